What follows belongs to an exercise in optimizing a design on an open flow for small area, a short achievable clock period and few clock cycles per item; a production flow would make more cautious choices.
RTL that was checked went through simulation tests only; none was proved equivalent to the original.
Order is by start time. A run may have started before the one above it ended, and the first run may already hold edits.
The series may have gaps, and a smaller design here may also do less where the tests do not look.
Function not checked in runs 4 to 12: the RTL went through the layout flow alone.
Power and IR drop assume default switching activity.

### run.sh
#!/bin/bash
# synth_recipe.tcl (not shown) runs the flow's synth.tcl, then flattens the netlist and writes it again
# the make line also repeats each setting of config.mk as NAME=value (left out here)
make -C /OpenROAD-flow-scripts/flow DESIGN_CONFIG=/design/flow/config.mk WORK_HOME=/design/flow/orfs CLKGATE_MAP_FILE= SYNTH_SCRIPT=/design/flow/synth_recipe.tcl finish
### constraint.sdc
create_clock -name core_clock -period 10.0 [get_ports {clk}]
set_input_delay 2.0000 -clock core_clock [delete_from_list [all_inputs] [get_ports {clk}]]
set_output_delay 2.0000 -clock core_clock [all_outputs]
set_load 0.01 [all_outputs]
### design.v
module radix4_table
(
input signed[6:0] dividend_index, 
input[3:0] divisor_index,
output[1:0] q_table
);
wire dividend_index_neg = dividend_index[6] ;
wire dividend_index_fix = dividend_index_neg ? ~dividend_index + 1 : dividend_index ;
wire d_1000 = (divisor_index == 4'b1000);
wire d_1001 = (divisor_index == 4'b1001);
wire d_1010 = (divisor_index == 4'b1010);
wire d_1011 = (divisor_index == 4'b1011);
wire d_1100 = (divisor_index == 4'b1100);
wire d_1101 = (divisor_index == 4'b1101);
wire d_1110 = (divisor_index == 4'b1110);
wire d_1111 = (divisor_index == 4'b1111);
wire x_ge_12 = (dividend_index >= 12) ;
wire x_ge_14 = (dividend_index >= 14) ;
wire x_ge_15 = (dividend_index >= 15) ;
wire x_ge_16 = (dividend_index >= 16) ;
wire x_ge_18 = (dividend_index >= 18) ;
wire x_ge_20 = (dividend_index >= 20) ;
wire x_ge_24 = (dividend_index >= 24) ;
wire x_ge_4 = (dividend_index >= 4) ;
wire x_ge_6 = (dividend_index >= 6) ;
wire x_ge_8 = (dividend_index >= 8) ;
wire x_ge_neg4 = (dividend_index >= -4) ;
wire x_ge_neg6 = (dividend_index >= -6) ;
wire x_ge_neg8 = (dividend_index >= -8) ;
wire x_ge_neg13 = (dividend_index >= -13) ;
wire x_ge_neg15 = (dividend_index >= -15) ;
wire x_ge_neg16 = (dividend_index >= -16) ;
wire x_ge_neg18 = (dividend_index >= -18) ;
wire x_ge_neg20 = (dividend_index >= -20) ;
wire x_ge_neg22 = (dividend_index >= -22) ;
wire x_ge_neg24 = (dividend_index >= -24) ;
wire d_1000_q_2 = (d_1000 & x_ge_12 ) ;
wire d_1000_q_1 = (d_1000 & x_ge_4 & ~x_ge_12 ) ;
wire d_1000_q_0 = (d_1000 & ~x_ge_4 & x_ge_neg4 ) ;
wire d_1000_q_neg1 = (d_1000 & x_ge_neg13 & ~x_ge_neg4 ) ;
wire d_1000_q_neg2 = (d_1000 & ~x_ge_neg13  ) ;
wire d_1001_q_2 = (d_1001 & x_ge_14 ) ;
wire d_1001_q_1 = (d_1001 & x_ge_4 & ~x_ge_14 ) ;
wire d_1001_q_0 = (d_1001 & x_ge_neg6 & ~x_ge_4 ) ;
wire d_1001_q_neg1 = (d_1001 & x_ge_neg15 & ~x_ge_neg6 ) ;
wire d_1001_q_neg2 = (d_1001 & ~x_ge_neg15  ) ;
wire d_1010_q_2 = (d_1010 & x_ge_15 ) ;
wire d_1010_q_1 = (d_1010 & x_ge_4 & ~x_ge_15 ) ;
wire d_1010_q_0 = (d_1010 & x_ge_neg6 & ~x_ge_4 ) ;
wire d_1010_q_neg1 = (d_1010 & x_ge_neg16 & ~x_ge_neg6 ) ;
wire d_1010_q_neg2 = (d_1010 & ~x_ge_neg16  ) ;
wire d_1011_q_2 = (d_1011 & x_ge_16 ) ;
wire d_1011_q_1 = (d_1011 & x_ge_4 & ~x_ge_16 ) ;
wire d_1011_q_0 = (d_1011 & x_ge_neg6 & ~x_ge_4 ) ;
wire d_1011_q_neg1 = (d_1011 & x_ge_neg18 & ~x_ge_neg6 ) ;
wire d_1011_q_neg2 = (d_1011 & ~x_ge_neg18  ) ;
wire d_1100_q_2 = (d_1100 & x_ge_18 ) ;
wire d_1100_q_1 = (d_1100 & x_ge_6 & ~x_ge_18 ) ;
wire d_1100_q_0 = (d_1100 & x_ge_neg8 & ~x_ge_6 ) ;
wire d_1100_q_neg1 = (d_1100 & x_ge_neg20 & ~x_ge_neg8 ) ;
wire d_1100_q_neg2 = (d_1100 & ~x_ge_neg20  ) ;
wire d_1101_q_2 = (d_1101 & x_ge_20 ) ;
wire d_1101_q_1 = (d_1101 & x_ge_6 & ~x_ge_20 ) ;
wire d_1101_q_0 = (d_1101 & x_ge_neg8 & ~x_ge_6 ) ;
wire d_1101_q_neg1 = (d_1101 & x_ge_neg20 & ~x_ge_neg8 ) ;
wire d_1101_q_neg2 = (d_1101 & ~x_ge_neg20  ) ;
wire d_1110_q_2 = (d_1110 & x_ge_20 ) ;
wire d_1110_q_1 = (d_1110 & x_ge_8 & ~x_ge_20 ) ;
wire d_1110_q_0 = (d_1110 & x_ge_neg8 & ~x_ge_8 ) ;
wire d_1110_q_neg1 = (d_1110 & x_ge_neg22 & ~x_ge_neg8 ) ;
wire d_1110_q_neg2 = (d_1110 & ~x_ge_neg22  ) ;
wire d_1111_q_2 = (d_1111 & x_ge_24 ) ;
wire d_1111_q_1 = (d_1111 & x_ge_8 & ~x_ge_24 ) ;
wire d_1111_q_0 = (d_1111 & x_ge_neg8 & ~x_ge_8 ) ;
wire d_1111_q_neg1 = (d_1111 & x_ge_neg24 & ~x_ge_neg8 ) ;
wire d_1111_q_neg2 = (d_1111 & ~x_ge_neg24  ) ;
wire q_2 = d_1111_q_2 | d_1110_q_2 | d_1101_q_2 | d_1100_q_2
			| d_1011_q_2 | d_1010_q_2 | d_1001_q_2 | d_1000_q_2;
wire q_1 = d_1111_q_1 | d_1110_q_1 | d_1101_q_1 | d_1100_q_1
			| d_1011_q_1 | d_1010_q_1 | d_1001_q_1 | d_1000_q_1;
wire q_0 = d_1111_q_0 | d_1110_q_0 | d_1101_q_0 | d_1100_q_0
			| d_1011_q_0 | d_1010_q_0 | d_1001_q_0 | d_1000_q_0;
wire q_neg1 = d_1111_q_neg1 | d_1110_q_neg1 | d_1101_q_neg1 | d_1100_q_neg1
			| d_1011_q_neg1 | d_1010_q_neg1 | d_1001_q_neg1 | d_1000_q_neg1;
wire q_neg2 = d_1111_q_neg2 | d_1110_q_neg2 | d_1101_q_neg2 | d_1100_q_neg2
			| d_1011_q_neg2 | d_1010_q_neg2 | d_1001_q_neg2 | d_1000_q_neg2;
assign q_table = (q_2 | q_neg2) ? 2'b10 : (q_1 | q_neg1) ? 2'b01 : q_0 ? 2'b00 : 2'b00 ;
endmodule
module pre_processing#(
parameter DW = 32,
parameter V  = 2,
parameter K  = 2)
(
input				start,
input[DW-1:0]		dividend,
input[DW-1:0] 		divisor,
output[DW/2-1:0] 	iterations,
output[DW+2:0] 		divisor_star,
output[DW+5:0] 		dividend_star,
output[DW/2-1:0] 	recovery
);
reg[DW-1:0]  divisor_temp;
reg[DW+2:0]  dividend_temp;
reg[DW/2-1:0]	 recovery_temp ;
reg[DW/2-1:0]     iterations_temp;
always @(*)
begin
if(start)
begin
	casez(divisor)
	    32'b1zzz_zzzz_zzzz_zzzz_zzzz_zzzz_zzzz_zzzz : 
			begin 
				divisor_temp = divisor;
				dividend_temp = {2'b0 , dividend , 1'b0 };
				iterations_temp = 1;
				recovery_temp   = 32;
			end
		32'b01zz_zzzz_zzzz_zzzz_zzzz_zzzz_zzzz_zzzz  : 
			begin 
				divisor_temp = {divisor[30:0] , 1'b0 };
				dividend_temp = {3'b0 , dividend  };
				iterations_temp = 2;
				recovery_temp   = 31;
			end
		32'b001z_zzzz_zzzz_zzzz_zzzz_zzzz_zzzz_zzzz  : 
			begin 
				divisor_temp = {divisor[29:0] , 2'b00 };
				dividend_temp = {2'b0 , dividend , 1'b0 };
				iterations_temp = 2;
				recovery_temp   = 30;
			end
		32'b0001_zzzz_zzzz_zzzz_zzzz_zzzz_zzzz_zzzz  : 
			begin 
				divisor_temp = {divisor[28:0] , 3'b000 };
				dividend_temp = {3'b0 , dividend  };
				iterations_temp = 3;
				recovery_temp   = 29;
			end
		32'b0000_1zzz_zzzz_zzzz_zzzz_zzzz_zzzz_zzzz  : 
			begin 
				divisor_temp = {divisor[27:0] , 4'b0000 };
				dividend_temp = {2'b0 , dividend , 1'b0 };
				iterations_temp = 3;
				recovery_temp   = 28;
			end	
		32'b0000_01zz_zzzz_zzzz_zzzz_zzzz_zzzz_zzzz : 
			begin 
				divisor_temp = {divisor[26:0] , 5'b00000};
				dividend_temp = {3'b0 , dividend  };
				iterations_temp = 4;
				recovery_temp   = 27;
			end			
		32'b0000_001z_zzzz_zzzz_zzzz_zzzz_zzzz_zzzz  : 
			begin 
				divisor_temp = {divisor[25:0] , 6'b000000 };
				dividend_temp = {2'b0 , dividend , 1'b0 };
				iterations_temp = 4;
				recovery_temp   = 26;
			end	
		32'b0000_0001_zzzz_zzzz_zzzz_zzzz_zzzz_zzzz : 
			begin 
				divisor_temp = {divisor[24:0] , 7'b0000000 };
				dividend_temp = {3'b0 , dividend  };
				iterations_temp = 5;
				recovery_temp   = 25;
			end	
		32'b0000_0000_1zzz_zzzz_zzzz_zzzz_zzzz_zzzz  : 
			begin 
				divisor_temp = {divisor[23:0] , 8'b00000000 } ;
				dividend_temp = {2'b0 , dividend ,1'b0 };
				iterations_temp = 5;
				recovery_temp   = 24;
			end	
		32'b0000_0000_01zz_zzzz_zzzz_zzzz_zzzz_zzzz : 
			begin 
				divisor_temp = {divisor[22:0] , 9'b000000000 };
				dividend_temp = {3'b0 , dividend  };
				iterations_temp = 6;
				recovery_temp   = 23;
			end	
		32'b0000_0000_001z_zzzz_zzzz_zzzz_zzzz_zzzz  : 
			begin 
				divisor_temp = {divisor[21:0] , 10'b0 } ;
				dividend_temp = {2'b0 , dividend ,1'b0 };
				iterations_temp = 6;
				recovery_temp   = 22;
			end
		32'b0000_0000_0001_zzzz_zzzz_zzzz_zzzz_zzzz : 
			begin 
				divisor_temp = {divisor[20:0] , 11'b0};
				dividend_temp = {3'b0 , dividend  };
				iterations_temp = 7;
				recovery_temp   = 21;
			end	
		32'b0000_0000_0000_1zzz_zzzz_zzzz_zzzz_zzzz  : 
			begin 
				divisor_temp = {divisor[19:0] , 12'b0 } ;
				dividend_temp = {2'b0 , dividend ,1'b0 };
				iterations_temp = 7;
				recovery_temp   = 20;
			end		
		32'b0000_0000_0000_01zz_zzzz_zzzz_zzzz_zzzz : 
			begin 
				divisor_temp = {divisor[18:0] , 13'b0 };
				dividend_temp = {3'b0 , dividend  };
				iterations_temp = 8;
				recovery_temp   = 19;
			end	
		32'b0000_0000_0000_001z_zzzz_zzzz_zzzz_zzzz  : 
			begin 
				divisor_temp = {divisor[17:0] , 14'b0 } ;
				dividend_temp = {2'b0 , dividend ,1'b0 };
				iterations_temp = 8;
				recovery_temp   = 18;
			end		
		32'b0000_0000_0000_0001_zzzz_zzzz_zzzz_zzzz : 
			begin 
				divisor_temp = {divisor[16:0] , 15'b0 };
				dividend_temp = {3'b0 , dividend  };
				iterations_temp = 9;
				recovery_temp   = 17;
			end	
		32'b0000_0000_0000_0000_1zzz_zzzz_zzzz_zzzz  : 
			begin 
				divisor_temp = {divisor[15:0] , 16'b0 } ;
				dividend_temp = {2'b0 , dividend ,1'b0 };
				iterations_temp = 9;
				recovery_temp   = 16;
			end		
		32'b0000_0000_0000_0000_01zz_zzzz_zzzz_zzzz : 
			begin 
				divisor_temp = {divisor[14:0] , 17'b0 };
				dividend_temp = {3'b0 , dividend  };
				iterations_temp = 10;
				recovery_temp   = 15;
			end	
		32'b0000_0000_0000_0000_001z_zzzz_zzzz_zzzz  : 
			begin 
				divisor_temp = {divisor[13:0] , 18'b0 } ;
				dividend_temp = {2'b0 , dividend ,1'b0 };
				iterations_temp = 10;
				recovery_temp   = 14;
			end		
		32'b0000_0000_0000_0000_0001_zzzz_zzzz_zzzz : 
			begin 
				divisor_temp = {divisor[12:0] , 19'b0 };
				dividend_temp = {3'b0 , dividend  };
				iterations_temp = 11;
				recovery_temp   = 13;
			end	
		32'b0000_0000_0000_0000_0000_1zzz_zzzz_zzzz  : 
			begin 
				divisor_temp = {divisor[11:0] , 20'b0 } ;
				dividend_temp = {2'b0 , dividend ,1'b0 };
				iterations_temp = 11;
				recovery_temp   = 12;
			end		
		32'b0000_0000_0000_0000_0000_01zz_zzzz_zzzz : 
			begin 
				divisor_temp = {divisor[10:0] , 21'b0 };
				dividend_temp = {3'b0 , dividend  };
				iterations_temp = 12;
				recovery_temp   = 11;
			end	
		32'b0000_0000_0000_0000_0000_001z_zzzz_zzzz  : 
			begin 
				divisor_temp = {divisor[9:0] , 22'b0 } ;
				dividend_temp = {2'b0 , dividend ,1'b0 };
				iterations_temp = 12;
				recovery_temp   = 10;
			end		
		32'b0000_0000_0000_0000_0000_0001_zzzz_zzzz : 
			begin 
				divisor_temp = {divisor[8:0] , 23'b0 };
				dividend_temp = {3'b0 , dividend  };
				iterations_temp = 13;
				recovery_temp   = 9;
			end	
		32'b0000_0000_0000_0000_0000_0000_1zzz_zzzz  : 
			begin 
				divisor_temp = {divisor[7:0] , 24'b0 } ;
				dividend_temp = {2'b0 , dividend ,1'b0 };
				iterations_temp = 13;
				recovery_temp   = 8;
			end		
		32'b0000_0000_0000_0000_0000_0000_01zz_zzzz : 
			begin 
				divisor_temp = {divisor[6:0] , 25'b0 };
				dividend_temp = {3'b0 , dividend  };
				iterations_temp = 14;
				recovery_temp   = 7;
			end	
		32'b0000_0000_0000_0000_0000_0000_001z_zzzz  : 
			begin 
				divisor_temp = {divisor[5:0] , 26'b0 } ;
				dividend_temp = {2'b0 , dividend ,1'b0 };
				iterations_temp = 14;
				recovery_temp   = 6;
			end		
		32'b0000_0000_0000_0000_0000_0000_0001_zzzz : 
			begin 
				divisor_temp = {divisor[4:0] , 27'b0 };
				dividend_temp = {3'b0 , dividend  };
				iterations_temp = 15;
				recovery_temp   = 5;
			end	
		32'b0000_0000_0000_0000_0000_0000_0000_1zzz  : 
			begin 
				divisor_temp = {divisor[3:0] , 28'b0 } ;
				dividend_temp = {2'b0 , dividend ,1'b0 };
				iterations_temp = 15;
				recovery_temp   = 4;
			end		
		32'b0000_0000_0000_0000_0000_0000_0000_01zz : 
			begin 
				divisor_temp = {divisor[2:0] , 29'b0 };
				dividend_temp = {3'b0 , dividend  };
				iterations_temp = 16;
				recovery_temp   = 3;
			end	
		32'b0000_0000_0000_0000_0000_0000_0000_001z  : 
			begin 
				divisor_temp = {divisor[1:0] , 30'b0 } ;
				dividend_temp = {2'b0 , dividend ,1'b0 };
				iterations_temp = 16;
				recovery_temp   = 2;
			end		
		32'b0000_0000_0000_0000_0000_0000_0000_0001 : 
			begin 
				divisor_temp = {divisor[0] , 31'b0 };
				dividend_temp = {3'b0 , dividend  };
				iterations_temp = 17;
				recovery_temp   = 1;
			end	
		32'b0000_0000_0000_0000_0000_0000_0000_0000  : 
			begin 
				divisor_temp = 0 ;
				dividend_temp = 0;
				iterations_temp = 0;
				recovery_temp   = 0;
			end		
		default:
			begin
				divisor_temp = 0 ;
				dividend_temp = 0;
				iterations_temp = 0;
				recovery_temp   = 0;
			end
	endcase
end
else begin
				divisor_temp = 0 ;
				dividend_temp = 0;
				iterations_temp = 0;
				recovery_temp   = 0;
end
end
assign dividend_star = {3'b0 , dividend_temp};
assign divisor_star = {3'b0 , divisor_temp};
assign iterations = iterations_temp;
assign recovery   = recovery_temp;
endmodule
module on_the_fly_conversion(
input clk,
input rst_n,
input[2:0] q_in,
input[1:0] state_in ,
output[31:0] q_out
);
reg[31:0] qm_reg;
reg[31:0] q_reg;
wire q_in_010 = (q_in == 3'b010);
wire q_in_001 = (q_in == 3'b001);
wire q_in_000 = (q_in[1:0] == 2'b00);
wire q_in_101 = (q_in == 3'b101);
wire q_in_110 = (q_in == 3'b110);
wire active = (state_in == 2'b01);
wire hold   = (state_in == 2'b10);
wire[31:0] qm_next = hold ? qm_reg :
	   (active & q_in_010 ) ? {q_reg[29:0] , 2'b01 } :
	   (active & q_in_001) ? {q_reg[29:0] , 2'b00 } :
	   (active & q_in_000) ? {qm_reg[29:0] , 2'b11 } :
	   (active & q_in_101 )? {qm_reg[29:0] , 2'b10 } :
	   (active & q_in_110) ? {qm_reg[29:0] , 2'b01 } : 32'b0;
wire[31:0] q_next  = hold ? q_reg :
	   (active & q_in_010) ? {q_reg[29:0] , 2'b10 } :
	   (active & q_in_001) ? {q_reg[29:0] , 2'b01 } :
	   (active & q_in_000) ? {q_reg[29:0] , 2'b00 } :
	   (active & q_in_101) ? {qm_reg[29:0] , 2'b11 } :
	   (active & q_in_110) ? {qm_reg[29:0] , 2'b10 } : 32'b0;
always @(posedge clk , negedge rst_n )
begin
	if (!rst_n)
	begin
		qm_reg <= 0;
		q_reg <= 0 ;
	end
	else
	begin 
		qm_reg <= qm_next;
		q_reg <= q_next ;
	end
end
assign q_out = q_reg ;
endmodule
module srt_4_div#(
parameter DW = 32)(
input 				clk,
input 				rst_n,
input				start,
input[DW-1:0]		dividend,
input[DW-1:0] 		divisor,
output[DW-1:0] 		quotient,
output[DW-1:0] 		reminder,
output				divfinish,
output				diverror
);
wire[DW/2-1:0] 		iterations;
wire[DW+2:0] 	divisor_star;
wire[DW+5:0] 	dividend_star;
wire[DW/2-1:0] 		recovery;
pre_processing u1(
.start(start),
.dividend(dividend),
.divisor(divisor),
.iterations(iterations),
.divisor_star(divisor_star),
.dividend_star(dividend_star),
.recovery(recovery)
);
wire[DW+3:0]			w_0_4 = dividend_star[DW+3:0]; 
   localparam				idle = 2'b00 , div = 2'b01 , hold = 2'b10 , finish = 2'b11 ;
reg[1:0]				state , state_next ;
reg[DW/4:0]	   			counter , counter_next ;
reg[DW+3:0] 		    w_reg,w_temp;
reg[DW+3:0] 		    divisor_reg,divisor_temp;
reg[DW/2-1:0] 			iterations_temp,iterations_reg,recovery_temp,recovery_reg;
   reg 				divbyzero_reg, divbyzero_temp;
wire[1:0]				state_in = state ;
wire[DW+3:0] divisor_real = divisor_reg ;
wire[DW+3:0] divisor_2_real = divisor_real << 1;
wire[DW+3:0] divisor_neg  = ~divisor_real + 1'b1;
wire[DW+3:0] divisor_2_neg = divisor_neg << 1;
wire dividend_eq_0_t = (dividend == 0);
wire divisor_eq_0_t = (divisor == 0);
wire signed[6:0] dividend_index = w_reg[DW+3:DW-3];
wire[3:0] divisor_index  = divisor_reg[DW:DW-3];
wire[1:0] q_table ;
radix4_table u2(
.dividend_index(dividend_index),
.divisor_index(divisor_index),
.q_table(q_table)
);
wire[DW+3:0] w_next_temp = ({dividend_index[6] , q_table} == 3'b001) ? divisor_neg + w_reg :
								({dividend_index[6] , q_table} == 3'b010) ? w_reg + divisor_2_neg :
									({dividend_index[6] , q_table} == 3'b101) ? w_reg + divisor_real :
										({dividend_index[6] , q_table} == 3'b110) ? w_reg + divisor_2_real :
											(q_table ==2'b00) ?  w_reg : 12'b0 ;
wire[DW+3:0] w_next = w_next_temp << 2 ;
wire[2:0]	 q_in   = {dividend_index[6] , q_table} ; 
wire[DW-1:0] q_out_1;
on_the_fly_conversion u3(
.clk(clk),
.rst_n(rst_n),
.q_in(q_in),
.state_in(state_in) ,
.q_out(q_out_1)
);
always @(posedge clk , negedge rst_n )
begin
	if (!rst_n)
	begin
		state <= idle;
		divisor_reg <= 0 ;
		counter <= 0 ;
		w_reg   <= 0 ;
		iterations_reg <= 0;
		recovery_reg <= 0;
	        divbyzero_reg <= 0;
	end
	else
	begin
		state   <= state_next;
		divisor_reg <= divisor_temp ;
		counter <= counter_next;
		w_reg   <= w_temp ;
		iterations_reg <= iterations_temp;
		recovery_reg <= recovery_temp;
         	divbyzero_reg <= divbyzero_temp;
	end
end
always @(*)
begin
	case(state)
		idle : 
		begin
			if (start & ~divisor_eq_0_t)
			begin
				state_next = div;
				divisor_temp = {divisor_star , 1'b0} ;
				w_temp = w_0_4 ;   
				counter_next = 0;
				iterations_temp = iterations;
				recovery_temp = recovery;
			        divbyzero_temp = 0;
			end else 
			if (start & divisor_eq_0_t)
			begin
				state_next = hold;
				divisor_temp = 0  ;
				w_temp = 0 ;
				counter_next = 0;
				iterations_temp = 0;
				recovery_temp = 0;
			        divbyzero_temp = 1;
			end else
			begin
				state_next = idle;
				divisor_temp = 0  ;
				w_temp = 0;
				counter_next = 0;
				iterations_temp = 0;
				recovery_temp = 0;
			        divbyzero_temp = 0;
			end
		end
		div:
		begin
			if(counter != iterations_reg - 1 )
			begin
				state_next = div;
				w_temp = w_next ;
				divisor_temp = divisor_reg ;
				counter_next = counter + 1'b1;
				iterations_temp = iterations_reg;
				recovery_temp = recovery_reg;
			        divbyzero_temp = 0;
			end
			else 
				begin
					state_next = (counter == 16) ? finish : hold;
					w_temp = w_next_temp;
					divisor_temp = divisor_reg ;
					counter_next =  counter + 1'b1;
					iterations_temp = iterations_reg;
					recovery_temp = recovery_reg;
			                divbyzero_temp = 0;
				end
			end
		finish:
		begin
			state_next = idle;
			divisor_temp = 0 ;
			counter_next = 0 ;
			w_temp   = 0 ;
			iterations_temp = 0;
			recovery_temp = 0;
		        divbyzero_temp = 0;
		end
		hold:
		  begin
		     divisor_temp = divisor_reg;
		     w_temp   = w_reg;
		     iterations_temp = 0;
		     recovery_temp = recovery_reg;
		     divbyzero_temp = divbyzero_reg;
		     if (counter == 16)
		       begin
			state_next = finish;
			counter_next = 0 ;
		       end
		     else
		       begin
			  state_next = hold;
			  counter_next = counter + 1'b1;
		       end
		  end
	endcase
end
wire   w_reg_unsign = (w_reg[DW+3] == 1) ;
wire[DW+3:0]   w_reg_fix = w_reg_unsign ? w_reg + divisor_real : w_reg ;
wire[DW-1:0]   q_out_fix = w_reg_unsign ? q_out_1 - 1 : q_out_1 ;
wire[DW+32:0]   reminder_temp = ({28'b0 , w_reg_fix} << recovery_reg);
assign reminder = reminder_temp[DW+32:DW+1];
assign quotient	= q_out_fix;
assign diverror  = divbyzero_reg;
assign divfinish = (state == finish) ;
endmodule
### config.mk
export PLATFORM = sky130hd
export DESIGN_NAME = srt_4_div
export DESIGN_NICKNAME = srt_4_div
export VERILOG_FILES = /design/flow/design.v
export SDC_FILE = /design/flow/constraint.sdc
export NUM_CORES = 4
export LEC_CHECK = 0
export CAP_MARGIN = 20
export CORE_MARGIN = 2
export CORE_UTILIZATION = 40
export SLEW_MARGIN = 20
==> run_results.csv, run 1 <==
group,metric,value,unit
power_and_ir_drop,p_sw_share,55.2,%
layout,layout_common_cells,"nand2_1, nor2_1, a21oi_1, o21ai_0, dfrtp_1",
timing,finalMaxSlewViolations,0,
power_and_ir_drop,seqPwrFrac,14.2,%
timing,setup_viol,0,
logic_synthesis,synthSimpleGateAreaFrac,21.1,%
logic_synthesis,synth_seq_cells,153,
setup_path,cpPeakStageDelay,750,ps
logic_synthesis,syn_inst,3330,
placed_design,portBuffers,132,
detailed_routing,vias_per_cell,6.83,
setup_path,critPathLaunch,"w_reg[17]",
clocking,numCtsBuffers,17,
layout,fillerInstances,6230,
setup_path,cp.required,8000,ps
global_routing,grt_usage,32.2,%
clocking,clock-sinks,153,
logic_synthesis,yosysSeqAreaShare,15.7,%
logic_synthesis,ys_warn_count,3,
detailed_routing,wl_per_cell,25.8,µm
logic_synthesis,synth_fa_ha_area_share,7.54,%
global_routing,grt_pass1_wl,160000,µm
detailed_routing,firstDrtPassIters,9,
die,row_count,90,
logic_synthesis,synth_top_cell_by_area,"dfrtp_1",
timing,timing.hold.ws,500,ps
job,drv_cap,0,
setup_path,crit_path_cell_trace,"ha_1 > nand4_1 > nor3_1 > o21ai_0 > and2_1 > o32ai_1 > nor2_1 > a221oi_1 > mux4_2 > nor2_1 > o32ai_1 > o2bb2ai_1 > clkdlybuf4s50_1",
clocking,clock_latency,510,ps
min_path,hp-start,"u3.qm_reg[29]",
logic_synthesis,synth_edf_count,0,
logic_synthesis,synth-xor-area-share,6.20,%
clocking,cts_root_buffer,"clkbuf_16",
placed_design,hpwl,76900,µm
logic_synthesis,synth_top_area_share,15.7,%
global_routing,grt_pass1_vias,25625,
detailed_routing,vias,27658,
setup_path,critPathKind,"reg -> out",
layout,drive_above_1_share,6.18,%
timing,fin_skew,20.1,ps
logic_synthesis,synth_ff_type,"dfrtp_1",
logic_synthesis,synth_compound_area_share,35.8,%
layout,final_common_cell,"nand2_1",
die,core,60400,µm²
logic_synthesis,ys_top_cells_by_area,"dfrtp_1, ha_1, nand2_1",
logic_synthesis,syn-num-nets,3542,
setup_path,crit_arrival,5550,ps
clocking,cts_tree,"yes",
setup_path,start_kind,"flip-flop",
detailed_routing,ant_nets,0,
setup_path,timing.rr.start,"divisor_reg[3]",
layout,areaGrowthSynthToFinish,8.68,%
outcome,run_status,"timing/DRC/antenna clean",
power_and_ir_drop,p_int,2940,µW
logic_synthesis,synth_top_family_by_area,"compound AO/OA/AOI/OAI gates",
power_and_ir_drop,pwr-share-clk,11.0,%
logic_synthesis,mappedNetlistArea,24400,µm²
power_and_ir_drop,power_leakage,0.0106,µW
clocking,htreeDepth,4,
timing,rsz0062_at_grt,"false",
timing,hold_viol,0,
die,io_pins,133,
clocking,hold_buffers,0,
logic_synthesis,async_flop_share,100,%
timing,worst_slew_pin_slew,1260,ps
clocking,clk_path_buf_depth,2,
timing,fin_tns_setup,0,ps
power_and_ir_drop,p_comb_share,74.8,%
global_routing,antenna_found_initial,2,
die,chipHeight,251,µm
die,design.die.area,63100,µm²
timing,fmax,0.133,GHz
power_and_ir_drop,p_total,6580,µW
placed_design,dpl.cell_count,4017,
logic_synthesis,synth.mux.area_fraction,6.96,%
logic_synthesis,synth_cell_types,109,
min_path,hold_class,"reg -> reg",
layout,final_nets,3466,
power_and_ir_drop,switching_power,3630,µW
timing,fin_crit,7550,ps
logic_synthesis,syn_avg_cell_area,7.34,µm²
detailed_routing,drc_errors,0,
global_routing,grt_overflow,0,
timing,slew_headroom,15.1,%
setup_path,r2r_slack,3310,ps
detailed_routing,first_iter_violations,3818,
clocking,cts_setup_buffers,0,
layout,largest_reg_flops,36,
timing,finalCritPeriodShare,75.5,%
power_and_ir_drop,power.density,248,nW/µm²
clocking,path_clk_slew,80,ps
clocking,ctsResizeCount,0,
global_routing,grt_max_degree,97,
setup_path,cp_max_fo,13,
layout,fin_cells,4050,
die,start_util,40.5,%
power_and_ir_drop,ir_drop,0.000169,V
placed_design,gp_congestion,1.03,
setup_path,critPathSlowestCell,"a221oi_1",
die,fp.dieW,251,µm
detailed_routing,routed_wl,104000,µm
setup_path,end_kind,"output pin",
kinds of logic after synthesis:
logic type               after synthesis
AO/OA/AOI/OAI                       1256
XOR/XNOR                             173
adder cells (fa/ha/maj)              145
buffers and inverters                375
flip-flops                           153
multiplexers                         147
AND/OR/NAND/NOR                     1081
power groups by stage:
stage | registers (µW) | logic (µW) | clock network [µW]
after floorplan | 834 | 3480 | 0
after global placement | 927 | 4820 | 0
after detailed placement | 933 | 4770 | 0
after CTS | 920 | 4800 | 733
after global routing | 942 | 5300 | 753
final | 934 | 4920 | 723
through the flow:
stage	setup WS (ps)	util, %	cell area (µm²)
6_report	2450	44.0	26600
3_3_place_gp	3200	43.0	25900
4_1_cts	2650	44.0	26600
5_1_grt	2330	44.0	26600
2_1_floorplan	4440	-	24400
3_5_place_dp	3200	43.0	25900
final cells by class:
class,instances,area (µm²),share of cell area (%)
diodes,1,2.50,0.00942
clock buffers,17,425,1.60
clock inverters,15,196,0.739
inverters,83,312,1.17
multi-input cells,2802,19000,71.6
flip-flops and latches,153,3830,14.4
well taps,782,978,3.68
repair buffers,197,1810,6.80
cell usage after synthesis (all sizes together), types with 17 or more instances:
cell and n:
nor3 88, nand3 80, inv 82, or3 23
nand2b 33, and3 43, a211oi 45, nand4 39
nand2 371, o21ai 248, nor2b 26, a21oi 252
a22o 33, a221o 21, mux2 24, ha 141
a211o 17, nor2 254, mux2i 107, a2bb2oi 17
or4 18, xnor2 97, a31oi 34, a221oi 63
o211ai 57, a222oi 39, a21o 73, o221ai 20
o21a 37, and2 25, a22oi 85, xor2 76
o22ai 39, nor4 43, dfrtp 153, buf 88
clkbuf 203
worst max-delay path: cells and delay by family (launching register included):
kind / cells / cell delay (ps)
flops: 1 / 480
compound gates: 5 / 1930
mux: 1 / 400
buf+inv: 1 / 550
fa+ha+maj: 1 / 600
simple gates: 5 / 1060
worst paths after layout:
path	cells past startpoint	to
min in group asynchronous	1	counter[8]
max	13	reminder[27]
min reg2reg	2	u3.qm_reg[29]
min	2	u3.qm_reg[29]
max reg2reg	19	w_reg[35]
max in group asynchronous	2	recovery_reg[0]
metal layers:
layer | track usage, % | part of all wire, % | vias up
met4 | 14.6 | 4.7 | 2
met3 | 5.55 | 9.0 | 268
met1 | 43.4 | 42 | 13238
li1 | - | - | 12581
met2 | 50.1 | 44 | 1569
met5 | 0 | 0.012 | -
Testbench counts, summed over its fixed seeds: cycles 60,800, divisions 3,200.
==> run 2, diff against run 1 <==
==> design.v (replaced) <==
module radix4_table;
endmodule
module pre_processing (
input  [31:0] a,
input  [31:0] d,
output [5:0]  lz_a,
output [5:0]  lz_d,
output [5:0]  k,
output [31:0] d_shl
);
function [5:0] clz32;
	input [31:0] x;
	integer i;
	begin
		clz32 = 6'd32;
		for (i = 0; i < 32; i = i + 1)
			if (x[i]) clz32 = 6'd31 - i[5:0];
	end
endfunction
assign lz_a = clz32(a);
assign lz_d = clz32(d);
assign k    = lz_d - lz_a;
assign d_shl = d << k[4:0];
endmodule
module on_the_fly_conversion;
endmodule
module srt_4_div#(
parameter DW = 32)(
input 				clk,
input 				rst_n,
input				start,
input[DW-1:0]		dividend,
input[DW-1:0] 		divisor,
output[DW-1:0] 		quotient,
output[DW-1:0] 		reminder,
output				divfinish,
output				diverror
);
reg st_prep, st_iter, st_fin;
reg [DW-1:0] r_reg;      
reg [DW-1:0] d_reg;      
reg [DW-1:0] q_reg;      
reg [4:0]    cnt;
reg          dz_reg;
wire [5:0] lz_a, lz_d;
wire [DW-1:0] d_shl;
wire [5:0] k;
wire       k_neg;
pre_processing u1 (
	.a(r_reg),
	.d(d_reg),
	.lz_a(lz_a),
	.lz_d(lz_d),
	.k(k),
	.d_shl(d_shl)
);
assign k_neg = k[5];
wire d_zero = lz_d[5];
wire [DW:0] diff = {1'b0, r_reg} - {1'b0, d_reg};
wire        q_bit = ~diff[DW];
wire last = (cnt == 5'd0);
always @(posedge clk, negedge rst_n)
begin
	if (!rst_n) begin
		st_prep <= 1'b0;
		st_iter <= 1'b0;
		st_fin  <= 1'b0;
	end else begin
		st_prep <= start;
		st_iter <= (st_prep & ~k_neg & ~d_zero) | (st_iter & ~last);
		st_fin  <= (st_prep & (k_neg | d_zero)) | (st_iter & last);
	end
end
always @(posedge clk)
begin
	if (start) begin
		r_reg <= dividend;
		d_reg <= divisor;
		q_reg <= {DW{1'b0}};
	end else if (st_prep) begin
		d_reg  <= d_shl;
		cnt    <= k[4:0];
		dz_reg <= d_zero;
	end else if (st_iter) begin
		if (q_bit)
			r_reg <= diff[DW-1:0];
		d_reg <= {1'b0, d_reg[DW-1:1]};
		q_reg <= {q_reg[DW-2:0], q_bit};
		cnt   <= cnt - 5'd1;
	end
end
assign quotient  = q_reg;
assign reminder  = r_reg;
assign divfinish = st_fin;
assign diverror  = dz_reg;
endmodule
==> run 2 against run 1 <==
Net effect:
- still clean on timing, DRC and antenna
- register-to-register slack gained 1800 ps
- non-clock buffer count decreased by 57
- critical path depth increased by 4
- die area shrank 65%
- first-iteration DRC count shrank 80%
- core utilization rose by 5.2 points
- clock-buffer cell count fell by 8
- global-route usage fell by 8.1 points
- cell count decreased by 66%
- critical endpoint is now d_reg[31]
==> run_results.csv, run 2 <==
group,metric,value,unit
die,start_util,40.3,%
clocking,path_clk_slew,90,ps
logic_synthesis,ys_top_cells_by_area,"edfxtp_1, nand2_1, dfxtp_1",
job,drv_cap,0,
logic_synthesis,synth_ff_type,"edfxtp_1",
setup_path,critPathSlowestCell,"fa_4",
setup_path,crit_path_cell_trace,"nor2b_1 > o21ai_0 > a21oi_1 > o211ai_1 > a21oi_1 > o31ai_1 > a31oi_1 > o41ai_1 > ha_1 > fa_4 > mux4_2 > nand2_1 > o21ai_0 > nor2_1 > a21oi_1 > mux2_2 > a22o_1",
timing,rsz0062_at_grt,"false",
min_path,hold_class,"reg -> reg",
setup_path,start_kind,"flip-flop",
timing,fin_crit,4860,ps
layout,post-route-util,49.2,%
logic_synthesis,synth_cell_types,68,
setup_path,end_kind,"flip-flop",
logic_synthesis,synth.most_common_cell,"nand2_1",
timing,timing.hold.ws,459,ps
detailed_routing,routed_wl,26700,µm
die,io_pins,133,
min_path,min_path_cells,2,
layout,drive_above_1_share,5.56,%
outcome,run_status,"timing/DRC/antenna clean",
layout,final_common_cell,"nand2_1",
setup_path,critPathKind,"reg -> reg",
setup_path,cp.depth,17,
clocking,cts_root_buffer,"clkbuf_16",
layout,fillerInstances,2078,
clocking,ctsResizeCount,0,
setup_path,crit_buf_inv,0,
timing,hold_viol,0,
clocking,hold_buffers,0,
logic_synthesis,async_flop_share,2.86,%
clocking,clock-sinks,105,
detailed_routing,first_iter_violations,755,
global_routing,antenna_found_initial,0,
logic_synthesis,yosysSeqAreaShare,33.5,%
logic_synthesis,syn_inst,1016,
layout,final-seq-area,2820,µm²
timing,finalCritPeriodShare,48.6,%
logic_synthesis,synth_top_cell_by_area,"edfxtp_1",
global_routing,grt_overflow,0,
die,fp.dieW,149,µm
logic_synthesis,synth_edf_count,70,
placed_design,portBuffers,132,
setup_path,path_delay_family,"adder cells",
setup_path,crit_top_cell,"a21oi_1",
detailed_routing,firstDrtPassIters,6,
detailed_routing,ant_nets,0,
detailed_routing,vias_per_cell,5.92,
logic_synthesis,synth_seq_cells,105,
logic_synthesis,syn_avg_cell_area,8.27,µm²
die,core,20800,µm²
clocking,numCtsBuffers,9,
setup_path,crit_arrival,4980,ps
clocking,clk_path_buf_depth,2,
layout,final_nets,1219,
logic_synthesis,synth_top_area_share,25.0,%
layout,layout_common_cells,"nand2_1, clkdlybuf4s50_1, a21oi_1, o21ai_0, nor2_1",
timing,slew_headroom,24.7,%
clocking,cts_tree,"yes",
die,design.die.area,22200,µm²
setup_path,cp_max_fo,40,
timing,worst_slew_pin_slew,1120,ps
timing,finalMaxSlewViolations,0,
die,chipHeight,149,µm
clocking,cts_setup_buffers,0,
placed_design,hpwl,19100,µm
global_routing,grt_max_degree,80,
setup_path,cp.required,10120,ps
logic_synthesis,mappedNetlistArea,8400,µm²
timing,setup_viol,0,
global_routing,grt_pass1_vias,7818,
clocking,clock_latency,370,ps
detailed_routing,wl_per_cell,19.2,µm
detailed_routing,drc_errors,0,
layout,multi_input_area,5190,µm²
setup_path,r2r_cells,17,
timing,fmax,0.206,GHz
die,row_count,53,
logic_synthesis,synth_commonest_cells,"nand2_1, a21oi_1, o21ai_0",
logic_synthesis,syn-num-nets,1124,
logic_synthesis,ys_warn_count,2,
timing,fin_tns_setup,0,ps
global_routing,grt_usage,24.1,%
timing,fin_skew,9.88,ps
global_routing,grt_pass1_wl,42300,µm
setup_path,cpPeakStageDelay,1270,ps
placed_design,gp_congestion,0.906,
layout,areaGrowthSynthToFinish,21.9,%
detailed_routing,vias,8234,
clocking,htreeDepth,3,
layout,n_antenna_cell,0,
==> run 2: cell count changes after synthesis, moves of 79 or more <==
cell	previous run	this run
nor2_1	252	77
xnor2_1	97	11
ha_1	141	39
o21ai_0	228	85
nand2_1	368	172
mux2i_1	107	28
a21oi_1	251	95
dfrtp_1	153	3
clkbuf_1	202	48
==> run 2: kinds of logic after synthesis <==
logic type / synth area share, %
and+or+nand+nor: 17.4
buffers and inverters: 5.12
muxes: 8.70
adders and majority gates: 6.29
xor gates and xnor gates: 2.71
DFF: 33.5
AOI/OAI and AO/OA: 26.3
==> run 2: area by class of cell <==
type                    instances  share of cell area [%]
clock buffers                   9                    2.20
repair buffers                140                    13.5
flip-flops and latches        105                    27.5
multi-input cells             797                    50.7
inverters                      58                    2.13
well taps                     275                    3.36
clock inverters                 7                   0.684
==> run 2: worst register-to-register path: cells and delay by family, from the launching register on <==
kind | cells | cell delay (ps)
AO/OA/AOI/OAI | 10 | 1380
adder cells (fa/ha/maj) | 2 | 1510
flip-flops | 1 | 520
AND/OR/NAND/NOR | 3 | 350
multiplexers | 2 | 880
==> run 2: path summary, 6_finish.rpt <==
| kind | startpoint | to | slack, ps |
|---|---|---|---|
| max | d_reg[1] | d_reg[31] | 5140 |
| min | q_reg[31] | q_reg[31] | 460 |
| max reg2reg | d_reg[1] | d_reg[31] | 5140 |
| min reg2reg | q_reg[31] | q_reg[31] | 460 |
| max in group asynchronous | rst_n | st_prep | 8040 |
| min in group asynchronous | rst_n | st_iter | 1810 |
==> run 2: routing by layer <==
metal	up-vias	wire length, µm	GRT usage, %
met5	-	0	0
met4	0	429	5.90
met3	37	2240	5.72
met2	355	12300	38.9
met1	3893	11800	32.6
li1	3949	-	-
==> run 2: through the flow <==
| stage | area (µm²) | instances | setup slack (ps) |
|---|---|---|---|
| 3_3_place_gp | 9940 | 1375 | 5110 |
| 6_report | 10200 | 1391 | 5140 |
| 5_1_grt | 10200 | 1391 | 4750 |
| 2_1_floorplan | 8400 | 1016 | 5900 |
| 4_1_cts | 10200 | 1391 | 5030 |
| 3_5_place_dp | 9940 | 1375 | 5050 |
Testbench counts for the RTL of run 2, summed over its fixed seeds: cycles 28,792, divisions 3,200.
Power of run 2 is not shown: default switching activity piles up to over one toggle a cycle in this logic, so the estimate is an artifact.
==> run 3, diff against run 2 <==
--- a/config.mk
+++ b/config.mk
@@ -5,7 +5,9 @@
 export SDC_FILE = /design/flow/constraint.sdc
 export NUM_CORES = 4
 export LEC_CHECK = 0
+export ABC_CLOCK_PERIOD_IN_PS = 3000
 export CAP_MARGIN = 20
 export CORE_MARGIN = 2
 export CORE_UTILIZATION = 40
+export SETUP_SLACK_MARGIN = 5
 export SLEW_MARGIN = 20
==> run 3 against run 2 <==
Net effect:
- core utilization increased by 0.20 points
- area after synthesis unchanged
- synthesized cell count unchanged
- register-to-register slack improved by 90 ps
- flip-flop and latch count unchanged
- critical path depth decreased by 2
- critical path type unchanged
- fmax increased by 1.8%
- worst setup slack improved by 87 ps
- highest routed layer unchanged
==> run_results.csv, run 3 <==
group,metric,value,unit
setup_path,r2r_cells,15,
clocking,cts_root_buffer,"clkbuf_16",
setup_path,cp_max_fo,12,
logic_synthesis,synth_seq_cells,105,
clocking,clk_path_buf_depth,2,
timing,fmax,0.210,GHz
timing,fin_crit,4770,ps
global_routing,antenna_found_initial,0,
job,drv_cap,0,
layout,final_nets,1221,
setup_path,r2r_slack,5230,ps
clocking,clock-sinks,105,
die,fp.dieW,149,µm
detailed_routing,routed_wl,26900,µm
min_path,hold_class,"reg -> reg",
detailed_routing,firstDrtPassIters,5,
detailed_routing,vias,8233,
timing,fin_skew,10.7,ps
layout,final_common_cell,"nand2_1",
die,row_count,53,
setup_path,r2r-end,"d_reg[31]",
setup_path,end_kind,"flip-flop",
timing,slew_headroom,25.6,%
logic_synthesis,synth_top_cell_by_area,"edfxtp_1",
setup_path,endpoint,"d_reg[31]",
die,chipHeight,149,µm
timing,rsz0062_at_grt,"false",
timing,finalCritPeriodShare,47.7,%
layout,areaGrowthSynthToFinish,22.4,%
clocking,path_clk_slew,90,ps
timing,finalMaxSlewViolations,0,
die,start_util,40.3,%
logic_synthesis,synth_edf_count,70,
outcome,run_status,"timing/DRC/antenna clean",
setup_path,cp.required,10120,ps
logic_synthesis,synth_top_area_share,25.0,%
setup_path,critPathKind,"reg -> reg",
global_routing,grt_usage,24.1,%
die,io_pins,133,
timing,setup_ws,5230,ps
logic_synthesis,syn_avg_cell_area,8.27,µm²
logic_synthesis,syn-num-nets,1124,
global_routing,grt_overflow,0,
logic_synthesis,synth.most_common_cell,"nand2_1",
logic_synthesis,mappedNetlistArea,8400,µm²
placed_design,gp_congestion,0.906,
global_routing,grt_max_degree,80,
timing,fin_tns_setup,0,ps
die,core,20800,µm²
logic_synthesis,async_flop_share,2.86,%
clocking,numCtsBuffers,9,
clocking,hold_buffers,0,
placed_design,hpwl,19100,µm
detailed_routing,wl_per_cell,19.3,µm
setup_path,crit_arrival,4890,ps
detailed_routing,ant_nets,0,
clocking,htreeDepth,3,
placed_design,post-place-ws,5050,ps
detailed_routing,vias_per_cell,5.91,
logic_synthesis,ys_warn_count,2,
logic_synthesis,syn_inst,1016,
logic_synthesis,ys_top_cells_by_area,"edfxtp_1, nand2_1, dfxtp_1",
detailed_routing,first_iter_violations,751,
placed_design,placed_area,9940,µm²
timing,hold_viol,0,
setup_path,critPathLaunch,"d_reg[1]",
timing,worst_slew_pin_slew,1110,ps
logic_synthesis,synth_commonest_cells,"nand2_1, a21oi_1, o21ai_0",
placed_design,portBuffers,132,
clocking,clock_latency,370,ps
layout,fillerInstances,2074,
layout,drive_above_1_share,5.81,%
global_routing,grt_pass1_vias,7818,
layout,layout_common_cells,"nand2_1, clkdlybuf4s50_1, a21oi_1, o21ai_0, nor2_1",
setup_path,timing.rr.start,"d_reg[1]",
global_routing,grt_pass1_wl,42300,µm
timing,setup_viol,0,
layout,design_area,10300,µm²
setup_path,start_kind,"flip-flop",
die,design.die.area,22200,µm²
layout,post-route-util,49.4,%
layout,n_antenna_cell,0,
logic_synthesis,synth_ff_type,"edfxtp_1",
detailed_routing,drc_errors,0,
logic_synthesis,synth_cell_types,68,
clocking,cts_tree,"yes",
logic_synthesis,yosysSeqAreaShare,33.5,%
-- run 3: cell counts after synthesis --
No cell type changed its count.
-- run 3: cells by family (layout without fill, tap and decap cells) --
family	after synthesis	count (layout)	share of synthesized area, %
buffers and inverters	114	216	5.12
AND/OR/NAND/NOR	333	333	17.4
multiplexers	51	51	8.70
flip-flops	105	105	33.5
XOR/XNOR	26	26	2.71
adder cells (fa/ha/maj)	41	41	6.29
AO/OA/AOI/OAI	346	346	26.3
-- run 3: per-layer routing --
metal | vias to the layer above | GRT usage (%) | routed length [µm]
met4 | 0 | 5.90 | 428
met5 | - | 0 | 0
li1 | 3946 | - | -
met1 | 3876 | 32.6 | 11900
met3 | 34 | 5.72 | 2310
met2 | 377 | 38.9 | 12300
-- run 3: area by class of cell --
class / count / area (µm²) / area share (%)
clock buffer: 9 / 225 / 2.19
clock inverter: 7 / 70.1 / 0.681
inverter: 58 / 218 / 2.12
multi-input combinational: 797 / 5190 / 50.5
sequential: 105 / 2820 / 27.4
tap: 275 / 344 / 3.35
timing repair buffer: 142 / 1420 / 13.8
-- run 3: worst max-delay path, stage by stage, from the launching register on --
cell and delay, ps:
edfxtp_1 510, nor2_1 90, o311ai_0 320, a311oi_1 190, o31ai_1 230, a211oi_1 110
o31ai_1 240, a211o_1 180, a21oi_1 90, fa_4 1040, buf_6 230, mux4_2 530
o211ai_1 180, o21ai_0 110, mux2_2 270, a22o_1 190
-- run 3: what timing repair did --
action | 4_1_cts | 5_1_grt
resized for setup | 0 | 1
setup endpoints to repair | 0 | 21
setup buffers | 0 | 2
-- run 3: per-stage QoR --
step,instances,hold slack (ps)
global placement,1375,444
floorplan,1016,481
CTS,1391,461
detailed placement,1375,451
global route,1393,484
finish,1393,459
-- run 3: how the worst min path moves through the flow --
stage               startpoint         to  slack (ps)  cells past startpoint
global route         q_reg[26]  q_reg[27]         480                      2
detailed placement   q_reg[31]  q_reg[31]         450                      2
global placement     q_reg[31]  q_reg[31]         440                      2
CTS                  q_reg[31]  q_reg[31]         460                      2
floorplan            q_reg[31]  q_reg[31]         480                      2
finish               q_reg[31]  q_reg[31]         460                      2
Power of run 3 is left out for the same reason.
==> run 4, diff against run 3 <==
==> design.v (replaced) <==
module radix4_table;
endmodule
module pre_processing (
input  [31:0] a,
input  [31:0] d,
output [5:0]  k,
output [31:0] d_shl
);
function [5:0] clz32;
	input [31:0] x;
	integer i;
	begin
		clz32 = 6'd32;
		for (i = 0; i < 32; i = i + 1)
			if (x[i]) clz32 = 6'd31 - i[5:0];
	end
endfunction
wire [5:0] lz_a = clz32(a);
wire [5:0] lz_d = clz32(d);
assign k     = lz_d - lz_a;
assign d_shl = d << {k[4:1], 1'b0};
endmodule
module on_the_fly_conversion;
endmodule
module srt_4_div#(
parameter DW = 32)(
input 				clk,
input 				rst_n,
input				start,
input[DW-1:0]		dividend,
input[DW-1:0] 		divisor,
output[DW-1:0] 		quotient,
output[DW-1:0] 		reminder,
output				divfinish,
output				diverror
);
reg st_prep, st_iter, st_fin;
reg [DW-1:0] r_reg;      
reg [DW-1:0] d_reg;      
reg [DW-1:0] q_reg;      
reg [3:0]    cnt;        
reg          dz_reg;
wire [5:0]    k;
wire [DW-1:0] d_shl;
pre_processing u1 (
	.a(r_reg),
	.d(d_reg),
	.k(k),
	.d_shl(d_shl)
);
wire [DW+1:0] t1 = {2'b00, r_reg} - {1'b0, d_reg, 1'b0};
wire          qa = ~t1[DW+1];
wire [DW-1:0] r1 = qa ? t1[DW-1:0] : r_reg;
wire [DW:0]   t2 = {1'b0, r1} - {1'b0, d_reg};
wire          qb = ~t2[DW];
wire [DW-1:0] r2 = qb ? t2[DW-1:0] : r1;
wire last = (cnt == 4'd0);
reg [DW-1:0] d_smear;
integer j;
always @(*) begin
	d_smear[DW-1] = divisor[DW-1];
	for (j = DW-2; j >= 0; j = j - 1)
		d_smear[j] = d_smear[j+1] | divisor[j];
end
wire early = ~|(dividend & ~{1'b0, d_smear[DW-1:1]});
wire in_dz = ~|divisor;
always @(posedge clk, negedge rst_n)
begin
	if (!rst_n) begin
		st_prep <= 1'b0;
		st_iter <= 1'b0;
		st_fin  <= 1'b0;
	end else begin
		st_prep <= start & ~early;
		st_iter <= st_prep | (st_iter & ~last);
		st_fin  <= (start & early) | (st_iter & last);
	end
end
always @(posedge clk)
begin
	if (start) begin
		r_reg <= dividend;
		d_reg <= divisor;
		q_reg <= {DW{1'b0}};
		dz_reg <= in_dz;
	end else if (st_prep) begin
		d_reg  <= d_shl;
		cnt    <= k[4:1];
	end else if (st_iter) begin
		r_reg <= r2;
		d_reg <= {2'b00, d_reg[DW-1:2]};
		q_reg <= {q_reg[DW-3:0], qa, qb};
		cnt   <= cnt - 4'd1;
	end
end
assign quotient  = q_reg;
assign reminder  = r_reg;
assign divfinish = st_fin;
assign diverror  = dz_reg;
endmodule
--- a/config.mk
+++ b/config.mk
@@ -5,7 +5,6 @@
 export SDC_FILE = /design/flow/constraint.sdc
 export NUM_CORES = 4
 export LEC_CHECK = 0
-export ABC_CLOCK_PERIOD_IN_PS = 3000
 export CAP_MARGIN = 20
 export CORE_MARGIN = 2
 export CORE_UTILIZATION = 40
==> run 4 against run 3 <==
Net effect:
- still clean on timing, DRC and antenna
- flip-flop and latch count fell by 1
- fmax fell by 18%
- core utilization rose by 4.9 points
- register-to-register slack got worse by 1100 ps
- largest cell class unchanged
- highest routed layer unchanged
==> run_results.csv, run 4 <==
group,metric,value,unit
timing,hold_viol,0,
die,start_util,40.5,%
logic_synthesis,mappedNetlistArea,10100,µm²
clocking,cts_tree,"yes",
timing,fmax,0.172,GHz
timing,fin_skew,17.5,ps
layout,multi_input_area,7430,µm²
timing,worst_slew_pin_slew,1130,ps
logic_synthesis,ys_top_cells_by_area,"edfxtp_1, ha_1, dfxtp_1",
logic_synthesis,synth_top_area_share,20.5,%
timing,finalMaxSlewViolations,0,
detailed_routing,first_iter_violations,1211,
min_path,hold_class,"reg -> reg",
logic_synthesis,synth_top_cell_by_area,"edfxtp_1",
global_routing,grt_pass1_wl,59600,µm
die,row_count,58,
logic_synthesis,syn_inst,1231,
global_routing,grtUsageMet2,46.1,%
timing,fin_crit,5820,ps
logic_synthesis,yosysSeqAreaShare,27.5,%
placed_design,hpwl,27200,µm
global_routing,grt_max_degree,90,
placed_design,gp_congestion,0.964,
global_routing,met1_usage,40.2,%
die,chipHeight,163,µm
logic_synthesis,synth_cell_types,84,
clocking,numCtsBuffers,9,
logic_synthesis,synth_ff_type,"edfxtp_1",
clocking,clock-sinks,104,
outcome,run_status,"timing/DRC/antenna clean",
detailed_routing,vias_per_cell,6.22,
timing,rsz0062_at_grt,"true",
detailed_routing,wl_per_cell,22.4,µm
setup_path,critPathKind,"reg -> reg",
clocking,htreeDepth,3,
global_routing,grt_overflow,0,
global_routing,grt.busiest_layer,"met2",
job,drv_cap,0,
logic_synthesis,synth_edf_count,69,
logic_synthesis,syn_avg_cell_area,8.23,µm²
logic_synthesis,ys_warn_count,2,
layout,final-seq-area,2790,µm²
setup_path,cp_max_fo,5,
layout,final_nets,1559,
detailed_routing,firstDrtPassIters,5,
timing,finalCritPeriodShare,58.2,%
timing,fin_tns_setup,0,ps
setup_path,crit_arrival,5900,ps
clocking,clock_latency,380,ps
logic_synthesis,synth.most_common_cell,"nor2_1",
global_routing,grt_usage,29.1,%
global_routing,met3_usage,4.55,%
detailed_routing,ant_nets,0,
global_routing,grt_pass1_vias,10310,
clocking,clk_path_buf_depth,2,
layout,drive_above_1_share,19.1,%
setup_path,end_kind,"flip-flop",
placed_design,portBuffers,132,
logic_synthesis,async_flop_share,2.88,%
logic_synthesis,synth_seq_cells,104,
die,core,25000,µm²
layout,areaGrowthSynthToFinish,34.2,%
clocking,cts_root_buffer,"clkbuf_16",
setup_path,start_kind,"flip-flop",
die,fp.dieW,163,µm
detailed_routing,routed_wl,39300,µm
layout,layout_common_cells,"clkdlybuf4s50_1, nor2_1, a21oi_1, nand2_1, buf_4",
clocking,hold_buffers,0,
logic_synthesis,syn-num-nets,1368,
global_routing,antenna_found_initial,1,
layout,final_common_cell,"clkdlybuf4s50_1",
detailed_routing,vias,10926,
timing,slew_headroom,24.9,%
timing,setup_viol,0,
timing,timing.hold.ws,484,ps
die,io_pins,133,
layout,fillerInstances,2352,
clocking,path_clk_slew,80,ps
setup_path,cp.required,10080,ps
logic_synthesis,synth_commonest_cells,"nor2_1, a21oi_1, nand2_1",
die,design.die.area,26600,µm²
detailed_routing,drc_errors,0,
## run 4: final cells by class
| type | count | share of cell area, % |
|---|---|---|
| inverter | 81 | 2.24 |
| sequential | 104 | 20.5 |
| tap | 330 | 3.04 |
| antenna | 1 | 0.0184 |
| clock inverter | 7 | 0.691 |
| timing repair buffer | 232 | 17.2 |
| multi-input combinational | 994 | 54.7 |
| clock buffer | 9 | 1.66 |
## run 4: path summary, 6_finish.rpt
kind / slack (ps) / startpoint / endpoint / depth (start not counted)
max: 4180 / r_reg[1] / r_reg[6] / 25
min: 480 / q_reg[0] / q_reg[0] / 2
max reg2reg: 4180 / r_reg[1] / r_reg[6] / 25
min reg2reg: 480 / q_reg[0] / q_reg[0] / 2
max in group asynchronous: 8040 / rst_n / st_prep / 1
min in group asynchronous: 1810 / rst_n / st_fin / 1
## run 4: kinds of logic after synthesis
kind of cell               Yosys count  synth area share, %
AOI/OAI and AO/OA                  460                 31.5
xor gates and xnor gates            49                 4.24
adders and majority gates           70                 8.87
buffers and inverters              136                 5.83
DFF                                104                 27.5
muxes                               53                 5.45
and+or+nand+nor                    359                 16.6
## run 4: through the flow
stage | util (%) | setup WS (ps) | area (µm²) | std cells
final | 54.3 | 4180 | 13600 | 1758
after global routing | 54.3 | 4030 | 13600 | 1757
after CTS | 51.8 | 4410 | 13000 | 1724
after detailed placement | 47.0 | 3150 | 11800 | 1650
after global placement | 47.0 | 3280 | 11800 | 1650
after floorplan | - | 4880 | 10200 | 1231
## run 4: per-layer routing
layer | up-vias | share of wire [%]
met4 | 0 | 3.8
met3 | 95 | 8.2
met1 | 5256 | 43
met5 | - | 0
li1 | 5053 | -
met2 | 522 | 45
## run 4: what timing repair did
item | CTS | global route
cloned | 7 | 1
resized for setup | 85 | 72
buffers inserted | 51 | 32
endpoints found under the setup margin | 70 | 69
pin swaps | 23 | 39
## run 4: worst max-delay path: stages, from the launching register on
cell	delay [ps]
edfxtp_1	410
inv_1	80
ha_2	180
inv_2	40
fa_2	390
a211oi_4	320
o21ai_4	110
nand4b_1	160
nand3_2	160
nor3_4	260
o31a_4	230
buf_12	140
mux2_4	330
ha_4	220
nor2b_4	120
o31a_1	280
o21ba_4	250
nand4b_1	260
a21o_1	280
a2111oi_4	390
buf_4	180
o21a_4	230
buf_12	160
a211oi_2	40
a211oi_1	220
a21oi_1	60
Power of run 4 is left out for the same reason.
==> run 5, diff against run 4 <==
==> flow/run.sh (new file) <==
#!/bin/bash
# Standard ORFS layout, with timing repair aimed past the clock period:
# repair_timing works until the setup slack reaches SETUP_SLACK_MARGIN.
set -euo pipefail
MARGIN=$(cat "$(dirname "$0")/margin.txt")
bash standard.sh SETUP_SLACK_MARGIN=$MARGIN finish > make_finish.log 2>&1
==> flow/margin.txt (new file) <==
6.5
==> standard.sh (new file) <==
#!/bin/bash
# synth_recipe.tcl (not shown) runs the flow's synth.tcl, then flattens the netlist and writes it again
# the make line also repeats each setting of config.mk as NAME=value (left out here)
make -C /OpenROAD-flow-scripts/flow DESIGN_CONFIG=/design/flow/config.mk WORK_HOME=/design/flow/orfs CLKGATE_MAP_FILE= SYNTH_SCRIPT=/design/flow/synth_recipe.tcl "${@:-finish}"
--- a/config.mk
+++ b/config.mk
@@ -8,5 +8,4 @@
 export CAP_MARGIN = 20
 export CORE_MARGIN = 2
 export CORE_UTILIZATION = 40
-export SETUP_SLACK_MARGIN = 5
 export SLEW_MARGIN = 20
removed: run.sh
==> run 5 against run 4 <==
Net effect:
- cell count rose by 5.2%
- flip-flop and latch count stayed put
- non-clock buffer count increased by 88
- still clean on timing, DRC and antenna
- clock-buffer cell count stayed put
- die area unchanged
==> run_results.csv, run 5 <==
group,metric,value,unit
setup_path,end_kind,"flip-flop",
min_path,hold_path_end,"q_reg[30]",
setup_path,crit_arrival,5680,ps
detailed_routing,vias_per_cell,6.28,
die,start_util,40.5,%
detailed_routing,wl_per_cell,23.7,µm
die,row_count,58,
setup_path,start_kind,"flip-flop",
logic_synthesis,synth_edf_count,69,
setup_path,crit_top_cell,"a21o_1",
timing,setup_viol,0,
logic_synthesis,synth_cell_types,84,
clocking,path_clk_slew,90,ps
logic_synthesis,synth_top_area_share,20.5,%
detailed_routing,firstDrtPassIters,5,
logic_synthesis,syn-num-nets,1368,
placed_design,hpwl,28300,µm
timing,timing.hold.ws,492,ps
min_path,hold_class,"reg -> reg",
detailed_routing,ant_nets,0,
clocking,clk_path_buf_depth,2,
global_routing,grt_overflow,0,
logic_synthesis,synth_commonest_cells,"nor2_1, a21oi_1, nand2_1",
setup_path,critPathSlowestCell,"edfxtp_1",
global_routing,met1_usage,41.1,%
logic_synthesis,synth_seq_cells,104,
timing,finalCritPeriodShare,55.8,%
timing,fin_tns_setup,0,ps
global_routing,grt_max_degree,54,
min_path,min_path_cells,1,
detailed_routing,vias,11619,
timing,rsz0062_at_grt,"true",
outcome,run_status,"timing/DRC/antenna clean",
layout,final_common_cell,"buf_4",
layout,drive_above_1_share,31.6,%
global_routing,grt_pass1_wl,63500,µm
setup_path,cp_max_fo,12,
global_routing,grt_usage,31.1,%
layout,n_antenna_cell,0,
min_path,hp-start,"q_reg[30]",
setup_path,cp.depth,21,
global_routing,antenna_found_initial,0,
layout,final_nets,1652,
die,io_pins,133,
die,design.die.area,26600,µm²
die,chipHeight,163,µm
global_routing,grt.busiest_layer,"met2",
logic_synthesis,ys_warn_count,2,
setup_path,r2r_slack,4420,ps
logic_synthesis,mappedNetlistArea,10100,µm²
setup_path,cpPeakStageDelay,500,ps
logic_synthesis,syn_inst,1231,
detailed_routing,drc_errors,0,
clocking,hold_buffers,0,
die,fp.dieW,163,µm
global_routing,met3_usage,6.35,%
timing,finalMaxSlewViolations,0,
timing,worst_slew_pin_slew,856,ps
setup_path,timing.rr.start,"d_reg[8]",
setup_path,r2r_cells,21,
placed_design,portBuffers,132,
timing,fmax,0.179,GHz
global_routing,grtUsageMet2,49.5,%
clocking,numCtsBuffers,9,
layout,areaGrowthSynthToFinish,49.6,%
detailed_routing,first_iter_violations,1127,
global_routing,grt_pass1_vias,10910,
clocking,cts_tree,"yes",
logic_synthesis,synth.most_common_cell,"nor2_1",
setup_path,critPathKind,"reg -> reg",
logic_synthesis,async_flop_share,2.88,%
setup_path,cp.required,10100,ps
logic_synthesis,syn_avg_cell_area,8.23,µm²
logic_synthesis,ys_top_cells_by_area,"edfxtp_1, ha_1, dfxtp_1",
placed_design,gp_congestion,0.983,
clocking,clock-sinks,104,
logic_synthesis,yosysSeqAreaShare,27.5,%
timing,hold_viol,0,
clocking,htreeDepth,3,
logic_synthesis,synth_top_cell_by_area,"edfxtp_1",
setup_path,crit_buf_inv,4,
timing,slew_headroom,41.5,%
setup_path,r2r-end,"r_reg[9]",
detailed_routing,routed_wl,43900,µm
setup_path,crit_path_cell_trace,"inv_1 > ha_1 > nand4_1 > nand4b_1 > nand3_2 > nor3_4 > o31a_4 > bufbuf_16 > o21ai_1 > ha_1 > a21o_1 > a21o_1 > nand4b_1 > a21o_1 > a2111oi_4 > buf_4 > o21a_4 > buf_12 > nor2_1 > a211oi_1 > a21oi_1",
job,drv_cap,0,
timing,fin_skew,9.49,ps
setup_path,path_delay_family,"compound AO/OA/AOI/OAI gates",
clocking,clock_latency,370,ps
die,core,25000,µm²
timing,fin_crit,5580,ps
layout,layout_common_cells,"buf_4, nor2_1, clkdlybuf4s50_1, nand2_1, a21oi_1",
logic_synthesis,synth_ff_type,"edfxtp_1",
clocking,cts_root_buffer,"clkbuf_16",
## run 5: cell types whose count changed in the layout (fill, tap and decap cells not counted), sizes merged, moves of 3 or more
cell           change
dlygate4sd2       +18
clkinvlp           +3
dlymetal6s2s      +15
clkbuf             +4
clkdlybuf4s50     -43
clkdlybuf4s15      +3
o21a               +3
buf               +91
## run 5: final cells by class
class	instances	area (µm²)
timing repair buffer	320	3200
tap	330	413
clock buffer	9	225
inverter	81	317
fill	2187	9880
multi-input combinational	998	8110
timing repair inverter	1	7.51
sequential	104	2790
clock inverter	7	93.8
## run 5: through the flow
stage	instance area (µm²)	worst slack, ps	util [%]	std cells
finish	15200	4420	60.5	1850
global route	15200	4280	60.5	1850
CTS	13900	4560	55.5	1771
detailed placement	11900	3300	47.3	1649
global placement	11900	3360	47.3	1649
floorplan	10400	4880	-	1231
## run 5: worst max-delay path by stage
stage | start | to | slack (ps)
finish | d_reg[8] | r_reg[9] | 4420
global route | d_reg[16] | r_reg[9] | 4280
CTS | r_reg[1] | r_reg[3] | 4560
detailed placement | d_reg[0] | r_reg[4] | 3300
global placement | d_reg[0] | r_reg[30] | 3360
floorplan | r_reg[1] | r_reg[18] | 4880
## run 5: logic make-up after synthesis
logic type,Yosys count,share of synthesized area [%]
flip-flops,104,27.5
AND/OR/NAND/NOR,359,16.6
buffers and inverters,136,5.83
AO/OA/AOI/OAI,460,31.5
XOR/XNOR,49,4.24
adder cells (fa/ha/maj),70,8.87
multiplexers,53,5.45
## run 5: repair_timing
item | CTS | global route
hold endpoints to repair | 0 | 0
setup endpoints to repair | 145 | 99
pin swaps | 61 | 35
cloned | 13 | 4
resized for setup | 238 | 139
buffers inserted | 93 | 75
## run 5: metal layers
| layer | part of all wire (%) | wire (µm) |
|---|---|---|
| met4 | 5.0 | 2170 |
| met5 | 0 | 0 |
| met1 | 41 | 18000 |
| met3 | 9.0 | 3970 |
| met2 | 45 | 19700 |
## run 5: worst reg2reg max path: stages, from the launching register on
cell and delay (ps):
edfxtp_1 500, inv_1 230, ha_1 440, nand4_1 200
nand4b_1 290, nand3_2 160, nor3_4 60, o31a_4 350
bufbuf_16 310, o21ai_1 230, ha_1 360, a21o_1 220
a21o_1 230, nand4b_1 260, a21o_1 280, a2111oi_4 350
buf_4 220, o21a_4 210, buf_12 140, nor2_1 40
a211oi_1 170, a21oi_1 70
Power of run 5 is left out for the same reason.
==> run 6, diff against run 5 <==
==> design.v (replaced) <==
module radix4_table;
endmodule
module pre_processing (
input  [31:0] dividend,
input  [31:0] divisor,
output [5:0]  lz_a,
output [5:0]  lz_d,
output        early,
input  [5:0]  lza_reg,
input  [5:0]  lzd_reg,
input  [31:0] d,
output [4:0]  k,
output [31:0] d_shl
);
function [5:0] clz32;
	input [31:0] x;
	integer i;
	begin
		clz32 = 6'd32;
		for (i = 0; i < 32; i = i + 1)
			if (x[i]) clz32 = 6'd31 - i[5:0];
	end
endfunction
assign lz_a = clz32(dividend);
assign lz_d = clz32(divisor);
reg [31:0] d_smear;
integer j;
always @(*) begin
	d_smear[31] = divisor[31];
	for (j = 30; j >= 0; j = j - 1)
		d_smear[j] = d_smear[j+1] | divisor[j];
end
assign early = ~|(dividend & ~{1'b0, d_smear[31:1]});
wire [5:0] kk = lzd_reg - lza_reg;
assign k     = kk[4:0];
assign d_shl = d << k;
endmodule
module on_the_fly_conversion;
endmodule
module srt_4_div#(
parameter DW = 32)(
input 				clk,
input 				rst_n,
input				start,
input[DW-1:0]		dividend,
input[DW-1:0] 		divisor,
output[DW-1:0] 		quotient,
output[DW-1:0] 		reminder,
output				divfinish,
output				diverror
);
reg st_prep, st_iter, st_fin;
reg [DW-1:0] r_reg;      
reg [DW-1:0] d_reg;      
reg [DW-1:0] q_reg;      
reg [4:0]    cnt;        
reg [5:0]    lza_reg, lzd_reg;
reg          dz_reg;
wire [5:0]    lz_a, lz_d;
wire          early;
wire [4:0]    k;
wire [DW-1:0] d_shl;
pre_processing u1 (
	.dividend(dividend),
	.divisor(divisor),
	.lz_a(lz_a),
	.lz_d(lz_d),
	.early(early),
	.lza_reg(lza_reg),
	.lzd_reg(lzd_reg),
	.d(d_reg),
	.k(k),
	.d_shl(d_shl)
);
wire [DW:0] diff  = {1'b0, r_reg} - {1'b0, d_reg};
wire        q_bit = ~diff[DW];
wire last = (cnt == 5'd0);
always @(posedge clk, negedge rst_n)
begin
	if (!rst_n) begin
		st_prep <= 1'b0;
		st_iter <= 1'b0;
		st_fin  <= 1'b0;
	end else begin
		st_prep <= start & ~early;
		st_iter <= st_prep | (st_iter & ~last);
		st_fin  <= (start & early) | (st_iter & last);
	end
end
always @(posedge clk)
begin
	lza_reg <= lz_a;
	lzd_reg <= lz_d;
	if (start) begin
		r_reg  <= dividend;
		d_reg  <= divisor;
		q_reg  <= {DW{1'b0}};
		dz_reg <= ~|divisor;
	end else if (st_prep) begin
		d_reg <= d_shl;
		cnt   <= k;
	end else if (st_iter) begin
		if (q_bit)
			r_reg <= diff[DW-1:0];
		d_reg <= {1'b0, d_reg[DW-1:1]};
		q_reg <= {q_reg[DW-2:0], q_bit};
		cnt   <= cnt - 5'd1;
	end
end
assign quotient  = q_reg;
assign reminder  = r_reg;
assign divfinish = st_fin;
assign diverror  = dz_reg;
endmodule
==> flow/run.sh (replaced) <==
#!/bin/bash
# Standard ORFS layout (standard.sh) with extra make variables, one
# per line in flow/args.txt: e.g. a setup repair margin aimed past the clock
# period, and the cell used for the port buffers.
set -euo pipefail
HERE=$(dirname "$0")
mapfile -t EXTRA < <(grep -v '^\s*$' "$HERE/args.txt")
bash standard.sh "${EXTRA[@]}" finish > make_finish.log 2>&1
==> flow/args.txt (new file) <==
SETUP_SLACK_MARGIN=6.5
BUFFER_PORTS_ARGS=-buffer_cell sky130_fd_sc_hd__buf_1
--- a/config.mk
+++ b/config.mk
@@ -7,5 +7,5 @@
 export LEC_CHECK = 0
 export CAP_MARGIN = 20
 export CORE_MARGIN = 2
-export CORE_UTILIZATION = 40
+export CORE_UTILIZATION = 60
 export SLEW_MARGIN = 20
removed: flow/margin.txt
==> run 6 against run 5 <==
Net effect:
- non-clock buffer count is 179 lower
- core utilization is 9.3 points higher
- synthesized cell count is 13% lower
- worst setup slack better by 2100 ps
- critical path depth is 16 lower
- still clean on timing, DRC and antenna
==> run_results.csv, run 6 <==
group,metric,value,unit
setup_path,r2r_slack,6710,ps
layout,layout_common_cells,"nand2_1, buf_1, a21oi_1, nor2_1, edfxtp_1",
logic_synthesis,synth_commonest_cells,"nand2_1, a21oi_1, nor2_1",
die,core,14500,µm²
placed_design,portBuffers,132,
timing,setup_viol,0,
logic_synthesis,async_flop_share,2.61,%
logic_synthesis,synth_top_cell_by_area,"edfxtp_1",
layout,final_common_cell,"nand2_1",
layout,drive_above_1_share,7.89,%
clocking,clock_latency,430,ps
logic_synthesis,synth_top_area_share,23.7,%
layout,fillerInstances,1270,
clocking,htreeDepth,4,
setup_path,cp.required,10160,ps
logic_synthesis,synth_ff_type,"edfxtp_1",
power_and_ir_drop,power_leakage,0.00398,µW
job,drv_cap,0,
logic_synthesis,mappedNetlistArea,8850,µm²
setup_path,critPathSlowestCell,"clkbuf_8",
outcome,run_status,"timing/DRC/antenna clean",
timing,finalMaxSlewViolations,0,
logic_synthesis,yosysSeqAreaShare,34.1,%
clocking,hold_buffers,0,
clocking,clk_path_buf_depth,2,
die,design.die.area,15700,µm²
logic_synthesis,synth_seq_cells,115,
layout,multi_input_area,5430,µm²
setup_path,critPathKind,"in -> reg",
logic_synthesis,ys_warn_count,2,
setup_path,path_delay_family,"buffers and inverters",
power_and_ir_drop,p_total,2600,µW
timing,fin_tns_setup,0,ps
logic_synthesis,synth.most_common_cell,"nand2_1",
timing,rsz0062_at_grt,"true",
detailed_routing,firstDrtPassIters,6,
die,fp.dieW,125,µm
detailed_routing,drc_errors,0,
setup_path,timing.rr.start,"lzd_reg[0]",
detailed_routing,vias_per_cell,6.33,
clocking,path_clk_slew,60,ps
min_path,hold_class,"reg -> reg",
detailed_routing,vias,8726,
layout,final-seq-area,3020,µm²
global_routing,grt_max_degree,115,
logic_synthesis,synth_edf_count,70,
setup_path,crit_buf_inv,2,
global_routing,grt_pass1_wl,41800,µm
clocking,numCtsBuffers,17,
clocking,cts_root_buffer,"clkbuf_16",
setup_path,critPathLaunch,"start",
die,io_pins,133,
die,start_util,61.1,%
die,row_count,44,
clocking,clock-sinks,115,
logic_synthesis,synth_cell_types,79,
logic_synthesis,syn_avg_cell_area,8.25,µm²
timing,worst_slew_pin_slew,962,ps
detailed_routing,routed_wl,27000,µm
logic_synthesis,syn_inst,1073,
setup_path,cp_max_fo,114,
setup_path,start_kind,"input pin",
setup_path,crit_arrival,3620,ps
placed_design,hpwl,20000,µm
setup_path,end_kind,"flip-flop",
logic_synthesis,syn-num-nets,1180,
global_routing,grt_usage,33.9,%
global_routing,antenna_found_initial,3,
power_and_ir_drop,ir_drop,0.000182,V
global_routing,grt_pass1_vias,7759,
power_and_ir_drop,power.density,257,nW/µm²
timing,hold_viol,0,
detailed_routing,ant_nets,0,
timing,fin_crit,3450,ps
layout,areaGrowthSynthToFinish,14.3,%
min_path,hp-start,"q_reg[5]",
layout,final_nets,1286,
global_routing,grt_overflow,0,
timing,finalCritPeriodShare,34.5,%
setup_path,cpPeakStageDelay,570,ps
setup_path,crit_path_cell_trace,"clkbuf_4 > clkbuf_8 > nor3b_1 > a221oi_1 > nand3_1",
timing,fmax,0.290,GHz
placed_design,gp_congestion,0.930,
detailed_routing,first_iter_violations,1115,
clocking,cts_tree,"yes",
timing,fin_skew,12.9,ps
logic_synthesis,ys_top_cells_by_area,"edfxtp_1, dfxtp_1, nand2_1",
detailed_routing,wl_per_cell,19.6,µm
timing,slew_headroom,35.8,%
die,chipHeight,125,µm
-- run 6: worst register-to-register path, stage by stage, from the launching register on --
cell and delay (ps):
dfxtp_1 300, inv_1 60, ha_1 140, inv_1 70, fa_1 500, a21o_1 250, a21oi_2 240, xnor2_4 240
nor2_4 390, nand2b_1 230, nor2_2 320, a31o_2 210, nand2_1 90
-- run 6: layout make-up --
| class | count | share of cell area, % |
|---|---|---|
| clock inverter | 14 | 1.43 |
| tap | 184 | 2.28 |
| sequential | 115 | 29.8 |
| timing repair buffer | 141 | 5.90 |
| multi-input combinational | 835 | 53.7 |
| inverter | 69 | 2.56 |
| antenna | 2 | 0.0495 |
| clock buffer | 18 | 4.24 |
-- run 6: cell families after synthesis --
kind of cell	synth area share, %
and+or+nand+nor	18.6
adders and majority gates	5.82
xor gates and xnor gates	3.25
buffers and inverters	5.60
DFF	34.1
AOI/OAI and AO/OA	23.1
muxes	9.57
-- run 6: metrics by stage --
stage / hold slack [ps] / instance area, µm² / util [%] / std cells / worst slack (ps)
finish: 463 / 10100 / 69.9 / 1378 / 6550
global route: 482 / 10100 / 69.8 / 1376 / 6440
CTS: 466 / 10000 / 69.2 / 1374 / 6530
detailed placement: 457 / 9430 / 65.1 / 1342 / 5890
global placement: 447 / 9430 / 65.1 / 1342 / 5920
floorplan: 481 / 8860 / - / 1073 / 6580
-- run 6: path summary, 6_finish.rpt --
kind	to	depth (start not counted)
min in group asynchronous	st_fin	1
setup reg to reg	d_reg[31]	12
setup / recovery	r_reg[31]	5
max in group asynchronous	st_iter	1
hold / removal	q_reg[6]	2
hold reg to reg	q_reg[6]	2
-- run 6: power by group --
| group | total [µW] | leakage [µW] | internal, µW | switching, µW |
|---|---|---|---|---|
| combinational | 1270 | 0.00260 | 504 | 769 |
| sequential | 732 | 0.00110 | 645 | 86.8 |
| clock | 594 | 0.000272 | 349 | 245 |
-- run 6: repair_timing --
| action | 4_1_cts | 5_1_grt |
|---|---|---|
| gates resized for setup | 3 | 14 |
| setup buffers | 0 | 0 |
| hold endpoints to repair | 0 | 0 |
| setup endpoints to repair | 41 | 72 |
| pin swaps | 0 | 1 |
| gates cloned | 0 | 1 |
-- run 6: layer usage --
layer | part of all wire (%) | vias to the layer above | global-route usage (%)
li1 | - | 4131 | -
met1 | 43 | 4071 | 49.9
met2 | 44 | 480 | 50.7
met3 | 11 | 44 | 7.57
met4 | 1.5 | 0 | 8.56
met5 | 0 | - | 0
==> run 7, diff against run 6 <==
--- a/design.v
+++ b/design.v
@@ -75,6 +75,7 @@
 wire [DW:0] diff  = {1'b0, r_reg} - {1'b0, d_reg};
 wire        q_bit = ~diff[DW];
 wire last = (cnt == 5'd0);
+wire idle = ~(st_prep | st_iter | st_fin);
 always @(posedge clk, negedge rst_n)
 begin
 	if (!rst_n) begin
@@ -91,7 +92,7 @@
 begin
 	lza_reg <= lz_a;
 	lzd_reg <= lz_d;
-	if (start) begin
+	if (idle) begin
 		r_reg  <= dividend;
 		d_reg  <= divisor;
 		q_reg  <= {DW{1'b0}};
==> flow/args.txt (replaced) <==
SETUP_SLACK_MARGIN=7
BUFFER_PORTS_ARGS=-buffer_cell sky130_fd_sc_hd__buf_1
==> run 7 against run 6 <==
Net effect:
- die area is 1.4% lower
- critical endpoint is now lzd_reg[1]
- first-iteration DRC count rose by 11%
- clock skew is 5.8 ps lower
- sequential share of layout area shrank 4.0 points
- worst setup slack better by 210 ps
- critical path depth increased by 4
- register-to-register slack gained 110 ps
- core utilization grew 12 points
- fmax rose by 6.5%
- synthesized cell count is 2.9% lower
- highest routed layer unchanged
- largest cell class unchanged
- flip-flop and latch count unchanged
- worst hold slack worse by 6.8 ps
==> run_results.csv, run 7 <==
group,metric,value,unit
outcome,run_status,"timing/DRC/antenna clean",
die,core,14400,µm²
timing,finalCritPeriodShare,32.4,%
job,drv_cap,0,
logic_synthesis,synth_edf_count,70,
logic_synthesis,synth_top_area_share,24.1,%
setup_path,crit_top_cell,"o31ai_2",
timing,hold_viol,0,
timing,fin_skew,7.17,ps
setup_path,path_delay_family,"compound AO/OA/AOI/OAI gates",
detailed_routing,vias_per_cell,6.69,
global_routing,grt_overflow,0,
timing,fmax,0.309,GHz
die,chipHeight,125,µm
logic_synthesis,ys_top_cells_by_area,"edfxtp_1, dfxtp_1, nand2_1",
setup_path,r2r-end,"r_reg[3]",
detailed_routing,drc_errors,0,
timing,timing.hold.ws,456,ps
setup_path,cp.required,10340,ps
clocking,cts_tree,"yes",
clocking,clock-sinks,115,
logic_synthesis,synth_top_cell_by_area,"edfxtp_1",
global_routing,grt_pass1_vias,8404,
setup_path,timing.rr.start,"r_reg[0]",
logic_synthesis,ys_warn_count,2,
setup_path,r2r_slack,6820,ps
setup_path,crit_buf_inv,1,
logic_synthesis,synth_cell_types,71,
logic_synthesis,synth.most_common_cell,"nand2_1",
layout,drive_above_1_share,25.6,%
setup_path,cp_max_fo,4,
layout,layout_common_cells,"nand2_1, buf_1, a21oi_1, nor2_1, edfxtp_1",
clocking,htreeDepth,4,
logic_synthesis,mappedNetlistArea,8730,µm²
logic_synthesis,yosysSeqAreaShare,34.6,%
placed_design,placed_area,9400,µm²
logic_synthesis,syn_inst,1042,
die,io_pins,133,
setup_path,critPathKind,"in -> reg",
logic_synthesis,synth_ff_type,"edfxtp_1",
placed_design,gp_congestion,0.929,
logic_synthesis,async_flop_share,2.61,%
detailed_routing,routed_wl,32000,µm
die,start_util,60.7,%
timing,setup_viol,0,
setup_path,critPathSlowestCell,"o31a_1",
placed_design,hpwl,19800,µm
min_path,hold_class,"reg -> reg",
min_path,hp-start,"q_reg[31]",
layout,design_area,11700,µm²
timing,rsz0062_at_grt,"true",
timing,worst_slew_pin_slew,1030,ps
timing,fin_tns_setup,0,ps
timing,fin_crit,3240,ps
global_routing,antenna_found_initial,0,
detailed_routing,firstDrtPassIters,6,
detailed_routing,wl_per_cell,22.4,µm
setup_path,cpPeakStageDelay,290,ps
detailed_routing,first_iter_violations,1233,
clocking,cts_root_buffer,"clkbuf_16",
layout,final_nets,1336,
layout,areaGrowthSynthToFinish,34.1,%
layout,n_antenna_cell,0,
logic_synthesis,syn-num-nets,1149,
global_routing,grt_max_degree,86,
clocking,path_clk_slew,60,ps
setup_path,crit_path_cell_trace,"buf_6 > o31a_1 > o31ai_1 > a21boi_1 > o31ai_2 > a211oi_2 > o31ai_2 > a211oi_1 > nor3_1",
setup_path,start_kind,"input pin",
clocking,clock_latency,420,ps
detailed_routing,ant_nets,0,
placed_design,portBuffers,132,
timing,finalMaxSlewViolations,0,
die,fp.dieW,125,µm
clocking,numCtsBuffers,17,
logic_synthesis,synth_commonest_cells,"nand2_1, a21oi_1, nor2_1",
min_path,min_path_cells,2,
logic_synthesis,synth_seq_cells,115,
setup_path,r2r_cells,14,
logic_synthesis,syn_avg_cell_area,8.38,µm²
setup_path,crit_arrival,3590,ps
die,row_count,44,
die,design.die.area,15500,µm²
layout,final_common_cell,"nand2_1",
clocking,clk_path_buf_depth,2,
clocking,hold_buffers,0,
timing,slew_headroom,31.3,%
global_routing,grt_pass1_wl,45600,µm
detailed_routing,vias,9543,
setup_path,end_kind,"flip-flop",
global_routing,grt_usage,37.1,%
min_path,hold_path_end,"q_reg[31]",
==> run 7: worst max path at each step <==
stage	from	depth (start not counted)	end	slack [ps]
floorplan	dividend[1]	9	lza_reg[1]	6710
global placement	dividend[1]	10	lza_reg[1]	6190
detailed placement	divisor[1]	10	lzd_reg[1]	6210
CTS	dividend[4]	10	lza_reg[1]	6670
global route	divisor[1]	10	lzd_reg[1]	6690
finish	divisor[3]	9	lzd_reg[1]	6760
==> run 7: cell type report <==
cell class	instances	area [µm²]
clock inverter	14	111
fill	922	2670
sequential	115	3020
timing repair buffer	215	1470
multi-input combinational	810	6160
tap	184	230
clock buffer	18	450
inverter	70	263
==> run 7: stage by stage <==
step,setup slack (ps),instances,utilization (%)
floorplan,6710,1042,-
global placement,6190,1322,65.4
detailed placement,6210,1322,65.4
CTS,6670,1389,75.0
global route,6690,1426,81.5
finish,6760,1426,81.5
==> run 7: timing repair <==
action,4_1_cts,5_1_grt
pin swaps,27,68
endpoints found under the hold margin,0,0
cloned,6,1
setup endpoints to repair,88,110
buffers inserted,29,36
resized for setup,115,168
==> run 7: routing by layer <==
layer	routed length, µm	part of all wire, %	vias to the layer above	global-route usage, %
met5	0	0	-	0
met4	1300	4.1	0	11.8
met3	4020	13	138	8.85
met2	14300	45	752	55.6
met1	12300	38	4462	53.4
li1	-	-	4191	-
==> run 7: logic make-up (layout without fill, tap and decap cells) <==
group / after synthesis / after routing / synth area share [%]
AND/OR/NAND/NOR: 340 / 341 / 17.0
buffers and inverters: 118 / 317 / 5.36
flip-flops: 115 / 115 / 34.6
AO/OA/AOI/OAI: 327 / 327 / 23.7
XOR/XNOR: 32 / 32 / 3.30
adder cells (fa/ha/maj): 40 / 40 / 5.91
multiplexers: 70 / 70 / 10.1
==> run 7: worst reg2reg max path, stage by stage (launching register included) <==
cell and delay [ps]:
edfxtp_1 370, inv_1 70, ha_2 190, fa_2 360, nor2b_2 140, o31a_1 190
o221ai_2 170, and2_4 190, a211oi_4 330, o22ai_4 130, o2111ai_4 280, o21ai_4 80
buf_6 140, nand2_8 80, buf_12 160
Power of run 7 is not shown: the default activity estimate is doubtful for this run.
==> run 8, diff against run 7 <==
==> flow/args.txt (replaced) <==
SETUP_SLACK_MARGIN=6.5
BUFFER_PORTS_ARGS=-buffer_cell sky130_fd_sc_hd__buf_1
==> run 8 against run 7 <==
Net effect:
- clock-buffer cell count did not move
- clock skew rose by 7.1 ps
- cell count fell by 4.3%
- critical path depth rose by 1
==> run_results.csv, run 8 <==
group,metric,value,unit
logic_synthesis,synth.most_common_cell,"nand2_1",
logic_synthesis,ys_warn_count,2,
timing,fin_skew,14.2,ps
die,core,14400,µm²
clocking,numCtsBuffers,17,
layout,n_antenna_cell,0,
global_routing,grt_usage,34.6,%
detailed_routing,firstDrtPassIters,5,
logic_synthesis,synth_cell_types,71,
timing,hold_viol,0,
global_routing,grt_pass1_vias,7881,
logic_synthesis,synth_commonest_cells,"nand2_1, a21oi_1, nor2_1",
clocking,clock-sinks,115,
layout,final_nets,1274,
clocking,cts_root_buffer,"clkbuf_16",
global_routing,antenna_found_initial,0,
timing,fmax,0.297,GHz
logic_synthesis,ys_top_cells_by_area,"edfxtp_1, dfxtp_1, nand2_1",
setup_path,critPathKind,"in -> reg",
die,io_pins,133,
die,design.die.area,15500,µm²
power_and_ir_drop,power.density,388,nW/µm²
setup_path,crit_arrival,3690,ps
clocking,clk_path_buf_depth,2,
clocking,cts_tree,"yes",
job,drv_cap,0,
detailed_routing,vias_per_cell,6.26,
timing,finalCritPeriodShare,33.7,%
logic_synthesis,syn_avg_cell_area,8.38,µm²
timing,slew_headroom,27.4,%
timing,fin_crit,3370,ps
die,start_util,60.7,%
timing,finalMaxSlewViolations,0,
placed_design,gp_congestion,0.957,
setup_path,start_kind,"input pin",
placed_design,hpwl,19500,µm
logic_synthesis,synth_edf_count,70,
detailed_routing,vias,8543,
global_routing,grt_overflow,0,
detailed_routing,first_iter_violations,991,
clocking,path_clk_slew,60,ps
timing,rsz0062_at_grt,"false",
min_path,hold_class,"reg -> reg",
detailed_routing,drc_errors,0,
global_routing,grt_pass1_wl,42500,µm
timing,worst_slew_pin_slew,1090,ps
die,fp.dieW,125,µm
setup_path,end_kind,"flip-flop",
clocking,hold_buffers,0,
die,row_count,44,
setup_path,crit_path_cell_trace,"buf_1 > nor2_1 > o31ai_2 > a211oi_2 > o31ai_1 > a211oi_1 > nor3_1 > o31ai_1 > a211oi_1 > o31a_1",
setup_path,critPathSlowestCell,"a211oi_1",
clocking,htreeDepth,4,
setup_path,cpPeakStageDelay,260,ps
setup_path,cp_max_fo,5,
logic_synthesis,synth_ff_type,"edfxtp_1",
power_and_ir_drop,ir_drop,0.000269,V
layout,final-seq-area,3020,µm²
placed_design,portBuffers,132,
power_and_ir_drop,p_total,3940,µW
detailed_routing,ant_nets,0,
outcome,run_status,"timing/DRC/antenna clean",
layout,drive_above_1_share,8.47,%
clocking,clock_latency,430,ps
power_and_ir_drop,power_leakage,0.00397,µW
layout,multi_input_area,5380,µm²
logic_synthesis,syn_inst,1042,
logic_synthesis,synth_top_area_share,24.1,%
logic_synthesis,synth_seq_cells,115,
die,chipHeight,125,µm
timing,fin_tns_setup,0,ps
global_routing,grt_max_degree,104,
detailed_routing,routed_wl,26800,µm
layout,layout_common_cells,"nand2_1, buf_1, a21oi_1, nor2_1, o21ai_0",
setup_path,cp.required,10320,ps
logic_synthesis,async_flop_share,2.61,%
layout,final_common_cell,"nand2_1",
logic_synthesis,yosysSeqAreaShare,34.6,%
layout,areaGrowthSynthToFinish,16.3,%
layout,fillerInstances,1218,
logic_synthesis,synth_top_cell_by_area,"edfxtp_1",
timing,timing.hold.ws,460,ps
timing,setup_viol,0,
detailed_routing,wl_per_cell,19.6,µm
logic_synthesis,mappedNetlistArea,8730,µm²
logic_synthesis,syn-num-nets,1149,
run 8: cell counts after synthesis:
No cell type changed its count.
run 8: worst paths after layout:
| kind | to | cells after the start | start | slack [ps] |
|---|---|---|---|---|
| setup / recovery | lza_reg[1] | 10 | dividend[1] | 6630 |
| hold / removal | q_reg[31] | 2 | q_reg[31] | 460 |
| setup reg to reg | r_reg[20] | 12 | d_reg[0] | 6640 |
| hold reg to reg | q_reg[31] | 2 | q_reg[31] | 460 |
| max in group asynchronous | st_fin | 1 | rst_n | 8470 |
| min in group asynchronous | st_iter | 1 | rst_n | 1370 |
run 8: cell families after synthesis:
| kind of cell | share of synthesized area, % |
|---|---|
| mux | 10.1 |
| simple gates | 17.0 |
| buf+inv | 5.36 |
| flops | 34.6 |
| compound gates | 23.7 |
| xor+xnor | 3.30 |
| fa+ha+maj | 5.91 |
run 8: per-stage QoR:
step	util, %	worst slack (ps)	area, µm²	std cells
6_report	70.7	6630	10200	1364
5_1_grt	70.7	6500	10200	1364
4_1_cts	70.0	6540	10100	1361
3_5_place_dp	65.2	5900	9370	1323
3_3_place_gp	65.2	6000	9370	1323
2_1_floorplan	-	6610	8730	1042
run 8: repair_timing:
item,in CTS,in global routing
resized for setup,6,14
buffers inserted,4,3
pin swaps,1,2
endpoints found under the setup margin,41,38
gates cloned,2,0
run 8: where the power goes:
| part | switching [µW] | internal [µW] | leakage (µW) |
|---|---|---|---|
| registers | 185 | 856 | 0.00110 |
| logic | 1350 | 944 | 0.00257 |
| clock network | 247 | 363 | 0.000289 |
| total | 1780 | 2160 | 0.00397 |
run 8: cell type report:
cell class                      count  area share, %
Sequential cell                   115           29.7
Clock inverter                     14           1.39
Multi-Input combinational cell    811           52.9
Timing Repair Buffer              152           6.65
Inverter                           70           2.59
Clock buffer                       18           4.44
Tap cell                          184           2.27
run 8: worst max-delay path, delay by kind of cell:
kind / cells / cell delay [ps]
buf+inv: 1 / 130
compound gates: 7 / 1290
simple gates: 2 / 280
run 8: layer usage:
metal	wire length, µm	vias up	part of all wire, %	GRT usage (%)
met3	2370	53	8.8	7.04
met2	12000	405	45	51.8
met4	508	0	1.9	9.52
li1	-	4075	-	-
met1	11900	4010	44	51.1
met5	0	-	0	0
==> run 9, diff against run 8 <==
--- a/design.v
+++ b/design.v
@@ -3,22 +3,22 @@
 module pre_processing (
 input  [31:0] dividend,
 input  [31:0] divisor,
-output [5:0]  lz_a,
-output [5:0]  lz_d,
+output [4:0]  lz_a,
+output [4:0]  lz_d,
 output        early,
-input  [5:0]  lza_reg,
-input  [5:0]  lzd_reg,
+input  [4:0]  lza_reg,
+input  [4:0]  lzd_reg,
 input  [31:0] d,
 output [4:0]  k,
 output [31:0] d_shl
 );
-function [5:0] clz32;
+function [4:0] clz32;
 	input [31:0] x;
 	integer i;
 	begin
-		clz32 = 6'd32;
-		for (i = 0; i < 32; i = i + 1)
-			if (x[i]) clz32 = 6'd31 - i[5:0];
+		clz32 = 5'd31;
+		for (i = 1; i < 32; i = i + 1)
+			if (x[i]) clz32 = 5'd31 - i[4:0];
 	end
 endfunction
 assign lz_a = clz32(dividend);
@@ -31,8 +31,7 @@
 		d_smear[j] = d_smear[j+1] | divisor[j];
 end
 assign early = ~|(dividend & ~{1'b0, d_smear[31:1]});
-wire [5:0] kk = lzd_reg - lza_reg;
-assign k     = kk[4:0];
+assign k     = lzd_reg - lza_reg;
 assign d_shl = d << k;
 endmodule
 module on_the_fly_conversion;
@@ -54,9 +53,9 @@
 reg [DW-1:0] d_reg;      
 reg [DW-1:0] q_reg;      
 reg [4:0]    cnt;        
-reg [5:0]    lza_reg, lzd_reg;
+reg [4:0]    lza_reg, lzd_reg;
 reg          dz_reg;
-wire [5:0]    lz_a, lz_d;
+wire [4:0]    lz_a, lz_d;
 wire          early;
 wire [4:0]    k;
 wire [DW-1:0] d_shl;
@@ -72,8 +71,14 @@
 	.k(k),
 	.d_shl(d_shl)
 );
-wire [DW:0] diff  = {1'b0, r_reg} - {1'b0, d_reg};
-wire        q_bit = ~diff[DW];
+wire [DW-1:0] diff;
+wire          q_bit;
+sub_bk u4 (
+	.a(r_reg),
+	.b(d_reg),
+	.diff(diff),
+	.ge(q_bit)
+);
 wire last = (cnt == 5'd0);
 wire idle = ~(st_prep | st_iter | st_fin);
 always @(posedge clk, negedge rst_n)
@@ -102,7 +107,7 @@
 		cnt   <= k;
 	end else if (st_iter) begin
 		if (q_bit)
-			r_reg <= diff[DW-1:0];
+			r_reg <= diff;
 		d_reg <= {1'b0, d_reg[DW-1:1]};
 		q_reg <= {q_reg[DW-2:0], q_bit};
 		cnt   <= cnt - 5'd1;
@@ -113,3 +118,34 @@
 assign divfinish = st_fin;
 assign diverror  = dz_reg;
 endmodule
+module sub_bk (
+input  [31:0] a,
+input  [31:0] b,
+output [31:0] diff,
+output        ge
+);
+wire [31:0] p0 = a ^ ~b;
+wire [31:0] g0 = a & ~b;
+reg [32:0] g, p;
+integer i, s;
+always @(*) begin
+	g[0] = 1'b1;
+	p[0] = 1'b0;
+	for (i = 0; i < 32; i = i + 1) begin
+		g[i+1] = g0[i];
+		p[i+1] = p0[i];
+	end
+	for (s = 1; s < 64; s = s * 2)
+		for (i = 2*s-1; i <= 32; i = i + 2*s) begin
+			g[i] = g[i] | (p[i] & g[i-s]);
+			p[i] = p[i] & p[i-s];
+		end
+	for (s = 32; s >= 1; s = s / 2)
+		for (i = 3*s-1; i <= 32; i = i + 2*s) begin
+			g[i] = g[i] | (p[i] & g[i-s]);
+			p[i] = p[i] & p[i-s];
+		end
+end
+assign diff = p0 ^ g[31:0];
+assign ge   = g[32];
+endmodule
==> run 9 against run 8 <==
Net effect:
- sequential power is essentially flat
- fmax shrank 2.4%
- clock power shrank 3.4%
- via count shrank 4.4%
- non-clock buffer count grew 29
==> run_results.csv, run 9 <==
group,metric,value,unit
power_and_ir_drop,p_sw_share,42.0,%
global_routing,grt_max_degree,96,
timing,setup_viol,0,
setup_path,start_kind,"input pin",
setup_path,r2r_slack,6550,ps
detailed_routing,vias_per_cell,6.31,
setup_path,r2r_cells,13,
placed_design,portBuffers,132,
logic_synthesis,mappedNetlistArea,8530,µm²
setup_path,timing.rr.start,"d_reg[1]",
job,drv_cap,0,
placed_design,gp_congestion,0.952,
die,fp.dieW,123,µm
global_routing,grt_overflow,0,
power_and_ir_drop,p_int,2190,µW
logic_synthesis,synth_cell_types,68,
clocking,clk_path_buf_depth,2,
die,chipHeight,123,µm
setup_path,end_kind,"flip-flop",
global_routing,grt_pass1_wl,38700,µm
detailed_routing,drc_errors,0,
clocking,clock-sinks,115,
power_and_ir_drop,ir_drop,0.000244,V
detailed_routing,wl_per_cell,20.3,µm
setup_path,cp.required,10300,ps
layout,final_common_cell,"buf_1",
logic_synthesis,synth.most_common_cell,"nand2_1",
clocking,clock_latency,420,ps
detailed_routing,firstDrtPassIters,6,
logic_synthesis,synth_top_area_share,24.6,%
layout,areaGrowthSynthToFinish,20.0,%
setup_path,crit_arrival,3760,ps
layout,fin_cells,1294,
die,io_pins,133,
setup_path,r2r-end,"r_reg[30]",
timing,rsz0062_at_grt,"true",
timing,worst_slew_pin_slew,1030,ps
logic_synthesis,async_flop_share,2.61,%
logic_synthesis,ys_warn_count,3,
timing,fin_skew,9.45,ps
setup_path,cp_max_fo,6,
power_and_ir_drop,seqPwrFrac,27.8,%
die,core,13900,µm²
clocking,cts_tree,"yes",
detailed_routing,first_iter_violations,864,
timing,fin_tns_setup,0,ps
logic_synthesis,ys_top_cells_by_area,"edfxtp_1, dfxtp_1, a21oi_1",
timing,fmax,0.289,GHz
power_and_ir_drop,power.density,369,nW/µm²
min_path,hold_path_end,"q_reg[31]",
global_routing,grt_pass1_vias,7136,
timing,timing.hold.ws,452,ps
power_and_ir_drop,p_comb_share,56.6,%
detailed_routing,vias,8164,
layout,final_nets,1222,
clocking,htreeDepth,4,
clocking,cts_root_buffer,"clkbuf_16",
timing,fin_crit,3460,ps
power_and_ir_drop,pwr-share-clk,15.6,%
min_path,hp-start,"q_reg[31]",
die,design.die.area,15200,µm²
global_routing,antenna_found_initial,0,
logic_synthesis,synth_ff_type,"edfxtp_1",
logic_synthesis,syn_inst,948,
clocking,hold_buffers,0,
logic_synthesis,synth_seq_cells,115,
logic_synthesis,synth_edf_count,70,
clocking,numCtsBuffers,17,
setup_path,critPathKind,"in -> reg",
placed_design,dpl.cell_count,1225,
power_and_ir_drop,power_leakage,0.00406,µW
timing,finalMaxSlewViolations,0,
detailed_routing,routed_wl,26300,µm
power_and_ir_drop,p_total,3780,µW
layout,drive_above_1_share,13.7,%
logic_synthesis,synth_top_cell_by_area,"edfxtp_1",
placed_design,hpwl,18300,µm
die,start_util,61.5,%
layout,layout_common_cells,"buf_1, nand2_1, a21oi_1, inv_1, nor2_1",
logic_synthesis,syn-num-nets,1069,
outcome,run_status,"timing/DRC/antenna clean",
clocking,path_clk_slew,60,ps
power_and_ir_drop,switching_power,1590,µW
detailed_routing,ant_nets,0,
min_path,min_path_cells,2,
layout,n_antenna_cell,0,
logic_synthesis,synth_commonest_cells,"nand2_1, a21oi_1, inv_1",
die,row_count,43,
layout,post-route-util,73.8,%
min_path,hold_class,"reg -> reg",
global_routing,grt_usage,34.0,%
logic_synthesis,yosysSeqAreaShare,35.4,%
logic_synthesis,syn_avg_cell_area,9.00,µm²
timing,finalCritPeriodShare,34.6,%
timing,hold_viol,0,
timing,slew_headroom,31.5,%
## run 9: changes by cell type after synthesis, moves of 9 or more
cell      change
a211oi_1     -11
fa_1         +15
inv_1        +16
mux2i_1      -16
nand2_1      -38
nand3_1      +15
nor2_1       -24
o21ai_0      -35
o21ai_1      +14
xnor2_1       -9
## run 9: worst max-delay path by stage
stage | start | endpoint | slack, ps
finish | divisor[30] | st_fin | 6540
global route | d_reg[1] | r_reg[30] | 6460
CTS | d_reg[1] | r_reg[12] | 6510
detailed placement | divisor[1] | st_fin | 6020
global placement | divisor[1] | st_fin | 6060
floorplan | r_reg[2] | r_reg[0] | 6520
## run 9: routing by layer
metal,track usage [%],vias to the layer above,routed length [µm]
li1,-,3774,-
met5,0,-,0
met3,8.67,55,2710
met4,12.4,0,731
met1,44.7,3859,10300
met2,54.3,476,12600
## run 9: cells by family after synthesis
| logic type | Yosys count | synth area share, % |
|---|---|---|
| AOI/OAI and AO/OA | 282 | 21.0 |
| xor gates and xnor gates | 22 | 2.43 |
| adders and majority gates | 54 | 9.41 |
| buffers and inverters | 134 | 6.44 |
| DFF | 115 | 35.4 |
| muxes | 67 | 11.2 |
| and+or+nand+nor | 274 | 14.2 |
## run 9: power by group through the flow
stage / sequential [µW] / clock (µW) / combinational (µW)
after global routing: 1080 / 613 / 2370
after CTS: 1070 / 592 / 1840
after floorplan: 1080 / 0 / 1280
final: 1050 / 589 / 2140
after global placement: 1090 / 0 / 1750
after detailed placement: 1090 / 0 / 1790
## run 9: area by class of cell
class | count | area [µm²]
sequential | 115 | 3020
multi-input combinational | 699 | 5160
clock inverter | 8 | 42.5
timing repair buffer | 181 | 940
fill | 1103 | 3640
tap | 180 | 225
clock buffer | 24 | 536
inverter | 87 | 327
## run 9: metrics by stage
stage	area, µm²	setup WS [ps]
floorplan	8530	6520
global placement	9140	6060
detailed placement	9140	6020
CTS	9770	6510
global route	10200	6460
finish	10200	6540
## run 9: repair_timing
action	4_1_cts	5_1_grt
endpoints found under the setup margin	37	38
cloned	0	3
hold endpoints to repair	0	0
setup buffers	3	30
pin swaps	0	12
resized for setup	9	34
## run 9: worst max-delay path: stages
cell and delay, ps:
buf_1 160, or4_1 610, nand2b_1 240, nor2_2 250, a311oi_2 190, a2bb2o_1 310
==> run 10, diff against run 9 <==
==> flow/args.txt (replaced) <==
SETUP_SLACK_MARGIN=6
BUFFER_PORTS_ARGS=-buffer_cell sky130_fd_sc_hd__buf_1
==> run 10 against run 9 <==
Net effect:
- worst hold slack barely moved
- register-to-register slack got worse by 310 ps
- synthesized cell count unchanged
- wire length is 5.0% lower
- largest cell class unchanged
- highest routed layer unchanged
==> run_results.csv, run 10 <==
group,metric,value,unit
outcome,run_status,"timing/DRC/antenna clean",
placed_design,portBuffers,132,
logic_synthesis,ys_warn_count,3,
setup_path,cp.required,10150,ps
timing,fin_skew,9.88,ps
clocking,clock-sinks,115,
timing,timing.hold.ws,452,ps
logic_synthesis,synth_cell_types,68,
detailed_routing,vias_per_cell,6.31,
clocking,clk_path_buf_depth,2,
clocking,cts_setup_buffers,0,
power_and_ir_drop,power.density,358,nW/µm²
clocking,hold_buffers,0,
clocking,ctsResizeCount,0,
layout,areaGrowthSynthToFinish,14.2,%
clocking,cts_root_buffer,"clkbuf_16",
timing,finalCritPeriodShare,37.6,%
timing,slew_headroom,34.4,%
logic_synthesis,mappedNetlistArea,8530,µm²
global_routing,grt_pass1_vias,7131,
timing,setup_ws,6240,ps
logic_synthesis,synth.most_common_cell,"nand2_1",
logic_synthesis,syn-num-nets,1069,
timing,fin_tns_setup,0,ps
timing,hold_viol,0,
detailed_routing,firstDrtPassIters,6,
clocking,clock_latency,420,ps
placed_design,post-place-ws,6020,ps
die,start_util,61.5,%
logic_synthesis,syn_inst,948,
setup_path,end_kind,"flip-flop",
clocking,path_clk_slew,60,ps
die,core,13900,µm²
setup_path,r2r-end,"d_reg[14]",
layout,final_common_cell,"buf_1",
detailed_routing,vias,7941,
min_path,hold_path_end,"q_reg[31]",
power_and_ir_drop,power_leakage,0.00383,µW
logic_synthesis,synth_edf_count,70,
die,chipHeight,123,µm
min_path,hold_class,"reg -> reg",
layout,n_antenna_cell,0,
setup_path,start_kind,"flip-flop",
setup_path,cp_max_fo,39,
setup_path,crit_arrival,3910,ps
min_path,hp-start,"q_reg[31]",
layout,drive_above_1_share,8.44,%
global_routing,antenna_found_initial,0,
power_and_ir_drop,p_total,3490,µW
power_and_ir_drop,ir_drop,0.000241,V
timing,fmax,0.266,GHz
logic_synthesis,synth_top_cell_by_area,"edfxtp_1",
logic_synthesis,synth_top_area_share,24.6,%
die,io_pins,133,
global_routing,grt_overflow,0,
logic_synthesis,syn_avg_cell_area,9.00,µm²
global_routing,grt_max_degree,96,
timing,worst_slew_pin_slew,984,ps
clocking,htreeDepth,4,
min_path,min_path_cells,2,
setup_path,r2r_slack,6240,ps
placed_design,gp_congestion,0.952,
layout,layout_common_cells,"buf_1, nand2_1, a21oi_1, inv_1, nor2_1",
logic_synthesis,synth_ff_type,"edfxtp_1",
logic_synthesis,ys_top_cells_by_area,"edfxtp_1, dfxtp_1, a21oi_1",
logic_synthesis,async_flop_share,2.61,%
detailed_routing,first_iter_violations,816,
job,drv_cap,0,
global_routing,grt_pass1_wl,38500,µm
logic_synthesis,yosysSeqAreaShare,35.4,%
logic_synthesis,synth_commonest_cells,"nand2_1, a21oi_1, inv_1",
die,row_count,43,
setup_path,critPathKind,"reg -> reg",
setup_path,timing.rr.start,"lzd_reg[0]",
logic_synthesis,synth_seq_cells,115,
clocking,numCtsBuffers,17,
layout,fillerInstances,1178,
timing,rsz0062_at_grt,"false",
clocking,cts_tree,"yes",
die,design.die.area,15200,µm²
detailed_routing,drc_errors,0,
detailed_routing,wl_per_cell,19.9,µm
detailed_routing,ant_nets,0,
placed_design,hpwl,18300,µm
timing,fin_crit,3760,ps
layout,final_nets,1186,
timing,finalMaxSlewViolations,0,
global_routing,grt_usage,33.7,%
timing,setup_viol,0,
detailed_routing,routed_wl,25000,µm
setup_path,r2r_cells,11,
die,fp.dieW,123,µm
==> run 10: cell count changes in the layout (fill, tap and decap cells not counted), moves of 3 or more <==
cell and change:
buf_4 -31, ha_1 +4, ha_4 -4, inv_1 +3
inv_2 -3
==> run 10: worst max-delay path by stage <==
| stage | start | to | slack, ps |
|---|---|---|---|
| 3_5_place_dp | divisor[1] | st_fin | 6020 |
| 6_report | lzd_reg[0] | d_reg[14] | 6240 |
| 4_1_cts | d_reg[2] | r_reg[12] | 6140 |
| 2_1_floorplan | r_reg[2] | r_reg[0] | 6520 |
| 5_1_grt | d_reg[21] | r_reg[0] | 6060 |
| 3_3_place_gp | divisor[1] | st_fin | 6060 |
==> run 10: metrics by stage <==
stage | area, µm² | cells | utilization, %
6_report | 9750 | 1258 | 70.2
5_1_grt | 9750 | 1258 | 70.2
4_1_cts | 9720 | 1257 | 70.0
3_5_place_dp | 9140 | 1225 | 65.8
3_3_place_gp | 9140 | 1225 | 65.8
2_1_floorplan | 8530 | 948 | -
==> run 10: cell families after synthesis <==
| kind of cell | Yosys count | share of synthesized area (%) |
|---|---|---|
| compound gates | 282 | 21.0 |
| xor+xnor | 22 | 2.43 |
| fa+ha+maj | 54 | 9.41 |
| buf+inv | 134 | 6.44 |
| flops | 115 | 35.4 |
| mux | 67 | 11.2 |
| simple gates | 274 | 14.2 |
==> run 10: area by class of cell <==
type,instances,area [µm²],area share (%)
multi-input combinational,699,4990,51.2
sequential,115,3020,31.0
timing repair buffer,145,606,6.21
clock buffer,24,536,5.49
inverter,87,327,3.35
tap,180,225,2.31
clock inverter,8,42.5,0.437
==> run 10: metal layers <==
metal	track usage [%]	part of all wire [%]	up-vias
li1	-	-	3717
met1	44.4	41	3732
met2	54.0	47	426
met3	8.67	9.2	66
met4	11.9	3.1	0
met5	0	0	-
==> run 10: worst max-delay path: stages (launching register included) <==
cell	delay, ps
dfxtp_1	300
inv_1	40
ha_1	160
inv_1	60
fa_2	510
buf_4	500
mux2_2	430
a22o_1	270
mux2i_1	460
mux2i_1	290
a221oi_1	360
a21oi_1	80
==> run 10: report_power, final <==
part / switching, µW / internal (µW)
Combinational: 1030 / 785
Clock: 218 / 372
Sequential: 229 / 857
Total: 1480 / 2010
==> run 11, diff against run 10 <==
--- a/design.v
+++ b/design.v
@@ -97,21 +97,18 @@
 begin
 	lza_reg <= lz_a;
 	lzd_reg <= lz_d;
-	if (idle) begin
-		r_reg  <= dividend;
-		d_reg  <= divisor;
-		q_reg  <= {DW{1'b0}};
+	if (idle | (st_iter & q_bit))
+		r_reg <= idle ? dividend : diff;
+	if (idle)
+		d_reg <= divisor;
+	else if (st_prep)
+		d_reg <= d_shl;
+	else
+		d_reg <= {1'b0, d_reg[DW-1:1]};
+	q_reg <= idle ? {DW{1'b0}} : {q_reg[DW-2:0], q_bit & st_iter};
+	cnt <= st_prep ? k : cnt - 5'd1;
+	if (idle)
 		dz_reg <= ~|divisor;
-	end else if (st_prep) begin
-		d_reg <= d_shl;
-		cnt   <= k;
-	end else if (st_iter) begin
-		if (q_bit)
-			r_reg <= diff;
-		d_reg <= {1'b0, d_reg[DW-1:1]};
-		q_reg <= {q_reg[DW-2:0], q_bit};
-		cnt   <= cnt - 5'd1;
-	end
 end
 assign quotient  = q_reg;
 assign reminder  = r_reg;
==> flow/args.txt (replaced) <==
SETUP_SLACK_MARGIN=6.5
BUFFER_PORTS_ARGS=-buffer_cell sky130_fd_sc_hd__buf_1
==> run 11 against run 10 <==
Net effect:
- via count fell by 2.3%
- synthesized cell count fell by 2.3%
- clock skew fell by 2.8 ps
- die area fell by 7.2%
- largest power group unchanged
==> run_results.csv, run 11 <==
group,metric,value,unit
outcome,run_status,"timing/DRC/antenna clean",
setup_path,crit_arrival,3920,ps
setup_path,critPathSlowestCell,"nor4_2",
logic_synthesis,syn-num-nets,1047,
setup_path,cp_max_fo,6,
clocking,clock_latency,430,ps
setup_path,crit_path_cell_trace,"buf_1 > nor4_2 > nand2_1 > nor3_4 > inv_2 > a2111o_1 > nor3b_2 > a21oi_2 > a32o_1",
detailed_routing,drc_errors,0,
detailed_routing,first_iter_violations,954,
logic_synthesis,synth_seq_cells,115,
logic_synthesis,synth_ff_type,"dfxtp_1",
die,design.die.area,14100,µm²
placed_design,gp_congestion,0.957,
logic_synthesis,syn_avg_cell_area,8.53,µm²
global_routing,grt_pass1_wl,37400,µm
timing,setup_viol,0,
global_routing,antenna_found_initial,0,
layout,final_common_cell,"nor2_1",
clocking,path_clk_slew,60,ps
die,io_pins,133,
timing,rsz0062_at_grt,"true",
global_routing,grt_usage,34.2,%
timing,fin_skew,7.12,ps
power_and_ir_drop,power.density,380,nW/µm²
layout,n_antenna_cell,0,
logic_synthesis,synth_edf_count,35,
detailed_routing,vias_per_cell,6.25,
clocking,clock-sinks,115,
global_routing,grt_pass1_vias,7127,
logic_synthesis,ys_top_cells_by_area,"dfxtp_1, edfxtp_1, a21oi_1",
timing,slew_headroom,31.8,%
detailed_routing,firstDrtPassIters,8,
placed_design,portBuffers,132,
logic_synthesis,syn_inst,926,
logic_synthesis,mappedNetlistArea,7900,µm²
clocking,cts_root_buffer,"clkbuf_16",
logic_synthesis,synth_top_cell_by_area,"dfxtp_1",
setup_path,cp.required,10310,ps
layout,fin_cells,1241,
power_and_ir_drop,power_leakage,0.00378,µW
layout,drive_above_1_share,14.5,%
die,core,12700,µm²
detailed_routing,vias,7756,
timing,finalCritPeriodShare,36.1,%
setup_path,start_kind,"input pin",
die,fp.dieW,119,µm
placed_design,post-place-ws,5810,ps
setup_path,critPathKind,"in -> reg",
layout,areaGrowthSynthToFinish,21.5,%
logic_synthesis,ys_warn_count,3,
placed_design,hpwl,17100,µm
logic_synthesis,async_flop_share,2.61,%
logic_synthesis,yosysSeqAreaShare,33.8,%
global_routing,grt_overflow,0,
timing,fin_crit,3610,ps
logic_synthesis,synth.most_common_cell,"nor2_1",
job,drv_cap,0,
detailed_routing,routed_wl,24800,µm
detailed_routing,ant_nets,0,
layout,final_nets,1177,
layout,layout_common_cells,"nor2_1, buf_1, a21oi_1, inv_1, nand2_1",
clocking,cts_tree,"yes",
clocking,numCtsBuffers,17,
placed_design,dpl.cell_count,1197,
clocking,htreeDepth,4,
die,chipHeight,119,µm
timing,hold_viol,0,
timing,fin_tns_setup,0,ps
timing,fmax,0.277,GHz
timing,finalMaxSlewViolations,0,
layout,fillerInstances,981,
die,start_util,62.1,%
power_and_ir_drop,ir_drop,0.000222,V
die,row_count,41,
min_path,hold_class,"reg -> reg",
setup_path,end_kind,"flip-flop",
detailed_routing,wl_per_cell,20.0,µm
timing,setup_ws,6390,ps
logic_synthesis,synth_commonest_cells,"nor2_1, a21oi_1, inv_1",
timing,timing.hold.ws,452,ps
timing,worst_slew_pin_slew,1020,ps
setup_path,cpPeakStageDelay,370,ps
clocking,hold_buffers,0,
logic_synthesis,synth_top_area_share,19.5,%
clocking,clk_path_buf_depth,2,
global_routing,grt_max_degree,64,
logic_synthesis,synth_cell_types,67,
run 11: cell types whose count changed after synthesis, sizes merged, moves of 7 or more:
| cell | before | now |
|---|---|---|
| a211oi | 9 | 18 |
| and2 | 0 | 32 |
| buf | 24 | 10 |
| clkbuf | 23 | 33 |
| dfxtp | 42 | 77 |
| edfxtp | 70 | 35 |
| mux2 | 9 | 1 |
| mux2i | 36 | 23 |
| nand2 | 115 | 66 |
| nand3 | 24 | 5 |
| nor2 | 79 | 132 |
| o211ai | 16 | 7 |
| o21a | 14 | 4 |
| o22ai | 3 | 10 |
run 11: power breakdown:
| part | total (µW) | internal [µW] | leakage [µW] | switching (µW) |
|---|---|---|---|---|
| Clock | 589 | 349 | 0.000286 | 240 |
| Sequential | 1020 | 826 | 0.00103 | 190 |
| Combinational | 2040 | 903 | 0.00246 | 1140 |
| Total | 3640 | 2080 | 0.00378 | 1570 |
run 11: logic make-up after synthesis:
logic type	after synthesis	synth area share [%]
buffers and inverters	129	6.25
xor gates and xnor gates	25	2.87
AOI/OAI and AO/OA	263	20.2
muxes	48	9.90
adders and majority gates	54	10.2
DFF	115	33.8
and+or+nand+nor	292	16.8
run 11: layout make-up:
cell class                 count  area (µm²)  share of cell area [%]
multi-input combinational    683        5080                    53.0
sequential                   115        2700                    28.2
timing repair buffer         153         701                    7.30
clock buffer                  20         479                    4.99
inverter                      86         323                    3.36
tap                          172         215                    2.24
clock inverter                12        93.8                   0.978
run 11: critical path: cells and delay by family:
kind / cells / cell delay [ps]
buf+inv: 2 / 270
compound gates: 3 / 710
simple gates: 4 / 940
run 11: path summary, 6_finish.rpt:
path / from / end / slack [ps] / depth (start not counted)
setup / recovery: divisor[27] / st_fin / 6390 / 9
hold / removal: q_reg[25] / q_reg[26] / 450 / 1
setup reg to reg: d_reg[9] / r_reg[15] / 6500 / 13
hold reg to reg: q_reg[25] / q_reg[26] / 450 / 1
max in group asynchronous: rst_n / st_prep / 8450 / 1
min in group asynchronous: rst_n / st_prep / 1380 / 1
run 11: stage by stage:
| step | utilization [%] | cell area, µm² | total power (µW) |
|---|---|---|---|
| floorplan | - | 7950 | 2240 |
| global placement | 67.5 | 8590 | 2700 |
| detailed placement | 67.5 | 8590 | 2730 |
| CTS | 73.0 | 9290 | 3430 |
| global route | 75.4 | 9600 | 3890 |
| finish | 75.4 | 9600 | 3640 |
run 11: per-layer routing:
layer  vias to the layer above  global-route usage [%]  share of wire (%)
met4                         0                    10.5                2.4
met5                         -                    1.84                  0
li1                       3560                       -                  -
met3                        52                    8.06                 11
met1                      3665                    47.9                 41
met2                       479                    52.3                 46
run 11: what timing repair did:
action	in CTS	in global routing
setup endpoints to repair	42	42
buffers inserted	6	4
resized for setup	15	56
cloned	1	1
pin swaps	9	20
==> run 12, diff against run 11 <==
--- a/design.v
+++ b/design.v
@@ -13,26 +13,53 @@
 output [31:0] d_shl
 );
 function [4:0] clz32;
-	input [31:0] x;
-	integer i;
+	input [31:0] v;
+	reg [15:0] h;
+	reg [7:0]  q;
+	reg [3:0]  n;
+	reg [1:0]  t;
 	begin
-		clz32 = 5'd31;
-		for (i = 1; i < 32; i = i + 1)
-			if (x[i]) clz32 = 5'd31 - i[4:0];
+		clz32[4] = ~|v[31:16];
+		h = clz32[4] ? v[15:0] : v[31:16];
+		clz32[3] = ~|h[15:8];
+		q = clz32[3] ? h[7:0] : h[15:8];
+		clz32[2] = ~|q[7:4];
+		n = clz32[2] ? q[3:0] : q[7:4];
+		clz32[1] = ~|n[3:2];
+		t = clz32[1] ? n[1:0] : n[3:2];
+		clz32[0] = ~t[1];
 	end
 endfunction
 assign lz_a = clz32(dividend);
 assign lz_d = clz32(divisor);
-reg [31:0] d_smear;
-integer j;
-always @(*) begin
-	d_smear[31] = divisor[31];
-	for (j = 30; j >= 0; j = j - 1)
-		d_smear[j] = d_smear[j+1] | divisor[j];
-end
-assign early = ~|(dividend & ~{1'b0, d_smear[31:1]});
-assign k     = lzd_reg - lza_reg;
-assign d_shl = d << k;
+wire [7:0] d_nib;
+wire [7:0] d_hi;      
+wire [7:0] bad;
+genvar g;
+generate
+	for (g = 0; g < 8; g = g + 1) begin : nib
+		wire [3:0] a4 = dividend[4*g+3:4*g];
+		wire [3:0] d4 = divisor[4*g+3:4*g];
+		assign d_nib[g] = |d4;
+		wire [3:0] above = {1'b0, d4[3], |d4[3:2], |d4[3:1]};
+		assign bad[g] = |(a4 & ~above) & ~d_hi[g];
+	end
+endgenerate
+assign d_hi[7] = 1'b0;
+assign d_hi[6] = d_nib[7];
+assign d_hi[5] = |d_nib[7:6];
+assign d_hi[4] = |d_nib[7:5];
+assign d_hi[3] = |d_nib[7:4];
+assign d_hi[2] = |d_nib[7:3];
+assign d_hi[1] = |d_nib[7:2];
+assign d_hi[0] = |d_nib[7:1];
+assign early = ~|bad;
+assign k = lzd_reg - lza_reg;
+wire [31:0] s0 = k[0] ? {d[30:0],  1'b0}  : d;
+wire [31:0] s1 = k[1] ? {s0[29:0], 2'b0}  : s0;
+wire [31:0] s2 = k[2] ? {s1[27:0], 4'b0}  : s1;
+wire [31:0] s3 = k[3] ? {s2[23:0], 8'b0}  : s2;
+assign d_shl   = k[4] ? {s3[15:0], 16'b0} : s3;
 endmodule
 module on_the_fly_conversion;
 endmodule
==> run 12 against run 11 <==
Net effect:
- still clean
- register-to-register slack worse by 90 ps
- via count is 0.75% higher
- worst hold slack better by 2.1 ps
- flip-flop and latch count stayed put
- first-iteration DRC count fell by 2.1%
- critical endpoint is now lza_reg[0]
- largest cell class unchanged
- highest routed layer is now met5
==> run_results.csv, run 12 <==
group,metric,value,unit
outcome,run_status,"timing/DRC/antenna clean",
logic_synthesis,syn_inst,864,
detailed_routing,vias,7814,
logic_synthesis,synth_top_cell_by_area,"dfxtp_1",
global_routing,grt_pass1_wl,39500,µm
timing,slew_headroom,35.6,%
timing,finalCritPeriodShare,37.7,%
setup_path,critPathKind,"in -> reg",
power_and_ir_drop,power.density,386,nW/µm²
layout,final-seq-area,2700,µm²
detailed_routing,firstDrtPassIters,6,
clocking,clock-sinks,115,
logic_synthesis,synth_seq_cells,115,
logic_synthesis,synth_ff_type,"dfxtp_1",
timing,fin_crit,3770,ps
placed_design,hpwl,19100,µm
die,start_util,61.0,%
logic_synthesis,yosysSeqAreaShare,34.8,%
setup_path,end_kind,"flip-flop",
timing,fin_tns_setup,0,ps
setup_path,cp.required,10360,ps
setup_path,r2r_cells,14,
setup_path,start_kind,"input pin",
timing,fin_skew,13.8,ps
logic_synthesis,synth.most_common_cell,"nand2_1",
logic_synthesis,synth_commonest_cells,"nand2_1, a21oi_1, dfxtp_1",
layout,final_nets,1136,
logic_synthesis,synth_edf_count,35,
timing,rsz0062_at_grt,"true",
timing,fmax,0.265,GHz
logic_synthesis,synth_cell_types,62,
timing,hold_viol,0,
layout,fillerInstances,859,
setup_path,r2r_slack,6410,ps
job,drv_cap,0,
setup_path,cp_max_fo,5,
global_routing,grt_usage,39.1,%
clocking,cts_tree,"yes",
global_routing,grt_overflow,0,
timing,finalMaxSlewViolations,0,
clocking,clk_path_buf_depth,2,
clocking,hold_buffers,0,
timing,setup_viol,0,
die,core,12600,µm²
global_routing,grt_pass1_vias,7268,
layout,design_area,9760,µm²
layout,final_common_cell,"buf_1",
placed_design,placed_area,8400,µm²
setup_path,critPathLaunch,"dividend[30]",
placed_design,portBuffers,132,
min_path,hold_class,"reg -> reg",
power_and_ir_drop,ir_drop,0.000264,V
logic_synthesis,syn-num-nets,985,
layout,multi_input_area,5060,µm²
clocking,clock_latency,430,ps
layout,areaGrowthSynthToFinish,27.4,%
detailed_routing,first_iter_violations,934,
detailed_routing,wl_met3,3120,µm
global_routing,antenna_found_initial,0,
die,row_count,41,
detailed_routing,wl_met2,12800,µm
logic_synthesis,synth_top_area_share,20.1,%
detailed_routing,wl_met1,9970,µm
logic_synthesis,ys_top_cells_by_area,"dfxtp_1, edfxtp_1, mux2i_1",
clocking,cts_root_buffer,"clkbuf_16",
power_and_ir_drop,power_leakage,0.00401,µW
logic_synthesis,mappedNetlistArea,7660,µm²
setup_path,endpoint,"lza_reg[0]",
timing,worst_slew_pin_slew,964,ps
placed_design,gp_congestion,0.996,
detailed_routing,routed_wl,27300,µm
logic_synthesis,syn_avg_cell_area,8.87,µm²
logic_synthesis,async_flop_share,2.61,%
setup_path,r2r-end,"r_reg[27]",
detailed_routing,ant_nets,0,
setup_path,crit_arrival,4130,ps
detailed_routing,top_layer_used,"met5",
layout,n_antenna_cell,0,
die,fp.dieW,117,µm
die,chipHeight,117,µm
clocking,numCtsBuffers,17,
die,io_pins,133,
detailed_routing,wl_per_cell,22.8,µm
layout,drive_above_1_share,18.8,%
clocking,htreeDepth,4,
layout,layout_common_cells,"buf_1, nand2_1, a21oi_1, nor2_1",
logic_synthesis,ys_warn_count,3,
detailed_routing,drc_errors,0,
detailed_routing,vias_per_cell,6.51,
die,design.die.area,13700,µm²
setup_path,timing.rr.start,"d_reg[8]",
global_routing,grt_max_degree,61,
clocking,path_clk_slew,60,ps
-- run 12: kinds of logic after synthesis --
group                    after synthesis  share of synthesized area, %
AND/OR/NAND/NOR                      246                          15.2
XOR/XNOR                              24                          2.84
buffers and inverters                113                          5.57
adder cells (fa/ha/maj)               54                          10.5
AO/OA/AOI/OAI                        240                          20.0
multiplexers                          72                          11.1
flip-flops                           115                          34.8
-- run 12: report_power, final --
| group | total (µW) | internal (µW) | switching, µW |
|---|---|---|---|
| Clock | 617 | 354 | 262 |
| Sequential | 1020 | 826 | 198 |
| Combinational | 2130 | 945 | 1180 |
| Total | 3770 | 2130 | 1650 |
-- run 12: per-stage QoR --
stage                     util (%)  hold WS (ps)  power (µW)  setup WS, ps  std cells
final                         77.7           454        3770          6230       1200
after global routing          77.7           474        3990          6170       1200
after CTS                     74.1           457        3520          6320       1184
after detailed placement      66.8           439        2760          5150       1132
after global placement        66.8           431        2670          5230       1132
after floorplan                  -           435        2230          5950        864
-- run 12: final cells by class --
| class | count | share of cell area, % |
|---|---|---|
| Sequential cell | 115 | 27.6 |
| Clock inverter | 15 | 1.67 |
| Clock buffer | 17 | 4.36 |
| Timing Repair Buffer | 176 | 9.65 |
| Inverter | 68 | 2.64 |
| Multi-Input combinational cell | 637 | 51.9 |
| Tap cell | 172 | 2.20 |
-- run 12: critical path: stages --
cell and delay (ps):
buf_6 100, or4_4 570, buf_4 170, a211o_4 340, o21ai_4 180, a221oi_4 100
a221o_1 340, a21oi_2 160, a21boi_2 160
-- run 12: what timing repair did --
action,4_1_cts,5_1_grt
gates cloned,1,1
pin swaps,19,39
buffers inserted,19,15
endpoints found under the setup margin,45,39
gates resized for setup,39,75
-- run 12: per-layer routing --
| metal | up-vias | track usage [%] |
|---|---|---|
| met2 | 577 | 62.1 |
| met3 | 136 | 11.1 |
| met1 | 3708 | 50.1 |
| met4 | 2 | 17.4 |
| li1 | 3391 | - |
| met5 | - | 0 |
-- run 12: worst min path at each step --
stage,from,end,cells past startpoint
final,q_reg[11],q_reg[12],1
after CTS,q_reg[11],q_reg[12],1
after global routing,q_reg[11],q_reg[12],1
after global placement,q_reg[25],q_reg[26],1
after detailed placement,q_reg[11],q_reg[12],1
after floorplan,cnt[0],cnt[0],1
==> run 13, diff against run 12 <==
--- a/design.v
+++ b/design.v
@@ -13,21 +13,12 @@
 output [31:0] d_shl
 );
 function [4:0] clz32;
-	input [31:0] v;
-	reg [15:0] h;
-	reg [7:0]  q;
-	reg [3:0]  n;
-	reg [1:0]  t;
+	input [31:0] x;
+	integer i;
 	begin
-		clz32[4] = ~|v[31:16];
-		h = clz32[4] ? v[15:0] : v[31:16];
-		clz32[3] = ~|h[15:8];
-		q = clz32[3] ? h[7:0] : h[15:8];
-		clz32[2] = ~|q[7:4];
-		n = clz32[2] ? q[3:0] : q[7:4];
-		clz32[1] = ~|n[3:2];
-		t = clz32[1] ? n[1:0] : n[3:2];
-		clz32[0] = ~t[1];
+		clz32 = 5'd31;
+		for (i = 1; i < 32; i = i + 1)
+			if (x[i]) clz32 = 5'd31 - i[4:0];
 	end
 endfunction
 assign lz_a = clz32(dividend);
==> run 13 against run 12 <==
Net effect:
- clock skew rose by 0.84 ps
- sequential power barely moved
- clock power fell by 5.3%
- register-to-register slack improved by 240 ps
- critical endpoint is now lza_reg[2]
- highest routed layer is now met4
==> run_results.csv, run 13 <==
group,metric,value,unit
die,fp.dieW,119,µm
timing,finalMaxSlewViolations,0,
timing,finalCritPeriodShare,33.8,%
timing,fin_crit,3380,ps
die,design.die.area,14100,µm²
detailed_routing,wl_per_cell,20.3,µm
min_path,hold_class,"reg -> reg",
timing,slew_headroom,31.0,%
layout,drive_above_1_share,8.06,%
detailed_routing,first_iter_violations,790,
placed_design,gp_congestion,1.02,
setup_path,cp_max_fo,5,
layout,layout_common_cells,"buf_1, inv_1, nor2_1, a21oi_1, dfxtp_1",
power_and_ir_drop,power.density,382,nW/µm²
layout,final_common_cell,"buf_1",
setup_path,critPathKind,"in -> reg",
setup_path,crit_top_cell,"nand2_1",
logic_synthesis,synth_ff_type,"dfxtp_1",
logic_synthesis,syn_inst,909,
logic_synthesis,synth_seq_cells,115,
timing,fin_skew,14.6,ps
timing,timing.hold.ws,449,ps
detailed_routing,vias,7625,
detailed_routing,routed_wl,24600,µm
setup_path,cp.required,10270,ps
layout,areaGrowthSynthToFinish,15.8,%
logic_synthesis,synthSimpleGateAreaFrac,15.8,%
detailed_routing,drc_errors,0,
clocking,hold_buffers,0,
setup_path,critPathSlowestCell,"nor4_1",
logic_synthesis,ys_warn_count,3,
placed_design,portBuffers,132,
logic_synthesis,synth_top_cell_by_area,"dfxtp_1",
setup_path,crit_arrival,3650,ps
logic_synthesis,synth.mux.area_fraction,10.4,%
logic_synthesis,synth.most_common_cell,"inv_1",
clocking,htreeDepth,4,
outcome,run_status,"timing/DRC/antenna clean",
power_and_ir_drop,power_leakage,0.00382,µW
layout,n_antenna_cell,0,
layout,final_nets,1150,
setup_path,path_delay_family,"simple AND/OR/NAND/NOR gates",
logic_synthesis,synth_edf_count,35,
logic_synthesis,synth_cell_types,62,
clocking,cts_root_buffer,"clkbuf_16",
logic_synthesis,yosysSeqAreaShare,33.7,%
die,chipHeight,119,µm
setup_path,end_kind,"flip-flop",
logic_synthesis,synth_commonest_cells,"inv_1, nor2_1, a21oi_1",
logic_synthesis,ys_top_cells_by_area,"dfxtp_1, edfxtp_1, mux2i_1",
logic_synthesis,syn_avg_cell_area,8.72,µm²
clocking,cts_tree,"yes",
clocking,clk_path_buf_depth,2,
job,drv_cap,0,
logic_synthesis,synth_top_family_by_area,"compound AO/OA/AOI/OAI gates",
setup_path,crit_path_cell_trace,"buf_1 > nor4_1 > o41ai_1 > nand2_1 > nand2_1 > nand2_1 > a21oi_1",
timing,fmax,0.296,GHz
timing,fin_tns_setup,0,ps
clocking,clock_latency,430,ps
timing,worst_slew_pin_slew,1030,ps
logic_synthesis,mappedNetlistArea,7920,µm²
detailed_routing,vias_per_cell,6.28,
die,io_pins,133,
layout,fillerInstances,1046,
timing,hold_viol,0,
detailed_routing,firstDrtPassIters,5,
clocking,path_clk_slew,60,ps
global_routing,grt_max_degree,122,
clocking,numCtsBuffers,17,
global_routing,grt_usage,35.2,%
setup_path,crit_buf_inv,1,
die,start_util,62.0,%
power_and_ir_drop,p_total,3500,µW
clocking,clock-sinks,115,
power_and_ir_drop,ir_drop,0.000217,V
setup_path,start_kind,"input pin",
timing,setup_viol,0,
timing,rsz0062_at_grt,"true",
setup_path,cpPeakStageDelay,750,ps
placed_design,hpwl,17800,µm
logic_synthesis,synth_compound_area_share,20.5,%
global_routing,grt_overflow,0,
global_routing,grt_pass1_wl,38600,µm
logic_synthesis,synth-xor-area-share,2.73,%
global_routing,grt_pass1_vias,7204,
logic_synthesis,synth_fa_ha_area_share,10.1,%
detailed_routing,ant_nets,0,
global_routing,antenna_found_initial,0,
die,row_count,41,
logic_synthesis,synth_top_area_share,19.5,%
die,core,12800,µm²
logic_synthesis,syn-num-nets,1030,
logic_synthesis,async_flop_share,2.61,%
## run 13: changes by cell type after synthesis, sizes merged, moves of 11 or more
| cell | before | now |
|---|---|---|
| a21o | 17 | 6 |
| clkbuf | 38 | 27 |
| inv | 67 | 87 |
| nand2 | 92 | 75 |
| nand3 | 3 | 24 |
| nor3 | 5 | 20 |
## run 13: worst register-to-register path, stage by stage (launching register included)
cell	delay (ps)
dfxtp_1	420
inv_1	70
ha_1	330
nand3_1	120
o221a_2	310
and3_1	190
nand2_1	80
a31oi_1	130
a211o_1	320
o21a_1	220
fa_2	470
o21ai_4	190
buf_12	180
## run 13: layer usage
metal | part of all wire, % | GRT usage [%]
met5 | 0 | 0
met4 | 4.8 | 17.9
met3 | 9.5 | 7.95
met2 | 46 | 55.0
met1 | 40 | 45.9
## run 13: report_power, final
part,internal (µW),switching [µW]
sequential,819,193
combinational,815,1090
clock,338,246
## run 13: stage by stage
| step | std cells | worst slack, ps | util [%] | area [µm²] |
|---|---|---|---|---|
| after detailed placement | 1178 | 6080 | 66.7 | 8520 |
| after global routing | 1214 | 6490 | 71.8 | 9180 |
| after floorplan | 909 | 6570 | - | 7930 |
| final | 1214 | 6620 | 71.8 | 9180 |
| after CTS | 1213 | 6560 | 71.7 | 9150 |
| after global placement | 1178 | 6020 | 66.7 | 8520 |
## run 13: layout make-up
class                      count  area [µm²]  area share (%)
inverter                      87         330            3.60
sequential                   115        2670            29.1
multi-input combinational    665        4790            52.2
tap                          172         215            2.35
clock inverter                14         116            1.27
timing repair inverter         1        5.00          0.0545
clock buffer                  18         450            4.91
timing repair buffer         142         599            6.53
## run 13: kinds of logic after synthesis
logic type               Yosys count
buffers and inverters            130
AND/OR/NAND/NOR                  268
flip-flops                       115
XOR/XNOR                          23
AO/OA/AOI/OAI                    251
multiplexers                      68
adder cells (fa/ha/maj)           54
## run 13: repair_timing
item	in CTS	in global routing
gates resized for setup	2	5
pin swaps	2	1
endpoints found under the setup margin	33	44
buffers inserted	2	0
gates cloned	1	1
## run 13: final timing paths
| path | start | end | slack, ps | cells past startpoint |
|---|---|---|---|---|
| max in group asynchronous | rst_n | st_prep | 8460 | 1 |
| worst min register to register | q_reg[26] | q_reg[27] | 450 | 1 |
| min in group asynchronous | rst_n | st_iter | 1380 | 1 |
| worst max-delay path | dividend[11] | lza_reg[2] | 6620 | 7 |
| worst max register to register | d_reg[10] | r_reg[14] | 6650 | 12 |
| worst min-delay path | q_reg[26] | q_reg[27] | 450 | 1 |
Testbench counts for the RTL of run 13, summed over its fixed seeds: cycles 27,282, divisions 3,200.
==> run 14, diff against run 13 <==
--- a/config.mk
+++ b/config.mk
@@ -8,4 +8,5 @@
 export CAP_MARGIN = 20
 export CORE_MARGIN = 2
 export CORE_UTILIZATION = 60
+export CTS_BUF_LIST = sky130_fd_sc_hd__clkbuf_8
 export SLEW_MARGIN = 20
==> run 14 against run 13 <==
Net effect:
- non-clock buffer count unchanged
- cell count unchanged
- core utilization decreased by 1.5 points
- critical path type is now reg -> reg
- largest cell class unchanged
- largest power group unchanged
==> run_results.csv, run 14 <==
group,metric,value,unit
layout,final_common_cell,"buf_1",
logic_synthesis,ys_warn_count,3,
global_routing,grtUsageMet2,53.4,%
setup_path,critPathLaunch,"d_reg[11]",
detailed_routing,routed_wl,24300,µm
logic_synthesis,synth.most_common_cell,"inv_1",
placed_design,hpwl,17800,µm
logic_synthesis,synth_top_cell_by_area,"dfxtp_1",
timing,rsz0062_at_grt,"true",
clocking,clock_latency,460,ps
detailed_routing,vias,7558,
layout,areaGrowthSynthToFinish,13.4,%
timing,slew_headroom,30.9,%
layout,final_nets,1150,
global_routing,grt.busiest_layer,"met2",
clocking,clock-sinks,115,
die,fp.dieW,119,µm
placed_design,placed_area,8520,µm²
global_routing,antenna_found_initial,0,
logic_synthesis,ys_top_cells_by_area,"dfxtp_1, edfxtp_1, mux2i_1",
logic_synthesis,async_flop_share,2.61,%
detailed_routing,drc_errors,0,
timing,setup_viol,0,
min_path,hp-start,"q_reg[26]",
logic_synthesis,yosysSeqAreaShare,33.7,%
global_routing,met3_usage,8.86,%
detailed_routing,wl_per_cell,20.0,µm
setup_path,r2r-end,"r_reg[18]",
die,io_pins,133,
die,start_util,62.0,%
detailed_routing,ant_nets,0,
global_routing,grt_pass1_vias,7209,
timing,worst_slew_pin_slew,1030,ps
power_and_ir_drop,power_leakage,0.00373,µW
placed_design,portBuffers,132,
logic_synthesis,synth_cell_types,62,
die,row_count,41,
global_routing,grt_usage,34.9,%
logic_synthesis,mappedNetlistArea,7920,µm²
setup_path,cp.required,10170,ps
logic_synthesis,synth_top_area_share,19.5,%
global_routing,grt_overflow,0,
logic_synthesis,synth_commonest_cells,"inv_1, nor2_1, a21oi_1",
die,core,12800,µm²
die,design.die.area,14100,µm²
setup_path,r2r_slack,6630,ps
clocking,path_clk_slew,80,ps
global_routing,met1_usage,45.0,%
detailed_routing,vias_per_cell,6.23,
timing,fin_skew,13.1,ps
timing,finalCritPeriodShare,33.7,%
setup_path,critPathKind,"reg -> reg",
logic_synthesis,syn_avg_cell_area,8.72,µm²
detailed_routing,firstDrtPassIters,5,
clocking,cts_tree,"yes",
global_routing,grt_max_degree,122,
min_path,hold_class,"reg -> reg",
setup_path,timing.rr.start,"d_reg[11]",
logic_synthesis,synth_seq_cells,115,
timing,timing.hold.ws,453,ps
clocking,numCtsBuffers,17,
power_and_ir_drop,power.density,371,nW/µm²
clocking,htreeDepth,4,
job,drv_cap,0,
outcome,run_status,"timing/DRC/antenna clean",
logic_synthesis,synth_edf_count,35,
clocking,cts_root_buffer,"clkbuf_8",
timing,hold_viol,0,
timing,finalMaxSlewViolations,0,
setup_path,end_kind,"flip-flop",
layout,fillerInstances,1084,
layout,n_antenna_cell,0,
setup_path,endpoint,"r_reg[18]",
layout,drive_above_1_share,7.97,%
logic_synthesis,syn-num-nets,1030,
setup_path,crit_arrival,3540,ps
clocking,clk_path_buf_depth,2,
timing,fin_crit,3370,ps
placed_design,gp_congestion,1.02,
die,chipHeight,119,µm
setup_path,start_kind,"flip-flop",
detailed_routing,first_iter_violations,805,
logic_synthesis,synth_ff_type,"dfxtp_1",
layout,design_area,8990,µm²
power_and_ir_drop,ir_drop,0.000223,V
timing,fmax,0.297,GHz
setup_path,cp_max_fo,16,
global_routing,grt_pass1_wl,38000,µm
setup_path,r2r_cells,12,
logic_synthesis,syn_inst,909,
layout,layout_common_cells,"buf_1, inv_1, nor2_1, a21oi_1, dfxtp_1",
timing,fin_tns_setup,0,ps
==> run 14: cell counts after synthesis <==
Identical to the previous run, type by type.
==> run 14: cells by family after synthesis <==
logic type,share of synthesized area (%)
flops,33.7
fa+ha+maj,10.1
simple gates,15.8
compound gates,20.5
mux,10.4
xor+xnor,2.73
buf+inv,6.66
==> run 14: worst min path at each step <==
stage	cells after the start	end	slack (ps)
4_1_cts	1	q_reg[27]	460
5_1_grt	1	q_reg[27]	470
3_3_place_gp	1	q_reg[23]	430
3_5_place_dp	1	q_reg[22]	440
6_report	1	q_reg[27]	450
2_1_floorplan	1	cnt[0]	430
==> run 14: cell type report <==
cell class | instances | area [µm²] | share of cell area [%]
multi-input cells | 665 | 4790 | 53.3
flip-flops and latches | 115 | 2670 | 29.7
repair buffers | 142 | 599 | 6.67
inverters | 87 | 330 | 3.68
clock buffers | 17 | 234 | 2.60
well taps | 172 | 215 | 2.39
clock inverters | 15 | 146 | 1.63
repair inverters | 1 | 5.00 | 0.0557
==> run 14: timing repair <==
action,CTS,global route
buffers inserted,2,0
pin swaps,2,0
cloned,1,1
hold buffers,0,0
hold endpoints to repair,0,0
gates resized for setup,1,5
setup endpoints to repair,32,45
==> run 14: layer usage <==
| metal | up-vias | routed length (µm) |
|---|---|---|
| li1 | 3513 | - |
| met1 | 3489 | 9600 |
| met2 | 459 | 11000 |
| met3 | 97 | 2390 |
| met4 | 0 | 1320 |
| met5 | - | 0 |
==> run 14: power breakdown <==
part | switching [µW] | total, µW | internal [µW]
combinational | 1080 | 1890 | 812
clock | 225 | 429 | 203
sequential | 192 | 1010 | 817
==> run 14: critical path: stages, from the launching register on <==
cell,delay [ps]
dfxtp_1,500
inv_1,80
ha_1,300
o21a_1,130
o211ai_1,80
and3b_1,200
nor3_1,210
a31oi_1,170
a211o_1,320
o21a_1,220
fa_2,470
o21ai_4,190
buf_12,180
==> run 14: metrics by stage <==
stage               instances  total power (µW)  util [%]  setup slack (ps)
floorplan                 909              2290         -              6570
global placement         1178              2780      66.7              6020
detailed placement       1178              2810      66.7              6080
CTS                      1213              3310      70.1              6540
global route             1214              3600      70.4              6470
finish                   1214              3330      70.4              6630
==> run 15, diff against run 14 <==
==> flow/args.txt (replaced) <==
SETUP_SLACK_MARGIN=6.8
BUFFER_PORTS_ARGS=-buffer_cell sky130_fd_sc_hd__buf_1
--- a/config.mk
+++ b/config.mk
@@ -8,5 +8,4 @@
 export CAP_MARGIN = 20
 export CORE_MARGIN = 2
 export CORE_UTILIZATION = 60
-export CTS_BUF_LIST = sky130_fd_sc_hd__clkbuf_8
 export SLEW_MARGIN = 20
==> run 15 against run 14 <==
Net effect:
- first-iteration DRC count is 10% higher
- non-clock buffer count is 9 higher
- wire length is 10% higher
- sequential share of layout area is 1.6 points lower
- critical path type unchanged
- still clean on timing, DRC and antenna
- core utilization is 4.5 points higher
- area after synthesis stayed put
- power is 11% higher
- flip-flop and latch count stayed put
- synthesized cell count stayed put
==> run_results.csv, run 15 <==
group,metric,value,unit
outcome,run_status,"timing/DRC/antenna clean",
layout,drive_above_1_share,13.2,%
clocking,numCtsBuffers,17,
setup_path,crit_arrival,3330,ps
placed_design,hpwl,19700,µm
timing,rsz0062_at_grt,"true",
timing,hold_viol,0,
layout,final_common_cell,"buf_1",
clocking,hold_buffers,0,
clocking,cts_tree,"yes",
detailed_routing,drc_errors,0,
logic_synthesis,synth_top_area_share,19.5,%
clocking,htreeDepth,4,
logic_synthesis,synth_cell_types,62,
layout,areaGrowthSynthToFinish,20.7,%
setup_path,start_kind,"flip-flop",
logic_synthesis,synth_top_cell_by_area,"dfxtp_1",
detailed_routing,ant_nets,0,
logic_synthesis,synthSimpleGateAreaFrac,15.8,%
global_routing,antenna_found_initial,1,
logic_synthesis,synth.mux.area_fraction,10.4,%
timing,fin_crit,3210,ps
detailed_routing,first_iter_violations,888,
logic_synthesis,synth.most_common_cell,"inv_1",
timing,setup_viol,0,
detailed_routing,routed_wl,26800,µm
logic_synthesis,synth-xor-area-share,2.73,%
power_and_ir_drop,power_leakage,0.00394,µW
setup_path,end_kind,"flip-flop",
logic_synthesis,synth_ff_type,"dfxtp_1",
logic_synthesis,synth_fa_ha_area_share,10.1,%
timing,fin_tns_setup,0,ps
setup_path,critPathLaunch,"d_reg[9]",
setup_path,path_delay_family,"compound AO/OA/AOI/OAI gates",
global_routing,grt_pass1_wl,41400,µm
min_path,hp-start,"q_reg[17]",
logic_synthesis,synth_commonest_cells,"inv_1, nor2_1, a21oi_1",
power_and_ir_drop,p_total,3700,µW
setup_path,cpPeakStageDelay,460,ps
logic_synthesis,ys_warn_count,3,
placed_design,portBuffers,132,
global_routing,grt_usage,37.9,%
detailed_routing,vias_per_cell,6.51,
logic_synthesis,synth_edf_count,35,
logic_synthesis,syn_avg_cell_area,8.72,µm²
die,core,12800,µm²
logic_synthesis,ys_top_cells_by_area,"dfxtp_1, edfxtp_1, mux2i_1",
detailed_routing,vias,7966,
layout,multi_input_area,5060,µm²
logic_synthesis,synth_seq_cells,115,
die,io_pins,133,
logic_synthesis,mappedNetlistArea,7920,µm²
clocking,cts_root_buffer,"clkbuf_16",
job,drv_cap,0,
timing,fin_skew,11.1,ps
setup_path,critPathSlowestCell,"fa_2",
logic_synthesis,synth_compound_area_share,20.5,%
setup_path,cp_max_fo,14,
timing,worst_slew_pin_slew,794,ps
clocking,clock-sinks,115,
die,start_util,62.0,%
global_routing,grt_pass1_vias,7783,
setup_path,crit_buf_inv,2,
power_and_ir_drop,power.density,387,nW/µm²
logic_synthesis,async_flop_share,2.61,%
clocking,clk_path_buf_depth,2,
layout,final_nets,1158,
timing,slew_headroom,47.0,%
logic_synthesis,syn-num-nets,1030,
die,row_count,41,
die,fp.dieW,119,µm
min_path,hold_class,"reg -> reg",
logic_synthesis,synth_top_family_by_area,"compound AO/OA/AOI/OAI gates",
clocking,clock_latency,420,ps
placed_design,gp_congestion,0.979,
setup_path,critPathKind,"reg -> reg",
die,chipHeight,119,µm
detailed_routing,firstDrtPassIters,7,
setup_path,timing.rr.start,"d_reg[9]",
timing,finalMaxSlewViolations,0,
setup_path,cp.required,10130,ps
die,design.die.area,14100,µm²
timing,finalCritPeriodShare,32.1,%
timing,fmax,0.312,GHz
logic_synthesis,yosysSeqAreaShare,33.7,%
setup_path,crit_path_cell_trace,"inv_1 > ha_4 > nand3_2 > o221a_4 > and3_4 > nand2_1 > a31oi_2 > a211o_1 > o21a_1 > fa_2 > o21ai_4 > buf_12",
power_and_ir_drop,ir_drop,0.000233,V
layout,layout_common_cells,"buf_1, inv_1, nor2_1, a21oi_1, nand2_1",
layout,fillerInstances,936,
global_routing,grt_overflow,0,
layout,final-seq-area,2690,µm²
detailed_routing,wl_per_cell,21.9,µm
logic_synthesis,syn_inst,909,
clocking,path_clk_slew,60,ps
global_routing,grt_max_degree,67,
run 15: cell families after synthesis:
family | count (synthesis)
AO/OA/AOI/OAI | 251
XOR/XNOR | 23
adder cells (fa/ha/maj) | 54
buffers and inverters | 130
flip-flops | 115
multiplexers | 68
AND/OR/NAND/NOR | 268
run 15: path summary, 6_finish.rpt:
check                      slack, ps         to  cells after the start
max                             6790  r_reg[29]                     12
min                              450  q_reg[18]                      1
max reg2reg                     6790  r_reg[29]                     12
min reg2reg                      450  q_reg[18]                      1
max in group asynchronous       8440    st_prep                      1
min in group asynchronous       1390     st_fin                      1
run 15: timing repair:
action / 4_1_cts / 5_1_grt
setup endpoints to repair: 42 / 47
setup buffers: 3 / 6
gates cloned: 1 / 0
pin swaps: 6 / 10
gates resized for setup: 18 / 32
run 15: area by class of cell:
class / instances / area share (%)
Tap cell: 172 / 2.25
Multi-Input combinational cell: 665 / 52.9
Clock inverter: 10 / 0.981
Sequential cell: 115 / 28.1
Timing Repair Buffer: 151 / 7.06
Clock buffer: 22 / 5.30
Inverter: 87 / 3.41
Antenna cell: 1 / 0.0262
run 15: layer usage:
| layer | GRT usage, % | routed length, µm | up-vias |
|---|---|---|---|
| met3 | 7.52 | 2340 | 114 |
| met5 | 0 | 0 | - |
| met2 | 61.6 | 12600 | 562 |
| met4 | 21.3 | 1630 | 0 |
| li1 | - | - | 3519 |
| met1 | 47.1 | 10200 | 3771 |
run 15: power breakdown:
group	switching [µW]	internal, µW
Combinational	1170	890
Sequential	197	825
Clock	230	385
Total	1600	2100
run 15: stage by stage:
stage	cells	instance area (µm²)	hold slack (ps)	utilization [%]	setup slack [ps]
2_1_floorplan	909	8060	435	-	6730
3_3_place_gp	1180	8660	429	67.8	6100
3_5_place_dp	1180	8660	437	67.8	6100
4_1_cts	1216	9380	450	73.5	6800
5_1_grt	1223	9560	470	74.9	6690
6_report	1223	9560	450	74.9	6790
==> run 16, diff against run 15 <==
--- a/config.mk
+++ b/config.mk
@@ -8,4 +8,5 @@
 export CAP_MARGIN = 20
 export CORE_MARGIN = 2
 export CORE_UTILIZATION = 60
+export CTS_BUF_LIST = sky130_fd_sc_hd__clkbuf_8
 export SLEW_MARGIN = 20
==> run 16 against run 15 <==
Net effect:
- power shrank 3.3%
- via count shrank 1.2%
- worst hold slack gained 3.3 ps
- cell count is essentially flat
- cell area shrank 2.1%
- area after synthesis is the same
- still clean
==> run_results.csv, run 16 <==
group,metric,value,unit
outcome,run_status,"timing/DRC/antenna clean",
die,design.die.area,14100,µm²
logic_synthesis,syn_avg_cell_area,8.72,µm²
timing,fin_skew,11.7,ps
placed_design,hpwl,19700,µm
layout,areaGrowthSynthToFinish,18.2,%
power_and_ir_drop,power.density,382,nW/µm²
detailed_routing,ant_nets,0,
die,start_util,62.0,%
clocking,cts_root_buffer,"clkbuf_8",
timing,finalMaxSlewViolations,0,
setup_path,start_kind,"flip-flop",
layout,multi_input_area,5050,µm²
logic_synthesis,mappedNetlistArea,7920,µm²
clocking,htreeDepth,4,
placed_design,portBuffers,132,
logic_synthesis,synth_ff_type,"dfxtp_1",
detailed_routing,drc_errors,0,
logic_synthesis,ys_top_cells_by_area,"dfxtp_1, edfxtp_1, mux2i_1",
logic_synthesis,synth_top_cell_by_area,"dfxtp_1",
timing,slew_headroom,45.7,%
logic_synthesis,synth_top_area_share,19.5,%
layout,fillerInstances,974,
layout,n_antenna_cell,0,
global_routing,grt_overflow,0,
setup_path,critPathLaunch,"r_reg[19]",
layout,drive_above_1_share,12.8,%
timing,fmax,0.313,GHz
logic_synthesis,synth_commonest_cells,"inv_1, nor2_1, a21oi_1",
detailed_routing,wl_per_cell,22.1,µm
logic_synthesis,synth.most_common_cell,"inv_1",
logic_synthesis,ys_warn_count,3,
timing,setup_viol,0,
die,io_pins,133,
clocking,path_clk_slew,80,ps
clocking,hold_buffers,0,
die,row_count,41,
global_routing,grt_pass1_wl,41200,µm
detailed_routing,vias,7874,
layout,layout_common_cells,"buf_1, inv_1, nor2_1, a21oi_1, nand2_1",
logic_synthesis,synth_edf_count,35,
logic_synthesis,async_flop_share,2.61,%
setup_path,end_kind,"flip-flop",
global_routing,grt_pass1_vias,7704,
min_path,hold_class,"reg -> reg",
die,fp.dieW,119,µm
logic_synthesis,yosysSeqAreaShare,33.7,%
layout,final-seq-area,2690,µm²
clocking,clock_latency,450,ps
setup_path,timing.rr.start,"r_reg[19]",
power_and_ir_drop,power_leakage,0.00384,µW
clocking,clk_path_buf_depth,2,
timing,timing.hold.ws,453,ps
layout,final_nets,1158,
logic_synthesis,syn-num-nets,1030,
setup_path,cp_max_fo,14,
min_path,min_path_cells,1,
power_and_ir_drop,ir_drop,0.000223,V
clocking,cts_tree,"yes",
detailed_routing,routed_wl,27000,µm
detailed_routing,first_iter_violations,919,
detailed_routing,firstDrtPassIters,6,
clocking,numCtsBuffers,17,
placed_design,gp_congestion,0.979,
setup_path,crit_arrival,3350,ps
setup_path,endpoint,"r_reg[3]",
timing,worst_slew_pin_slew,813,ps
timing,finalCritPeriodShare,32.0,%
logic_synthesis,synth_cell_types,62,
setup_path,critPathKind,"reg -> reg",
die,core,12800,µm²
job,drv_cap,0,
logic_synthesis,syn_inst,909,
setup_path,r2r-end,"r_reg[3]",
timing,hold_viol,0,
setup_path,cp.required,10160,ps
layout,final_common_cell,"buf_1",
layout,design_area,9360,µm²
timing,fin_crit,3200,ps
setup_path,r2r_cells,11,
layout,post-route-util,73.3,%
detailed_routing,vias_per_cell,6.44,
global_routing,grt_max_degree,67,
timing,fin_tns_setup,0,ps
global_routing,antenna_found_initial,0,
logic_synthesis,synth_seq_cells,115,
die,chipHeight,119,µm
global_routing,grt_usage,37.9,%
clocking,clock-sinks,115,
timing,rsz0062_at_grt,"true",
setup_path,r2r_slack,6800,ps
placed_design,placed_area,8660,µm²
## run 16: cell counts after synthesis
Identical to the previous run, type by type.
## run 16: routing by layer
layer / vias to the layer above / global-route usage (%) / wire length [µm]
met3: 107 / 8.24 / 2310
met1: 3729 / 47.1 / 10300
met5: - / 0 / 0
met4: 0 / 21.9 / 1520
met2: 510 / 61.0 / 12800
li1: 3528 / - / -
## run 16: cells by family after synthesis
family | count (synthesis) | synth area share, %
simple gates | 268 | 15.8
fa+ha+maj | 54 | 10.1
buf+inv | 130 | 6.66
xor+xnor | 23 | 2.73
compound gates | 251 | 20.5
flops | 115 | 33.7
mux | 68 | 10.4
## run 16: power breakdown
part	leakage, µW	switching, µW	internal, µW	total (µW)
Combinational	0.00259	1180	899	2080
Clock	0.000218	209	259	468
Sequential	0.00103	201	826	1030
Total	0.00384	1590	1980	3580
## run 16: how the worst min path moves through the flow
stage               startpoint         to  slack (ps)
floorplan               cnt[0]     cnt[0]         430
global placement     q_reg[18]  q_reg[19]         430
detailed placement   q_reg[28]  q_reg[29]         440
CTS                  q_reg[28]  q_reg[29]         450
global route         q_reg[14]  q_reg[15]         470
finish               q_reg[25]  q_reg[26]         450
## run 16: through the flow
| step | worst slack [ps] | power (µW) | instances |
|---|---|---|---|
| global route | 6710 | 3810 | 1222 |
| finish | 6800 | 3580 | 1222 |
| detailed placement | 6100 | 2910 | 1180 |
| global placement | 6100 | 2830 | 1180 |
| CTS | 6810 | 3460 | 1219 |
| floorplan | 6730 | 2340 | 909 |
## run 16: layout make-up
class | count | area share (%)
multi-input cells | 665 | 53.9
repair buffers | 151 | 7.11
inverters | 87 | 3.49
flip-flops and latches | 115 | 28.7
well taps | 172 | 2.30
clock buffers | 19 | 2.79
clock inverters | 13 | 1.68
## run 16: what timing repair did
action	in CTS	in global routing
buffers inserted	6	3
gates cloned	1	0
pin swaps	4	9
endpoints found under the setup margin	43	49
resized for setup	12	35
## run 16: critical path, cell delays in order, from the launching register on
cell      delay, ps
edfxtp_1        440
ha_1            330
nand4_1         150
o21bai_2        260
o41ai_4         110
o21ai_1         140
a31oi_1          90
a211o_1         360
o21a_1          200
fa_2            430
o21ai_4         180
buf_12          180
==> run 17, diff against run 16 <==
--- a/config.mk
+++ b/config.mk
@@ -8,5 +8,5 @@
 export CAP_MARGIN = 20
 export CORE_MARGIN = 2
 export CORE_UTILIZATION = 60
-export CTS_BUF_LIST = sky130_fd_sc_hd__clkbuf_8
+export CTS_BUF_LIST = sky130_fd_sc_hd__clkbuf_4
 export SLEW_MARGIN = 20
==> run 17 against run 16 <==
Net effect:
- combinational power barely moved
- cell area fell by 2.1%
- clock-buffer cell count fell by 1
- largest power group unchanged
==> run_results.csv, run 17 <==
group,metric,value,unit
logic_synthesis,synth.most_common_cell,"inv_1",
die,design.die.area,14100,µm²
detailed_routing,ant_nets,0,
die,fp.dieW,119,µm
power_and_ir_drop,seqPwrFrac,29.5,%
layout,design_area,9170,µm²
global_routing,grt_pass1_vias,7744,
detailed_routing,vias_per_cell,6.51,
layout,post-route-util,71.8,%
min_path,hold_class,"reg -> reg",
detailed_routing,routed_wl,26800,µm
setup_path,end_kind,"flip-flop",
layout,layout_common_cells,"buf_1, inv_1, nor2_1, a21oi_1, nand2_1",
timing,fin_skew,19.5,ps
power_and_ir_drop,switching_power,1580,µW
power_and_ir_drop,pwr-share-clk,10.7,%
logic_synthesis,syn_avg_cell_area,8.72,µm²
layout,areaGrowthSynthToFinish,15.7,%
logic_synthesis,synth_top_area_share,19.5,%
detailed_routing,first_iter_violations,775,
detailed_routing,vias,7950,
global_routing,grt_max_degree,67,
setup_path,start_kind,"flip-flop",
detailed_routing,drc_errors,0,
outcome,run_status,"timing/DRC/antenna clean",
power_and_ir_drop,p_int,1890,µW
clocking,hold_buffers,0,
logic_synthesis,synth_ff_type,"dfxtp_1",
setup_path,critPathSlowestCell,"dfxtp_1",
timing,finalCritPeriodShare,32.8,%
logic_synthesis,mappedNetlistArea,7920,µm²
setup_path,cp.required,10280,ps
logic_synthesis,ys_warn_count,3,
clocking,clock-sinks,115,
power_and_ir_drop,ir_drop,0.000249,V
setup_path,critPathKind,"reg -> reg",
timing,fin_crit,3280,ps
placed_design,portBuffers,132,
power_and_ir_drop,p_sw_share,45.4,%
logic_synthesis,yosysSeqAreaShare,33.7,%
timing,hold_viol,0,
clocking,numCtsBuffers,17,
clocking,cts_root_buffer,"clkbuf_4",
detailed_routing,firstDrtPassIters,6,
logic_synthesis,syn-num-nets,1030,
layout,final_common_cell,"buf_1",
power_and_ir_drop,p_comb_share,59.8,%
logic_synthesis,syn_inst,909,
timing,setup_viol,0,
setup_path,cp_max_fo,7,
clocking,path_clk_slew,120,ps
logic_synthesis,synth_top_cell_by_area,"dfxtp_1",
timing,worst_slew_pin_slew,795,ps
clocking,htreeDepth,4,
global_routing,antenna_found_initial,1,
timing,fmax,0.305,GHz
timing,timing.hold.ws,462,ps
logic_synthesis,ys_top_cells_by_area,"dfxtp_1, edfxtp_1, mux2i_1",
global_routing,grt_overflow,0,
placed_design,placed_area,8660,µm²
setup_path,crit_path_cell_trace,"inv_1 > ha_1 > o211ai_1 > and3b_1 > nor3_1 > a31oi_1 > a211o_1 > o21a_1 > fa_2 > o21ai_4 > buf_4",
timing,slew_headroom,46.9,%
placed_design,gp_congestion,0.979,
die,io_pins,133,
min_path,min_path_cells,1,
logic_synthesis,synth_edf_count,35,
timing,finalMaxSlewViolations,0,
setup_path,cpPeakStageDelay,540,ps
die,core,12800,µm²
die,row_count,41,
global_routing,grt_usage,37.6,%
logic_synthesis,synth_seq_cells,115,
job,drv_cap,0,
setup_path,r2r_cells,11,
clocking,clock_latency,550,ps
power_and_ir_drop,power_leakage,0.00379,µW
logic_synthesis,synth_cell_types,62,
die,start_util,62.0,%
timing,fin_tns_setup,0,ps
detailed_routing,wl_per_cell,21.9,µm
power_and_ir_drop,power.density,378,nW/µm²
logic_synthesis,async_flop_share,2.61,%
global_routing,grt_pass1_wl,41000,µm
timing,rsz0062_at_grt,"true",
clocking,cts_tree,"yes",
placed_design,hpwl,19700,µm
clocking,clk_path_buf_depth,2,
setup_path,crit_arrival,3560,ps
layout,drive_above_1_share,12.1,%
die,chipHeight,119,µm
logic_synthesis,synth_commonest_cells,"inv_1, nor2_1, a21oi_1",
layout,final_nets,1156,
## run 17: cell count changes in the layout (fill, tap and decap cells not counted), sizes merged
cell / delta
clkbuf: -1
buf: -2
clkinv: +2
diode: +1
inv: -1
## run 17: cell type report
class                      count  area (µm²)
clock inverter                14         161
inverter                      87         327
clock buffer                  18         135
antenna                        1        2.50
sequential                   115        2690
fill                        1022        3600
multi-input combinational    665        4960
tap                          172         215
timing repair buffer         149         676
## run 17: timing repair
item | 4_1_cts | 5_1_grt
pin swaps | 2 | 3
buffers inserted | 4 | 3
gates cloned | 1 | 0
gates resized for setup | 16 | 32
setup endpoints to repair | 46 | 57
## run 17: power by group through the flow
stage / combinational (µW) / clock [µW] / sequential [µW]
3_3_place_gp: 1830 / 0 / 1000
6_report: 2080 / 371 / 1020
5_1_grt: 2260 / 393 / 1040
3_5_place_dp: 1890 / 0 / 1020
2_1_floorplan: 1310 / 0 / 1030
4_1_cts: 1980 / 372 / 1010
## run 17: layer usage
layer  up-vias  global-route usage [%]  routed length, µm
li1       3522                       -                  -
met3       115                    8.67               2270
met5         -                       0                  0
met1      3796                    45.8              10200
met2       517                    60.3              12500
met4         0                    23.1               1730
## run 17: worst max-delay path, delay by kind of cell (launching register included)
family          cells  cell delay, ps
flops               1             540
compound gates      5            1040
simple gates        2             410
buf+inv             2             260
fa+ha+maj           2             750
## run 17: per-stage QoR
stage	worst slack, ps	total power, µW	instances
after floorplan	6730	2340	909
after global placement	6100	2830	1180
after detailed placement	6100	2910	1180
after CTS	6770	3360	1217
after global routing	6670	3690	1221
final	6720	3470	1221
## run 17: final timing paths
path | to | slack [ps] | from
worst max-delay path | r_reg[27] | 6720 | d_reg[13]
worst min-delay path | q_reg[26] | 460 | q_reg[25]
worst max register to register | r_reg[27] | 6720 | d_reg[13]
worst min register to register | q_reg[26] | 460 | q_reg[25]
max in group asynchronous | st_prep | 8580 | rst_n
min in group asynchronous | st_fin | 1250 | rst_n
## run 17: kinds of logic after synthesis
family / after synthesis / synth area share (%)
AND/OR/NAND/NOR: 268 / 15.8
AO/OA/AOI/OAI: 251 / 20.5
buffers and inverters: 130 / 6.66
flip-flops: 115 / 33.7
multiplexers: 68 / 10.4
adder cells (fa/ha/maj): 54 / 10.1
XOR/XNOR: 23 / 2.73
==> run 18, diff against run 17 <==
--- a/design.v
+++ b/design.v
@@ -9,8 +9,9 @@
 input  [4:0]  lza_reg,
 input  [4:0]  lzd_reg,
 input  [31:0] d,
+input         prep,
 output [4:0]  k,
-output [31:0] d_shl
+output [31:0] d_rot
 );
 function [4:0] clz32;
 	input [31:0] x;
@@ -46,11 +47,12 @@
 assign d_hi[0] = |d_nib[7:1];
 assign early = ~|bad;
 assign k = lzd_reg - lza_reg;
-wire [31:0] s0 = k[0] ? {d[30:0],  1'b0}  : d;
-wire [31:0] s1 = k[1] ? {s0[29:0], 2'b0}  : s0;
-wire [31:0] s2 = k[2] ? {s1[27:0], 4'b0}  : s1;
-wire [31:0] s3 = k[3] ? {s2[23:0], 8'b0}  : s2;
-assign d_shl   = k[4] ? {s3[15:0], 16'b0} : s3;
+wire [4:0]  amt = k | {5{~prep}};
+wire [31:0] s0 = amt[0] ? {d[30:0],  d[31]}     : d;
+wire [31:0] s1 = amt[1] ? {s0[29:0], s0[31:30]} : s0;
+wire [31:0] s2 = amt[2] ? {s1[27:0], s1[31:28]} : s1;
+wire [31:0] s3 = amt[3] ? {s2[23:0], s2[31:24]} : s2;
+assign d_rot   = amt[4] ? {s3[15:0], s3[31:16]} : s3;
 endmodule
 module on_the_fly_conversion;
 endmodule
@@ -76,7 +78,7 @@
 wire [4:0]    lz_a, lz_d;
 wire          early;
 wire [4:0]    k;
-wire [DW-1:0] d_shl;
+wire [DW-1:0] d_rot;
 pre_processing u1 (
 	.dividend(dividend),
 	.divisor(divisor),
@@ -86,8 +88,9 @@
 	.lza_reg(lza_reg),
 	.lzd_reg(lzd_reg),
 	.d(d_reg),
+	.prep(st_prep),
 	.k(k),
-	.d_shl(d_shl)
+	.d_rot(d_rot)
 );
 wire [DW-1:0] diff;
 wire          q_bit;
@@ -117,12 +120,7 @@
 	lzd_reg <= lz_d;
 	if (idle | (st_iter & q_bit))
 		r_reg <= idle ? dividend : diff;
-	if (idle)
-		d_reg <= divisor;
-	else if (st_prep)
-		d_reg <= d_shl;
-	else
-		d_reg <= {1'b0, d_reg[DW-1:1]};
+	d_reg <= idle ? divisor : d_rot;
 	q_reg <= idle ? {DW{1'b0}} : {q_reg[DW-2:0], q_bit & st_iter};
 	cnt <= st_prep ? k : cnt - 5'd1;
 	if (idle)
==> flow/args.txt (replaced) <==
SETUP_SLACK_MARGIN=6.8
BUFFER_PORTS_ARGS=-buffer_cell sky130_fd_sc_hd__buf_1
RECOVER_POWER=100
--- a/config.mk
+++ b/config.mk
@@ -8,5 +8,5 @@
 export CAP_MARGIN = 20
 export CORE_MARGIN = 2
 export CORE_UTILIZATION = 60
-export CTS_BUF_LIST = sky130_fd_sc_hd__clkbuf_4
+export CTS_BUF_LIST = sky130_fd_sc_hd__clkbuf_8
 export SLEW_MARGIN = 20
==> run 18 against run 17 <==
Net effect:
- combinational power increased by 4%
- area after synthesis decreased by 0.33%
- sequential power is essentially flat
- now fails the layout checks on capacitance limit, slew limit
- largest power group unchanged
- synthesized cell count fell by 4.5%
- first-iteration DRC count is 25% lower
- clock power is 19% higher
- cell count shrank 2.6%
==> run_results.csv, run 18 <==
group,metric,value,unit
setup_path,timing.rr.start,"st_prep",
logic_synthesis,async_flop_share,2.61,%
logic_synthesis,ys_warn_count,3,
clocking,clock-sinks,115,
detailed_routing,vias_per_cell,6.07,
timing,finalCritPeriodShare,59.5,%
timing,fin_tns_setup,0,ps
timing,slew_headroom,-119,%
die,start_util,62.1,%
global_routing,antenna_found_initial,0,
power_and_ir_drop,power.density,394,nW/µm²
logic_synthesis,synth_top_area_share,20.4,%
global_routing,grt_max_degree,84,
clocking,htreeDepth,4,
logic_synthesis,synth_cell_types,56,
placed_design,portBuffers,132,
logic_synthesis,synth_edf_count,33,
die,fp.dieW,119,µm
timing,worst_slew_pin_slew,3290,ps
setup_path,crit_arrival,6090,ps
setup_path,start_kind,"flip-flop",
timing,setup_viol,0,
logic_synthesis,synth_top_cell_by_area,"mux2i_1",
logic_synthesis,synth_commonest_cells,"mux2i_1, inv_1, dfxtp_1",
logic_synthesis,synth.most_common_cell,"mux2i_1",
clocking,cts_tree,"yes",
timing,finalMaxSlewViolations,267,
power_and_ir_drop,ir_drop,0.000295,V
detailed_routing,vias,7221,
setup_path,cp.required,10140,ps
layout,drive_above_1_share,9.14,%
timing,fin_skew,14.1,ps
timing,hold_viol,0,
layout,fillerInstances,1063,
detailed_routing,drc_errors,0,
layout,final_common_cell,"mux2i_1",
logic_synthesis,yosysSeqAreaShare,33.5,%
detailed_routing,wl_per_cell,21.1,µm
detailed_routing,firstDrtPassIters,6,
global_routing,grt_usage,35.4,%
layout,areaGrowthSynthToFinish,16.3,%
logic_synthesis,mappedNetlistArea,7900,µm²
timing,rsz0062_at_grt,"true",
layout,design_area,9180,µm²
timing,fmax,0.168,GHz
die,core,12700,µm²
detailed_routing,routed_wl,25000,µm
detailed_routing,first_iter_violations,580,
die,design.die.area,14100,µm²
detailed_routing,ant_nets,0,
setup_path,r2r_cells,5,
clocking,clock_latency,470,ps
placed_design,placed_area,8580,µm²
clocking,numCtsBuffers,17,
global_routing,grt_pass1_vias,7043,
outcome,so_faults,"capacitance limit, slew limit",
layout,layout_common_cells,"mux2i_1, buf_1, inv_1, dfxtp_1, nor2_1",
outcome,run_status,"failed layout checks",
clocking,hold_buffers,0,
logic_synthesis,ys_top_cells_by_area,"mux2i_1, dfxtp_1, edfxtp_1",
placed_design,gp_congestion,0.961,
placed_design,hpwl,18900,µm
global_routing,grt_pass1_wl,38100,µm
setup_path,r2r-end,"d_reg[17]",
clocking,path_clk_slew,80,ps
job,drv_cap,5,
logic_synthesis,syn_avg_cell_area,9.10,µm²
power_and_ir_drop,power_leakage,0.00439,µW
global_routing,grt_overflow,0,
setup_path,cp_max_fo,83,
setup_path,end_kind,"flip-flop",
clocking,clk_path_buf_depth,2,
logic_synthesis,syn_inst,868,
logic_synthesis,synth_ff_type,"dfxtp_1",
min_path,min_path_cells,1,
min_path,hold_class,"reg -> reg",
layout,n_antenna_cell,0,
die,row_count,41,
logic_synthesis,synth_seq_cells,115,
layout,final_nets,1125,
logic_synthesis,syn-num-nets,989,
die,io_pins,133,
min_path,hp-start,"q_reg[12]",
min_path,hold_path_end,"q_reg[13]",
timing,fin_crit,5950,ps
setup_path,r2r_slack,4050,ps
clocking,cts_root_buffer,"clkbuf_8",
die,chipHeight,119,µm
setup_path,critPathKind,"reg -> reg",
## run 18: where the power goes
| group | switching (µW) | leakage (µW) | internal [µW] | total (µW) |
|---|---|---|---|---|
| sequential | 179 | 0.00102 | 832 | 1010 |
| combinational | 1280 | 0.00316 | 880 | 2160 |
| clock | 233 | 0.000205 | 208 | 441 |
## run 18: how the worst max path moves through the flow
stage                           from        end  slack (ps)
after global placement    divisor[9]     st_fin        6190
after CTS                  r_reg[18]  r_reg[31]        6780
final                        st_prep  d_reg[17]        4050
after global routing         st_prep  d_reg[17]        3480
after floorplan            r_reg[10]   r_reg[0]        6720
after detailed placement   r_reg[20]  r_reg[17]        6080
## run 18: final cells by class
class / instances / area, µm² / area share, %
inverters: 86 / 323 / 3.52
repair buffers: 150 / 607 / 6.61
clock inverters: 15 / 154 / 1.68
clock buffers: 17 / 234 / 2.55
well taps: 172 / 215 / 2.34
flip-flops and latches: 115 / 2660 / 28.9
multi-input cells: 634 / 4990 / 54.4
## run 18: cells by family (layout without fill, tap and decap cells)
kind of cell / Yosys count / count (layout) / share of synthesized area (%)
AOI/OAI and AO/OA: 181 / 182 / 14.2
xor gates and xnor gates: 21 / 21 / 2.33
adders and majority gates: 54 / 54 / 10.2
buffers and inverters: 120 / 268 / 6.32
DFF: 115 / 115 / 33.5
muxes: 161 / 161 / 20.4
and+or+nand+nor: 216 / 216 / 13.0
## run 18: per-stage QoR
stage                     hold slack [ps]  power [µW]  setup WS, ps  utilization [%]  std cells
after CTS                             463        3590          6780             71.9       1183
after floorplan                       481        2400          6720                -        868
after detailed placement              435        3020          6080             67.4       1143
after global routing                  476        3870          3480             72.2       1189
final                                 456        3610          4050             72.2       1189
after global placement                430        2940          6190             67.4       1143
## run 18: critical path, stage by stage (launching register included)
cell and delay (ps):
dfrtp_1 590, or3_2 550, clkbuf_1 1180, clkinv_1 190
clkbuf_1 2340, o21ai_0 710
## run 18: metal layers
metal	up-vias	global-route usage [%]	share of wire [%]
li1	3318	-	-
met1	3453	44.6	40
met2	378	57.4	47
met3	72	7.09	8.5
met4	0	18.4	4.9
met5	-	0	0
## run 18: timing repair
action / 4_1_cts / 5_1_grt
hold endpoints to repair: 0 / 0
resized for setup: 18 / 28
endpoints found under the setup margin: 47 / 45
buffers inserted: 7 / 6
cloned: 1 / 0
pin swaps: 5 / 7
Testbench counts for the RTL of run 18, summed over its fixed seeds: cycles 27,282, divisions 3,200.
==> run 19, diff against run 18 <==
==> flow/args.txt (replaced) <==
SETUP_SLACK_MARGIN=6.8
BUFFER_PORTS_ARGS=-buffer_cell sky130_fd_sc_hd__buf_1
==> run 19 against run 18 <==
Net effect:
- now clean on timing, DRC and antenna
- die area stayed put
- cell count stayed put
- synthesized cell count stayed put
- critical path depth is 6 higher
- first-iteration DRC count is 10% higher
- core utilization is 0.89 points higher
- via count is 0.50% lower
- sequential share of layout area is 0.34 points lower
==> run_results.csv, run 19 <==
group,metric,value,unit
logic_synthesis,synth_ff_type,"dfxtp_1",
die,io_pins,133,
clocking,cts_root_buffer,"clkbuf_8",
logic_synthesis,yosysSeqAreaShare,33.5,%
logic_synthesis,synth.most_common_cell,"mux2i_1",
detailed_routing,firstDrtPassIters,6,
layout,final_common_cell,"mux2i_1",
detailed_routing,routed_wl,25000,µm
logic_synthesis,synth_top_cell_by_area,"mux2i_1",
timing,worst_slew_pin_slew,828,ps
timing,fin_crit,3240,ps
logic_synthesis,syn-num-nets,989,
detailed_routing,vias,7185,
logic_synthesis,synth_seq_cells,115,
clocking,numCtsBuffers,17,
logic_synthesis,syn_inst,868,
setup_path,cp_max_fo,11,
timing,rsz0062_at_grt,"true",
timing,slew_headroom,44.8,%
clocking,htreeDepth,4,
placed_design,gp_congestion,0.961,
global_routing,grt_pass1_vias,7043,
placed_design,portBuffers,132,
logic_synthesis,syn_avg_cell_area,9.10,µm²
timing,finalMaxSlewViolations,0,
layout,post-route-util,73.0,%
global_routing,grt_overflow,0,
clocking,path_clk_slew,90,ps
timing,fmax,0.309,GHz
min_path,hold_class,"reg -> reg",
layout,areaGrowthSynthToFinish,17.7,%
detailed_routing,vias_per_cell,6.04,
timing,hold_viol,0,
die,design.die.area,14100,µm²
setup_path,r2r_cells,11,
logic_synthesis,synth_cell_types,56,
outcome,run_status,"timing/DRC/antenna clean",
die,core,12700,µm²
clocking,clock_latency,470,ps
clocking,clk_path_buf_depth,2,
global_routing,grt_pass1_wl,38100,µm
layout,drive_above_1_share,10.7,%
logic_synthesis,mappedNetlistArea,7900,µm²
layout,layout_common_cells,"mux2i_1, buf_1, inv_1, dfxtp_1, nor2_1",
die,chipHeight,119,µm
setup_path,crit_arrival,3410,ps
setup_path,cp.required,10180,ps
timing,fin_skew,14.7,ps
die,start_util,62.1,%
layout,n_antenna_cell,0,
detailed_routing,drc_errors,0,
job,drv_cap,0,
die,row_count,41,
clocking,hold_buffers,0,
logic_synthesis,ys_warn_count,3,
setup_path,critPathKind,"reg -> reg",
clocking,cts_tree,"yes",
global_routing,antenna_found_initial,0,
placed_design,hpwl,18900,µm
setup_path,end_kind,"flip-flop",
timing,finalCritPeriodShare,32.4,%
detailed_routing,first_iter_violations,639,
global_routing,grt_usage,35.4,%
logic_synthesis,synth_edf_count,33,
logic_synthesis,synth_commonest_cells,"mux2i_1, inv_1, dfxtp_1",
detailed_routing,wl_per_cell,21.0,µm
clocking,clock-sinks,115,
setup_path,start_kind,"flip-flop",
logic_synthesis,async_flop_share,2.61,%
detailed_routing,ant_nets,0,
logic_synthesis,synth_top_area_share,20.4,%
timing,setup_viol,0,
timing,fin_tns_setup,0,ps
die,fp.dieW,119,µm
logic_synthesis,ys_top_cells_by_area,"mux2i_1, dfxtp_1, edfxtp_1",
layout,final_nets,1125,
min_path,min_path_cells,1,
global_routing,grt_max_degree,84,
-- run 19: what timing repair did --
item,in CTS,in global routing
gates cloned,1,0
pin swaps,5,7
endpoints found under the setup margin,47,45
buffers inserted,7,6
resized for setup,18,28
-- run 19: path summary, 6_finish.rpt --
check / slack (ps) / endpoint / start
worst max-delay path: 6760 / r_reg[29] / r_reg[11]
worst min-delay path: 460 / q_reg[13] / q_reg[12]
worst max register to register: 6760 / r_reg[29] / r_reg[11]
worst min register to register: 460 / q_reg[13] / q_reg[12]
max in group asynchronous: 8500 / st_prep / rst_n
min in group asynchronous: 1330 / st_fin / rst_n
-- run 19: metal layers --
metal	wire, µm	track usage (%)	share of wire [%]
met5	0	0	0
met4	1240	18.4	5.0
met3	2040	7.09	8.2
met2	11700	57.4	47
met1	10000	44.6	40
-- run 19: final cells by class --
type	count	area, µm²
clock buffer	17	234
clock inverter	15	154
fill	1043	3430
inverter	86	323
multi-input combinational	634	5040
sequential	115	2660
tap	172	215
timing repair buffer	150	666
-- run 19: cell families after synthesis --
| logic type | synth area share (%) |
|---|---|
| buffers and inverters | 6.32 |
| multiplexers | 20.4 |
| adder cells (fa/ha/maj) | 10.2 |
| AND/OR/NAND/NOR | 13.0 |
| XOR/XNOR | 2.33 |
| flip-flops | 33.5 |
| AO/OA/AOI/OAI | 14.2 |
-- run 19: stage by stage --
| stage | hold WS [ps] | cells | setup WS [ps] | area, µm² |
|---|---|---|---|---|
| after global routing | 476 | 1189 | 6700 | 9290 |
| after CTS | 463 | 1183 | 6780 | 9150 |
| after detailed placement | 435 | 1143 | 6080 | 8580 |
| after floorplan | 481 | 868 | 6720 | 8000 |
| after global placement | 430 | 1143 | 6190 | 8580 |
| final | 456 | 1189 | 6760 | 9290 |
-- run 19: worst max-delay path, cell delays in order, from the launching register on --
cell	delay (ps)
edfxtp_1	440
ha_1	340
o21a_1	130
o211ai_1	90
and3b_1	250
nor3_4	170
a31oi_4	140
a211o_1	330
o21a_1	210
fa_2	450
o21ai_4	210
buf_12	170
Power of run 19 is not shown: the default activity estimate is doubtful for this run.
==> run 20, diff against run 19 <==
==> flow/args.txt (replaced) <==
SETUP_SLACK_MARGIN=7.0
BUFFER_PORTS_ARGS=-buffer_cell sky130_fd_sc_hd__buf_1
==> run 20 against run 19 <==
Net effect:
- clock skew decreased by 2.2 ps
- sequential share of layout area is 1.6 points lower
- via count grew 2.8%
- die area unchanged
- clock-buffer cell count did not move
- cell area increased by 6.3%
- synthesized cell count did not move
- global-route usage shrank 0.20 points
- non-clock buffer count is 15 higher
- cell count increased by 1.3%
- area after synthesis unchanged
- register-to-register slack about the same
==> run_results.csv, run 20 <==
group,metric,value,unit
outcome,run_status,"timing/DRC/antenna clean",
die,core,12700,µm²
global_routing,grt_max_degree,84,
clocking,cts_root_buffer,"clkbuf_8",
power_and_ir_drop,power.density,387,nW/µm²
placed_design,gp_congestion,0.972,
logic_synthesis,ys_top_cells_by_area,"mux2i_1, dfxtp_1, edfxtp_1",
setup_path,crit_arrival,3390,ps
timing,hold_viol,0,
timing,worst_slew_pin_slew,877,ps
timing,fin_skew,12.5,ps
clocking,hold_buffers,0,
die,io_pins,133,
setup_path,critPathKind,"reg -> reg",
die,design.die.area,14100,µm²
logic_synthesis,ys_warn_count,3,
logic_synthesis,synth_ff_type,"dfxtp_1",
setup_path,critPathSlowestCell,"edfxtp_1",
logic_synthesis,synth_cell_types,56,
logic_synthesis,syn-num-nets,989,
die,fp.dieW,119,µm
min_path,min_path_cells,1,
clocking,clk_path_buf_depth,2,
power_and_ir_drop,ir_drop,0.000224,V
timing,finalCritPeriodShare,32.2,%
layout,layout_common_cells,"mux2i_1, inv_1, buf_1, dfxtp_1, nor2_1",
setup_path,timing.rr.start,"r_reg[18]",
detailed_routing,firstDrtPassIters,6,
global_routing,grt_pass1_wl,38000,µm
layout,multi_input_area,5320,µm²
logic_synthesis,synth_edf_count,33,
placed_design,hpwl,18900,µm
layout,final_common_cell,"mux2i_1",
setup_path,crit_path_cell_trace,"ha_4 > nand4_1 > o21bai_2 > o41ai_4 > o21ai_2 > a31oi_2 > a211o_1 > o21a_1 > fa_2 > o21ai_4 > clkbuf_16",
clocking,clock_latency,450,ps
timing,setup_viol,0,
logic_synthesis,synth_top_cell_by_area,"mux2i_1",
global_routing,antenna_found_initial,0,
logic_synthesis,yosysSeqAreaShare,33.5,%
detailed_routing,routed_wl,25600,µm
clocking,numCtsBuffers,17,
layout,n_antenna_cell,0,
min_path,hold_class,"reg -> reg",
setup_path,r2r_cells,11,
clocking,path_clk_slew,80,ps
logic_synthesis,syn_inst,868,
power_and_ir_drop,p_total,3820,µW
clocking,cts_tree,"yes",
global_routing,grt_pass1_vias,7049,
layout,areaGrowthSynthToFinish,25.1,%
detailed_routing,first_iter_violations,835,
layout,final_nets,1140,
setup_path,crit_buf_inv,1,
logic_synthesis,synth_commonest_cells,"mux2i_1, inv_1, dfxtp_1",
setup_path,r2r-end,"r_reg[4]",
detailed_routing,ant_nets,0,
min_path,hold_path_end,"q_reg[4]",
die,start_util,62.1,%
die,row_count,41,
timing,fmax,0.310,GHz
detailed_routing,vias_per_cell,6.14,
power_and_ir_drop,power_leakage,0.00473,µW
timing,rsz0062_at_grt,"true",
setup_path,cp.required,10170,ps
layout,drive_above_1_share,20.6,%
placed_design,post-place-ws,6200,ps
setup_path,r2r_slack,6780,ps
logic_synthesis,synth.most_common_cell,"mux2i_1",
global_routing,grt_overflow,0,
setup_path,cpPeakStageDelay,440,ps
min_path,hp-start,"q_reg[3]",
logic_synthesis,synth_seq_cells,115,
timing,timing.hold.ws,458,ps
timing,finalMaxSlewViolations,0,
setup_path,cp_max_fo,8,
job,drv_cap,0,
logic_synthesis,async_flop_share,2.61,%
detailed_routing,wl_per_cell,21.3,µm
logic_synthesis,mappedNetlistArea,7900,µm²
layout,final-seq-area,2660,µm²
layout,fillerInstances,917,
timing,fin_tns_setup,0,ps
timing,slew_headroom,41.6,%
timing,fin_crit,3220,ps
setup_path,path_delay_family,"compound AO/OA/AOI/OAI gates",
logic_synthesis,synth_top_area_share,20.4,%
placed_design,portBuffers,132,
clocking,htreeDepth,4,
logic_synthesis,syn_avg_cell_area,9.10,µm²
setup_path,start_kind,"flip-flop",
detailed_routing,vias,7387,
detailed_routing,drc_errors,0,
clocking,clock-sinks,115,
die,chipHeight,119,µm
timing,setup_ws,6780,ps
global_routing,grt_usage,35.2,%
setup_path,end_kind,"flip-flop",
## run 20: changes by cell type in the layout (fill, tap and decap cells not counted), sizes merged
cell / previous run / this run
clkbuf: 21 / 42
inv: 99 / 96
clkinv: 1 / 4
buf: 146 / 140
## run 20: cell families after synthesis
kind of cell,after synthesis,synth area share [%]
mux,161,20.4
buf+inv,120,6.32
fa+ha+maj,54,10.2
simple gates,216,13.0
xor+xnor,21,2.33
compound gates,181,14.2
flops,115,33.5
## run 20: layer usage
| layer | wire [µm] | GRT usage [%] | vias up |
|---|---|---|---|
| met4 | 1290 | 16.4 | 0 |
| met5 | 0 | 0 | - |
| met3 | 2400 | 7.77 | 97 |
| met1 | 10000 | 45.6 | 3510 |
| met2 | 11900 | 56.0 | 424 |
| li1 | - | - | 3356 |
## run 20: per-stage QoR
stage	utilization [%]	area [µm²]	instances
final	77.6	9870	1204
after floorplan	-	8010	868
after CTS	74.2	9440	1191
after global routing	77.6	9870	1204
after detailed placement	67.5	8590	1143
after global placement	67.5	8590	1143
## run 20: area by class of cell
type	instances	area share [%]
Clock inverter	15	1.32
Clock buffer	17	2.37
Multi-Input combinational cell	634	53.9
Tap cell	172	2.18
Timing Repair Buffer	165	10.0
Inverter	86	3.32
Sequential cell	115	27.0
## run 20: repair_timing
action                                  4_1_cts  5_1_grt
pin swaps                                    33       36
buffers inserted                             15       12
cloned                                        1        1
endpoints found under the setup margin      104       84
gates resized for setup                      98       85
## run 20: worst max path at each step
stage / from / endpoint / slack [ps] / cells after the start
finish: r_reg[18] / r_reg[4] / 6780 / 11
global placement: divisor[9] / st_fin / 6210 / 8
global route: d_reg[6] / r_reg[23] / 6700 / 12
CTS: d_reg[16] / r_reg[27] / 6830 / 12
floorplan: r_reg[10] / r_reg[0] / 6720 / 10
detailed placement: divisor[9] / st_fin / 6200 / 8
## run 20: power by group
part / internal, µW / total [µW] / switching [µW]
clock: 199 / 417 / 218
sequential: 828 / 1010 / 185
combinational: 1050 / 2390 / 1340
==> run 21, diff against run 20 <==
==> flow/args.txt (replaced) <==
SETUP_SLACK_MARGIN=6.9
BUFFER_PORTS_ARGS=-buffer_cell sky130_fd_sc_hd__buf_1
==> run 21 against run 20 <==
Net effect:
- highest routed layer unchanged
- worst hold slack worse by 0.87 ps
- global-route usage rose by 0.069 points
- critical path depth is 1 higher
- sequential power barely moved
- core utilization shrank 2.1 points
- synthesized cell count is the same
- die area stayed put
- non-clock buffer count shrank 8
- critical path type unchanged
- via count down 1.3%
- register-to-register slack is essentially flat
- clock skew fell by 2.0 ps
- first-iteration DRC count is 1.6% lower
==> run_results.csv, run 21 <==
group,metric,value,unit
timing,fmax,0.310,GHz
die,io_pins,133,
die,chipHeight,119,µm
clocking,clock_latency,460,ps
clocking,clock-sinks,115,
layout,final_nets,1132,
logic_synthesis,synth_ff_type,"dfxtp_1",
clocking,clk_path_buf_depth,2,
logic_synthesis,synth.mux.area_fraction,20.4,%
setup_path,end_kind,"flip-flop",
die,design.die.area,14100,µm²
timing,fin_skew,10.6,ps
power_and_ir_drop,power.density,387,nW/µm²
global_routing,grtUsageMet2,55.0,%
timing,slew_headroom,43.3,%
power_and_ir_drop,p_sw_share,46.3,%
setup_path,crit_buf_inv,2,
logic_synthesis,synth.most_common_cell,"mux2i_1",
setup_path,r2r_slack,6770,ps
setup_path,cp.required,10170,ps
timing,setup_ws,6770,ps
power_and_ir_drop,seqPwrFrac,27.0,%
global_routing,grt_overflow,0,
power_and_ir_drop,ir_drop,0.000208,V
detailed_routing,vias,7292,
layout,design_area,9600,µm²
power_and_ir_drop,power_leakage,0.00460,µW
power_and_ir_drop,p_comb_share,61.7,%
layout,final_common_cell,"mux2i_1",
clocking,htreeDepth,4,
placed_design,gp_congestion,0.993,
logic_synthesis,synth_top_family_by_area,"multiplexers",
setup_path,critPathKind,"reg -> reg",
placed_design,post-place-ws,6150,ps
timing,fin_crit,3230,ps
logic_synthesis,ys_warn_count,3,
timing,finalMaxSlewViolations,0,
logic_synthesis,mappedNetlistArea,7900,µm²
global_routing,met1_usage,44.8,%
job,drv_cap,0,
logic_synthesis,synth_top_cell_by_area,"mux2i_1",
setup_path,crit_path_cell_trace,"inv_1 > ha_4 > nand4_1 > o21bai_2 > o41ai_4 > o21ai_2 > a31oi_2 > a211o_1 > o21a_1 > fa_2 > o21ai_4 > buf_12",
power_and_ir_drop,p_int,2000,µW
global_routing,antenna_found_initial,0,
detailed_routing,drc_errors,0,
outcome,run_status,"timing/DRC/antenna clean",
min_path,hold_class,"reg -> reg",
clocking,cts_root_buffer,"clkbuf_8",
timing,finalCritPeriodShare,32.3,%
setup_path,cpPeakStageDelay,440,ps
logic_synthesis,synth_seq_cells,115,
detailed_routing,ant_nets,0,
placed_design,hpwl,18800,µm
logic_synthesis,synth_compound_area_share,14.2,%
logic_synthesis,async_flop_share,2.61,%
detailed_routing,first_iter_violations,822,
setup_path,start_kind,"flip-flop",
global_routing,grt_pass1_wl,38200,µm
timing,rsz0062_at_grt,"true",
die,fp.dieW,119,µm
placed_design,placed_area,8590,µm²
layout,layout_common_cells,"mux2i_1, buf_1, inv_1, dfxtp_1, nor2_1",
detailed_routing,wl_per_cell,20.9,µm
clocking,cts_tree,"yes",
logic_synthesis,synth_top_area_share,20.4,%
die,start_util,62.1,%
timing,timing.hold.ws,457,ps
setup_path,crit_arrival,3400,ps
logic_synthesis,synth_cell_types,56,
logic_synthesis,synth_commonest_cells,"mux2i_1, inv_1, dfxtp_1",
logic_synthesis,syn-num-nets,989,
logic_synthesis,synth-xor-area-share,2.33,%
clocking,numCtsBuffers,17,
global_routing,grt_usage,35.3,%
logic_synthesis,synth_edf_count,33,
detailed_routing,routed_wl,25000,µm
logic_synthesis,syn_avg_cell_area,9.10,µm²
layout,areaGrowthSynthToFinish,21.6,%
placed_design,portBuffers,132,
die,core,12700,µm²
timing,hold_viol,0,
layout,n_antenna_cell,0,
timing,setup_viol,0,
global_routing,grt_pass1_vias,7080,
logic_synthesis,synth_fa_ha_area_share,10.2,%
logic_synthesis,yosysSeqAreaShare,33.5,%
logic_synthesis,synthSimpleGateAreaFrac,13.0,%
timing,fin_tns_setup,0,ps
timing,worst_slew_pin_slew,850,ps
power_and_ir_drop,switching_power,1720,µW
setup_path,path_delay_family,"compound AO/OA/AOI/OAI gates",
die,row_count,41,
setup_path,cp_max_fo,14,
global_routing,met3_usage,7.63,%
clocking,path_clk_slew,80,ps
global_routing,grt_max_degree,84,
detailed_routing,vias_per_cell,6.10,
layout,drive_above_1_share,15.8,%
logic_synthesis,ys_top_cells_by_area,"mux2i_1, dfxtp_1, edfxtp_1",
global_routing,grt.busiest_layer,"met2",
logic_synthesis,syn_inst,868,
detailed_routing,firstDrtPassIters,6,
power_and_ir_drop,pwr-share-clk,11.3,%
setup_path,critPathSlowestCell,"fa_2",
[run 21: cell counts after synthesis]
No cell type changed its count.
[run 21: through the flow]
stage,power [µW],utilization [%],instances
6_report,3720,75.5,1196
4_1_cts,3590,73.2,1189
5_1_grt,3970,75.5,1196
2_1_floorplan,2400,-,868
3_3_place_gp,2930,67.5,1143
3_5_place_dp,3000,67.5,1143
[run 21: kinds of logic after synthesis]
kind of cell	count (synthesis)
and+or+nand+nor	216
muxes	161
adders and majority gates	54
DFF	115
AOI/OAI and AO/OA	181
buffers and inverters	120
xor gates and xnor gates	21
[run 21: final timing paths]
kind / start / cells after the start / end
worst max-delay path: d_reg[18] / 12 / r_reg[19]
worst min-delay path: q_reg[26] / 1 / q_reg[27]
worst max register to register: d_reg[18] / 12 / r_reg[19]
worst min register to register: q_reg[26] / 1 / q_reg[27]
max in group asynchronous: rst_n / 1 / st_prep
min in group asynchronous: rst_n / 1 / st_fin
[run 21: layout make-up]
class	instances	area, µm²
Multi-Input combinational cell	634	5210
Fill cell	962	3120
Sequential cell	115	2660
Timing Repair Buffer	157	827
Inverter	86	328
Clock buffer	17	234
Tap cell	172	215
Clock inverter	15	136
[run 21: per-layer routing]
layer	vias to the layer above	wire [µm]
met5	-	0
met4	0	1470
met3	102	2430
met2	452	11300
met1	3404	9750
li1	3334	-
[run 21: repair_timing]
item	in CTS	in global routing
cloned	1	0
pin swaps	22	29
endpoints found under the setup margin	61	53
setup buffers	13	7
resized for setup	65	62
hold buffers	0	0
[run 21: power by group through the flow]
stage	Combinational, µW	Sequential (µW)	Clock (µW)
2_1_floorplan	1380	1020	0
3_3_place_gp	1940	998	0
3_5_place_dp	1990	1010	0
4_1_cts	2170	998	423
5_1_grt	2500	1030	444
6_report	2300	1010	419
==> run 22, diff against run 21 <==
==> flow/args.txt (replaced) <==
SETUP_SLACK_MARGIN=6.8
BUFFER_PORTS_ARGS=-buffer_cell sky130_fd_sc_hd__buf_1
--- a/config.mk
+++ b/config.mk
@@ -7,6 +7,6 @@
 export LEC_CHECK = 0
 export CAP_MARGIN = 20
 export CORE_MARGIN = 2
-export CORE_UTILIZATION = 60
+export CORE_UTILIZATION = 70
 export CTS_BUF_LIST = sky130_fd_sc_hd__clkbuf_8
 export SLEW_MARGIN = 20
==> run 22 against run 21 <==
Net effect:
- flip-flop and latch count is the same
- non-clock buffer count shrank 15
- fmax shrank 1.5%
- clock skew grew 3.8 ps
- worst setup slack lost 48 ps
- die area shrank 14%
- worst hold slack gained 3.0 ps
- wire length grew 4.8%
- first-iteration DRC count grew 19%
- core utilization grew 8.5 points
- register-to-register slack lost 50 ps
- area after synthesis is the same
- highest routed layer unchanged
==> run_results.csv, run 22 <==
group,metric,value,unit
layout,areaGrowthSynthToFinish,16.4,%
timing,finalCritPeriodShare,32.8,%
timing,fin_tns_setup,0,ps
setup_path,r2r_cells,12,
layout,fillerInstances,654,
die,core,10900,µm²
setup_path,crit_arrival,3450,ps
logic_synthesis,synth_top_area_share,20.4,%
timing,finalMaxSlewViolations,0,
logic_synthesis,syn_inst,868,
logic_synthesis,synth_top_cell_by_area,"mux2i_1",
timing,hold_viol,0,
clocking,cts_root_buffer,"clkbuf_8",
clocking,clk_path_buf_depth,2,
detailed_routing,first_iter_violations,975,
detailed_routing,ant_nets,0,
placed_design,post-place-ws,6200,ps
detailed_routing,routed_wl,26200,µm
timing,setup_viol,0,
die,start_util,72.2,%
setup_path,critPathKind,"reg -> reg",
logic_synthesis,synth_ff_type,"dfxtp_1",
layout,final_nets,1117,
timing,rsz0062_at_grt,"true",
logic_synthesis,synthSimpleGateAreaFrac,13.0,%
setup_path,timing.rr.start,"d_reg[19]",
logic_synthesis,yosysSeqAreaShare,33.5,%
logic_synthesis,synth_seq_cells,115,
layout,layout_common_cells,"mux2i_1, buf_1, inv_1, dfxtp_1, nor2_1",
timing,fmax,0.305,GHz
die,design.die.area,12100,µm²
setup_path,cp_max_fo,16,
min_path,hold_path_end,"q_reg[17]",
detailed_routing,firstDrtPassIters,6,
logic_synthesis,synth_fa_ha_area_share,10.2,%
logic_synthesis,ys_top_cells_by_area,"mux2i_1, dfxtp_1, edfxtp_1",
logic_synthesis,syn-num-nets,989,
global_routing,grt_usage,43.0,%
min_path,hp-start,"q_reg[16]",
placed_design,hpwl,18800,µm
clocking,hold_buffers,0,
detailed_routing,vias_per_cell,6.64,
setup_path,r2r-end,"r_reg[29]",
logic_synthesis,synth.mux.area_fraction,20.4,%
outcome,run_status,"timing/DRC/antenna clean",
timing,setup_ws,6720,ps
layout,multi_input_area,5040,µm²
setup_path,r2r_slack,6720,ps
timing,fin_crit,3280,ps
clocking,clock-sinks,115,
logic_synthesis,synth_cell_types,56,
min_path,min_path_cells,1,
placed_design,gp_congestion,1.05,
logic_synthesis,synth_edf_count,33,
clocking,htreeDepth,4,
logic_synthesis,async_flop_share,2.61,%
timing,slew_headroom,42.8,%
placed_design,portBuffers,132,
setup_path,cp.required,10180,ps
layout,n_antenna_cell,0,
die,io_pins,133,
detailed_routing,vias,7629,
global_routing,grt_max_degree,84,
global_routing,grt_pass1_vias,7157,
clocking,clock_latency,460,ps
logic_synthesis,ys_warn_count,3,
logic_synthesis,synth_top_family_by_area,"multiplexers",
clocking,path_clk_slew,80,ps
logic_synthesis,synth.most_common_cell,"mux2i_1",
die,chipHeight,110,µm
detailed_routing,drc_errors,0,
detailed_routing,wl_per_cell,22.8,µm
layout,final-seq-area,2650,µm²
global_routing,grt_overflow,0,
global_routing,grt_pass1_wl,38200,µm
logic_synthesis,syn_avg_cell_area,9.10,µm²
job,drv_cap,0,
logic_synthesis,mappedNetlistArea,7900,µm²
setup_path,end_kind,"flip-flop",
timing,fin_skew,14.4,ps
logic_synthesis,synth_compound_area_share,14.2,%
timing,worst_slew_pin_slew,858,ps
die,fp.dieW,110,µm
clocking,cts_tree,"yes",
layout,final_common_cell,"mux2i_1",
min_path,hold_class,"reg -> reg",
clocking,numCtsBuffers,17,
global_routing,antenna_found_initial,0,
logic_synthesis,synth-xor-area-share,2.33,%
logic_synthesis,synth_commonest_cells,"mux2i_1, inv_1, dfxtp_1",
layout,drive_above_1_share,10.3,%
die,row_count,38,
setup_path,critPathLaunch,"d_reg[19]",
setup_path,start_kind,"flip-flop",
run 22: cell types whose count changed in the layout (fill, tap and decap cells not counted), sizes merged:
cell / change
inv: -1
clkbuf: -1
buf: -14
clkinv: +1
run 22: how the worst max path moves through the flow:
stage / end / slack (ps)
after floorplan: r_reg[0] / 6720
after global routing: r_reg[29] / 6680
after global placement: st_fin / 6210
after detailed placement: st_fin / 6200
after CTS: r_reg[29] / 6800
final: r_reg[29] / 6720
run 22: through the flow:
step           area (µm²)  instances  hold slack [ps]  utilization [%]
4_1_cts              9040       1147              464             82.7
2_1_floorplan        8000        868              481                -
3_5_place_dp         8540       1111              437             78.1
3_3_place_gp         8540       1111              432             78.1
5_1_grt              9190       1149              483             84.0
6_report             9190       1149              460             84.0
run 22: area by class of cell:
class | count | share of cell area (%)
inverter | 86 | 3.51
tap | 140 | 1.91
sequential | 115 | 28.9
clock inverter | 15 | 1.48
multi-input combinational | 634 | 54.8
clock buffer | 17 | 2.55
timing repair buffer | 142 | 6.88
run 22: routing by layer:
metal  up-vias  track usage [%]  wire [µm]
met5         -                0          0
met4         0             26.8       1900
met3       165             11.5       3310
met2       615             67.3      11500
met1      3536             52.8       9450
li1       3313                -          -
run 22: kinds of logic (layout without fill, tap and decap cells):
logic type | count (synthesis) | in the layout
buffers and inverters | 120 | 260
adder cells (fa/ha/maj) | 54 | 54
AO/OA/AOI/OAI | 181 | 182
AND/OR/NAND/NOR | 216 | 216
multiplexers | 161 | 161
flip-flops | 115 | 115
XOR/XNOR | 21 | 21
run 22: worst max-delay path, stage by stage, from the launching register on:
cell and delay, ps:
dfxtp_1 410, inv_1 80, ha_1 320, nand4_1 150, inv_1 100, nand3_2 140
nor3_2 220, a31oi_2 150, a211o_1 360, o21a_1 220, fa_2 460, o21ai_4 200
buf_12 180
run 22: repair_timing:
item	CTS	global route
setup buffers	3	2
hold endpoints to repair	0	0
pin swaps	12	11
gates resized for setup	17	37
endpoints found under the setup margin	54	45
gates cloned	1	0
Power of run 22 is not shown: the default activity estimate is doubtful for this run.
==> run 23, diff against run 22 <==
==> flow/args.txt (replaced) <==
SETUP_SLACK_MARGIN=6.7
BUFFER_PORTS_ARGS=-buffer_cell sky130_fd_sc_hd__buf_1
--- a/config.mk
+++ b/config.mk
@@ -7,6 +7,6 @@
 export LEC_CHECK = 0
 export CAP_MARGIN = 20
 export CORE_MARGIN = 2
-export CORE_UTILIZATION = 70
+export CORE_UTILIZATION = 65
 export CTS_BUF_LIST = sky130_fd_sc_hd__clkbuf_8
 export SLEW_MARGIN = 20
==> run 23 against run 22 <==
Net effect:
- critical path type is now in -> reg
- via count shrank 3.2%
- critical endpoint is now st_fin
- clock skew is essentially flat
- die area grew 7.4%
==> run_results.csv, run 23 <==
group,metric,value,unit
logic_synthesis,async_flop_share,2.61,%
detailed_routing,routed_wl,25200,µm
global_routing,antenna_found_initial,1,
job,drv_cap,0,
timing,finalMaxSlewViolations,0,
die,design.die.area,13000,µm²
logic_synthesis,synth_cell_types,56,
detailed_routing,ant_nets,0,
setup_path,cp_max_fo,6,
logic_synthesis,ys_top_cells_by_area,"mux2i_1, dfxtp_1, edfxtp_1",
layout,areaGrowthSynthToFinish,16.5,%
setup_path,cp.required,10340,ps
global_routing,grt_usage,39.0,%
logic_synthesis,mappedNetlistArea,7900,µm²
min_path,hold_class,"reg -> reg",
clocking,cts_tree,"yes",
clocking,hold_buffers,0,
die,chipHeight,114,µm
timing,fmax,0.304,GHz
placed_design,hpwl,19100,µm
logic_synthesis,synth_commonest_cells,"mux2i_1, inv_1, dfxtp_1",
timing,fin_tns_setup,0,ps
timing,setup_viol,0,
die,start_util,66.3,%
global_routing,grt_pass1_wl,38100,µm
clocking,clock_latency,460,ps
logic_synthesis,synth_seq_cells,115,
setup_path,critPathLaunch,"divisor[26]",
layout,drive_above_1_share,8.50,%
min_path,hp-start,"q_reg[28]",
global_routing,grt_pass1_vias,7022,
min_path,min_path_cells,1,
detailed_routing,first_iter_violations,927,
detailed_routing,firstDrtPassIters,6,
clocking,clk_path_buf_depth,2,
timing,fin_crit,3290,ps
detailed_routing,vias_per_cell,6.37,
timing,fin_skew,14.0,ps
outcome,run_status,"timing/DRC/antenna clean",
global_routing,grt_max_degree,84,
global_routing,grt_overflow,0,
logic_synthesis,syn-num-nets,989,
setup_path,crit_arrival,3630,ps
die,io_pins,133,
die,core,11900,µm²
setup_path,r2r_cells,11,
logic_synthesis,synth_top_cell_by_area,"mux2i_1",
setup_path,start_kind,"input pin",
clocking,cts_root_buffer,"clkbuf_8",
clocking,numCtsBuffers,17,
die,row_count,40,
logic_synthesis,synth_edf_count,33,
clocking,path_clk_slew,70,ps
layout,final_common_cell,"mux2i_1",
logic_synthesis,synth_top_area_share,20.4,%
logic_synthesis,yosysSeqAreaShare,33.5,%
clocking,clock-sinks,115,
layout,final_nets,1120,
setup_path,end_kind,"flip-flop",
logic_synthesis,synth_ff_type,"dfxtp_1",
detailed_routing,wl_per_cell,21.8,µm
placed_design,gp_congestion,1.00,
layout,n_antenna_cell,0,
timing,worst_slew_pin_slew,844,ps
timing,slew_headroom,43.7,%
clocking,htreeDepth,4,
logic_synthesis,syn_inst,868,
die,fp.dieW,114,µm
detailed_routing,vias,7383,
timing,rsz0062_at_grt,"false",
setup_path,timing.rr.start,"r_reg[12]",
detailed_routing,drc_errors,0,
logic_synthesis,synth.most_common_cell,"mux2i_1",
logic_synthesis,ys_warn_count,3,
placed_design,portBuffers,132,
timing,hold_viol,0,
setup_path,critPathKind,"in -> reg",
timing,finalCritPeriodShare,32.9,%
layout,layout_common_cells,"mux2i_1, buf_1, inv_1, dfxtp_1, nor2_1",
logic_synthesis,syn_avg_cell_area,9.10,µm²
-- run 23: cell count changes in the layout (fill, tap and decap cells not counted), moves of 3 or more --
cell	before	now
clkbuf_2	6	0
buf_6	3	0
inv_8	5	0
buf_1	120	131
inv_4	0	3
nor4_2	3	0
nor4_1	10	13
-- run 23: cell type report --
type / count / area, µm²
clock buffer: 18 / 248
tap: 147 / 184
timing repair buffer: 145 / 637
clock inverter: 14 / 148
fill: 874 / 2720
inverter: 86 / 323
multi-input combinational: 634 / 5000
sequential: 115 / 2660
-- run 23: worst max-delay path, stage by stage --
cell and delay, ps:
buf_1 200, nor4_1 430, nand3_1 250, a31oi_1 300, o41ai_4 160, a32o_1 280
-- run 23: worst paths after layout --
path / slack [ps] / to
max reg2reg: 6720 / r_reg[22]
max: 6710 / st_fin
min: 460 / q_reg[29]
min in group asynchronous: 1340 / st_iter
max in group asynchronous: 8500 / st_prep
min reg2reg: 460 / q_reg[29]
-- run 23: logic make-up (layout without fill, tap and decap cells) --
| group | count (synthesis) | after routing | share of synthesized area [%] |
|---|---|---|---|
| AOI/OAI and AO/OA | 181 | 182 | 14.2 |
| DFF | 115 | 115 | 33.5 |
| xor gates and xnor gates | 21 | 21 | 2.33 |
| and+or+nand+nor | 216 | 216 | 13.0 |
| muxes | 161 | 161 | 20.4 |
| adders and majority gates | 54 | 54 | 10.2 |
| buffers and inverters | 120 | 263 | 6.32 |
-- run 23: what timing repair did --
item | CTS | global route
pin swaps | 2 | 12
endpoints found under the setup margin | 41 | 45
cloned | 1 | 1
setup buffers | 2 | 5
resized for setup | 4 | 28
-- run 23: layer usage --
layer  global-route usage, %  vias to the layer above  wire (µm)
li1                        -                     3317          -
met1                    48.9                     3425       9530
met2                    61.4                      540      11400
met3                    10.0                       99       2850
met4                    22.0                        2       1420
met5                       0                        -         14
-- run 23: per-stage QoR --
stage | hold slack [ps] | utilization [%] | instance area [µm²] | instances | setup slack [ps]
after floorplan | 481 | - | 7970 | 868 | 6710
after global placement | 431 | 71.5 | 8510 | 1118 | 6100
after detailed placement | 438 | 71.5 | 8510 | 1118 | 6060
after CTS | 465 | 75.4 | 8980 | 1153 | 6720
after global routing | 477 | 77.2 | 9200 | 1159 | 6630
final | 462 | 77.2 | 9200 | 1159 | 6710
Power of run 23 is not shown: the default activity estimate is doubtful for this run.
==> run 24, diff against run 23 <==
==> flow/args.txt (replaced) <==
SETUP_SLACK_MARGIN=6.8
BUFFER_PORTS_ARGS=-buffer_cell sky130_fd_sc_hd__buf_1
==> run 24 against run 23 <==
Net effect:
- fmax increased by 2.7%
- first-iteration DRC count decreased by 11%
- flip-flop and latch count is the same
- synthesized cell count unchanged
- non-clock buffer count stayed put
- global-route usage decreased by 0.44 points
- die area unchanged
- register-to-register slack improved by 70 ps
- largest cell class unchanged
==> run_results.csv, run 24 <==
group,metric,value,unit
outcome,run_status,"timing/DRC/antenna clean",
setup_path,critPathKind,"reg -> reg",
clocking,path_clk_slew,80,ps
detailed_routing,vias,7298,
logic_synthesis,ys_warn_count,3,
clocking,cts_tree,"yes",
layout,layout_common_cells,"mux2i_1, buf_1, inv_1, dfxtp_1, nor2_1",
timing,worst_slew_pin_slew,858,ps
placed_design,portBuffers,132,
logic_synthesis,synth_commonest_cells,"mux2i_1, inv_1, dfxtp_1",
die,start_util,66.3,%
setup_path,end_kind,"flip-flop",
timing,fin_crit,3210,ps
logic_synthesis,synth_edf_count,33,
global_routing,antenna_found_initial,1,
setup_path,critPathLaunch,"r_reg[20]",
logic_synthesis,synth_ff_type,"dfxtp_1",
die,io_pins,133,
logic_synthesis,synth_seq_cells,115,
logic_synthesis,synth_top_cell_by_area,"mux2i_1",
clocking,clk_path_buf_depth,2,
clocking,clock-sinks,115,
logic_synthesis,synth_top_area_share,20.4,%
clocking,numCtsBuffers,17,
logic_synthesis,synth_cell_types,56,
timing,setup_ws,6790,ps
setup_path,crit_arrival,3380,ps
timing,slew_headroom,42.8,%
layout,fin_cells,1160,
logic_synthesis,synth.most_common_cell,"mux2i_1",
global_routing,grt_pass1_vias,7149,
detailed_routing,wl_per_cell,21.3,µm
layout,final_nets,1120,
logic_synthesis,syn_inst,868,
logic_synthesis,ys_top_cells_by_area,"mux2i_1, dfxtp_1, edfxtp_1",
timing,fin_tns_setup,0,ps
die,core,11900,µm²
die,design.die.area,13000,µm²
global_routing,grt_overflow,0,
timing,hold_viol,0,
clocking,cts_root_buffer,"clkbuf_8",
detailed_routing,first_iter_violations,828,
timing,fin_skew,13.2,ps
logic_synthesis,yosysSeqAreaShare,33.5,%
clocking,clock_latency,460,ps
setup_path,timing.rr.start,"r_reg[20]",
job,drv_cap,0,
layout,areaGrowthSynthToFinish,16.9,%
placed_design,post-place-ws,6160,ps
placed_design,dpl.cell_count,1118,
logic_synthesis,syn-num-nets,989,
timing,rsz0062_at_grt,"true",
timing,setup_viol,0,
global_routing,grt_max_degree,84,
logic_synthesis,mappedNetlistArea,7900,µm²
detailed_routing,ant_nets,0,
setup_path,start_kind,"flip-flop",
setup_path,cp_max_fo,15,
timing,fmax,0.312,GHz
global_routing,grt_pass1_wl,38000,µm
detailed_routing,drc_errors,0,
die,chipHeight,114,µm
logic_synthesis,syn_avg_cell_area,9.10,µm²
detailed_routing,firstDrtPassIters,6,
placed_design,gp_congestion,1.00,
logic_synthesis,async_flop_share,2.61,%
layout,drive_above_1_share,10.7,%
detailed_routing,vias_per_cell,6.29,
detailed_routing,routed_wl,24700,µm
setup_path,cp.required,10170,ps
die,fp.dieW,114,µm
min_path,hp-start,"q_reg[26]",
placed_design,hpwl,18700,µm
clocking,htreeDepth,4,
timing,finalCritPeriodShare,32.1,%
global_routing,grt_usage,38.6,%
timing,finalMaxSlewViolations,0,
die,row_count,40,
min_path,hold_class,"reg -> reg",
clocking,hold_buffers,0,
layout,final_common_cell,"mux2i_1",
[run 24: logic make-up after synthesis]
logic type | Yosys count | share of synthesized area (%)
xor gates and xnor gates | 21 | 2.33
buffers and inverters | 120 | 6.32
muxes | 161 | 20.4
AOI/OAI and AO/OA | 181 | 14.2
DFF | 115 | 33.5
and+or+nand+nor | 216 | 13.0
adders and majority gates | 54 | 10.2
[run 24: worst paths after layout]
| check | to | slack [ps] | cells after the start |
|---|---|---|---|
| worst max-delay path | r_reg[31] | 6790 | 11 |
| max in group asynchronous | st_fin | 8490 | 1 |
| worst min-delay path | q_reg[27] | 460 | 1 |
| min in group asynchronous | st_prep | 1340 | 1 |
| worst max register to register | r_reg[31] | 6790 | 11 |
| worst min register to register | q_reg[27] | 460 | 1 |
[run 24: critical path, cell delays in order, from the launching register on]
cell      delay (ps)
edfxtp_1         450
ha_4             310
nand4_1          180
o21bai_2         280
o41ai_4          110
o21ai_2          150
a31oi_2           90
a211o_1          320
o21a_1           210
fa_2             450
o21ai_4          200
buf_12           180
[run 24: metrics by stage]
| stage | hold WS (ps) | cell area [µm²] | util (%) |
|---|---|---|---|
| floorplan | 481 | 8000 | - |
| global placement | 431 | 8540 | 71.7 |
| detailed placement | 443 | 8540 | 71.7 |
| CTS | 464 | 9080 | 76.2 |
| global route | 479 | 9230 | 77.5 |
| finish | 461 | 9230 | 77.5 |
[run 24: routing by layer]
| metal | track usage (%) | vias up | wire length, µm | share of wire [%] |
|---|---|---|---|---|
| met5 | 0 | - | 0 | 0 |
| met4 | 19.1 | 0 | 1200 | 4.8 |
| met3 | 7.89 | 89 | 2420 | 9.8 |
| met2 | 62.5 | 436 | 11600 | 47 |
| met1 | 49.3 | 3463 | 9530 | 39 |
| li1 | - | 3310 | - | - |
[run 24: repair_timing]
action	4_1_cts	5_1_grt
buffers inserted	4	4
endpoints found under the setup margin	54	42
pin swaps	8	16
gates cloned	1	0
resized for setup	16	42
[run 24: cell type report]
type | count | area, µm²
antenna | 1 | 2.50
inverter | 86 | 323
clock inverter | 14 | 144
tap | 147 | 184
fill | 841 | 2680
multi-input combinational | 634 | 5020
sequential | 115 | 2660
clock buffer | 18 | 248
timing repair buffer | 145 | 647
Power of run 24 is not shown: the default activity estimate is doubtful for this run.
==> run 25, diff against run 24 <==
--- a/config.mk
+++ b/config.mk
@@ -9,4 +9,5 @@
 export CORE_MARGIN = 2
 export CORE_UTILIZATION = 65
 export CTS_BUF_LIST = sky130_fd_sc_hd__clkbuf_8
+export PLACE_DENSITY = 0.85
 export SLEW_MARGIN = 20
==> run 25 against run 24 <==
Net effect:
- worst setup slack got worse by 51 ps
- global-route usage down 1.4 points
- via count decreased by 1.6%
- critical path type unchanged
==> run_results.csv, run 25 <==
group,metric,value,unit
timing,fin_tns_setup,0,ps
logic_synthesis,synth_ff_type,"dfxtp_1",
clocking,cts_tree,"yes",
detailed_routing,drc_errors,0,
placed_design,post-place-ws,6150,ps
timing,rsz0062_at_grt,"true",
detailed_routing,first_iter_violations,870,
die,io_pins,133,
detailed_routing,wl_per_cell,20.4,µm
layout,n_antenna_cell,0,
clocking,clock-sinks,115,
detailed_routing,firstDrtPassIters,5,
timing,setup_viol,0,
global_routing,antenna_found_initial,0,
clocking,htreeDepth,4,
layout,final_nets,1123,
layout,drive_above_1_share,10.4,%
global_routing,grt_pass1_wl,36600,µm
power_and_ir_drop,ir_drop,0.000329,V
layout,fillerInstances,830,
clocking,path_clk_slew,90,ps
die,row_count,40,
global_routing,grt_max_degree,84,
logic_synthesis,synth_edf_count,33,
setup_path,end_kind,"flip-flop",
power_and_ir_drop,power.density,396,nW/µm²
placed_design,portBuffers,132,
setup_path,start_kind,"flip-flop",
job,drv_cap,0,
timing,hold_viol,0,
logic_synthesis,ys_warn_count,3,
power_and_ir_drop,power_leakage,0.00448,µW
timing,finalCritPeriodShare,32.6,%
timing,fin_crit,3260,ps
placed_design,hpwl,17400,µm
logic_synthesis,synth.most_common_cell,"mux2i_1",
setup_path,cp_max_fo,10,
layout,multi_input_area,5070,µm²
logic_synthesis,synth_seq_cells,115,
outcome,run_status,"timing/DRC/antenna clean",
logic_synthesis,syn-num-nets,989,
clocking,clk_path_buf_depth,2,
logic_synthesis,ys_top_cells_by_area,"mux2i_1, dfxtp_1, edfxtp_1",
logic_synthesis,yosysSeqAreaShare,33.5,%
global_routing,grt_usage,37.1,%
logic_synthesis,synth_top_area_share,20.4,%
layout,layout_common_cells,"mux2i_1, buf_1, inv_1, dfxtp_1, nor2_1",
global_routing,grt_overflow,0,
logic_synthesis,async_flop_share,2.61,%
setup_path,crit_arrival,3440,ps
setup_path,cp.required,10180,ps
clocking,numCtsBuffers,17,
logic_synthesis,synth_top_cell_by_area,"mux2i_1",
die,core,11900,µm²
logic_synthesis,synth_commonest_cells,"mux2i_1, inv_1, dfxtp_1",
clocking,clock_latency,470,ps
timing,finalMaxSlewViolations,0,
logic_synthesis,synth_cell_types,56,
logic_synthesis,mappedNetlistArea,7900,µm²
die,fp.dieW,114,µm
detailed_routing,vias,7180,
layout,areaGrowthSynthToFinish,17.8,%
timing,slew_headroom,44.4,%
timing,fmax,0.307,GHz
layout,final_common_cell,"mux2i_1",
logic_synthesis,syn_avg_cell_area,9.10,µm²
die,chipHeight,114,µm
timing,fin_skew,18.0,ps
detailed_routing,routed_wl,23800,µm
logic_synthesis,syn_inst,868,
detailed_routing,vias_per_cell,6.18,
min_path,hold_class,"reg -> reg",
timing,worst_slew_pin_slew,835,ps
clocking,hold_buffers,0,
timing,setup_ws,6740,ps
layout,final-seq-area,2650,µm²
die,start_util,66.3,%
setup_path,critPathKind,"reg -> reg",
global_routing,grt_pass1_vias,6910,
clocking,cts_root_buffer,"clkbuf_8",
placed_design,gp_congestion,0.952,
detailed_routing,ant_nets,0,
die,design.die.area,13000,µm²
[run 25: cell counts after synthesis]
No cell type changed its count.
[run 25: worst paths after layout]
kind	from	to	slack [ps]	depth (start not counted)
min reg2reg	q_reg[27]	q_reg[28]	460	1
max in group asynchronous	rst_n	st_iter	8460	1
max	r_reg[12]	r_reg[10]	6740	11
max reg2reg	r_reg[12]	r_reg[10]	6740	11
min	q_reg[27]	q_reg[28]	460	1
min in group asynchronous	rst_n	st_fin	1360	1
[run 25: kinds of logic (layout without fill, tap and decap cells)]
family | Yosys count | in the layout | share of synthesized area (%)
and+or+nand+nor | 216 | 216 | 13.0
AOI/OAI and AO/OA | 181 | 182 | 14.2
muxes | 161 | 161 | 20.4
buffers and inverters | 120 | 266 | 6.32
DFF | 115 | 115 | 33.5
adders and majority gates | 54 | 54 | 10.2
xor gates and xnor gates | 21 | 21 | 2.33
[run 25: repair_timing]
action                                  CTS  global route
endpoints found under the setup margin   37            59
endpoints found under the hold margin     0             0
pin swaps                                 8            14
gates cloned                              1             0
setup buffers                             8             3
gates resized for setup                  15            35
[run 25: area by class of cell]
class	count	share of cell area, %
clock inverters	15	1.95
well taps	147	1.98
flip-flops and latches	115	28.5
multi-input cells	634	54.5
inverters	86	3.47
repair buffers	148	7.10
clock buffers	17	2.51
[run 25: report_power, final]
| group | total (µW) | switching (µW) | internal (µW) |
|---|---|---|---|
| Sequential | 996 | 172 | 824 |
| Combinational | 2220 | 1270 | 947 |
| Clock | 470 | 236 | 234 |
[run 25: worst max-delay path, cell delays in order, from the launching register on]
cell and delay, ps:
edfxtp_1 440, ha_4 300, o21a_1 120, o211ai_1 70, and3b_2 230, nor3_4 220, a31oi_4 140, a211o_1 340
o21a_1 220, fa_2 460, o21ai_4 230, buf_12 180
[run 25: stage by stage]
step	instances	power, µW	hold slack, ps	cell area [µm²]	utilization [%]
2_1_floorplan	868	2400	481	8000	-
3_3_place_gp	1118	2890	433	8540	71.7
3_5_place_dp	1118	2950	439	8540	71.7
4_1_cts	1159	3560	459	9130	76.6
5_1_grt	1162	3940	471	9300	78.1
6_report	1162	3680	459	9300	78.1
[run 25: metal layers]
| layer | part of all wire (%) | wire, µm | global-route usage (%) | up-vias |
|---|---|---|---|---|
| met3 | 11 | 2540 | 9.53 | 79 |
| met1 | 40 | 9400 | 47.9 | 3314 |
| met4 | 5.0 | 1190 | 19.8 | 0 |
| met2 | 45 | 10600 | 57.5 | 461 |
| met5 | 0 | 0 | 0 | - |
| li1 | - | - | - | 3326 |

==> re-timing with driven ports <==
The results above use ideal ports. As a check the final layouts listed here were re-extracted and re-timed, cells and wires unchanged. Step 1 (the two cells are an assumption about what drives the block):
set clk [get_ports {clk}]
set_driving_cell -lib_cell sky130_fd_sc_hd__clkbuf_16 $clk
set_driving_cell -lib_cell sky130_fd_sc_hd__buf_2 [delete_from_list [all_inputs] $clk]
Step 2 also shifts input and output timing later by t, the mid clock arrival at the registers, as if the neighbouring blocks saw the same clock. a / b / c = ideal / step 1 / step 2; a / b = the first two.
| run | t (ns) | setup WS [ns] | worst hold slack (ns) | slew at the worst register clock pin (ns) | worst slew at a driven data input, ns |
|---|---|---|---|---|---|
| run 1 | 0.558 | 2.454 / 2.396 / 2.954 | 0.500 / 0.500 / 0.500 | 0.09 / 0.09 | 0.06 |
| run 2 | 0.411 | 5.143 / 5.143 / 5.143 | 0.459 / 0.459 / 0.459 | 0.09 / 0.09 | 0.05 |
| run 3 | 0.411 | 5.230 / 5.230 / 5.230 | 0.459 / 0.459 / 0.459 | 0.09 / 0.09 | 0.05 |
| run 4 | 0.417 | 4.177 / 4.177 / 4.177 | 0.484 / 0.484 / 0.484 | 0.10 / 0.10 | 0.04 |
| run 5 | 0.415 | 4.420 / 4.420 / 4.420 | 0.492 / 0.492 / 0.492 | 0.09 / 0.09 | 0.05 |
| run 6 | 0.467 | 6.549 / 6.571 / 6.104 | 0.463 / 0.463 / 0.463 | 0.06 / 0.06 | 0.08 |
| run 7 | 0.466 | 6.759 / 6.753 / 6.287 | 0.456 / 0.456 / 0.456 | 0.06 / 0.06 | 0.07 |
| run 8 | 0.467 | 6.629 / 6.638 / 6.190 | 0.460 / 0.460 / 0.460 | 0.06 / 0.06 | 0.06 |
| run 9 | 0.461 | 6.545 / 6.553 / 6.105 | 0.452 / 0.452 / 0.452 | 0.06 / 0.06 | 0.05 |
| run 10 | 0.463 | 6.237 / 6.237 / 5.933 | 0.452 / 0.452 / 0.452 | 0.06 / 0.06 | 0.05 |
| run 11 | 0.467 | 6.392 / 6.413 / 5.946 | 0.452 / 0.452 / 0.452 | 0.06 / 0.06 | 0.04 |
| run 12 | 0.468 | 6.232 / 6.232 / 5.764 | 0.454 / 0.454 / 0.454 | 0.07 / 0.07 | 0.06 |
| run 13 | 0.469 | 6.618 / 6.643 / 6.174 | 0.449 / 0.449 / 0.449 | 0.06 / 0.06 | 0.03 |
| run 14 | 0.490 | 6.632 / 6.632 / 6.181 | 0.453 / 0.453 / 0.453 | 0.08 / 0.08 | 0.03 |
| run 15 | 0.464 | 6.794 / 6.788 / 6.367 | 0.450 / 0.450 / 0.450 | 0.06 / 0.06 | 0.08 |
| run 16 | 0.485 | 6.805 / 6.792 / 6.369 | 0.453 / 0.453 / 0.453 | 0.08 / 0.08 | 0.07 |
| run 17 | 0.579 | 6.719 / 6.702 / 6.211 | 0.462 / 0.462 / 0.462 | 0.12 / 0.12 | 0.07 |
| run 18 | 0.499 | 4.053 / 4.053 / 4.053 | 0.456 / 0.456 / 0.456 | 0.09 / 0.09 | 0.06 |
| run 19 | 0.498 | 6.764 / 6.764 / 6.312 | 0.456 / 0.456 / 0.456 | 0.09 / 0.09 | 0.06 |
| run 20 | 0.483 | 6.778 / 6.778 / 6.407 | 0.458 / 0.458 / 0.458 | 0.08 / 0.08 | 0.07 |
| run 21 | 0.492 | 6.770 / 6.770 / 6.391 | 0.457 / 0.457 / 0.457 | 0.09 / 0.09 | 0.07 |
| run 22 | 0.493 | 6.722 / 6.722 / 6.297 | 0.460 / 0.460 / 0.460 | 0.09 / 0.09 | 0.07 |
| run 23 | 0.487 | 6.705 / 6.718 / 6.231 | 0.462 / 0.462 / 0.462 | 0.08 / 0.08 | 0.07 |
| run 24 | 0.495 | 6.791 / 6.764 / 6.323 | 0.461 / 0.461 / 0.461 | 0.08 / 0.08 | 0.08 |
| run 25 | 0.495 | 6.740 / 6.740 / 6.333 | 0.459 / 0.459 / 0.459 | 0.09 / 0.09 | 0.06 |
For run 17, which loses most, drivers alone change the setup slack by -0.017 ns; drivers and shift together by -0.508 ns.
